This design comes from an exercise in tuning for small area on the open sky130 flow, not from production work. RTL that was checked went through simulation tests only; none was proved equivalent to the original. Order is by start time. A run may have started before the one above it ended, and the first run may already hold edits. The series may have gaps, and a smaller design here may also do less where the tests do not look. For runs 4 to 6, only the layout was checked, not whether the RTL still works. The clock port is modelled as an ideal driver; clocking choices that lean on that would not hold on a real chip. Power and IR drop assume default switching activity.

### flow/design.v
module topLevel (input start, stop, clr, countDown, timeSet, lap, clk, reset, output [3:0] an, output [0:6] seg, output dp, output [2:0] stateOut);
	wire enable, up, resetCount, slow_clk, flashing, flashState, lapState, manualTrigger, fastish_clk;
	wire [3:0] mins, tens, ones, tenths;
	controller ctrl( enable, up, resetCount, flashState, lapState, manualTrigger, start, stop, clr, countDown, timeSet, lap, clk, reset, flashing, stateOut);
	counter cnt(mins, tens, ones, tenths, flashing, enable, up, resetCount, manualTrigger, slow_clk , fastish_clk, clk, reset);
	display disp(seg, an, dp, mins, tens, ones, tenths, clk, reset, flashState, lapState);
	clk_div clockDivider(clk, reset, slow_clk, fastish_clk);
endmodule
module controller ( enable, up, resetCount, flashState, lapState, manualTrigger, start, stop, clr, countDown, timeSet, lap, clk, reset, flashing, stateOut);
	output enable, up, resetCount, flashState, lapState , manualTrigger;
	input start, stop, clr, countDown, timeSet, lap, clk, reset, flashing;
	output [2:0] stateOut;
	reg [2:0] presentState, nextState;
	parameter Zero = 3'b000, CntUp = 3'b001, CntDwn = 3'b010, HoldDisp = 3'b011, Flash = 3'b100, Lap = 3'b110, TimeJog = 3'b111;
	always @(posedge clk or posedge reset)
		if(reset) presentState <= Zero;
		else presentState <= nextState;
	always @(start, stop, clr, countDown, timeSet, lap, presentState, flashing) begin
		case (presentState)
			Zero: nextState = timeSet ? TimeJog : (start ? (countDown ? CntDwn : CntUp) : Zero);  
			CntUp: nextState = flashing ? Flash: (lap ? Lap: ( stop ? HoldDisp : CntUp));  
			CntDwn: nextState = flashing ? Flash: ( stop ? HoldDisp : CntDwn);  
			HoldDisp: nextState = clr ? Zero : (timeSet ? TimeJog : ((start ? (countDown ? CntDwn : CntUp) : HoldDisp))); 
			Flash: begin	if( start | stop) nextState = start ? (countDown ? CntDwn : CntUp) : Zero; 
					else nextState = Flash; end
			Lap: nextState = start ? (countDown ? CntDwn : CntUp): Lap;
			TimeJog: nextState = timeSet ? TimeJog : HoldDisp;
			default: nextState = Zero;
		endcase
	end
	assign enable = presentState == Zero | presentState == CntDwn | presentState == CntUp | presentState == Lap | (presentState == TimeJog & start);
	assign up = (presentState == CntUp) | (presentState == HoldDisp & ~countDown) | (presentState == Lap & ~countDown) | (presentState == TimeJog & ~countDown);
	assign resetCount = (presentState == Zero) | presentState == Flash;
	assign flashState = (presentState == Flash);
	assign lapState = presentState == Lap;
	assign stateOut = presentState; 
	assign manualTrigger = (presentState == TimeJog) & start;
endmodule
module counter(mins, tens, ones, tenths, flashTrue, enable, up, resetCount, manualTrigger, slow_clk, fastish_clk, clk, rst);
	output [3:0] mins, tens, ones, tenths;
	output flashTrue;
	input  enable, up, resetCount, manualTrigger, fastish_clk, slow_clk, clk, rst;
	wire tenthsUpEn, tenthsDwnEn;
	wire onesUpEn, onesDwnEn, onesEnable;
	wire tensUpEn, tensDwnEn, tensEnable;
	wire minsEnable;
	wire tenthsRollover, minsRollover;
	wire internalClock;
	assign internalClock = manualTrigger ? fastish_clk : slow_clk;
	count tenthsCount (tenths, clk, rst, internalClock, resetCount, enable, up, tenthsUpEn, tenthsDwnEn, tenthsRollover);
	count onesCount (ones, clk, rst, internalClock, resetCount, onesEnable, up, onesUpEn, onesDwnEn,);
	count5 tensCount (tens, clk, rst, internalClock, resetCount, tensEnable, up, tensUpEn, tensDwnEn);
	count minsCount (mins, clk, rst, internalClock, resetCount, minsEnable, up, , ,minsRollover);  
	assign onesEnable = (resetCount && enable) || tenthsUpEn || tenthsDwnEn;
	assign tensEnable = (resetCount && enable) || onesUpEn || onesDwnEn;
	assign minsEnable = (resetCount && enable) || tensUpEn || tensDwnEn;
	assign flashTrue = ((tenthsRollover  & mins == 0  & tens == 0 & ones == 0 & tenths == 0 & ~up) | (minsRollover & mins == 9 & tens == 5 & ones == 9 & tenths==9 & up)) & enable;
endmodule
module count(cnt,clk,rst,tick,clr,en,up,upen,bken, rollover);
	output [3:0] cnt;
	output       upen, bken;
	output reg rollover;
	input        clk, rst, tick, clr, en, up;
	reg    [3:0] cnt, ncnt;
	always @(posedge clk or posedge rst)
	begin
		if(rst)
			cnt <= 0;
		else if(tick && en)  
			if(clr)
				cnt <=  0;  
			else
				cnt <= ncnt;  
		else
			cnt <= cnt; 
	end
	always @(cnt or up)
	begin
		if(up)begin
			rollover = cnt == 9 ? 1'b1 : 1'b0;
			ncnt=(cnt==9) ? 0 : cnt+1;
		end else begin
			rollover = cnt == 0 ? 1'b1 : 1'b0;
			ncnt=(cnt==0) ? 9 : cnt-1;
		end
	end
	assign upen = (cnt==9) && up && en;
	assign bken = (cnt==0) && !up && en;
endmodule
module count5(cnt,clk,rst,tick,clr,en,up,upen,bken);
	output [3:0] cnt;
	output       upen, bken;
	input        clk, rst, tick, clr, en, up;
	reg    [3:0] cnt, ncnt;
	always @(posedge clk or posedge rst)
	begin
		if(rst)
			cnt <= 0;
		else if(tick && en)
			if(clr)
				cnt <= 0;
			else
				cnt <= ncnt;
		else
			cnt <= cnt;
	end
	always @(cnt or up)
	begin
		if(up)
			ncnt=(cnt==5) ? 0 : cnt+1;
		else
			ncnt=(cnt==0) ? 5 : cnt-1;
	end
	assign upen = (cnt==5) && up && en;
	assign bken = (cnt==0) && !up && en;
endmodule
module display (sevenSeg, displaySelect, decimal, mins, tens, ones, tenths, clk, reset, flashState, lapState);
	output [6:0] sevenSeg;
	output [3:0] displaySelect;
	output decimal;
	input [3:0] mins, tens, ones, tenths;
	input clk, reset, flashState, lapState;
	wire [3:0] hexVal;
	wire [3:0] blankDisp; 
	reg [10:0] clk_div_cnt;
	reg [3:0] minsHold, tensHold, onesHold, tenthsHold;
	reg [3:0] minsLast, tensLast, onesLast, tenthsLast;
	always @(posedge clk)
	   if (!lapState) begin
	       minsLast <= mins;
	       tensLast <= tens;
	       onesLast <= ones;
	       tenthsLast <= tenths;
	   end
	always @(*)
	   if (lapState) begin
	       minsHold =  minsLast;
	       tensHold =  tensLast;
	       onesHold =  onesLast;
	       tenthsHold =  tenthsLast;
	   end
	   else begin 
	       minsHold = mins;
	       tensHold = tens;
	       onesHold = ones;
	       tenthsHold = tenths;
        end
	always @(posedge clk or posedge reset)
	   if (reset) clk_div_cnt <= 0;
	   else clk_div_cnt <= clk_div_cnt + 1;
	assign blankDisp = flashState ? ((clk_div_cnt[10] == 1) ? 4'b1111: 4'b0000) : 4'b0000; 
	Mux4Machine #(.NUMSVAR(6)) mux (hexVal, displaySelect, minsHold, tensHold, onesHold, tenthsHold, clk, reset, blankDisp);
	sevenseghexdecoder decode (sevenSeg, hexVal, flashState);
	assign decimal = ~((displaySelect == 4'b0111) | (displaySelect == 4'b1101));
endmodule
module Mux4Machine(muxd,adrive,A,B,C,D,clk,reset,blank);
  output [3:0] muxd;  
  output [3:0] adrive;   
  input  [3:0] A,B,C,D,blank;
  input        clk,reset;
  reg    [3:0] muxd, adrive;
  parameter NUMSVAR=20;
  reg    [NUMSVAR:1] nS, S;  
  always @(posedge clk)
    if (reset) S <= 0;
    else  S <= nS;
  always @(S)
    nS = S + 1;
  always @(S[NUMSVAR:NUMSVAR-1] or A or B or C or D or blank)
  begin
    case(S[NUMSVAR:NUMSVAR-1])
        2'b11: begin muxd=A; adrive=(!blank[3] ? 4'b0111 : 4'b1111); end
        2'b10: begin muxd=B; adrive=(!blank[2] ? 4'b1011 : 4'b1111); end
        2'b01: begin muxd=C; adrive=(!blank[1] ? 4'b1101 : 4'b1111); end
        2'b00: begin muxd=D; adrive=(!blank[0] ? 4'b1110 : 4'b1111); end
        default: begin muxd=A; adrive=4'b1111; end
    endcase
  end
endmodule
module sevenseghexdecoder(Seg, HexVal, flashState);
	output [0:6] Seg;
	input [3:0] HexVal;
	input flashState;
	reg [0:6] Seg;
	always @(*)
	begin
	   if (~flashState)
            case (HexVal)
                4'h0:	Seg = 7'b000_0001;  
                4'h1:	Seg = 7'b100_1111;
                4'h2:	Seg = 7'b001_0010;
                4'h3:	Seg = 7'b000_0110;
                4'h4:	Seg = 7'b100_1100;
                4'h5:	Seg = 7'b010_0100;
                4'h6:	Seg = 7'b010_0000;
                4'h7:	Seg = 7'b000_1111;
                4'h8:	Seg = 7'b000_0000;
                4'h9:	Seg = 7'b000_0100;
                4'hA:	Seg = 7'b000_1000;
                4'hB:	Seg = 7'b110_0000;
                4'hC:	Seg = 7'b011_0001;
                4'hD:	Seg = 7'b100_0010;
                4'hE:	Seg = 7'b011_0000;
                4'hF:	Seg = 7'b011_1000;	
                default: Seg = 7'b111_1111;  
            endcase
          else Seg = 7'b000_0001;
	end
endmodule
module clk_div(input clk, rst, output clk_divide, faster_clk_divide);
	reg [9:0] clk_cnt;
	wire [9:0] next_cnt;
	always @(posedge clk, posedge rst)
		if (rst) clk_cnt <= 10'd0;
		else clk_cnt <= next_cnt;
	assign next_cnt = (clk_cnt == 10'd610) ? 10'd0 : clk_cnt + 10'd1;  
	assign clk_divide = ~clk_cnt[9] & next_cnt[9];  
	assign faster_clk_divide = ~clk_cnt[7] & next_cnt[7];
endmodule
### flow/run.sh
#!/bin/bash
# synth_recipe.tcl (not shown) runs the flow's synth.tcl, then flattens the netlist and writes it again
# the make line also repeats each setting of config.mk as NAME=value (left out here)
make -C /OpenROAD-flow-scripts/flow DESIGN_CONFIG=/design/flow/config.mk WORK_HOME=/design/flow/orfs CLKGATE_MAP_FILE= SYNTH_SCRIPT=/design/flow/synth_recipe.tcl finish
### flow/config.mk
export PLATFORM = sky130hd
export DESIGN_NAME = topLevel
export DESIGN_NICKNAME = topLevel
export VERILOG_FILES = /design/flow/design.v
export SDC_FILE = /design/flow/constraint.sdc
export NUM_CORES = 4
export LEC_CHECK = 0
export CAP_MARGIN = 20
export CORE_MARGIN = 2
export CORE_UTILIZATION = 40
export SLEW_MARGIN = 20
### flow/constraint.sdc
create_clock -name core_clock -period 6.0 [get_ports {clk}]
set_input_delay 1.2000 -clock core_clock [delete_from_list [all_inputs] [get_ports {clk}]]
set_output_delay 1.2000 -clock core_clock [all_outputs]
set_load 0.01 [all_outputs]
==> results of run 1 <==
layout make-up:
type / count / area [µm²]
inverter: 17 / 63.8
timing repair buffer: 25 / 243
clock inverter: 4 / 28.8
clock buffer: 12 / 165
sequential: 62 / 1440
multi-input combinational: 360 / 2480
fill: 996 / 5600
tap: 136 / 170
how the worst min path moves through the flow:
stage,start,endpoint,slack (ns),depth (start not counted)
after floorplan,disp.mux.S[1],disp.mux.S[1],0.41,1
after global placement,disp.tenthsLast[0],disp.tenthsLast[0],0.42,2
after detailed placement,disp.tenthsLast[1],disp.tenthsLast[1],0.43,2
after CTS,disp.tenthsLast[1],disp.tenthsLast[1],0.44,2
after global routing,disp.tenthsLast[3],disp.tenthsLast[3],0.46,2
final,disp.minsLast[0],disp.minsLast[0],0.44,2
flip-flops by register name (all words and copies together), names as in the netlist:
register,count
cnt.onesCount.cnt,4
disp.onesLast,4
disp.clk_div_cnt,11
disp.minsLast,4
clockDivider.clk_cnt,10
cnt.minsCount.cnt,4
ctrl.presentState,3
cnt.tensCount.cnt,4
disp.mux.S,6
cnt.tenthsCount.cnt,4
disp.tenthsLast,4
disp.tensLast,4
layer usage:
layer / track usage / share of wire
met5: 0 / 0
met4: 0.0461 / 0.018
met3: 0.0519 / 0.039
met2: 0.271 / 0.47
met1: 0.239 / 0.48
critical path, cell delays in order (launching register included):
cell and delay [ns]:
dfrtp_1 0.67, and3b_4 0.54, mux4_2 0.57, mux2i_1 0.38
inv_1 0.16, ha_1 0.34, nor2_1 0.11, a21oi_1 0.06
a211oi_2 0.22, clkdlybuf4s50_1 0.56
metrics by stage:
step                hold WS, ns  area, µm²
floorplan                 0.408       4120
global placement          0.421       4390
detailed placement        0.430       4390
CTS                       0.439       4590
global route              0.459       4590
finish                    0.435       4590
kinds of logic (layout without fill, tap and decap cells):
kind of cell	count (synthesis)	in the layout
XOR/XNOR	23	23
adder cells (fa/ha/maj)	17	17
AND/OR/NAND/NOR	182	182
buffers and inverters	45	58
flip-flops	62	62
AO/OA/AOI/OAI	107	107
multiplexers	31	31
cells in the final DEF, fill, tap and decap left out, types with 4 or more instances in the layout:
cell | netlist | final
and3_1 | 5 | 5
nor3_1 | 11 | 11
nand2_1 | 62 | 62
o211ai_1 | 8 | 8
nand3_1 | 20 | 20
a21oi_1 | 19 | 19
nor2b_1 | 7 | 7
o21ai_0 | 27 | 27
ha_1 | 17 | 17
nor2_1 | 33 | 33
inv_1 | 17 | 17
mux2_2 | 9 | 9
xnor2_1 | 16 | 16
mux4_2 | 6 | 6
nand4_1 | 9 | 9
dfxtp_1 | 22 | 22
clkdlybuf4s50_1 | 0 | 22
clkbuf_8 | 0 | 12
xor2_1 | 7 | 7
nand2b_1 | 5 | 5
and2_1 | 4 | 4
a211oi_1 | 8 | 8
a22oi_1 | 4 | 4
dfrtp_1 | 40 | 40
mux2i_1 | 15 | 15
synthesized netlist by cell type, drive strengths merged, types with 9 or more instances:
library cell	count
mux2	9
nand3	20
nand4	9
inv	17
nand2	62
clkbuf	16
dfrtp	40
buf	12
ha	17
a21oi	21
xnor2	16
nor3	11
mux2i	16
dfxtp	22
a211oi	9
nor2	34
o21ai	30
power by group through the flow:
stage               combinational, mW  clock (mW)  sequential [mW]
floorplan                       0.362           0            0.463
global placement                0.443           0            0.475
detailed placement              0.446           0            0.477
CTS                             0.448       0.367            0.468
global route                    0.498       0.386            0.473
finish                          0.452       0.356            0.468
==> summary.txt, run 1 <==
Run status
  • Status: no timing/DRC/antenna violations

CTS
  • Number of buffers created by CTS: 9
  • Post-CTS resize count: 0
  • TritonCTS clock tree: yes
  • H-tree lvl count: 3
  • Clock latency on the worst-skew pair: 0.36 ns
  • Root Buffer: clkbuf_8
  • CTS clk-pin slew, worst paths: 0.07 ns
  • Max Root-Sink Buffers: 2
  • CTS Hold Buffers Added: 0
  • Setup Buffers After CTS: 0
  • Clock Sinks: 62

STA
  • Worst-Margin Slew: 0.858 ns
  • Final Setup Violations: 0
  • Unrepaired setup endpoints after global routing: false
  • Final Cycle Share: 0.863
  • Maximum clock frequency: 193 MHz
  • Setup TNS: 0 ns
  • Clock skew: 0.00678 ns
  • Fin. max-slew vios: 0
  • Max-slew headroom: 0.426
  • Final hold viol count: 0
  • Setup WS post-layout: 0.824 ns
  • Final worst path period need: 5.18 ns

Placed design
  • Gp weighted congestion: 0.890
  • # placed instances: 600
  • IO Port Bufs: 22
  • Pre-CTS WS: 1.21 ns
  • Final HPWL from detailed placement: 6570 µm

Logic synthesis
  • Ys Warns: 7
  • Post-Synthesis Cells: 467
  • Simple-Gate Fraction of Synth Area: 0.225
  • Adder-cell area share of the yosys netlist: 0.0516
  • Syn_nets: 492
  • Synthesized area per cell: 8.83 µm²
  • Area share of the largest cell type after synthesis: 0.243
  • Synth async-reset ratio: 0.645
  • Sequential fraction of the synthesis area: 0.350
  • Cell Area, Synth: 4120 µm²
  • Synth Flop Type: dfrtp_1
  • Post-synthesis mux area share: 0.0992
  • Distinct cells, synth: 69
  • Post-synth EDFFs: 0
  • Synth Area in Compound Gates: 0.175
  • Synthesized flop and latch total: 62
  • Top cells by area, synth: dfrtp_1 (24%), dfxtp_1 (11%), nand2_1 (5.6%), ha_1 (5.2%), mux2i_1 (3.6%)
  • Leading area contributor after synthesis: dfrtp_1
  • Largest family of logic cells by synthesized area: simple AND/OR/NAND/NOR gates
  • Post-synthesis xor/xnor area fraction: 0.0489

Power and ir drop
  • Combinational power share: 0.354
  • Pwr dens: 278 nW/µm²
  • Pleak: 1.86 nW
  • Net Sw Frac: 0.389
  • Psw: 497 µW
  • Worst IR Drop VDD: 0.000148 V
  • Clk pwr share: 0.279
  • Int Pwr: 779 µW
  • Tot Pwr: 1.28 mW
  • Sequential Power Share: 0.367

Worst setup path
  • Critical Path RT: 4.80 ns
  • FF-to-FF End: cnt.tensCount.cnt[1]
  • Critical Path Source: ctrl.presentState[1]
  • Worst setup path class: flop to output pin
  • R2R depth: 7
  • Critical Path Sink: seg[3]
  • R2R Setup Slk: 3.50 ns
  • Crit start category: flop
  • Reg2Reg Launch Point: cnt.onesCount.cnt[1]
  • Crit path max fanout: 30
  • Crit end category: output pin
  • WP data arrival: 3.98 ns

Route
  • Drt via density: 5.62
  • DRC: 0
  • Pre-antenna DRT Iters: 5
  • Final ANT Viol Nets: 0
  • Vias: 3,462
  • DRT iter0 DRCs: 204
  • DR WL/cell: 15.0 µm
  • Drt total wl: 9260 µm

Final layout
  • # diodes: 0
  • Share of cells above drive strength 1: 0.0979
  • Nets: 500
  • Core Util, Final: 0.450
  • Area delta synth->final: 11.3%
  • Non-Filler Instances: 616

Global route
  • Largest net degree at the start of global routing: 41
  • Initial antenna violation count: 0
  • Global Route Usage Sum: 0.175
  • Number of global-route vias before repair: 3,134
  • Grt total ovfl: 0
  • First-pass GRT wire length: 15,600 µm

Floorplanning
  • Die ar.: 11,100 µm²
  • Core region area: 10,200 µm²
  • Rows: 37
  • Initial Utilization: 0.405
  • Die width: 106 µm
  • Die Y-Extent: 106 µm
  • I/O Pins: 23

Run
  • Maxcap violations: 0

Min path
  • Hold crit path type: flop to flop
==> inputs of run 2 (changes only) <==
==> flow/design.v (replaced) <==
module topLevel (input start, stop, clr, countDown, timeSet, lap, clk, reset,
                 output [3:0] an, output [0:6] seg, output dp, output [2:0] stateOut);
	localparam Zero = 3'b000, CntUp = 3'b001, CntDwn = 3'b010, HoldDisp = 3'b011,
	           Flash = 3'b100, Lap = 3'b110, TimeJog = 3'b111;
	reg [2:0] st;
	reg [9:0] div;        
	reg [10:0] scan;      
	reg [3:0] mins, ones, tenths;
	reg [2:0] tens;
	reg [3:0] dMins, dOnes, dTenths;    
	reg [2:0] dTens;
	wire sZero = ~st[2] & ~st[1] & ~st[0];
	wire sFlash = st[2] & ~st[1];
	wire sJog = st[2] & st[1] & st[0];
	wire counting = st[1] ^ st[0];           
	wire jogRun = sJog & start;
	wire [9:0] divInc = div + 10'd1;
	wire slowTick = ~div[9] & (&div[8:0]);
	wire fastTick = ~div[9] & ~div[7] & (&div[6:0]);
	always @(posedge clk)
		if (reset | (div[9] & div[6] & div[5] & div[1])) div <= 10'd0;
		else div <= divInc;
	always @(posedge clk)
		if (reset) scan <= 11'd0;
		else scan <= scan + 11'd1;
	wire up = st[2] ? ~countDown : st[0];
	wire clrD = reset | (sZero & slowTick);
	wire step = (jogRun & fastTick) | (counting & slowTick);
	wire e1 = up ? (tenths[3] & tenths[0]) : (tenths == 4'd0);
	wire e2 = e1 & (up ? (ones[3] & ones[0]) : (ones == 4'd0));
	wire e3 = e2 & (up ? (tens[2] & tens[0]) : (tens == 3'd0));
	wire e4 = e3 & (up ? (mins[3] & mins[0]) : (mins == 4'd0));
	function [3:0] dec10;    
		input [3:0] d;
		input u;
		dec10 = u ? ((d[3] & d[0]) ? 4'd0 : d + 4'd1) : ((d == 4'd0) ? 4'd9 : d - 4'd1);
	endfunction
	function [2:0] dec6;
		input [2:0] d;
		input u;
		dec6 = u ? ((d[2] & d[0]) ? 3'd0 : d + 3'd1) : ((d == 3'd0) ? 3'd5 : d - 3'd1);
	endfunction
	wire [3:0] nTenths = clrD ? 4'd0 : step ? dec10(tenths, up) : tenths;
	wire [3:0] nOnes = clrD ? 4'd0 : (step & e1) ? dec10(ones, up) : ones;
	wire [2:0] nTens = clrD ? 3'd0 : (step & e2) ? dec6(tens, up) : tens;
	wire [3:0] nMins = clrD ? 4'd0 : (step & e3) ? dec10(mins, up) : mins;
	always @(posedge clk) begin
		tenths <= nTenths;
		ones <= nOnes;
		tens <= nTens;
		mins <= nMins;
	end
	wire flashing = e4;      
	wire [2:0] go = countDown ? CntDwn : CntUp;
	reg [2:0] nst;
	always @(*)
		case (st)
			Zero: nst = timeSet ? TimeJog : start ? go : Zero;
			CntUp: nst = flashing ? Flash : lap ? Lap : stop ? HoldDisp : CntUp;
			CntDwn: nst = flashing ? Flash : stop ? HoldDisp : CntDwn;
			HoldDisp: nst = clr ? Zero : timeSet ? TimeJog : start ? go : HoldDisp;
			Flash: nst = start ? go : stop ? Zero : Flash;
			Lap: nst = start ? go : Lap;
			TimeJog: nst = timeSet ? TimeJog : HoldDisp;
			default: nst = Zero;
		endcase
	wire [2:0] nstR = reset ? Zero : nst;
	always @(posedge clk)
		st <= nstR;
	wire nLap = nstR == Lap;
	always @(posedge clk)
		if (!nLap) begin
			dTenths <= nTenths;
			dOnes <= nOnes;
			dTens <= nTens;
			dMins <= nMins;
		end
	wire blank = sFlash & scan[10];
	reg [3:0] hexVal;
	always @(*)
		case (scan[5:4])
			2'b11: hexVal = dMins;
			2'b10: hexVal = {1'b0, dTens};
			2'b01: hexVal = dOnes;
			default: hexVal = dTenths;
		endcase
	assign an = blank ? 4'b1111 : ~(4'b0001 << scan[5:4]);
	assign dp = ~(scan[4] & ~blank);
	wire [3:0] h = sFlash ? 4'd0 : hexVal;
	reg [0:6] dec;
	always @(*)
		case (h)
			4'd0: dec = 7'b000_0001;
			4'd1: dec = 7'b100_1111;
			4'd2: dec = 7'b001_0010;
			4'd3: dec = 7'b000_0110;
			4'd4: dec = 7'b100_1100;
			4'd5: dec = 7'b010_0100;
			4'd6: dec = 7'b010_0000;
			4'd7: dec = 7'b000_1111;
			4'd8: dec = 7'b000_0000;
			default: dec = 7'b000_0100;
		endcase
	assign seg = dec;
	assign stateOut = st;
endmodule
==> summary.txt, run 2 <==
Run status
  • Status: no timing/DRC/antenna violations (unchanged)

Logic synthesis
  • Synth Flop Type: dfxtp_1 (was dfrtp_1)
  • Post-synth EDFFs: 15 (was 0)
  • Leading area contributor after synthesis: dfxtp_1 (was dfrtp_1)
  • Synthesized flop and latch total: 54 (was 62)
  • Top cells by area, synth: dfxtp_1 (24%), edfxtp_1 (14%), ha_1 (8.2%), nor2_1 (6.4%), a21oi_1 (3.6%) (was dfrtp_1 (24%), dfxtp_1 (11%), nand2_1 (5.6%), ha_1 (5.2%), mux2i_1 (3.6%))
  • Syn_nets: 392 (was 492)
  • Post-synth top cells: nor2_1 (55), dfxtp_1 (39), nand2_1 (25), a21oi_1 (23), inv_1 (22) (was nand2_1 (62), dfrtp_1 (40), nor2_1 (33), o21ai_0 (27), dfxtp_1 (22))
  • Sequential fraction of the synthesis area: 0.384 (was 0.350)
  • Count leader, synth: nor2_1 (was nand2_1)
  • Area share of the largest cell type after synthesis: 0.243 (about the same)
  • Post-Synthesis Cells: 363 (was 467)
  • Synth async-reset ratio: 0 (was 0.645)
  • Synthesized area per cell: 8.84 µm² (was 8.83 µm²)
  • Cell Area, Synth: 3210 µm² (was 4120 µm²)
  • Distinct cells, synth: 59 (was 69)
  • Ys Warns: 1 (was 7)

Final layout
  • Footprint of the multi-input gates: 1840 µm² (was 2480 µm²)
  • Area delta synth->final: 12.7% (was 11.3%)
  • Non-Filler Instances: 482 (was 616)
  • Share of cells above drive strength 1: 0.0605 (was 0.0979)
  • Nets: 408 (was 500)
  • Commonest non-fill, non-tap cell in the layout: nor2_1 (was nand2_1)
  • Max FFs per register: 11 (unchanged)
  • Filler cells: 778 (was 996)
  • Biggest register: scan (was disp.clk_div_cnt)
  • Sequential Area: 1230 µm² (was 1440 µm²)
  • Top flop regs: scan (11), div (10) (was disp.clk_div_cnt (11), clockDivider.clk_cnt (10), disp.mux.S (6))
  • # diodes: 0 (unchanged)
  • Commonest non-fill, non-tap cells in the layout: nor2_1 (55), dfxtp_1 (39), nand2_1 (25) (was nand2_1 (62), dfrtp_1 (40), nor2_1 (33))

Global route
  • Number of global-route vias before repair: 2,344 (was 3,134)
  • First-pass GRT wire length: 11,500 µm (was 15,600 µm)
  • Largest net degree at the start of global routing: 18 (was 41)
  • Initial antenna violation count: 0 (unchanged)
  • Global Route Usage Sum: 0.167 (was 0.175)
  • Grt total ovfl: 0 (unchanged)

Worst setup path
  • CP bufs+invs: 2 (unchanged)
  • Crit-path most repeated cell: nor2_1
  • Crit start category: flop (unchanged)
  • Slowest library cell on the worst path: dfxtp_1 (was dfrtp_1)
  • Crit path cell chain: mux4_2 > and2_1 > inv_1 > ha_1 > nor2_1 > a21oi_1 > nor2_1 > clkdlybuf4s50_1 (was and3b_4 > mux4_2 > mux2i_1 > inv_1 > ha_1 > nor2_1 > a21oi_1 > a211oi_2 > clkdlybuf4s50_1)
  • Crit path max fanout: 13 (was 30)
  • CP top delay family: flip-flops (was multiplexers)
  • Crit end category: output pin (unchanged)
  • WP data arrival: 2.88 ns (was 3.98 ns)
  • Worst setup path class: flop to output pin (unchanged)
  • R2R depth: 5 (was 7)
  • Critical Path RT: 4.80 ns (about the same)
  • Critical Path Stages: 8 (was 9)
  • Crit-path max cell delay: 0.67 ns (about the same)

Placed design
  • Gp weighted congestion: 0.868 (was 0.890)
  • Final HPWL from detailed placement: 5000 µm (was 6570 µm)
  • IO Port Bufs: 22 (unchanged)
  • # placed instances: 474 (was 600)
  • Pre-CTS WS: 1.84 ns (was 1.21 ns)

STA
  • Final worst path period need: 4.08 ns (was 5.18 ns)
  • Maximum clock frequency: 245 MHz (was 193 MHz)
  • Setup WS post-layout: 1.92 ns (was 0.824 ns)
  • Final hold viol count: 0 (unchanged)
  • Fin. max-slew vios: 0 (unchanged)
  • Worst-Margin Slew: 0.946 ns (was 0.858 ns)
  • Clock skew: 0.00479 ns (was 0.00678 ns)
  • Unrepaired setup endpoints after global routing: false (unchanged)
  • Max-slew headroom: 0.367 (was 0.426)
  • Final Cycle Share: 0.679 (was 0.863)
  • Final Setup Violations: 0 (unchanged)
  • Setup TNS: 0 ns (unchanged)

Floorplanning
  • Rows: 32 (was 37)
  • Initial Utilization: 0.413 (was 0.405)
  • I/O Pins: 23 (unchanged)
  • Die Y-Extent: 93.6 µm (was 106 µm)
  • Core region area: 7770 µm² (was 10,200 µm²)
  • Die ar.: 8760 µm² (was 11,100 µm²)
  • Die width: 93.6 µm (was 106 µm)

Power and ir drop
  • Tot Pwr: 1.11 mW (was 1.28 mW)
  • Pwr dens: 308 nW/µm² (was 278 nW/µm²)
  • Pleak: 1.32 nW (was 1.86 nW)
  • Worst IR Drop VDD: 0.000147 V (was 0.000148 V)

CTS
  • Max Root-Sink Buffers: 2 (unchanged)
  • H-tree lvl count: 2 (was 3)
  • Number of buffers created by CTS: 5 (was 9)
  • Setup Buffers After CTS: 0 (unchanged)
  • Post-CTS resize count: 0 (unchanged)
  • CTS clk-pin slew, worst paths: 0.10 ns (was 0.07 ns)
  • Clock Sinks: 54 (was 62)
  • TritonCTS clock tree: yes (unchanged)
  • CTS Hold Buffers Added: 0 (unchanged)
  • Clock latency on the worst-skew pair: 0.31 ns (was 0.36 ns)
  • Root Buffer: clkbuf_8 (unchanged)

Route
  • Pre-antenna DRT Iters: 5 (unchanged)
  • DRC: 0 (unchanged)
  • DR WL/cell: 14.2 µm (was 15.0 µm)
  • Drt total wl: 6840 µm (was 9260 µm)
  • DRT iter0 DRCs: 187 (was 204)
  • Final ANT Viol Nets: 0 (unchanged)
  • Drt via density: 5.43 (was 5.62)
  • Vias: 2,615 (was 3,462)

Run
  • Maxcap violations: 0 (unchanged)

Min path
  • Worst hold path depth: 1 (was 2)
  • Hold crit path type: flop to flop (unchanged)
==> run 2: path summary, 6_finish.rpt <==
| check | start | to | slack [ns] |
|---|---|---|---|
| worst min-delay path | div[0] | div[0] | 0.46 |
| worst max register to register | st[2] | dOnes[3] | 2.89 |
| worst max-delay path | scan[5] | seg[3] | 1.92 |
| worst min register to register | div[0] | div[0] | 0.46 |
==> run 2: logic make-up after synthesis <==
kind of cell	Yosys count	synth area share
xor gates and xnor gates	14	0.0382
muxes	6	0.0308
DFF	54	0.384
adders and majority gates	21	0.0819
AOI/OAI and AO/OA	97	0.213
and+or+nand+nor	136	0.209
buffers and inverters	35	0.0433
==> run 2: report_power, final <==
group	switching, mW	internal [mW]
combinational	0.236	0.173
clock	0.126	0.121
sequential	0.0363	0.421
==> run 2: per-stage QoR <==
stage / hold WS [ns] / utilization / instance area [µm²]
after floorplan: 0.418 / - / 3210
after global placement: 0.429 / 0.451 / 3500
after global routing: 0.495 / 0.466 / 3620
final: 0.462 / 0.466 / 3620
after CTS: 0.468 / 0.466 / 3620
after detailed placement: 0.446 / 0.451 / 3500
==> run 2: layer usage <==
layer / wire, µm / vias to the layer above / global-route usage
met2: 3040 / 55 / 0.249
met3: 272 / 7 / 0.0330
met5: 0 / - / 0
met1: 3440 / 1210 / 0.240
met4: 90 / 0 / 0.0592
li1: - / 1343 / -
==> run 2: final cells by class <==
cell class / count / area share
Clock inverter: 1 / 0.00242
Tap cell: 102 / 0.0353
Sequential cell: 54 / 0.340
Inverter: 22 / 0.0228
Clock buffer: 7 / 0.0297
Multi-Input combinational cell: 274 / 0.508
Timing Repair Buffer: 22 / 0.0609
==> run 2: worst register-to-register path: stages (launching register included) <==
cell and delay [ns]:
dfxtp_1 0.66, nand2b_1 0.37, a2111oi_0 0.59, a31oi_1 0.12
o311a_1 0.34, nand3b_1 0.59
==> inputs of run 3 (changes only) <==
==> flow/flow/run.sh (new file) <==
#!/bin/bash
# The standard layout, with an area-oriented abc script, no adder cells, and buf_1 port buffers.
set -euo pipefail
W=$(pwd)
bash standard.sh SYNTH_SCRIPT=$W/flow/synth.tcl AREA_ABC_SCRIPT=$W/flow/area.abc ADDER_MAP_FILE= \
  "BUFFER_PORTS_ARGS=-buffer_cell sky130_fd_sc_hd__buf_1" finish > $W/standard.log 2>&1
==> flow/flow/area.abc (new file) <==
strash
&get -n
&st
&dch -f
&nf -R 1000
&put
==> flow/flow/synth.tcl (new file) <==
# synth_recipe.tcl with one change: abc maps with the area script in flow/area.abc.
proc synth {args} { yosys synth -nofsm -noshare {*}$args }
proc abc {args} {
  set i [lsearch $args -script]
  if { $i >= 0 } { lset args [expr {$i + 1}] $::env(AREA_ABC_SCRIPT) }
  yosys abc {*}$args
}
source $::env(SCRIPTS_DIR)/synth.tcl
# left out here: clear keep_hierarchy, flatten, clean up, hide names made inside functions, write 1_2_yosys.v
==> flow/standard.sh (new file) <==
#!/bin/bash
# synth_recipe.tcl (not shown) runs the flow's synth.tcl, then flattens the netlist and writes it again
# the make line also repeats each setting of config.mk as NAME=value (left out here)
make -C /OpenROAD-flow-scripts/flow DESIGN_CONFIG=/design/flow/config.mk WORK_HOME=/design/flow/orfs CLKGATE_MAP_FILE= SYNTH_SCRIPT=/design/flow/synth_recipe.tcl "${@:-finish}"
removed: flow/run.sh
==> summary.txt, run 3 <==
Run status
  • Status: no timing/DRC/antenna violations (unchanged)

Final layout
  • Commonest non-fill, non-tap cell in the layout: nor2_1 (unchanged)
  • Commonest non-fill, non-tap cells in the layout: nor2_1 (50), dfxtp_1 (39), nand2_1 (32) (was nor2_1 (55), dfxtp_1 (39), nand2_1 (25))
  • Area delta synth->final: 11.0% (was 12.7%)
  • Max FFs per register: 11 (unchanged)
  • Top flop regs: scan (11), div (10) (unchanged)
  • Footprint of the multi-input gates: 1300 µm² (was 1840 µm²)
  • # diodes: 0 (unchanged)
  • Share of cells above drive strength 1: 0.0286 (was 0.0605)
  • Biggest register: scan (unchanged)
  • Nets: 322 (was 408)
  • Sequential Area: 1230 µm² (unchanged)
  • Filler cells: 607 (was 778)

STA
  • Unrepaired setup endpoints after global routing: false (unchanged)
  • Final hold viol count: 0 (unchanged)
  • Worst-Margin Slew: 0.712 ns (was 0.946 ns)
  • Final worst path period need: 3.56 ns (was 4.08 ns)
  • Maximum clock frequency: 281 MHz (was 245 MHz)
  • Fin. max-slew vios: 0 (unchanged)
  • Clock skew: 0.0119 ns (was 0.00479 ns)
  • Final Setup Violations: 0 (unchanged)
  • Setup TNS: 0 ns (unchanged)
  • Max-slew headroom: 0.519 (was 0.367)
  • Hold slack final: 0.477 ns (was 0.462 ns)
  • Final Cycle Share: 0.594 (was 0.679)

Global route
  • Global Route Usage Sum: 0.148 (was 0.167)
  • Initial antenna violation count: 0 (unchanged)
  • Largest net degree at the start of global routing: 20 (was 18)
  • Number of global-route vias before repair: 1,866 (was 2,344)
  • First-pass GRT wire length: 8510 µm (was 11,500 µm)
  • Grt total ovfl: 0 (unchanged)

Placed design
  • Gp weighted congestion: 0.776 (was 0.868)
  • Final HPWL from detailed placement: 3640 µm (was 5000 µm)
  • IO Port Bufs: 22 (unchanged)

Route
  • DRT iter0 DRCs: 104 (was 187)
  • DR WL/cell: 12.9 µm (was 14.2 µm)
  • DRC: 0 (unchanged)
  • Drt total wl: 5010 µm (was 6840 µm)
  • Pre-antenna DRT Iters: 7 (was 5)
  • Drt via density: 5.33 (was 5.43)
  • Final ANT Viol Nets: 0 (unchanged)
  • Vias: 2,077 (was 2,615)

Logic synthesis
  • Synthesized area per cell: 8.92 µm² (was 8.84 µm²)
  • Synthesized flop and latch total: 54 (unchanged)
  • Count leader, synth: nor2_1 (unchanged)
  • Synth async-reset ratio: 0 (unchanged)
  • Distinct cells, synth: 39 (was 59)
  • Post-synth EDFFs: 15 (unchanged)
  • Syn_nets: 292 (was 392)
  • Ys Warns: 1 (unchanged)
  • Leading area contributor after synthesis: dfxtp_1 (unchanged)
  • Sequential fraction of the synthesis area: 0.486 (was 0.384)
  • Post-synth top cells: nor2_1 (50), dfxtp_1 (39), nand2_1 (32), a21oi_1 (19), nor3_1 (18) (was nor2_1 (55), dfxtp_1 (39), nand2_1 (25), a21oi_1 (23), inv_1 (22))
  • Post-Synthesis Cells: 284 (was 363)
  • Synth Flop Type: dfxtp_1 (unchanged)
  • Area share of the largest cell type after synthesis: 0.308 (was 0.243)
  • Top cells by area, synth: dfxtp_1 (31%), edfxtp_1 (18%), nor2_1 (7.4%), nand2_1 (4.7%), xnor2_1 (4.5%) (was dfxtp_1 (24%), edfxtp_1 (14%), ha_1 (8.2%), nor2_1 (6.4%), a21oi_1 (3.6%))
  • Cell Area, Synth: 2530 µm² (was 3210 µm²)

Worst setup path
  • Crit start category: flop (unchanged)
  • Crit path cell chain: nor2b_1 > a22oi_1 > a31oi_1 > clkinv_1 > a21oi_1 > o21ai_0 > a21oi_1 > buf_1 (was mux4_2 > and2_1 > inv_1 > ha_1 > nor2_1 > a21oi_1 > nor2_1 > clkdlybuf4s50_1)
  • Critical Path Source: scan[4] (was scan[5])
  • Reg2Reg Launch Point: st[2] (unchanged)
  • CP bufs+invs: 2 (unchanged)
  • Crit end category: output pin (unchanged)
  • Crit-path most repeated cell: a21oi_1 (was nor2_1)
  • R2R depth: 10 (was 5)
  • Critical Path Sink: seg[3] (unchanged)
  • Critical Path RT: 4.80 ns (about the same)
  • R2R Setup Slk: 2.82 ns (was 2.89 ns)
  • WP data arrival: 2.36 ns (was 2.88 ns)
  • Crit-path max cell delay: 0.44 ns (was 0.67 ns)
  • Crit path max fanout: 7 (was 13)
  • Critical Path Stages: 8 (unchanged)
  • FF-to-FF End: dTens[2] (was dOnes[3])
  • Slowest library cell on the worst path: dfxtp_1 (unchanged)
  • CP top delay family: compound AO/OA/AOI/OAI gates (was flip-flops)
  • Worst setup path class: flop to output pin (unchanged)

Floorplanning
  • Die ar.: 6980 µm² (was 8760 µm²)
  • Die Y-Extent: 83.6 µm (was 93.6 µm)
  • Die width: 83.6 µm (was 93.6 µm)
  • I/O Pins: 23 (unchanged)
  • Core region area: 6030 µm² (was 7770 µm²)
  • Initial Utilization: 0.420 (was 0.413)
  • Rows: 28 (was 32)

CTS
  • Max Root-Sink Buffers: 2 (unchanged)
  • Setup Buffers After CTS: 0 (unchanged)
  • CTS clk-pin slew, worst paths: 0.11 ns (was 0.10 ns)
  • CTS Hold Buffers Added: 0 (unchanged)
  • H-tree lvl count: 2 (unchanged)
  • Clock Sinks: 54 (unchanged)
  • TritonCTS clock tree: yes (unchanged)
  • Post-CTS resize count: 0 (unchanged)
  • Number of buffers created by CTS: 5 (unchanged)
  • Root Buffer: clkbuf_8 (unchanged)
  • Clock latency on the worst-skew pair: 0.31 ns (about the same)

Power and ir drop
  • Net Sw Frac: 0.357 (about the same)
  • Worst IR Drop VDD: 0.000133 V (was 0.000147 V)
  • Pleak: 0.989 nW (was 1.32 nW)
  • Int Pwr: 607 µW (was 715 µW)
  • Clk pwr share: 0.227 (was 0.221)
  • Sequential Power Share: 0.487 (was 0.411)
  • Psw: 337 µW (was 398 µW)
  • Pwr dens: 336 nW/µm² (was 308 nW/µm²)
  • Combinational power share: 0.286 (was 0.368)

Min path
  • Hold crit path type: flop to flop (unchanged)

Run
  • Maxcap violations: 0 (unchanged)
-- run 3: changes by cell type after synthesis, moves of 8 or more --
cell / before / now
inv_1: 22 / 0
o21ai_0: 17 / 7
nor3_1: 7 / 18
clkbuf_1: 12 / 0
nand3_1: 10 / 2
ha_1: 21 / 0
-- run 3: worst min path at each step --
stage | slack [ns] | depth (start not counted) | from | endpoint
after floorplan | 0.43 | 1 | scan[0] | scan[0]
after global placement | 0.45 | 1 | scan[0] | scan[0]
after detailed placement | 0.45 | 1 | scan[0] | scan[0]
after CTS | 0.48 | 1 | scan[0] | scan[0]
after global routing | 0.51 | 1 | div[0] | div[0]
final | 0.48 | 1 | scan[0] | scan[0]
-- run 3: metal layers --
layer / routed length [µm] / share of wire / vias to the layer above / GRT usage
li1: - / - / 1104 / -
met1: 2590 / 0.52 / 927 / 0.207
met5: 0 / 0 / - / 0
met3: 179 / 0.036 / 4 / 0.0425
met2: 2210 / 0.44 / 42 / 0.224
met4: 36 / 0.0072 / 0 / 0.0381
-- run 3: stage by stage --
step           area (µm²)  std cells   util  total power, mW  setup slack (ns)
2_1_floorplan        2530        284      -            0.660              2.75
3_3_place_gp         2720        382  0.451            0.735              2.27
3_5_place_dp         2720        382  0.451            0.739              2.18
4_1_cts              2810        390  0.467            0.954              2.46
5_1_grt              2810        390  0.467             1.01              2.19
6_report             2810        390  0.467            0.944              2.44
-- run 3: final cells by class --
cell class | count | share of cell area
Sequential cell | 54 | 0.438
Clock inverter | 3 | 0.00935
Inverter | 1 | 0.00134
Timing Repair Buffer | 23 | 0.0320
Clock buffer | 5 | 0.0245
Tap cell | 75 | 0.0334
Multi-Input combinational cell | 229 | 0.462
-- run 3: cell families after synthesis --
logic type / share of synthesized area
AO/OA/AOI/OAI: 0.180
XOR/XNOR: 0.0692
buffers and inverters: 0.00148
flip-flops: 0.486
multiplexers: 0.0128
AND/OR/NAND/NOR: 0.250
-- run 3: power by group through the flow --
stage	clock network, mW	logic [mW]	registers [mW]
final	0.214	0.270	0.460
after global routing	0.239	0.303	0.468
after floorplan	0	0.200	0.460
after global placement	0	0.265	0.469
after detailed placement	0	0.270	0.469
after CTS	0.223	0.270	0.461
==> inputs of run 4 (changes only) <==
==> flow/design.v (replaced) <==
module topLevel (input start, stop, clr, countDown, timeSet, lap, clk, reset,
                 output [3:0] an, output [0:6] seg, output dp, output [2:0] stateOut);
	reg [2:0] st;
	reg [9:0] div;        
	reg [10:0] scan;      
	reg [3:0] mins, ones, tenths;
	reg [2:0] tens;
	reg [3:0] dMins, dOnes, dTenths;    
	reg [2:0] dTens;
	wire sZero = ~st[2] & ~st[1] & ~st[0];
	wire sFlash = st[2] & ~st[1];
	wire sJog = st[2] & st[1] & st[0];
	wire counting = st[1] ^ st[0];           
	wire slowTick = ~div[9] & (&div[8:0]);
	wire fastTick = ~div[9] & ~div[7] & (&div[6:0]);
	always @(posedge clk)
		if (reset | (div[9] & div[6] & div[5] & div[1])) div <= 10'd0;
		else div <= div + 10'd1;
	always @(posedge clk)
		if (reset) scan <= 11'd0;
		else scan <= scan + 11'd1;
	wire up = st[2] ? ~countDown : st[0];
	wire c = reset | (sZero & slowTick);
	wire step = (sJog & start & fastTick) | (counting & slowTick);
	wire [3:0] pT = ~(tenths ^ {4{up}});
	wire [3:0] pO = ~(ones ^ {4{up}});
	wire [2:0] pS = ~(tens ^ {3{up}});
	wire [3:0] pM = ~(mins ^ {4{up}});
	wire wT = pT[0] & (up ? tenths[3] : (pT[1] & pT[2] & pT[3]));
	wire wO = pO[0] & (up ? ones[3] : (pO[1] & pO[2] & pO[3]));
	wire wS = pS[0] & (up ? tens[2] : (pS[1] & pS[2]));
	wire wM = pM[0] & (up ? mins[3] : (pM[1] & pM[2] & pM[3]));
	wire sT = step;
	wire sO = sT & wT;
	wire sS = sO & wO;
	wire sM = sS & wS;
	wire [3:0] nTenths = c ? 4'd0 : tenths ^ ({4{sT}} & {(pT[0] & pT[1] & pT[2]) | wT, pT[0] & pT[1] & ~wT, pT[0] & ~wT, 1'b1});
	wire [3:0] nOnes = c ? 4'd0 : ones ^ ({4{sO}} & {(pO[0] & pO[1] & pO[2]) | wO, pO[0] & pO[1] & ~wO, pO[0] & ~wO, 1'b1});
	wire [2:0] nTens = c ? 3'd0 : tens ^ ({3{sS}} & {(pS[0] & pS[1]) | wS, pS[0] & ~wS, 1'b1});
	wire [3:0] nMins = c ? 4'd0 : mins ^ ({4{sM}} & {(pM[0] & pM[1] & pM[2]) | wM, pM[0] & pM[1] & ~wM, pM[0] & ~wM, 1'b1});
	always @(posedge clk) begin
		tenths <= nTenths;
		ones <= nOnes;
		tens <= nTens;
		mins <= nMins;
	end
	wire f = wT & wO & wS & wM;
	wire ts = timeSet, sa = start, sp = stop, cd = countDown, cl = clr, lp = lap;
	wire s2 = st[2], s1 = st[1], s0 = st[0];
	reg [2:0] nst;
	always @(*)
		case (st)
			3'd0: nst = {ts, ts | (sa & cd), ts | (sa & ~cd)};
			3'd1: nst = {f | lp, ~f & (lp | sp), ~f & ~lp};
			3'd2: nst = {f, ~f, ~f & sp};
			3'd3: nst = {~cl & ts, ~cl & (ts | ~sa | cd), ~cl & (ts | ~sa | ~cd)};
			3'd4: nst = {~sa & ~sp, sa & cd, sa & ~cd};
			3'd5: nst = {ts, sa & cd, sa & ~cd};
			3'd6: nst = {~sa, ~sa | cd, sa & ~cd};
			default: nst = {ts, 1'b1, 1'b1};
		endcase
	wire [2:0] nstR = reset ? 3'd0 : nst;
	always @(posedge clk)
		st <= nstR;
	wire nLap = nstR == 3'd6;
	always @(posedge clk)
		if (!nLap) begin
			dTenths <= nTenths;
			dOnes <= nOnes;
			dTens <= nTens;
			dMins <= nMins;
		end
	wire blank = sFlash & scan[10];
	reg [3:0] hexVal;
	always @(*)
		case (scan[5:4])
			2'b11: hexVal = dMins;
			2'b10: hexVal = {1'b0, dTens};
			2'b01: hexVal = dOnes;
			default: hexVal = dTenths;
		endcase
	assign an = blank ? 4'b1111 : ~(4'b0001 << scan[5:4]);
	assign dp = ~(scan[4] & ~blank);
	wire [3:0] h = sFlash ? 4'd0 : hexVal;
	reg [0:6] dec;
	always @(*)
		case (h)
			4'd0: dec = 7'b000_0001;
			4'd1: dec = 7'b100_1111;
			4'd2: dec = 7'b001_0010;
			4'd3: dec = 7'b000_0110;
			4'd4: dec = 7'b100_1100;
			4'd5: dec = 7'b010_0100;
			4'd6: dec = 7'b010_0000;
			4'd7: dec = 7'b000_1111;
			4'd8: dec = 7'b000_0000;
			default: dec = 7'b000_0100;
		endcase
	assign seg = dec;
	assign stateOut = st;
endmodule
--- a/flow/config.mk
+++ b/flow/config.mk
@@ -9,3 +9,6 @@
 export CORE_MARGIN = 2
 export CORE_UTILIZATION = 40
+export CTS_BUF_LIST = sky130_fd_sc_hd__clkbuf_16
+export CTS_CLUSTER_DIAMETER = 500
+export CTS_CLUSTER_SIZE = 100
 export SLEW_MARGIN = 20
==> summary.txt, run 4 <==
CTS
  • CTS clk-pin slew, worst paths: 0.07 ns (was 0.11 ns)
  • Setup Buffers After CTS: 0 (unchanged)
  • Number of buffers created by CTS: 5 (unchanged)
  • TritonCTS clock tree: yes (unchanged)
  • Clock Sinks: 54 (unchanged)
  • Max Root-Sink Buffers: 2 (unchanged)
  • CTS Hold Buffers Added: 0 (unchanged)
  • Post-CTS resize count: 0 (unchanged)
  • H-tree lvl count: 2 (unchanged)
  • Root Buffer: clkbuf_16 (was clkbuf_8)
  • Clock latency on the worst-skew pair: 0.29 ns (was 0.31 ns)

Placed design
  • IO Port Bufs: 22 (unchanged)
  • Gp weighted congestion: 0.866 (was 0.776)
  • Pre-CTS WS: 1.78 ns (was 2.18 ns)
  • Final HPWL from detailed placement: 3510 µm (was 3640 µm)

Worst setup path
  • WP data arrival: 3.99 ns (was 2.36 ns)
  • R2R depth: 10 (unchanged)
  • Crit end category: flop (was output pin)
  • Critical Path RT: 6.10 ns (was 4.80 ns)
  • Critical Path Source: countDown (was scan[4])
  • Worst setup path class: primary input to flop (was flop to output pin)
  • Crit start category: primary input (was flop)
  • Reg2Reg Launch Point: st[2] (unchanged)
  • Crit path max fanout: 19 (was 7)

Logic synthesis
  • Cell Area, Synth: 2470 µm² (was 2530 µm²)
  • Sequential fraction of the synthesis area: 0.498 (was 0.486)
  • Count leader, synth: nor2_1 (unchanged)
  • Post-Synthesis Cells: 272 (was 284)
  • Area share of the largest cell type after synthesis: 0.316 (was 0.308)
  • Synth async-reset ratio: 0 (unchanged)
  • Top cells by area, synth: dfxtp_1 (32%), edfxtp_1 (18%), xnor2_1 (7.4%), nor2_1 (7.3%), nor3_1 (4.1%) (was dfxtp_1 (31%), edfxtp_1 (18%), nor2_1 (7.4%), nand2_1 (4.7%), xnor2_1 (4.5%))
  • Ys Warns: 1 (unchanged)
  • Post-synth top cells: nor2_1 (48), dfxtp_1 (39), nand2_1 (25), xnor2_1 (21), nor3_1 (20) (was nor2_1 (50), dfxtp_1 (39), nand2_1 (32), a21oi_1 (19), nor3_1 (18))
  • Syn_nets: 280 (was 292)
  • Leading area contributor after synthesis: dfxtp_1 (unchanged)
  • Synthesized flop and latch total: 54 (unchanged)
  • Post-synth EDFFs: 15 (unchanged)
  • Synthesized area per cell: 9.08 µm² (was 8.92 µm²)
  • Distinct cells, synth: 34 (was 39)
  • Synth Flop Type: dfxtp_1 (unchanged)

Power and ir drop
  • Pleak: 0.998 nW (was 0.989 nW)
  • Pwr dens: 386 nW/µm² (was 336 nW/µm²)
  • Psw: 380 µW (was 337 µW)
  • Worst IR Drop VDD: 0.000159 V (was 0.000133 V)
  • Net Sw Frac: 0.355 (was 0.357)
  • Sequential Power Share: 0.409 (was 0.487)
  • Combinational power share: 0.327 (was 0.286)
  • Int Pwr: 690 µW (was 607 µW)
  • Clk pwr share: 0.264 (was 0.227)

Final layout
  • Share of cells above drive strength 1: 0.0268 (was 0.0286)
  • Biggest register: scan (unchanged)
  • Area delta synth->final: 12.2% (was 11.0%)
  • Top flop regs: scan (11), div (10) (unchanged)
  • # diodes: 0 (unchanged)
  • Core Util, Final: 0.465 (was 0.467)
  • Nets: 306 (was 322)
  • Commonest non-fill, non-tap cells in the layout: nor2_1 (48), dfxtp_1 (39), nand2_1 (25) (was nor2_1 (50), dfxtp_1 (39), nand2_1 (32))
  • Commonest non-fill, non-tap cell in the layout: nor2_1 (unchanged)
  • Max FFs per register: 11 (unchanged)

Floorplanning
  • Die width: 82.6 µm (was 83.6 µm)
  • Die Y-Extent: 82.6 µm (was 83.6 µm)
  • Initial Utilization: 0.415 (was 0.420)
  • I/O Pins: 23 (unchanged)
  • Core region area: 5960 µm² (was 6030 µm²)
  • Rows: 28 (unchanged)
  • Die ar.: 6820 µm² (was 6980 µm²)

Global route
  • Initial antenna violation count: 0 (unchanged)
  • First-pass GRT wire length: 7570 µm (was 8510 µm)
  • Global Route Usage Sum: 0.148 (about the same)
  • Number of global-route vias before repair: 1,657 (was 1,866)
  • Largest net degree at the start of global routing: 20 (unchanged)
  • Grt total ovfl: 0 (unchanged)

STA
  • Clock skew: 0.00448 ns (was 0.0119 ns)
  • Fin. max-slew vios: 0 (unchanged)
  • Setup WS post-layout: 2.11 ns (was 2.44 ns)
  • Maximum clock frequency: 257 MHz (was 281 MHz)
  • Final hold viol count: 0 (unchanged)
  • Final worst path period need: 3.89 ns (was 3.56 ns)
  • Max-slew headroom: 0.325 (was 0.519)
  • Worst-Margin Slew: 1.01 ns (was 0.712 ns)
  • Unrepaired setup endpoints after global routing: false (unchanged)
  • Setup TNS: 0 ns (unchanged)
  • Final Cycle Share: 0.648 (was 0.594)
  • Final Setup Violations: 0 (unchanged)

Route
  • DRC: 0 (unchanged)
  • Drt via density: 5.15 (was 5.33)
  • Vias: 1,925 (was 2,077)
  • DR WL/cell: 12.9 µm (about the same)
  • Pre-antenna DRT Iters: 4 (was 7)
  • Final ANT Viol Nets: 0 (unchanged)
  • Drt total wl: 4810 µm (was 5010 µm)
  • DRT iter0 DRCs: 94 (was 104)

Min path
  • Worst hold path depth: 1 (unchanged)
  • Worst hold start: div[0] (was scan[0])
  • Hold crit path type: flop to flop (unchanged)

Run
  • Maxcap violations: 0 (unchanged)

Run status
  • Status: no timing/DRC/antenna violations (unchanged)
==> run 4: cell count changes after synthesis, sizes merged, moves of 3 or more <==
cell and change:
a211oi -6, xnor2 +8, o22ai -5, buf +3
nand2 -7, xor2 +3, o31ai -4, a31oi -3
nand2b -3, nor4 +4
==> run 4: kinds of logic (layout without fill, tap and decap cells) <==
group,Yosys count,count (layout),share of synthesized area
XOR/XNOR,31,31,0.110
AO/OA/AOI/OAI,46,46,0.118
flip-flops,54,54,0.498
buffers and inverters,6,33,0.0137
AND/OR/NAND/NOR,135,135,0.260
==> run 4: critical path, stage by stage <==
cell and delay [ns]:
buf_1 0.15, a21oi_2 0.79, xnor2_1 0.24, nor2b_1 0.24, nor2b_1 0.41, and2_0 0.30
nand2_1 0.16, nor2_1 0.18, nor2_1 0.06, a211oi_1 0.26
==> run 4: final timing paths <==
check                  end  slack, ns
setup / recovery  dMins[3]       2.11
hold / removal      div[0]       0.44
setup reg to reg  dMins[3]       2.59
hold reg to reg     div[0]       0.44
==> run 4: cell type report <==
type	count	area [µm²]
well taps	75	93.8
inverters	3	11.3
clock inverters	3	17.5
fillers	604	3180
multi-input cells	212	1210
clock buffers	5	125
repair buffers	22	82.6
flip-flops and latches	54	1230
==> run 4: power by group through the flow <==
stage | registers (mW) | logic, mW | clock network (mW)
floorplan | 0.435 | 0.289 | 0
global placement | 0.446 | 0.341 | 0
detailed placement | 0.446 | 0.348 | 0
CTS | 0.437 | 0.350 | 0.290
global route | 0.442 | 0.399 | 0.305
finish | 0.438 | 0.350 | 0.282
==> run 4: per-stage QoR <==
step	power (mW)	cell area (µm²)	instances	hold slack (ns)
global route	1.15	2770	374	0.452
detailed placement	0.793	2630	366	0.428
floorplan	0.724	2470	272	0.409
finish	1.07	2770	374	0.438
CTS	1.08	2770	374	0.439
global placement	0.787	2630	366	0.424
==> run 4: layer usage <==
metal  up-vias  part of all wire  track usage
met5         -                 0            0
met4         0             0.016       0.0590
met3         6             0.039       0.0424
met2        32              0.44        0.233
met1       874              0.51        0.191
li1       1013                 -            -
==> inputs of run 5 (changes only) <==
--- a/flow/config.mk
+++ b/flow/config.mk
@@ -8,7 +8,6 @@
 export CAP_MARGIN = 20
 export CORE_MARGIN = 2
-export CORE_UTILIZATION = 40
-export CTS_BUF_LIST = sky130_fd_sc_hd__clkbuf_16
-export CTS_CLUSTER_DIAMETER = 500
-export CTS_CLUSTER_SIZE = 100
+export CORE_UTILIZATION = 60
+export CTS_BUF_LIST = sky130_fd_sc_hd__clkbuf_4 sky130_fd_sc_hd__clkbuf_8
+export CTS_CLUSTER_SIZE = 30
 export SLEW_MARGIN = 20
==> summary.txt, run 5 <==
Final layout
  • Top flop regs: scan (11), div (10) (unchanged)
  • Filler cells: 332 (was 604)
  • # diodes: 0 (unchanged)
  • Nets: 306 (unchanged)
  • Biggest register: scan (unchanged)
  • Commonest non-fill, non-tap cell in the layout: nor2_1 (unchanged)
  • Share of cells above drive strength 1: 0.0301 (was 0.0268)
  • Area delta synth->final: 9.72% (was 12.2%)
  • Final instance area: 2710 µm² (was 2770 µm²)
  • Commonest non-fill, non-tap cells in the layout: nor2_1 (48), dfxtp_1 (39), nand2_1 (25) (unchanged)
  • Max FFs per register: 11 (unchanged)
  • Core Util, Final: 0.683 (was 0.465)

Route
  • Vias: 1,969 (was 1,925)
  • Final ANT Viol Nets: 0 (unchanged)
  • Drt via density: 5.64 (was 5.15)
  • DR WL/cell: 13.8 µm (was 12.9 µm)
  • Drt total wl: 4800 µm (was 4810 µm)
  • DRT iter0 DRCs: 83 (was 94)
  • DRC: 0 (unchanged)
  • Pre-antenna DRT Iters: 4 (unchanged)

Worst setup path
  • Reg2Reg Launch Point: st[0] (was st[2])
  • Critical Path Sink: dOnes[3] (was dMins[3])
  • R2R depth: 9 (was 10)
  • Critical Path RT: 5.87 ns (was 6.10 ns)
  • R2R Setup Slk: 2.50 ns (was 2.59 ns)
  • Crit start category: primary input (unchanged)
  • WP data arrival: 3.84 ns (was 3.99 ns)
  • Critical Path Source: countDown (unchanged)
  • Crit path max fanout: 19 (unchanged)
  • Worst setup path class: primary input to flop (unchanged)
  • Crit end category: flop (unchanged)
  • FF-to-FF End: dOnes[3] (was dMins[3])

STA
  • Final worst path period need: 3.96 ns (was 3.89 ns)
  • Worst-Margin Slew: 1.04 ns (was 1.01 ns)
  • Fin. max-slew vios: 0 (unchanged)
  • Final Setup Violations: 0 (unchanged)
  • Unrepaired setup endpoints after global routing: false (unchanged)
  • Setup WS post-layout: 2.04 ns (was 2.11 ns)
  • Clock skew: 0.00727 ns (was 0.00448 ns)
  • Final hold viol count: 0 (unchanged)
  • Max-slew headroom: 0.308 (was 0.325)
  • Maximum clock frequency: 252 MHz (was 257 MHz)
  • Setup TNS: 0 ns (unchanged)
  • Final Cycle Share: 0.661 (was 0.648)

Global route
  • Global Route Usage Sum: 0.227 (was 0.148)
  • Number of global-route vias before repair: 1,757 (was 1,657)
  • First-pass GRT wire length: 7820 µm (was 7570 µm)
  • Grt total ovfl: 0 (unchanged)
  • Largest net degree at the start of global routing: 20 (unchanged)
  • Initial antenna violation count: 0 (unchanged)

CTS
  • TritonCTS clock tree: yes (unchanged)
  • Max Root-Sink Buffers: 2 (unchanged)
  • H-tree lvl count: 2 (unchanged)
  • Number of buffers created by CTS: 5 (unchanged)
  • Root Buffer: clkbuf_8 (was clkbuf_16)
  • CTS clk-pin slew, worst paths: 0.09 ns (was 0.07 ns)
  • Post-CTS resize count: 0 (unchanged)
  • Setup Buffers After CTS: 0 (unchanged)
  • Clock Sinks: 54 (unchanged)
  • CTS Hold Buffers Added: 0 (unchanged)
  • Clock latency on the worst-skew pair: 0.31 ns (was 0.29 ns)

Floorplanning
  • Rows: 23 (was 28)
  • Die ar.: 4650 µm² (was 6820 µm²)
  • I/O Pins: 23 (unchanged)
  • Die width: 68.2 µm (was 82.6 µm)
  • Die Y-Extent: 68.2 µm (was 82.6 µm)
  • Initial Utilization: 0.622 (was 0.415)
  • Core region area: 3970 µm² (was 5960 µm²)

Logic synthesis
  • Count leader, synth: nor2_1 (unchanged)
  • Syn_nets: 280 (unchanged)
  • Post-Synthesis Cells: 272 (unchanged)
  • Sequential fraction of the synthesis area: 0.498 (unchanged)
  • Post-synth top cells: nor2_1 (48), dfxtp_1 (39), nand2_1 (25), xnor2_1 (21), nor3_1 (20) (unchanged)
  • Area share of the largest cell type after synthesis: 0.316 (unchanged)
  • Synth async-reset ratio: 0 (unchanged)
  • Synth Flop Type: dfxtp_1 (unchanged)
  • Post-synth EDFFs: 15 (unchanged)
  • Synthesized flop and latch total: 54 (unchanged)
  • Cell Area, Synth: 2470 µm² (unchanged)
  • Leading area contributor after synthesis: dfxtp_1 (unchanged)
  • Ys Warns: 1 (unchanged)
  • Top cells by area, synth: dfxtp_1 (32%), edfxtp_1 (18%), xnor2_1 (7.4%), nor2_1 (7.3%), nor3_1 (4.1%) (unchanged)
  • Synthesized area per cell: 9.08 µm² (unchanged)
  • Distinct cells, synth: 34 (unchanged)

Placed design
  • Gp weighted congestion: 0.887 (was 0.866)
  • Final HPWL from detailed placement: 3430 µm (was 3510 µm)
  • Pre-CTS WS: 1.75 ns (was 1.78 ns)
  • IO Port Bufs: 22 (unchanged)
  • Placed cell area: 2600 µm² (was 2630 µm²)

Power and ir drop
  • Tot Pwr: 1.04 mW (was 1.07 mW)
  • Pwr dens: 382 nW/µm² (was 386 nW/µm²)
  • Net Sw Frac: 0.358 (was 0.355)
  • Worst IR Drop VDD: 0.000179 V (was 0.000159 V)
  • Int Pwr: 665 µW (was 690 µW)
  • Pleak: 0.978 nW (was 0.998 nW)
  • Clk pwr share: 0.238 (was 0.264)
  • Psw: 371 µW (was 380 µW)
  • Sequential Power Share: 0.423 (was 0.409)
  • Combinational power share: 0.339 (was 0.327)

Min path
  • Hold crit path type: flop to flop (unchanged)

Run
  • Maxcap violations: 0 (unchanged)

Run status
  • Status: no timing/DRC/antenna violations (unchanged)
[run 5: cell counts after synthesis]
Identical to the previous run, type by type.
[run 5: cell families (layout without fill, tap and decap cells)]
kind of cell              after synthesis  in the layout  synth area share
and+or+nand+nor                       135            135             0.260
DFF                                    54             54             0.498
AOI/OAI and AO/OA                      46             46             0.118
xor gates and xnor gates               31             31             0.110
buffers and inverters                   6             33            0.0137
[run 5: through the flow]
stage / cells / hold slack (ns)
2_1_floorplan: 272 / 0.409
3_3_place_gp: 341 / 0.421
3_5_place_dp: 341 / 0.440
4_1_cts: 349 / 0.460
5_1_grt: 349 / 0.488
6_report: 349 / 0.458
[run 5: final cells by class]
type | count | area, µm² | share of cell area
Sequential cell | 54 | 1230 | 0.454
Inverter | 3 | 11.3 | 0.00415
Multi-Input combinational cell | 212 | 1210 | 0.446
Tap cell | 50 | 62.6 | 0.0231
Clock inverter | 2 | 37.5 | 0.0138
Clock buffer | 6 | 76.3 | 0.0281
Timing Repair Buffer | 22 | 82.6 | 0.0305
[run 5: per-layer routing]
| metal | wire length, µm | part of all wire | track usage | up-vias |
|---|---|---|---|---|
| li1 | - | - | - | 1027 |
| met1 | 2390 | 0.50 | 0.309 | 885 |
| met2 | 2110 | 0.44 | 0.359 | 47 |
| met3 | 203 | 0.042 | 0.0362 | 10 |
| met4 | 105 | 0.022 | 0.0975 | 0 |
| met5 | 0 | 0 | 0 | - |
[run 5: worst min path at each step]
| stage | startpoint | slack, ns | endpoint | depth (start not counted) |
|---|---|---|---|---|
| after global routing | div[0] | 0.49 | div[0] | 1 |
| after CTS | div[0] | 0.46 | div[0] | 1 |
| after global placement | div[0] | 0.42 | div[0] | 1 |
| final | div[0] | 0.46 | div[0] | 1 |
| after detailed placement | div[0] | 0.44 | div[0] | 1 |
| after floorplan | div[0] | 0.41 | div[0] | 1 |
[run 5: critical path, cell delays in order]
cell and delay, ns:
buf_1 0.16, a21oi_2 0.81, xnor2_1 0.26, nor2b_1 0.25, nand4_1 0.21, a21oi_1 0.18
o32ai_1 0.10, nor2_1 0.16, nand3b_1 0.51
[run 5: power by group through the flow]
stage                     Clock (mW)  Combinational (mW)  Sequential [mW]
after global placement             0               0.340            0.446
after detailed placement           0               0.346            0.446
after floorplan                    0               0.289            0.435
final                          0.247               0.351            0.438
after CTS                      0.253               0.349            0.437
after global routing           0.261               0.400            0.442
==> inputs of run 6 (changes only) <==
==> flow/flow/run.sh (replaced) <==
#!/bin/bash
# The standard layout with these changes: synthesis maps with the abc script in
# flow/area.abc and without adder cells; ports get buf_1 buffers; the clock port drives
# four clkbuf_8 buffers, each feeding a group of nearby registers (flow/pre_cts.tcl).
set -euo pipefail
W=$(pwd)
bash standard.sh SYNTH_SCRIPT=$W/flow/synth.tcl AREA_ABC_SCRIPT=$W/flow/area.abc ADDER_MAP_FILE= \
  "BUFFER_PORTS_ARGS=-buffer_cell sky130_fd_sc_hd__buf_1" \
  PRE_CTS_TCL=$W/flow/pre_cts.tcl ONE_CLKBUF=sky130_fd_sc_hd__clkbuf_8 ONE_CLKBUF_N=4 \
  finish > $W/standard.log 2>&1
==> flow/flow/area.abc (replaced) <==
strash
&get -n
&st
&deepsyn -I 10 -J 100
&dch -f
&nf -R 1000 -p
&put
==> flow/flow/pre_cts.tcl (new file) <==
# Clock tree: the clock port drives ONE_CLKBUF_N buffers (ONE_CLKBUF), each placed at the
# centroid of a group of registers found by k-means on their locations.
set block [ord::get_db_block]
set clknet [$block findNet clk]
set master [[ord::get_db] findMaster $::env(ONE_CLKBUF)]
set k $::env(ONE_CLKBUF_N)
set sinks {}
set xs {}
set ys {}
foreach it [$clknet getITerms] {
  set b [[$it getInst] getBBox]
  lappend sinks $it
  lappend xs [expr {([$b xMin] + [$b xMax]) / 2.0}]
  lappend ys [expr {([$b yMin] + [$b yMax]) / 2.0}]
}
set n [llength $sinks]
# start the centres on sinks spread through the list sorted by y then x
set order [lsort -integer -indices [lmap x $xs y $ys {expr {int($y) * 100000 + int($x)}}]]
set cx {}
set cy {}
for {set j 0} {$j < $k} {incr j} {
  set i [lindex $order [expr {int(($j + 0.5) * $n / $k)}]]
  lappend cx [lindex $xs $i]
  lappend cy [lindex $ys $i]
}
set cap [expr {int(ceil(double($n) / $k))}]
for {set iter 0} {$iter < 50} {incr iter} {
  # balanced assignment: each sink goes to the nearest centre that still has room,
  # taking sinks in order of how much they prefer their best centre
  set cnt [lrepeat $k 0]
  set asg [lrepeat $n -1]
  set pairs {}
  for {set i 0} {$i < $n} {incr i} {
    for {set j 0} {$j < $k} {incr j} {
      set d [expr {abs([lindex $xs $i] - [lindex $cx $j]) + abs([lindex $ys $i] - [lindex $cy $j])}]
      lappend pairs [list $d $i $j]
    }
  }
  foreach p [lsort -real -index 0 $pairs] {
    lassign $p d i j
    if { [lindex $asg $i] >= 0 || [lindex $cnt $j] >= $cap } { continue }
    lset asg $i $j
    lset cnt $j [expr {[lindex $cnt $j] + 1}]
  }
  set nx [lrepeat $k 0.0]
  set ny [lrepeat $k 0.0]
  for {set i 0} {$i < $n} {incr i} {
    set j [lindex $asg $i]
    lset nx $j [expr {[lindex $nx $j] + [lindex $xs $i]}]
    lset ny $j [expr {[lindex $ny $j] + [lindex $ys $i]}]
  }
  for {set j 0} {$j < $k} {incr j} {
    if { [lindex $cnt $j] > 0 } {
      lset cx $j [expr {[lindex $nx $j] / [lindex $cnt $j]}]
      lset cy $j [expr {[lindex $ny $j] / [lindex $cnt $j]}]
    }
  }
}
for {set j 0} {$j < $k} {incr j} {
  set inst [odb::dbInst_create $block $master clkbuf_leaf_$j]
  set net [odb::dbNet_create $block clknet_leaf_$j]
  $net setSigType CLOCK
  [$inst findITerm A] connect $clknet
  [$inst findITerm X] connect $net
  $inst setLocation [expr {int([lindex $cx $j])}] [expr {int([lindex $cy $j])}]
  $inst setPlacementStatus PLACED
  set nets($j) $net
}
for {set i 0} {$i < $n} {incr i} {
  set it [lindex $sinks $i]
  $it disconnect
  $it connect $nets([lindex $asg $i])
}
puts "clock: $k [$master getName] buffers, sinks per buffer: $cnt"
# The clock port now drives only the buffers above; point CTS at a net with a single
# sink so that it builds nothing.
foreach net [$block getNets] {
  if { [$net getSigType] ne "SIGNAL" || [llength [$net getBTerms]] > 0 } { continue }
  if { [llength [$net getITerms]] == 2 } {
    set ::env(CTS_ARGS) "-clk_nets [$net getName]"
    break
  }
}
puts "CTS_ARGS: $::env(CTS_ARGS)"
--- a/flow/config.mk
+++ b/flow/config.mk
@@ -9,5 +9,3 @@
 export CORE_MARGIN = 2
 export CORE_UTILIZATION = 60
-export CTS_BUF_LIST = sky130_fd_sc_hd__clkbuf_4 sky130_fd_sc_hd__clkbuf_8
-export CTS_CLUSTER_SIZE = 30
 export SLEW_MARGIN = 20
==> summary.txt, run 6 <==
Logic synthesis
  • Synth async-reset ratio: 0 (unchanged)
  • Area share of the largest cell type after synthesis: 0.322 (was 0.316)
  • Count leader, synth: nor2_1 (unchanged)
  • Sequential fraction of the synthesis area: 0.508 (was 0.498)
  • Ys Warns: 1 (unchanged)
  • Post-synth top cells: nor2_1 (44), dfxtp_1 (39), nor3_1 (22), a21oi_1 (21), nand2_1 (19) (was nor2_1 (48), dfxtp_1 (39), nand2_1 (25), xnor2_1 (21), nor3_1 (20))
  • Leading area contributor after synthesis: dfxtp_1 (unchanged)
  • Post-synth EDFFs: 15 (unchanged)
  • Distinct cells, synth: 39 (was 34)
  • Synth Flop Type: dfxtp_1 (unchanged)
  • Syn_nets: 272 (was 280)
  • Synthesized area per cell: 9.18 µm² (was 9.08 µm²)
  • Cell Area, Synth: 2420 µm² (was 2470 µm²)
  • Top cells by area, synth: dfxtp_1 (32%), edfxtp_1 (19%), nor2_1 (6.8%), nor3_1 (4.5%), a21oi_1 (4.3%) (was dfxtp_1 (32%), edfxtp_1 (18%), xnor2_1 (7.4%), nor2_1 (7.3%), nor3_1 (4.1%))
  • Synthesized flop and latch total: 54 (unchanged)
  • Post-Synthesis Cells: 264 (was 272)

Global route
  • Number of global-route vias before repair: 1,578 (was 1,757)
  • Grt total ovfl: 0 (unchanged)
  • First-pass GRT wire length: 7380 µm (was 7820 µm)
  • Global Route Usage Sum: 0.206 (was 0.227)
  • Initial antenna violation count: 0 (unchanged)
  • Largest net degree at the start of global routing: 17 (was 20)

STA
  • Final hold viol count: 0 (unchanged)
  • Max-slew headroom: 0.314 (was 0.308)
  • Worst-Margin Slew: 1.00 ns (was 1.04 ns)
  • Fin. max-slew vios: 0 (unchanged)
  • Unrepaired setup endpoints after global routing: false (unchanged)
  • Setup TNS: 0 ns (unchanged)
  • Hold slack final: 0.471 ns (was 0.458 ns)
  • Maximum clock frequency: 240 MHz (was 252 MHz)
  • Final Setup Violations: 0 (unchanged)
  • Final Cycle Share: 0.694 (was 0.661)
  • Final worst path period need: 4.16 ns (was 3.96 ns)
  • Clock skew: 0.00878 ns (was 0.00727 ns)

Worst setup path
  • Crit end category: flop (unchanged)
  • R2R depth: 9 (unchanged)
  • WP data arrival: 3.87 ns (was 3.84 ns)
  • Crit-path max cell delay: 0.52 ns (was 0.81 ns)
  • Crit path max fanout: 15 (was 19)
  • CP top delay family: simple AND/OR/NAND/NOR gates (unchanged)
  • Slowest library cell on the worst path: nand3b_1 (was a21oi_2)
  • Crit start category: primary input (unchanged)
  • Critical Path RT: 5.71 ns (was 5.87 ns)
  • CP bufs+invs: 1 (unchanged)
  • Crit path cell chain: buf_1 > mux2i_1 > or3_1 > nor3_1 > a31oi_1 > a211o_1 > nor2_1 > nand2_1 > nand3_1 > nor2_1 > nor3_1 > nand3b_1 (was buf_1 > a21oi_2 > xnor2_1 > nor2b_1 > nand4_1 > a21oi_1 > o32ai_1 > nor2_1 > nand3b_1)
  • Critical Path Stages: 12 (was 9)
  • Worst setup path class: primary input to flop (unchanged)

Run
  • Maxcap violations: 0 (unchanged)

Route
  • Drt via density: 5.69 (was 5.64)
  • Pre-antenna DRT Iters: 4 (unchanged)
  • DRC: 0 (unchanged)
  • Drt total wl: 4530 µm (was 4800 µm)
  • Final ANT Viol Nets: 0 (unchanged)
  • DR WL/cell: 13.4 µm (was 13.8 µm)
  • DRT iter0 DRCs: 94 (was 83)
  • Vias: 1,916 (was 1,969)

Final layout
  • Top flop regs: scan (11), div (10) (unchanged)
  • Max FFs per register: 11 (unchanged)
  • Commonest non-fill, non-tap cells in the layout: nor2_1 (44), dfxtp_1 (39), nor3_1 (22), buf_1 (22), a21oi_1 (21) (was nor2_1 (48), dfxtp_1 (39), nand2_1 (25))
  • Area delta synth->final: 7.33% (was 9.72%)
  • Commonest non-fill, non-tap cell in the layout: nor2_1 (unchanged)
  • # diodes: 0 (unchanged)
  • Nets: 297 (was 306)
  • Filler cells: 327 (was 332)
  • Sequential Area: 1230 µm² (unchanged)
  • Footprint of the multi-input gates: 1140 µm² (was 1210 µm²)
  • Biggest register: scan (unchanged)
  • Share of cells above drive strength 1: 0.0209 (was 0.0301)

Min path
  • Worst hold path depth: 1 (unchanged)
  • Hold crit path type: flop to flop (unchanged)

Power and ir drop
  • Pleak: 0.950 nW (was 0.978 nW)
  • Pwr dens: 319 nW/µm² (was 382 nW/µm²)
  • Tot Pwr: 831 µW (was 1.04 mW)
  • Worst IR Drop VDD: 0.000197 V (was 0.000179 V)

Floorplanning
  • Die width: 67.6 µm (was 68.2 µm)
  • Die Y-Extent: 67.6 µm (was 68.2 µm)
  • Die ar.: 4570 µm² (was 4650 µm²)
  • I/O Pins: 23 (unchanged)
  • Initial Utilization: 0.615 (was 0.622)
  • Core region area: 3940 µm² (was 3970 µm²)
  • Rows: 23 (unchanged)

CTS
  • CTS clk-pin slew, worst paths: 0.08 ns (was 0.09 ns)
  • Post-CTS resize count: 0 (unchanged)
  • Setup Buffers After CTS: 0 (unchanged)
  • Clock latency on the worst-skew pair: 0.15 ns (was 0.31 ns)
  • CTS Hold Buffers Added: 0 (unchanged)

Placed design
  • Final HPWL from detailed placement: 3400 µm (was 3430 µm)
  • Gp weighted congestion: 0.825 (was 0.887)
  • IO Port Bufs: 22 (unchanged)

Run status
  • Status: no timing/DRC/antenna violations (unchanged)
==> run 6: stage by stage <==
stage	cell area (µm²)	cells	worst slack, ns	utilization
2_1_floorplan	2420	264	2.27	-
3_3_place_gp	2550	333	1.76	0.646
3_5_place_dp	2550	333	1.68	0.646
4_1_cts	2600	337	1.67	0.660
5_1_grt	2600	337	1.40	0.660
6_report	2600	337	1.84	0.660
==> run 6: where the power goes <==
group          internal, mW  switching (mW)
sequential            0.419          0.0316
clock                0.0613          0.0872
combinational        0.0878           0.145
total                 0.568           0.264
==> run 6: layout make-up <==
class                           instances  share of cell area
Timing Repair Buffer                   22              0.0317
Multi-Input combinational cell        200               0.440
Tap cell                               50              0.0240
Inverter                                7              0.0101
Buffer                                  4              0.0212
Sequential cell                        54               0.473
==> run 6: cells by family after synthesis <==
kind of cell | Yosys count | synth area share
mux | 4 | 0.0268
compound gates | 56 | 0.144
flops | 54 | 0.508
simple gates | 126 | 0.251
xor+xnor | 14 | 0.0506
buf+inv | 10 | 0.0201
==> run 6: path summary, 6_finish.rpt <==
check,from,end,slack [ns]
hold / removal,div[0],div[0],0.47
setup / recovery,countDown,dTens[0],1.84
hold reg to reg,div[0],div[0],0.47
setup reg to reg,st[2],dTens[0],2.39
==> run 6: per-layer routing <==
metal | routed length (µm) | part of all wire | up-vias | track usage
li1 | - | - | 1000 | -
met1 | 2260 | 0.50 | 873 | 0.300
met2 | 2020 | 0.45 | 35 | 0.338
met3 | 176 | 0.039 | 8 | 0.0183
met4 | 76 | 0.017 | 0 | 0.0306
met5 | 0 | 0 | - | 0
==> inputs of run 7 (changes only) <==
--- a/flow/design.v
+++ b/flow/design.v
@@ -25,18 +25,18 @@
 	wire [3:0] pT = ~(tenths ^ {4{up}});
 	wire [3:0] pO = ~(ones ^ {4{up}});
-	wire [2:0] pS = ~(tens ^ {3{up}});
 	wire [3:0] pM = ~(mins ^ {4{up}});
-	wire wT = pT[0] & (up ? tenths[3] : (pT[1] & pT[2] & pT[3]));
-	wire wO = pO[0] & (up ? ones[3] : (pO[1] & pO[2] & pO[3]));
-	wire wS = pS[0] & (up ? tens[2] : (pS[1] & pS[2]));
-	wire wM = pM[0] & (up ? mins[3] : (pM[1] & pM[2] & pM[3]));
+	wire wT = pT[3] & pT[2];
+	wire wO = pO[3] & pO[2];
+	wire wM = pM[3] & pM[2];
+	wire wS = up ? (tens == 3'd0) : (tens == 3'd3);
 	wire sT = step;
 	wire sO = sT & wT;
 	wire sS = sO & wO;
 	wire sM = sS & wS;
-	wire [3:0] nTenths = c ? 4'd0 : tenths ^ ({4{sT}} & {(pT[0] & pT[1] & pT[2]) | wT, pT[0] & pT[1] & ~wT, pT[0] & ~wT, 1'b1});
-	wire [3:0] nOnes = c ? 4'd0 : ones ^ ({4{sO}} & {(pO[0] & pO[1] & pO[2]) | wO, pO[0] & pO[1] & ~wO, pO[0] & ~wO, 1'b1});
-	wire [2:0] nTens = c ? 3'd0 : tens ^ ({3{sS}} & {(pS[0] & pS[1]) | wS, pS[0] & ~wS, 1'b1});
-	wire [3:0] nMins = c ? 4'd0 : mins ^ ({4{sM}} & {(pM[0] & pM[1] & pM[2]) | wM, pM[0] & pM[1] & ~wM, pM[0] & ~wM, 1'b1});
+	wire [3:0] nTenths = c ? 4'd3 : tenths ^ ({4{sT}} & {(pT[0] & pT[1] & pT[2]) | wT, (pT[0] & pT[1]) | wT, pT[0] | wT, 1'b1});
+	wire [3:0] nOnes = c ? 4'd3 : ones ^ ({4{sO}} & {(pO[0] & pO[1] & pO[2]) | wO, (pO[0] & pO[1]) | wO, pO[0] | wO, 1'b1});
+	wire [3:0] nMins = c ? 4'd3 : mins ^ ({4{sM}} & {(pM[0] & pM[1] & pM[2]) | wM, (pM[0] & pM[1]) | wM, pM[0] | wM, 1'b1});
+	wire [2:0] tensStep = up ? (wS ? 3'd3 : tens + 3'd1) : (wS ? 3'd0 : tens - 3'd1);
+	wire [2:0] nTens = c ? 3'd3 : sS ? tensStep : tens;
 	always @(posedge clk) begin
 		tenths <= nTenths;
@@ -72,28 +72,23 @@
 		end
 	wire blank = sFlash & scan[10];
-	reg [3:0] hexVal;
-	always @(*)
-		case (scan[5:4])
-			2'b11: hexVal = dMins;
-			2'b10: hexVal = {1'b0, dTens};
-			2'b01: hexVal = dOnes;
-			default: hexVal = dTenths;
-		endcase
+	wire [3:0] sel = {4{~sFlash}} & (4'b0001 << scan[5:4]);
+	wire [3:0] h = ({4{sel[3]}} & dMins) | ({4{sel[2]}} & {~(|dTens), dTens}) |
+	               ({4{sel[1]}} & dOnes) | ({4{sel[0]}} & dTenths);
 	assign an = blank ? 4'b1111 : ~(4'b0001 << scan[5:4]);
 	assign dp = ~(scan[4] & ~blank);
-	wire [3:0] h = sFlash ? 4'd0 : hexVal;
 	reg [0:6] dec;
 	always @(*)
 		case (h)
-			4'd0: dec = 7'b000_0001;
-			4'd1: dec = 7'b100_1111;
-			4'd2: dec = 7'b001_0010;
-			4'd3: dec = 7'b000_0110;
-			4'd4: dec = 7'b100_1100;
-			4'd5: dec = 7'b010_0100;
-			4'd6: dec = 7'b010_0000;
-			4'd7: dec = 7'b000_1111;
-			4'd8: dec = 7'b000_0000;
-			default: dec = 7'b000_0100;
+			4'd3: dec = 7'b000_0001;
+			4'd4: dec = 7'b100_1111;
+			4'd5: dec = 7'b001_0010;
+			4'd6: dec = 7'b000_0110;
+			4'd7: dec = 7'b100_1100;
+			4'd8: dec = 7'b010_0100;
+			4'd9: dec = 7'b010_0000;
+			4'd10: dec = 7'b000_1111;
+			4'd11: dec = 7'b000_0000;
+			4'd12: dec = 7'b000_0100;
+			default: dec = 7'b000_0001;
 		endcase
 	assign seg = dec;
==> summary.txt, run 7 <==
STA
  • Unrepaired setup endpoints after global routing: false (unchanged)
  • Max-slew headroom: 0.354 (was 0.314)
  • Hold slack final: 0.479 ns (was 0.471 ns)
  • Final Cycle Share: 0.696 (was 0.694)
  • Final worst path period need: 4.17 ns (was 4.16 ns)
  • Setup WS post-layout: 1.83 ns (was 1.84 ns)
  • Clock skew: 0.00790 ns (was 0.00878 ns)
  • Setup TNS: 0 ns (unchanged)
  • Maximum clock frequency: 240 MHz (about the same)
  • Final hold viol count: 0 (unchanged)
  • Worst-Margin Slew: 0.969 ns (was 1.00 ns)
  • Fin. max-slew vios: 0 (unchanged)
  • Final Setup Violations: 0 (unchanged)

Worst setup path
  • Crit start category: primary input (unchanged)
  • WP data arrival: 3.89 ns (was 3.87 ns)
  • Crit-path most repeated cell: a21oi_1
  • Crit path max fanout: 15 (unchanged)
  • Crit end category: flop (unchanged)
  • Worst setup path class: primary input to flop (unchanged)
  • Critical Path RT: 5.72 ns (was 5.71 ns)
  • FF-to-FF End: dTens[2] (was dTens[0])
  • R2R Setup Slk: 2.33 ns (was 2.39 ns)
  • R2R depth: 11 (was 9)
  • Reg2Reg Launch Point: div[1] (was st[2])
  • Slowest library cell on the worst path: a21oi_1 (was nand3b_1)
  • Crit path cell chain: buf_1 > a21oi_1 > nand3_1 > nor3_1 > o21bai_1 > o31ai_1 > a21oi_1 > nand2b_1 > a31oi_1 > nand3b_1 (was buf_1 > mux2i_1 > or3_1 > nor3_1 > a31oi_1 > a211o_1 > nor2_1 > nand2_1 > nand3_1 > nor2_1 > nor3_1 > nand3b_1)
  • Crit-path max cell delay: 0.79 ns (was 0.52 ns)

Final layout
  • Final instance area: 2580 µm² (was 2600 µm²)
  • Non-Filler Instances: 334 (was 337)
  • Sequential Area: 1230 µm² (unchanged)
  • Top flop regs: scan (11), div (10) (unchanged)
  • Max FFs per register: 11 (unchanged)
  • Footprint of the multi-input gates: 1150 µm² (was 1140 µm²)
  • Commonest non-fill, non-tap cells in the layout: dfxtp_1 (39), a21oi_1 (34), nand2_1 (27), nor2_1 (27), buf_1 (22) (was nor2_1 (44), dfxtp_1 (39), nor3_1 (22), buf_1 (22), a21oi_1 (21))
  • # diodes: 0 (unchanged)
  • Commonest non-fill, non-tap cell in the layout: dfxtp_1 (was nor2_1)
  • Biggest register: scan (unchanged)
  • Nets: 294 (was 297)
  • Share of cells above drive strength 1: 0.0176 (was 0.0209)
  • Area delta synth->final: 7.38% (was 7.33%)
  • Filler cells: 337 (was 327)
  • Core Util, Final: 0.656 (was 0.660)

CTS
  • Clock latency on the worst-skew pair: 0.14 ns (was 0.15 ns)
  • Post-CTS resize count: 0 (unchanged)
  • Setup Buffers After CTS: 0 (unchanged)
  • CTS Hold Buffers Added: 0 (unchanged)
  • CTS clk-pin slew, worst paths: 0.08 ns (about the same)

Floorplanning
  • Die ar.: 4530 µm² (was 4570 µm²)
  • Core region area: 3940 µm² (unchanged)
  • Die width: 67.3 µm (was 67.6 µm)
  • Initial Utilization: 0.611 (was 0.615)
  • I/O Pins: 23 (unchanged)
  • Die Y-Extent: 67.3 µm (was 67.6 µm)
  • Rows: 23 (unchanged)

Min path
  • Hold crit path type: flop to flop (unchanged)
  • Worst hold path depth: 1 (unchanged)
  • Hold path endpoint: div[0] (unchanged)
  • Worst hold start: div[0] (unchanged)

Logic synthesis
  • Post-synth EDFFs: 15 (unchanged)
  • Count leader, synth: dfxtp_1 (was nor2_1)
  • Syn_nets: 269 (was 272)
  • Synthesized flop and latch total: 54 (unchanged)
  • Synth async-reset ratio: 0 (unchanged)
  • Synthesized area per cell: 9.22 µm² (was 9.18 µm²)
  • Leading area contributor after synthesis: dfxtp_1 (unchanged)
  • Area share of the largest cell type after synthesis: 0.324 (was 0.322)
  • Post-synth top cells: dfxtp_1 (39), a21oi_1 (34), nand2_1 (27), nor2_1 (27), nor3_1 (18) (was nor2_1 (44), dfxtp_1 (39), nor3_1 (22), a21oi_1 (21), nand2_1 (19))
  • Post-Synthesis Cells: 261 (was 264)
  • Ys Warns: 1 (unchanged)
  • Synth Flop Type: dfxtp_1 (unchanged)
  • Top cells by area, synth: dfxtp_1 (32%), edfxtp_1 (19%), a21oi_1 (7.1%), nand2_1 (4.2%), nor2_1 (4.2%) (was dfxtp_1 (32%), edfxtp_1 (19%), nor2_1 (6.8%), nor3_1 (4.5%), a21oi_1 (4.3%))
  • Distinct cells, synth: 38 (was 39)
  • Cell Area, Synth: 2410 µm² (was 2420 µm²)
  • Sequential fraction of the synthesis area: 0.511 (was 0.508)

Run status
  • Status: no timing/DRC/antenna violations (unchanged)

Route
  • Final ANT Viol Nets: 0 (unchanged)
  • DRT iter0 DRCs: 94 (unchanged)
  • Drt total wl: 4420 µm (was 4530 µm)
  • DR WL/cell: 13.2 µm (was 13.4 µm)
  • Vias: 1,898 (was 1,916)
  • DRC: 0 (unchanged)
  • Pre-antenna DRT Iters: 5 (was 4)
  • Drt via density: 5.68 (was 5.69)

Placed design
  • IO Port Bufs: 22 (unchanged)
  • Final HPWL from detailed placement: 3270 µm (was 3400 µm)
  • Pre-CTS WS: 1.62 ns (was 1.68 ns)
  • Gp weighted congestion: 0.884 (was 0.825)
  • # placed instances: 330 (was 333)
  • Placed cell area: 2530 µm² (was 2550 µm²)

Global route
  • Initial antenna violation count: 0 (unchanged)
  • Met2 Resource Use GR: 0.350 (was 0.338)
  • Largest net degree at the start of global routing: 18 (was 17)
  • Met1 Use GR: 0.305 (was 0.300)
  • First-pass GRT wire length: 7620 µm (was 7380 µm)
  • Grt total ovfl: 0 (unchanged)
  • Number of global-route vias before repair: 1,694 (was 1,578)
  • Global Route Usage Sum: 0.210 (was 0.206)
  • Met3 usage: 0.0200 (was 0.0183)
  • GRT busiest layer: met2 (unchanged)

Power and ir drop
  • Tot Pwr: 822 µW (was 831 µW)
  • Pwr dens: 318 nW/µm² (was 319 nW/µm²)
  • Worst IR Drop VDD: 0.000215 V (was 0.000197 V)
  • Pleak: 0.972 nW (was 0.950 nW)

Run
  • Maxcap violations: 0 (unchanged)
[run 7: area by class of cell]
| type | instances | area share |
|---|---|---|
| repair buffers | 22 | 0.0319 |
| well taps | 50 | 0.0242 |
| multi-input cells | 203 | 0.445 |
| plain buffers | 4 | 0.0213 |
| flip-flops and latches | 54 | 0.476 |
| inverters | 1 | 0.00145 |
[run 7: power breakdown]
part / total (mW) / internal [mW] / switching (mW)
combinational: 0.231 / 0.0877 / 0.144
sequential: 0.446 / 0.411 / 0.0347
clock: 0.145 / 0.0612 / 0.0840
total: 0.822 / 0.560 / 0.262
[run 7: per-layer routing]
layer  routed length [µm]  part of all wire
met5                    0                 0
met4                   43            0.0097
met3                  166             0.038
met2                 1990              0.45
met1                 2220              0.50
[run 7: cells by family (layout without fill, tap and decap cells)]
logic type                after synthesis  after routing  synth area share
DFF                                    54             54             0.511
buffers and inverters                   4             27            0.0109
and+or+nand+nor                       117            117             0.240
muxes                                   4              4            0.0223
xor gates and xnor gates               11             11            0.0400
AOI/OAI and AO/OA                      71             71             0.175
[run 7: worst max path at each step]
| stage | startpoint | endpoint | slack [ns] | cells past startpoint |
|---|---|---|---|---|
| finish | countDown | dOnes[3] | 1.83 | 10 |
| global route | countDown | dMins[2] | 1.45 | 10 |
| CTS | countDown | dOnes[3] | 1.63 | 10 |
| detailed placement | countDown | dOnes[3] | 1.62 | 10 |
| global placement | countDown | dOnes[1] | 1.75 | 10 |
| floorplan | scan[4] | seg[0] | 2.24 | 10 |
[run 7: worst max-delay path: cells and delay by family]
kind                   cells  cell delay (ns)
and+or+nand+nor            4             1.04
buffers and inverters      1             0.12
AOI/OAI and AO/OA          5             1.53
==> inputs of run 8 (changes only) <==
==> flow/flow/run.sh (replaced) <==
#!/bin/bash
# The standard layout with these changes: synthesis maps with the abc script in
# flow/area.abc and without adder cells; ports get buf_1 buffers; the clock port drives
# three clkbuf_8 buffers, each feeding a group of nearby registers (flow/pre_cts.tcl).
set -euo pipefail
W=$(pwd)
bash standard.sh SYNTH_SCRIPT=$W/flow/synth.tcl AREA_ABC_SCRIPT=$W/flow/area.abc ADDER_MAP_FILE= \
  "BUFFER_PORTS_ARGS=-buffer_cell sky130_fd_sc_hd__buf_1" \
  PRE_CTS_TCL=$W/flow/pre_cts.tcl ONE_CLKBUF=sky130_fd_sc_hd__clkbuf_8 ONE_CLKBUF_N=3 \
  finish > $W/standard.log 2>&1
==> summary.txt, run 8 <==
Final layout
  • Biggest register: scan (unchanged)
  • Commonest non-fill, non-tap cells in the layout: dfxtp_1 (39), a21oi_1 (34), nand2_1 (27), nor2_1 (27), buf_1 (22) (unchanged)
  • Footprint of the multi-input gates: 1150 µm² (unchanged)
  • Max FFs per register: 11 (unchanged)
  • Top flop regs: scan (11), div (10) (unchanged)
  • Sequential Area: 1230 µm² (unchanged)
  • Non-Filler Instances: 333 (was 334)
  • Share of cells above drive strength 1: 0.0141 (was 0.0176)
  • Filler cells: 335 (was 337)
  • # diodes: 0 (unchanged)
  • Area delta synth->final: 6.81% (was 7.38%)
  • Commonest non-fill, non-tap cell in the layout: dfxtp_1 (unchanged)
  • Nets: 293 (was 294)

Global route
  • Initial antenna violation count: 0 (unchanged)
  • First-pass GRT wire length: 7700 µm (was 7620 µm)
  • Number of global-route vias before repair: 1,711 (was 1,694)
  • Grt total ovfl: 0 (unchanged)
  • Largest net degree at the start of global routing: 19 (was 18)
  • Global Route Usage Sum: 0.211 (was 0.210)

Min path
  • Hold crit path type: flop to flop (unchanged)

Route
  • Vias: 1,894 (was 1,898)
  • DRC: 0 (unchanged)
  • Final ANT Viol Nets: 0 (unchanged)
  • DRT iter0 DRCs: 84 (was 94)
  • Drt total wl: 4400 µm (was 4420 µm)
  • Drt via density: 5.69 (was 5.68)
  • DR WL/cell: 13.2 µm (about the same)
  • Pre-antenna DRT Iters: 4 (was 5)

Placed design
  • # placed instances: 330 (unchanged)
  • IO Port Bufs: 22 (unchanged)
  • Gp weighted congestion: 0.884 (unchanged)
  • Final HPWL from detailed placement: 3270 µm (unchanged)

STA
  • Setup TNS: 0 ns (unchanged)
  • Unrepaired setup endpoints after global routing: false (unchanged)
  • Fin. max-slew vios: 0 (unchanged)
  • Final worst path period need: 4.15 ns (was 4.17 ns)
  • Max-slew headroom: 0.349 (was 0.354)
  • Final Setup Violations: 0 (unchanged)
  • Final hold viol count: 0 (unchanged)
  • Worst-Margin Slew: 0.977 ns (was 0.969 ns)
  • Maximum clock frequency: 241 MHz (was 240 MHz)
  • Final Cycle Share: 0.692 (was 0.696)
  • Clock skew: 0.00704 ns (was 0.00790 ns)

Worst setup path
  • WP data arrival: 3.88 ns (was 3.89 ns)
  • Slowest library cell on the worst path: a21oi_1 (unchanged)
  • Worst setup path class: primary input to flop (unchanged)
  • Crit-path most repeated cell: a21oi_1 (unchanged)
  • Critical Path RT: 5.73 ns (was 5.72 ns)
  • Crit path max fanout: 15 (unchanged)
  • Crit-path max cell delay: 0.79 ns (about the same)
  • Crit end category: flop (unchanged)
  • CP bufs+invs: 1 (unchanged)
  • Crit start category: primary input (unchanged)
  • CP top delay family: compound AO/OA/AOI/OAI gates (unchanged)
  • Crit path cell chain: buf_1 > a21oi_1 > nand3_1 > nor3_1 > o21bai_1 > o31ai_1 > a21oi_1 > nand2b_1 > a31oi_1 > nand3b_1 (unchanged)

Power and ir drop
  • Worst IR Drop VDD: 0.000221 V (was 0.000215 V)
  • Tot Pwr: 806 µW (was 822 µW)
  • Pleak: 0.965 nW (was 0.972 nW)
  • Pwr dens: 314 nW/µm² (was 318 nW/µm²)

Logic synthesis
  • Post-synth EDFFs: 15 (unchanged)
  • Leading area contributor after synthesis: dfxtp_1 (unchanged)
  • Post-Synthesis Cells: 261 (unchanged)
  • Ys Warns: 1 (unchanged)
  • Syn_nets: 269 (unchanged)
  • Distinct cells, synth: 38 (unchanged)
  • Post-synth top cells: dfxtp_1 (39), a21oi_1 (34), nand2_1 (27), nor2_1 (27), nor3_1 (18) (unchanged)
  • Area share of the largest cell type after synthesis: 0.324 (unchanged)
  • Count leader, synth: dfxtp_1 (unchanged)
  • Synth Flop Type: dfxtp_1 (unchanged)
  • Sequential fraction of the synthesis area: 0.511 (unchanged)
  • Cell Area, Synth: 2410 µm² (unchanged)
  • Synth async-reset ratio: 0 (unchanged)
  • Synthesized area per cell: 9.22 µm² (unchanged)
  • Top cells by area, synth: dfxtp_1 (32%), edfxtp_1 (19%), a21oi_1 (7.1%), nand2_1 (4.2%), nor2_1 (4.2%) (unchanged)
  • Synthesized flop and latch total: 54 (unchanged)

Floorplanning
  • Core region area: 3940 µm² (unchanged)
  • Die Y-Extent: 67.3 µm (unchanged)
  • I/O Pins: 23 (unchanged)
  • Rows: 23 (unchanged)
  • Initial Utilization: 0.611 (unchanged)
  • Die ar.: 4530 µm² (unchanged)
  • Die width: 67.3 µm (unchanged)

CTS
  • CTS Hold Buffers Added: 0 (unchanged)
  • Setup Buffers After CTS: 0 (unchanged)
  • Clock latency on the worst-skew pair: 0.16 ns (was 0.14 ns)
  • Post-CTS resize count: 0 (unchanged)
  • CTS clk-pin slew, worst paths: 0.10 ns (was 0.08 ns)

Run status
  • Status: no timing/DRC/antenna violations (unchanged)

Run
  • Maxcap violations: 0 (unchanged)
==> run 8: cell counts after synthesis <==
No cell type changed its count.
==> run 8: final cells by class <==
cell class                      instances  share of cell area
Multi-Input combinational cell        203               0.447
Inverter                                1             0.00146
Buffer                                  3              0.0161
Sequential cell                        54               0.479
Timing Repair Buffer                   22              0.0321
Tap cell                               50              0.0243
==> run 8: logic make-up (layout without fill, tap and decap cells) <==
logic type | after synthesis | in the layout | synth area share
and+or+nand+nor | 117 | 117 | 0.240
AOI/OAI and AO/OA | 71 | 71 | 0.175
DFF | 54 | 54 | 0.511
xor gates and xnor gates | 11 | 11 | 0.0400
muxes | 4 | 4 | 0.0223
buffers and inverters | 4 | 26 | 0.0109
==> run 8: worst paths after layout <==
path / startpoint / to / slack, ns / cells after the start
worst max-delay path: countDown / dOnes[1] / 1.85 / 10
worst min-delay path: scan[0] / scan[0] / 0.48 / 1
worst max register to register: div[1] / dTens[2] / 2.30 / 11
worst min register to register: scan[0] / scan[0] / 0.48 / 1
==> run 8: power breakdown <==
group | switching, mW | internal [mW] | total, mW
Combinational | 0.144 | 0.0877 | 0.232
Sequential | 0.0344 | 0.411 | 0.445
Clock | 0.0826 | 0.0465 | 0.129
==> run 8: through the flow <==
stage | setup WS (ns) | hold slack (ns) | utilization | area [µm²]
floorplan | 2.24 | 0.434 | - | 2410
detailed placement | 1.62 | 0.461 | 0.642 | 2530
global placement | 1.75 | 0.449 | 0.642 | 2530
finish | 1.85 | 0.484 | 0.652 | 2570
CTS | 1.63 | 0.461 | 0.652 | 2570
global route | 1.48 | 0.521 | 0.652 | 2570
==> run 8: routing by layer <==
layer,up-vias,track usage,wire [µm]
met5,-,0,0
met4,0,0.0281,61
met3,7,0.0133,143
met2,41,0.360,2020
met1,840,0.304,2180
li1,1006,-,-
==> inputs of run 9 (changes only) <==
--- a/flow/design.v
+++ b/flow/design.v
@@ -56,5 +56,5 @@
 			3'd3: nst = {~cl & ts, ~cl & (ts | ~sa | cd), ~cl & (ts | ~sa | ~cd)};
 			3'd4: nst = {~sa & ~sp, sa & cd, sa & ~cd};
-			3'd5: nst = {ts, sa & cd, sa & ~cd};
+			3'd5: nst = {~sa, 1'b1, 1'b1};
 			3'd6: nst = {~sa, ~sa | cd, sa & ~cd};
 			default: nst = {ts, 1'b1, 1'b1};
==> summary.txt, run 9 <==
Logic synthesis
  • Syn_nets: 278 (was 269)
  • Distinct cells, synth: 36 (was 38)
  • Area share of the largest cell type after synthesis: 0.323 (was 0.324)
  • Post-Synthesis Cells: 270 (was 261)
  • Leading area contributor after synthesis: dfxtp_1 (unchanged)
  • Top cells by area, synth: dfxtp_1 (32%), edfxtp_1 (19%), a21oi_1 (6.6%), nor2_1 (5.1%), nand2_1 (4.4%) (was dfxtp_1 (32%), edfxtp_1 (19%), a21oi_1 (7.1%), nand2_1 (4.2%), nor2_1 (4.2%))
  • Post-synth EDFFs: 15 (unchanged)
  • Synthesized area per cell: 8.94 µm² (was 9.22 µm²)
  • Ys Warns: 1 (unchanged)
  • Count leader, synth: dfxtp_1 (unchanged)
  • Synth Flop Type: dfxtp_1 (unchanged)
  • Post-synthesis xor/xnor area fraction: 0.0472 (was 0.0400)
  • Synth Area in Compound Gates: 0.173 (was 0.175)
  • Sequential fraction of the synthesis area: 0.510 (was 0.511)
  • Largest family of logic cells by synthesized area: simple AND/OR/NAND/NOR gates (unchanged)
  • Adder-cell area share of the yosys netlist: 0 (unchanged)
  • Simple-Gate Fraction of Synth Area: 0.241 (was 0.240)
  • Synthesized flop and latch total: 54 (unchanged)
  • Cell Area, Synth: 2410 µm² (about the same)
  • Post-synth top cells: dfxtp_1 (39), nor2_1 (33), a21oi_1 (32), nand2_1 (28), nor3_1 (21) (was dfxtp_1 (39), a21oi_1 (34), nand2_1 (27), nor2_1 (27), nor3_1 (18))
  • Post-synthesis mux area share: 0.0130 (was 0.0223)
  • Synth async-reset ratio: 0 (unchanged)

Floorplanning
  • Die ar.: 4550 µm² (was 4530 µm²)
  • Die Y-Extent: 67.4 µm (was 67.3 µm)
  • Core region area: 3940 µm² (unchanged)
  • Die width: 67.4 µm (was 67.3 µm)
  • I/O Pins: 23 (unchanged)
  • Rows: 23 (unchanged)
  • Initial Utilization: 0.613 (was 0.611)

Placed design
  • Gp weighted congestion: 0.867 (was 0.884)
  • Placed cell area: 2540 µm² (was 2530 µm²)
  • IO Port Bufs: 22 (unchanged)
  • # placed instances: 340 (was 330)
  • Pre-CTS WS: 2.00 ns (was 1.62 ns)
  • Final HPWL from detailed placement: 3270 µm (about the same)

Global route
  • Initial antenna violation count: 0 (unchanged)
  • Grt total ovfl: 0 (unchanged)
  • Largest net degree at the start of global routing: 20 (was 19)
  • Number of global-route vias before repair: 1,614 (was 1,711)
  • Global Route Usage Sum: 0.201 (was 0.211)
  • First-pass GRT wire length: 7210 µm (was 7700 µm)

Power and ir drop
  • Net Sw Frac: 0.342 (was 0.324)
  • Pwr dens: 327 nW/µm² (was 314 nW/µm²)
  • Sequential Power Share: 0.525 (was 0.553)
  • Int Pwr: 556 µW (was 545 µW)
  • Worst IR Drop VDD: 0.000150 V (was 0.000221 V)
  • Combinational power share: 0.315 (was 0.287)
  • Psw: 289 µW (was 261 µW)
  • Clk pwr share: 0.160 (about the same)
  • Pleak: 0.919 nW (was 0.965 nW)
  • Tot Pwr: 845 µW (was 806 µW)

STA
  • Worst-Margin Slew: 0.719 ns (was 0.977 ns)
  • Hold slack final: 0.480 ns (was 0.484 ns)
  • Final hold viol count: 0 (unchanged)
  • Unrepaired setup endpoints after global routing: false (unchanged)
  • Setup TNS: 0 ns (unchanged)
  • Setup WS post-layout: 2.16 ns (was 1.85 ns)
  • Maximum clock frequency: 260 MHz (was 241 MHz)
  • Fin. max-slew vios: 0 (unchanged)
  • Final worst path period need: 3.84 ns (was 4.15 ns)
  • Final Setup Violations: 0 (unchanged)
  • Clock skew: 0.0162 ns (was 0.00704 ns)
  • Final Cycle Share: 0.640 (was 0.692)
  • Max-slew headroom: 0.521 (was 0.349)

Final layout
  • Max FFs per register: 11 (unchanged)
  • Commonest non-fill, non-tap cell in the layout: dfxtp_1 (unchanged)
  • Commonest non-fill, non-tap cells in the layout: dfxtp_1 (39), nor2_1 (33), a21oi_1 (32) (was dfxtp_1 (39), a21oi_1 (34), nand2_1 (27), nor2_1 (27), buf_1 (22))
  • Biggest register: scan (unchanged)
  • Nets: 303 (was 293)
  • # diodes: 0 (unchanged)
  • Final instance area: 2590 µm² (was 2570 µm²)
  • Core Util, Final: 0.656 (was 0.652)
  • Filler cells: 334 (was 335)
  • Share of cells above drive strength 1: 0.0137 (was 0.0141)
  • Top flop regs: scan (11), div (10) (unchanged)
  • Sequential Area: 1230 µm² (unchanged)
  • Area delta synth->final: 7.10% (was 6.81%)
  • Non-Filler Instances: 343 (was 333)
  • Footprint of the multi-input gates: 1150 µm² (about the same)

CTS
  • CTS Hold Buffers Added: 0 (unchanged)
  • Setup Buffers After CTS: 0 (unchanged)
  • Post-CTS resize count: 0 (unchanged)
  • Clock latency on the worst-skew pair: 0.17 ns (was 0.16 ns)
  • CTS clk-pin slew, worst paths: 0.12 ns (was 0.10 ns)

Route
  • Drt via density: 5.56 (was 5.69)
  • Pre-antenna DRT Iters: 4 (unchanged)
  • DR WL/cell: 12.7 µm (was 13.2 µm)
  • DRC: 0 (unchanged)
  • Vias: 1,908 (was 1,894)
  • Drt total wl: 4370 µm (was 4400 µm)
  • Final ANT Viol Nets: 0 (unchanged)
  • DRT iter0 DRCs: 66 (was 84)

Worst setup path
  • Critical Path RT: 4.80 ns (was 5.73 ns)
  • Worst setup path class: flop to output pin (was primary input to flop)
  • R2R Setup Slk: 2.57 ns (was 2.30 ns)
  • WP data arrival: 2.64 ns (was 3.88 ns)
  • Crit start category: flop (was primary input)
  • Crit path max fanout: 12 (was 15)
  • R2R depth: 12 (was 11)
  • Crit end category: output pin (was flop)

Min path
  • Worst hold path depth: 1 (unchanged)
  • Hold crit path type: flop to flop (unchanged)

Run status
  • Status: no timing/DRC/antenna violations (unchanged)

Run
  • Maxcap violations: 0 (unchanged)
-- run 9: per-layer routing --
metal  vias up  track usage  routed length, µm
li1       1025            -                  -
met2        26        0.354               2010
met4         0       0.0255                 67
met1       848        0.282               2170
met3         9       0.0117                116
met5         -            0                  0
-- run 9: worst max-delay path, stage by stage (launching register included) --
cell	delay, ns
dfxtp_1	0.54
nand2b_1	0.25
o22ai_1	0.09
or3_1	0.31
or3_1	0.39
nor2_1	0.13
a211oi_1	0.07
nand2_1	0.12
o21ai_0	0.10
o21bai_1	0.19
nor2_1	0.12
buf_1	0.17
-- run 9: cell type report --
class                   instances  share of cell area
flip-flops and latches         54               0.476
multi-input cells             209               0.443
repair buffers                 23              0.0348
inverters                       4             0.00581
plain buffers                   3              0.0160
well taps                      50              0.0242
-- run 9: cell families after synthesis --
group,after synthesis
xor+xnor,13
flops,54
mux,3
simple gates,122
compound gates,71
buf+inv,7
-- run 9: power groups by stage --
stage / combinational (mW) / clock [mW] / sequential (mW)
floorplan: 0.214 / 0 / 0.441
global route: 0.302 / 0.148 / 0.450
CTS: 0.266 / 0.100 / 0.452
detailed placement: 0.264 / 0 / 0.452
global placement: 0.262 / 0 / 0.451
finish: 0.266 / 0.135 / 0.444
-- run 9: path summary, 6_finish.rpt --
kind / endpoint / start
worst max-delay path: seg[2] / scan[4]
worst min-delay path: scan[0] / scan[0]
worst max register to register: dTens[2] / div[1]
worst min register to register: scan[0] / scan[0]
==> inputs of run 10 (changes only) <==
==> flow/flow/run.sh (replaced) <==
#!/bin/bash
# The standard layout with these changes: synthesis maps the logic with each abc script
# flow/abc_*.abc, keeps the smallest result, and uses no adder cells; ports get buf_1
# buffers; the clock port drives three clkbuf_8 buffers, each feeding a group of nearby
# registers (flow/pre_cts.tcl).
set -euo pipefail
W=$(pwd)
bash standard.sh SYNTH_SCRIPT=$W/flow/synth.tcl "AREA_ABC_SCRIPTS=$(ls $W/flow/abc_*.abc | tr '\n' ' ')" ADDER_MAP_FILE= \
  "BUFFER_PORTS_ARGS=-buffer_cell sky130_fd_sc_hd__buf_1" \
  PRE_CTS_TCL=$W/flow/pre_cts.tcl ONE_CLKBUF=sky130_fd_sc_hd__clkbuf_8 ONE_CLKBUF_N=3 \
  finish > $W/standard.log 2>&1
==> flow/flow/abc_b6.abc (new file) <==
strash
&get -n
&st
&deepsyn -I 10 -J 100
&dch -f
&nf -R 1000 -p
&put
==> flow/flow/abc_e3.abc (new file) <==
strash
&get -n
&st
&deepsyn -I 10 -J 100
&dch -f
&nf -R 1000 -p -E 100
&put
==> flow/flow/abc_s4.abc (new file) <==
strash
&get -n
&st
&deepsyn -I 10 -J 100 -S 3
&dch -f
&nf -R 1000 -p
&put
==> flow/flow/abc_s5.abc (new file) <==
strash
&get -n
&st
&deepsyn -I 10 -J 100 -S 5
&dch -f
&nf -R 1000 -p -E 100
&put
==> flow/flow/synth.tcl (replaced) <==
# synth_recipe.tcl with one change: abc maps the logic with each script in AREA_ABC_SCRIPTS
# (in flow/) and keeps the smallest result.
proc synth {args} { yosys synth -nofsm -noshare {*}$args }
proc abc {args} {
  set i [lsearch $args -script]
  set lib [lindex $args [expr {[lsearch $args -liberty] + 1}]]
  yosys design -save pre_abc
  set best_area 1e18
  set best ""
  foreach script $::env(AREA_ABC_SCRIPTS) {
    yosys design -load pre_abc
    lset args [expr {$i + 1}] $script
    yosys abc {*}$args
    yosys tee -q -o $::env(OBJECTS_DIR)/abc_area.txt stat -liberty $lib
    set f [open $::env(OBJECTS_DIR)/abc_area.txt]
    set txt [read $f]
    close $f
    regexp {Chip area for module[^:]*:\s*([0-9.]+)} $txt -> area
    puts "abc script $script: area $area"
    if { $area < $best_area } {
      set best_area $area
      set best $script
      yosys design -save best_abc
    }
  }
  yosys design -load best_abc
  puts "abc: kept $best (area $best_area)"
}
source $::env(SCRIPTS_DIR)/synth.tcl
# left out here: clear keep_hierarchy, flatten, clean up, hide names made inside functions, write 1_2_yosys.v
removed: flow/flow/area.abc
==> summary.txt, run 10 <==
Route
  • Pre-antenna DRT Iters: 7 (was 4)
  • DR WL/cell: 12.7 µm (about the same)
  • DRT iter0 DRCs: 54 (was 66)
  • Final ANT Viol Nets: 0 (unchanged)
  • Drt via density: 5.63 (was 5.56)
  • DRC: 0 (unchanged)
  • Vias: 1,882 (was 1,908)
  • Drt total wl: 4250 µm (was 4370 µm)

Worst setup path
  • Crit end category: output pin (unchanged)
  • WP data arrival: 2.45 ns (was 2.64 ns)
  • Critical Path RT: 4.80 ns (about the same)
  • Crit start category: flop (unchanged)
  • Worst setup path class: flop to output pin (unchanged)
  • Crit path max fanout: 11 (was 12)

Placed design
  • Final HPWL from detailed placement: 3210 µm (was 3270 µm)
  • Gp weighted congestion: 0.823 (was 0.867)
  • IO Port Bufs: 22 (unchanged)

Final layout
  • Top flop regs: scan (11), div (10) (unchanged)
  • # diodes: 0 (unchanged)
  • Share of cells above drive strength 1: 0.0246 (was 0.0137)
  • Area delta synth->final: 7.13% (was 7.10%)
  • Nets: 294 (was 303)
  • Max FFs per register: 11 (unchanged)
  • Biggest register: scan (unchanged)
  • Commonest non-fill, non-tap cells in the layout: dfxtp_1 (39), nor2_1 (37), a21oi_1 (24) (was dfxtp_1 (39), nor2_1 (33), a21oi_1 (32))
  • Commonest non-fill, non-tap cell in the layout: dfxtp_1 (unchanged)

STA
  • Maximum clock frequency: 274 MHz (was 260 MHz)
  • Clock skew: 0.00878 ns (was 0.0162 ns)
  • Final hold viol count: 0 (unchanged)
  • Max-slew headroom: 0.531 (was 0.521)
  • Final worst path period need: 3.65 ns (was 3.84 ns)
  • Worst-Margin Slew: 0.696 ns (was 0.719 ns)
  • Final Cycle Share: 0.608 (was 0.640)
  • Unrepaired setup endpoints after global routing: false (unchanged)
  • Final Setup Violations: 0 (unchanged)
  • Setup TNS: 0 ns (unchanged)
  • Fin. max-slew vios: 0 (unchanged)

Power and ir drop
  • Int Pwr: 544 µW (was 556 µW)
  • Sequential Power Share: 0.542 (was 0.525)
  • Pwr dens: 315 nW/µm² (was 327 nW/µm²)
  • Worst IR Drop VDD: 0.000132 V (was 0.000150 V)
  • Net Sw Frac: 0.329 (was 0.342)
  • Pleak: 0.912 nW (was 0.919 nW)
  • Psw: 267 µW (was 289 µW)
  • Tot Pwr: 811 µW (was 845 µW)
  • Combinational power share: 0.298 (was 0.315)
  • Clk pwr share: 0.161 (was 0.160)

Floorplanning
  • Core region area: 3910 µm² (was 3940 µm²)
  • Rows: 23 (unchanged)
  • I/O Pins: 23 (unchanged)
  • Initial Utilization: 0.614 (was 0.613)
  • Die width: 67.3 µm (was 67.4 µm)
  • Die ar.: 4530 µm² (was 4550 µm²)
  • Die Y-Extent: 67.3 µm (was 67.4 µm)

Global route
  • Largest net degree at the start of global routing: 20 (unchanged)
  • Initial antenna violation count: 0 (unchanged)
  • Number of global-route vias before repair: 1,597 (was 1,614)
  • First-pass GRT wire length: 7020 µm (was 7210 µm)
  • Global Route Usage Sum: 0.197 (was 0.201)
  • Grt total ovfl: 0 (unchanged)

Logic synthesis
  • Area share of the largest cell type after synthesis: 0.325 (was 0.323)
  • Ys Warns: 1 (unchanged)
  • Synth async-reset ratio: 0 (unchanged)
  • Top cells by area, synth: dfxtp_1 (32%), edfxtp_1 (19%), nor2_1 (5.8%), a21oi_1 (5.0%), o21ai_0 (4.8%) (was dfxtp_1 (32%), edfxtp_1 (19%), a21oi_1 (6.6%), nor2_1 (5.1%), nand2_1 (4.4%))
  • Distinct cells, synth: 35 (was 36)
  • Cell Area, Synth: 2400 µm² (was 2410 µm²)
  • Synthesized flop and latch total: 54 (unchanged)
  • Syn_nets: 269 (was 278)
  • Synth Flop Type: dfxtp_1 (unchanged)
  • Post-synth EDFFs: 15 (unchanged)
  • Post-Synthesis Cells: 261 (was 270)
  • Synthesized area per cell: 9.21 µm² (was 8.94 µm²)
  • Sequential fraction of the synthesis area: 0.512 (was 0.510)
  • Count leader, synth: dfxtp_1 (unchanged)
  • Post-synth top cells: dfxtp_1 (39), nor2_1 (37), a21oi_1 (24), o21ai_0 (23), nand2_1 (20) (was dfxtp_1 (39), nor2_1 (33), a21oi_1 (32), nand2_1 (28), nor3_1 (21))
  • Leading area contributor after synthesis: dfxtp_1 (unchanged)

CTS
  • CTS clk-pin slew, worst paths: 0.10 ns (was 0.12 ns)
  • Setup Buffers After CTS: 0 (unchanged)
  • Clock latency on the worst-skew pair: 0.16 ns (was 0.17 ns)
  • CTS Hold Buffers Added: 0 (unchanged)
  • Post-CTS resize count: 0 (unchanged)

Min path
  • Hold crit path type: flop to flop (unchanged)

Run status
  • Status: no timing/DRC/antenna violations (unchanged)

Run
  • Maxcap violations: 0 (unchanged)
-- run 10: cell count changes in the layout (fill, tap and decap cells not counted), sizes merged, moves of 5 or more --
cell and change:
and2 +5, o21ai +11, a21oi -8, nand2b -5, nor3 -5, nand2 -8
o21a -6
-- run 10: logic make-up after synthesis --
group / after synthesis / synth area share
XOR/XNOR: 11 / 0.0401
multiplexers: 8 / 0.0494
AND/OR/NAND/NOR: 116 / 0.233
buffers and inverters: 11 / 0.0219
flip-flops: 54 / 0.512
AO/OA/AOI/OAI: 61 / 0.144
-- run 10: power groups by stage --
stage | sequential [mW] | combinational, mW | clock [mW]
finish | 0.439 | 0.241 | 0.130
global placement | 0.446 | 0.237 | 0
floorplan | 0.437 | 0.195 | 0
global route | 0.443 | 0.273 | 0.148
CTS | 0.448 | 0.241 | 0.100
detailed placement | 0.448 | 0.240 | 0
-- run 10: worst paths after layout --
check	from	endpoint	slack [ns]	cells after the start
setup reg to reg	div[1]	dOnes[3]	2.49	14
hold / removal	scan[10]	scan[10]	0.45	1
setup / recovery	scan[4]	seg[2]	2.35	9
hold reg to reg	scan[10]	scan[10]	0.45	1
-- run 10: through the flow --
step / std cells / cell area [µm²] / util / setup slack [ns] / hold WS (ns)
2_1_floorplan: 261 / 2400 / - / 2.17 / 0.422
3_3_place_gp: 331 / 2530 / 0.648 / 2.36 / 0.434
3_5_place_dp: 331 / 2530 / 0.648 / 2.30 / 0.442
4_1_cts: 334 / 2580 / 0.658 / 2.28 / 0.442
5_1_grt: 334 / 2580 / 0.658 / 2.07 / 0.502
6_report: 334 / 2580 / 0.658 / 2.35 / 0.455
-- run 10: routing by layer --
metal,GRT usage,share of wire,up-vias
met2,0.345,0.46,20
li1,-,-,984
met5,0,0,-
met3,0.0100,0.021,4
met1,0.283,0.51,874
met4,0.0128,0.0082,0
-- run 10: worst max-delay path, cell delays in order, from the launching register on --
cell and delay (ns):
dfxtp_1 0.58, mux4_2 0.61, nor2_1 0.18, mux2i_1 0.23
a21oi_1 0.09, nand2_1 0.09, o21ai_0 0.10, o21bai_1 0.19
nor2_1 0.09, buf_1 0.15
-- run 10: area by class of cell --
type | instances | area, µm²
Buffer | 3 | 41.3
Fill cell | 323 | 1340
Inverter | 8 | 30.0
Multi-Input combinational cell | 196 | 1120
Sequential cell | 54 | 1230
Tap cell | 50 | 62.6
Timing Repair Buffer | 23 | 90.1
==> inputs of run 11 (changes only) <==
--- a/flow/design.v
+++ b/flow/design.v
@@ -10,5 +10,5 @@
 	wire sZero = ~st[2] & ~st[1] & ~st[0];
 	wire sFlash = st[2] & ~st[1];
-	wire sJog = st[2] & st[1] & st[0];
+	wire sJog = st[2] & st[0];
 	wire counting = st[1] ^ st[0];           
 	wire slowTick = ~div[9] & (&div[8:0]);
==> flow/flow/run.sh (replaced) <==
#!/bin/bash
# The standard layout with these changes:
# - synthesis maps the logic with abc (no adder cells): each script flow/abc_*.abc is tried
#   in a synthesis of its own (try_*/, logs in try_*.log), and the layout uses the script
#   whose netlist has the smallest cell area;
# - ports get buf_1 buffers;
# - the clock port drives three clkbuf_8 buffers, each feeding a group of nearby
#   registers (flow/pre_cts.tcl).
set -euo pipefail
W=$(pwd)
COMMON=(ADDER_MAP_FILE= "BUFFER_PORTS_ARGS=-buffer_cell sky130_fd_sc_hd__buf_1"
  PRE_CTS_TCL=$W/flow/pre_cts.tcl ONE_CLKBUF=sky130_fd_sc_hd__clkbuf_8 ONE_CLKBUF_N=3)
for s in $W/flow/abc_*.abc; do
  n=$(basename $s .abc)
  bash standard.sh SYNTH_SCRIPT=$W/flow/synth.tcl "AREA_ABC_SCRIPTS=$s" "${COMMON[@]}" \
    WORK_HOME=$W/try_$n synth > $W/try_$n.log 2>&1 &
  while [ $(jobs -rp | wc -l) -ge ${NUM_CORES:-4} ]; do sleep 1; done
done
wait
best=""
best_area=""
for s in $W/flow/abc_*.abc; do
  n=$(basename $s .abc)
  f=$W/try_$n/reports/sky130hd/topLevel/base/synth_stat.txt
  [ -f $f ] || continue
  a=$(grep -m1 "Chip area" $f | awk '{print $NF}')
  echo "$n: $a" >> $W/synth_choice.log
  if [ -z "$best" ] || awk -v a=$a -v b=$best_area 'BEGIN{exit !(a < b)}'; then
    best=$s
    best_area=$a
  fi
done
echo "kept $best ($best_area)" >> $W/synth_choice.log
bash standard.sh SYNTH_SCRIPT=$W/flow/synth.tcl "AREA_ABC_SCRIPTS=$best" "${COMMON[@]}" \
  finish > $W/standard.log 2>&1
==> flow/flow/abc_s0e.abc (new file) <==
strash
&get -n
&st
&deepsyn -I 10 -J 100 -S 0
&dch -f
&nf -R 1000 -p -E 100
&put
==> flow/flow/abc_s0p.abc (new file) <==
strash
&get -n
&st
&deepsyn -I 10 -J 100 -S 0
&dch -f
&nf -R 1000 -p
&put
==> flow/flow/abc_s3e.abc (new file) <==
strash
&get -n
&st
&deepsyn -I 10 -J 100 -S 3
&dch -f
&nf -R 1000 -p -E 100
&put
==> flow/flow/abc_s3p.abc (new file) <==
strash
&get -n
&st
&deepsyn -I 10 -J 100 -S 3
&dch -f
&nf -R 1000 -p
&put
==> flow/flow/abc_s5e.abc (new file) <==
strash
&get -n
&st
&deepsyn -I 10 -J 100 -S 5
&dch -f
&nf -R 1000 -p -E 100
&put
==> flow/flow/abc_s5p.abc (new file) <==
strash
&get -n
&st
&deepsyn -I 10 -J 100 -S 5
&dch -f
&nf -R 1000 -p
&put
==> flow/flow/abc_s7e.abc (new file) <==
strash
&get -n
&st
&deepsyn -I 10 -J 100 -S 7
&dch -f
&nf -R 1000 -p -E 100
&put
==> flow/flow/abc_s7p.abc (new file) <==
strash
&get -n
&st
&deepsyn -I 10 -J 100 -S 7
&dch -f
&nf -R 1000 -p
&put
removed: flow/flow/abc_b6.abc
removed: flow/flow/abc_e3.abc
removed: flow/flow/abc_s4.abc
removed: flow/flow/abc_s5.abc
==> summary.txt, run 11 <==
CTS
  • Post-CTS resize count: 0 (unchanged)
  • CTS clk-pin slew, worst paths: 0.11 ns (was 0.10 ns)
  • Clock latency on the worst-skew pair: 0.17 ns (was 0.16 ns)
  • CTS Hold Buffers Added: 0 (unchanged)
  • Setup Buffers After CTS: 0 (unchanged)

Floorplanning
  • Core region area: 3740 µm² (was 3910 µm²)
  • Die width: 66.9 µm (was 67.3 µm)
  • Initial Utilization: 0.635 (was 0.614)
  • Die ar.: 4480 µm² (was 4530 µm²)
  • I/O Pins: 23 (unchanged)
  • Rows: 22 (was 23)
  • Die Y-Extent: 66.9 µm (was 67.3 µm)

Power and ir drop
  • Pleak: 0.904 nW (was 0.912 nW)
  • Tot Pwr: 787 µW (was 811 µW)
  • Pwr dens: 309 nW/µm² (was 315 nW/µm²)
  • Worst IR Drop VDD: 0.000145 V (was 0.000132 V)

Final layout
  • Top flop regs: scan (11), div (10) (unchanged)
  • # diodes: 0 (unchanged)
  • Biggest register: scan (unchanged)
  • Final instance area: 2550 µm² (was 2580 µm²)
  • Max FFs per register: 11 (unchanged)
  • Area delta synth->final: 7.11% (was 7.13%)
  • Commonest non-fill, non-tap cells in the layout: dfxtp_1 (39), nor2_1 (31), nand2_1 (29), a21oi_1 (29), buf_1 (22) (was dfxtp_1 (39), nor2_1 (37), a21oi_1 (24))
  • Nets: 289 (was 294)
  • Core Util, Final: 0.680 (was 0.658)
  • Commonest non-fill, non-tap cell in the layout: dfxtp_1 (unchanged)
  • Share of cells above drive strength 1: 0.0179 (was 0.0246)

STA
  • Maximum clock frequency: 278 MHz (was 274 MHz)
  • Hold slack final: 0.485 ns (was 0.455 ns)
  • Setup TNS: 0 ns (unchanged)
  • Unrepaired setup endpoints after global routing: false (unchanged)
  • Max-slew headroom: 0.521 (was 0.531)
  • Final worst path period need: 3.60 ns (was 3.65 ns)
  • Final Cycle Share: 0.600 (was 0.608)
  • Fin. max-slew vios: 0 (unchanged)
  • Final hold viol count: 0 (unchanged)
  • Worst-Margin Slew: 0.718 ns (was 0.696 ns)
  • Final Setup Violations: 0 (unchanged)
  • Clock skew: 0.0100 ns (was 0.00878 ns)

Logic synthesis
  • Synth Flop Type: dfxtp_1 (unchanged)
  • Syn_nets: 264 (was 269)
  • Sequential fraction of the synthesis area: 0.518 (was 0.512)
  • Top cells by area, synth: dfxtp_1 (33%), edfxtp_1 (19%), a21oi_1 (6.1%), nor2_1 (4.9%), nand2_1 (4.6%) (was dfxtp_1 (32%), edfxtp_1 (19%), nor2_1 (5.8%), a21oi_1 (5.0%), o21ai_0 (4.8%))
  • Area share of the largest cell type after synthesis: 0.328 (was 0.325)
  • Post-Synthesis Cells: 256 (was 261)
  • Leading area contributor after synthesis: dfxtp_1 (unchanged)
  • Ys Warns: 1 (unchanged)
  • Post-synth top cells: dfxtp_1 (39), nor2_1 (31), a21oi_1 (29), nand2_1 (29), nor3_1 (17) (was dfxtp_1 (39), nor2_1 (37), a21oi_1 (24), o21ai_0 (23), nand2_1 (20))
  • Distinct cells, synth: 39 (was 35)
  • Synthesized flop and latch total: 54 (unchanged)
  • Count leader, synth: dfxtp_1 (unchanged)
  • Synth async-reset ratio: 0 (unchanged)
  • Cell Area, Synth: 2380 µm² (was 2400 µm²)
  • Post-synth EDFFs: 15 (unchanged)
  • Synthesized area per cell: 9.29 µm² (was 9.21 µm²)

Placed design
  • Final HPWL from detailed placement: 3160 µm (was 3210 µm)
  • Gp weighted congestion: 0.973 (was 0.823)
  • IO Port Bufs: 22 (unchanged)
  • Placed cell area: 2500 µm² (was 2530 µm²)

Global route
  • Grt total ovfl: 0 (unchanged)
  • Global Route Usage Sum: 0.200 (was 0.197)
  • Largest net degree at the start of global routing: 19 (was 20)
  • Number of global-route vias before repair: 1,601 (was 1,597)
  • First-pass GRT wire length: 7090 µm (was 7020 µm)
  • Initial antenna violation count: 0 (unchanged)

Min path
  • Hold crit path type: flop to flop (unchanged)

Route
  • Pre-antenna DRT Iters: 4 (was 7)
  • Drt total wl: 4190 µm (was 4250 µm)
  • DRT iter0 DRCs: 65 (was 54)
  • DRC: 0 (unchanged)
  • Final ANT Viol Nets: 0 (unchanged)
  • DR WL/cell: 12.8 µm (was 12.7 µm)
  • Vias: 1,843 (was 1,882)
  • Drt via density: 5.64 (was 5.63)

Worst setup path
  • R2R depth: 12 (was 14)
  • Critical Path RT: 4.80 ns (about the same)
  • Crit-path max cell delay: 0.52 ns (was 0.61 ns)
  • Crit start category: flop (unchanged)
  • FF-to-FF End: dOnes[3] (unchanged)
  • Slowest library cell on the worst path: dfxtp_1 (was mux4_2)
  • Critical Path Stages: 10 (was 9)
  • WP data arrival: 2.40 ns (was 2.45 ns)
  • Crit path max fanout: 10 (was 11)
  • Critical Path Source: scan[5] (was scan[4])
  • Worst setup path class: flop to output pin (unchanged)
  • Crit path cell chain: nor2b_1 > or3b_1 > o21ai_0 > nand2_1 > nor2_1 > nand2_1 > o22ai_1 > o21bai_1 > nor2_1 > buf_1 (was mux4_2 > nor2_1 > mux2i_1 > a21oi_1 > nand2_1 > o21ai_0 > o21bai_1 > nor2_1 > buf_1)
  • Critical Path Sink: seg[2] (unchanged)
  • CP top delay family: simple AND/OR/NAND/NOR gates (was multiplexers)
  • CP bufs+invs: 1 (unchanged)
  • Crit end category: output pin (unchanged)
  • R2R Setup Slk: 2.89 ns (was 2.49 ns)
  • Reg2Reg Launch Point: div[0] (was div[1])

Run
  • Maxcap violations: 0 (unchanged)

Run status
  • Status: no timing/DRC/antenna violations (unchanged)
## run 11: power breakdown
group          switching (mW)  internal (mW)  total, mW
Combinational           0.132         0.0821      0.214
Sequential             0.0250          0.411      0.436
Clock                  0.0895         0.0467      0.136
## run 11: layer usage
metal  global-route usage  wire [µm]  vias to the layer above
li1                     -          -                      968
met1                0.290       2170                      839
met2                0.346       1870                       33
met3              0.00845        114                        3
met4               0.0153         31                        0
met5                    0          0                        -
## run 11: area by class of cell
type,count,area [µm²]
buffer,3,41.3
fill,321,1200
inverter,2,7.51
multi-input combinational,197,1120
sequential,54,1230
tap,48,60.1
timing repair buffer,23,90.1
## run 11: how the worst min path moves through the flow
stage	from	end	cells past startpoint
after global placement	scan[0]	scan[0]	1
after CTS	scan[0]	scan[0]	1
after detailed placement	scan[0]	scan[0]	1
final	scan[0]	scan[0]	1
after global routing	scan[0]	scan[0]	1
after floorplan	scan[0]	scan[0]	1
## run 11: cells by family after synthesis
logic type             after synthesis  synth area share
XOR/XNOR                            16            0.0589
multiplexers                         3            0.0184
AND/OR/NAND/NOR                    113             0.226
buffers and inverters                5            0.0126
AO/OA/AOI/OAI                       65             0.166
flip-flops                          54             0.518
## run 11: per-stage QoR
stage | cells | setup slack [ns]
after CTS | 327 | 2.33
after floorplan | 256 | 2.48
after global placement | 324 | 2.44
after detailed placement | 324 | 2.35
final | 327 | 2.40
after global routing | 327 | 2.13
## run 11: worst reg2reg max path, cell delays in order, from the launching register on
cell and delay [ns]:
dfxtp_1 0.40, and3_1 0.23, and3_1 0.26, and3_1 0.28, and3_1 0.28, a32oi_1 0.16, nor3_1 0.37, nor3b_1 0.30
mux2_1 0.17, nor2_1 0.05, nor2_1 0.16, xnor2_1 0.13, nor2_1 0.07
==> inputs of run 12 (changes only) <==
==> flow/flow/abc_e3.abc (new file) <==
strash
&get -n
&st
&deepsyn -I 10 -J 100
&dch -f
&nf -R 1000 -p -E 100
&put
--- a/flow/config.mk
+++ b/flow/config.mk
@@ -6,6 +6,6 @@
 export NUM_CORES = 4
 export LEC_CHECK = 0
-export CAP_MARGIN = 20
+export CAP_MARGIN = 0
 export CORE_MARGIN = 2
 export CORE_UTILIZATION = 60
-export SLEW_MARGIN = 20
+export SLEW_MARGIN = 0
removed: flow/flow/abc_s0e.abc
removed: flow/flow/abc_s0p.abc
removed: flow/flow/abc_s3e.abc
removed: flow/flow/abc_s3p.abc
removed: flow/flow/abc_s5e.abc
removed: flow/flow/abc_s5p.abc
removed: flow/flow/abc_s7e.abc
removed: flow/flow/abc_s7p.abc
==> summary.txt, run 12 <==
Run status
  • Status: no timing/DRC/antenna violations (unchanged)

Power and ir drop
  • Pwr dens: 309 nW/µm² (unchanged)
  • Pleak: 0.904 nW (unchanged)
  • Sequential Power Share: 0.555 (about the same)
  • Combinational power share: 0.272 (about the same)
  • Worst IR Drop VDD: 0.000145 V (unchanged)
  • Tot Pwr: 787 µW (unchanged)
  • Net Sw Frac: 0.313 (unchanged)
  • Clk pwr share: 0.173 (about the same)
  • Int Pwr: 540 µW (unchanged)
  • Psw: 247 µW (unchanged)

Logic synthesis
  • Post-synth EDFFs: 15 (unchanged)
  • Distinct cells, synth: 39 (unchanged)
  • Synth async-reset ratio: 0 (unchanged)
  • Top cells by area, synth: dfxtp_1 (33%), edfxtp_1 (19%), a21oi_1 (6.1%), nor2_1 (4.9%), nand2_1 (4.6%) (unchanged)
  • Synthesized area per cell: 9.29 µm² (unchanged)
  • Post-synth top cells: dfxtp_1 (39), nor2_1 (31), a21oi_1 (29), nand2_1 (29), nor3_1 (17) (unchanged)
  • Synthesized flop and latch total: 54 (unchanged)
  • Leading area contributor after synthesis: dfxtp_1 (unchanged)
  • Count leader, synth: dfxtp_1 (unchanged)
  • Area share of the largest cell type after synthesis: 0.328 (unchanged)
  • Ys Warns: 1 (unchanged)
  • Synth Flop Type: dfxtp_1 (unchanged)
  • Cell Area, Synth: 2380 µm² (unchanged)
  • Post-Synthesis Cells: 256 (unchanged)
  • Sequential fraction of the synthesis area: 0.518 (unchanged)
  • Syn_nets: 264 (unchanged)

Final layout
  • Nets: 289 (unchanged)
  • Max FFs per register: 11 (unchanged)
  • Final instance area: 2550 µm² (unchanged)
  • Non-Filler Instances: 327 (unchanged)
  • Biggest register: scan (unchanged)
  • Core Util, Final: 0.680 (unchanged)
  • Commonest non-fill, non-tap cells in the layout: dfxtp_1 (39), nor2_1 (31), nand2_1 (29), a21oi_1 (29), buf_1 (22) (unchanged)
  • Top flop regs: scan (11), div (10) (unchanged)
  • Share of cells above drive strength 1: 0.0179 (unchanged)
  • # diodes: 0 (unchanged)
  • Area delta synth->final: 7.11% (unchanged)
  • Commonest non-fill, non-tap cell in the layout: dfxtp_1 (unchanged)

Worst setup path
  • R2R depth: 12 (unchanged)
  • WP data arrival: 2.40 ns (about the same)
  • Crit end category: output pin (unchanged)
  • Crit start category: flop (unchanged)
  • Reg2Reg Launch Point: div[0] (unchanged)
  • Crit path max fanout: 10 (unchanged)
  • FF-to-FF End: dOnes[3] (unchanged)
  • Worst setup path class: flop to output pin (unchanged)
  • Critical Path RT: 4.80 ns (about the same)
  • R2R Setup Slk: 2.89 ns (about the same)

Floorplanning
  • I/O Pins: 23 (unchanged)
  • Die ar.: 4480 µm² (unchanged)
  • Initial Utilization: 0.635 (unchanged)
  • Die Y-Extent: 66.9 µm (unchanged)
  • Die width: 66.9 µm (unchanged)
  • Core region area: 3740 µm² (unchanged)
  • Rows: 22 (unchanged)

Placed design
  • # placed instances: 324 (unchanged)
  • IO Port Bufs: 22 (unchanged)
  • Final HPWL from detailed placement: 3160 µm (unchanged)
  • Pre-CTS WS: 2.35 ns (unchanged)
  • Placed cell area: 2500 µm² (unchanged)
  • Gp weighted congestion: 0.973 (unchanged)

Route
  • Vias: 1,843 (unchanged)
  • DRC: 0 (unchanged)
  • Drt via density: 5.64 (unchanged)
  • DRT iter0 DRCs: 65 (unchanged)
  • Drt total wl: 4190 µm (unchanged)
  • Final ANT Viol Nets: 0 (unchanged)
  • DR WL/cell: 12.8 µm (unchanged)
  • Pre-antenna DRT Iters: 4 (unchanged)

CTS
  • CTS Hold Buffers Added: 0 (unchanged)
  • Clock latency on the worst-skew pair: 0.17 ns (about the same)
  • Post-CTS resize count: 0 (unchanged)
  • CTS clk-pin slew, worst paths: 0.11 ns (about the same)
  • Setup Buffers After CTS: 0 (unchanged)

STA
  • Final hold viol count: 0 (unchanged)
  • Unrepaired setup endpoints after global routing: false (unchanged)
  • Clock skew: 0.0100 ns (unchanged)
  • Setup WS post-layout: 2.40 ns (unchanged)
  • Final worst path period need: 3.60 ns (unchanged)
  • Fin. max-slew vios: 0 (unchanged)
  • Maximum clock frequency: 278 MHz (unchanged)
  • Final Setup Violations: 0 (unchanged)
  • Final Cycle Share: 0.600 (unchanged)
  • Max-slew headroom: 0.521 (unchanged)
  • Setup TNS: 0 ns (unchanged)
  • Worst-Margin Slew: 0.718 ns (unchanged)
  • Hold slack final: 0.485 ns (unchanged)

Global route
  • Number of global-route vias before repair: 1,601 (unchanged)
  • First-pass GRT wire length: 7090 µm (unchanged)
  • Global Route Usage Sum: 0.200 (unchanged)
  • Initial antenna violation count: 0 (unchanged)
  • Largest net degree at the start of global routing: 19 (unchanged)
  • Grt total ovfl: 0 (unchanged)

Run
  • Maxcap violations: 0 (unchanged)

Min path
  • Hold path endpoint: scan[0] (unchanged)
  • Hold crit path type: flop to flop (unchanged)
  • Worst hold start: scan[0] (unchanged)
  • Worst hold path depth: 1 (unchanged)
==> run 12: worst max path at each step <==
stage                         start  cells past startpoint    endpoint  slack, ns
final                       scan[5]                     10      seg[2]       2.40
after global routing        scan[5]                      9      seg[2]       2.13
after CTS                 countDown                     12  dTenths[0]       2.33
after detailed placement  countDown                     12  dTenths[0]       2.35
after global placement    countDown                     12    dTens[0]       2.44
after floorplan           countDown                     10    dMins[0]       2.48
==> run 12: cells by family (layout without fill, tap and decap cells) <==
kind of cell / Yosys count / count (layout) / synth area share
and+or+nand+nor: 113 / 113 / 0.226
AOI/OAI and AO/OA: 65 / 65 / 0.166
DFF: 54 / 54 / 0.518
xor gates and xnor gates: 16 / 16 / 0.0589
buffers and inverters: 5 / 28 / 0.0126
muxes: 3 / 3 / 0.0184
==> run 12: critical path, cell delays in order (launching register included) <==
cell	delay, ns
dfxtp_1	0.52
nor2b_1	0.31
or3b_1	0.36
o21ai_0	0.21
nand2_1	0.12
nor2_1	0.15
nand2_1	0.09
o22ai_1	0.16
o21bai_1	0.15
nor2_1	0.05
buf_1	0.12
==> run 12: power groups by stage <==
stage	Combinational, mW	Sequential [mW]	Clock (mW)
floorplan	0.174	0.437	0
global placement	0.212	0.445	0
detailed placement	0.214	0.445	0
CTS	0.214	0.445	0.100
global route	0.246	0.442	0.148
finish	0.214	0.436	0.136
==> run 12: area by class of cell <==
| cell class | instances | area (µm²) |
|---|---|---|
| plain buffers | 3 | 41.3 |
| fillers | 321 | 1200 |
| inverters | 2 | 7.51 |
| multi-input cells | 197 | 1120 |
| flip-flops and latches | 54 | 1230 |
| well taps | 48 | 60.1 |
| repair buffers | 23 | 90.1 |
==> run 12: metal layers <==
layer / global-route usage / vias up / routed length [µm]
met5: 0 / - / 0
met3: 0.00845 / 3 / 114
met4: 0.0153 / 0 / 31
met1: 0.290 / 839 / 2170
met2: 0.346 / 33 / 1870
li1: - / 968 / -
==> inputs of run 13 (changes only) <==
--- a/flow/flow/run.sh
+++ b/flow/flow/run.sh
@@ -10,5 +10,5 @@
 W=$(pwd)
 COMMON=(ADDER_MAP_FILE= "BUFFER_PORTS_ARGS=-buffer_cell sky130_fd_sc_hd__buf_1"
-  PRE_CTS_TCL=$W/flow/pre_cts.tcl ONE_CLKBUF=sky130_fd_sc_hd__clkbuf_8 ONE_CLKBUF_N=3)
+  PRE_GLOBAL_PLACE_TCL=$W/flow/pre_place.tcl PRE_CTS_TCL=$W/flow/pre_cts.tcl ONE_CLKBUF=sky130_fd_sc_hd__clkbuf_8 ONE_CLKBUF_N=3)
 for s in $W/flow/abc_*.abc; do
   n=$(basename $s .abc)
==> flow/flow/pre_place.tcl (new file) <==
# Placement is not timing-driven here, so remove the synthesis buffers as timing-driven
# placement would.
remove_buffers
--- a/flow/config.mk
+++ b/flow/config.mk
@@ -6,6 +6,7 @@
 export NUM_CORES = 4
 export LEC_CHECK = 0
-export CAP_MARGIN = 0
+export CAP_MARGIN = 20
 export CORE_MARGIN = 2
 export CORE_UTILIZATION = 60
-export SLEW_MARGIN = 0
+export GPL_TIMING_DRIVEN = 0
+export SLEW_MARGIN = 20
==> summary.txt, run 13 <==
Power and ir drop
  • Pwr dens: 308 nW/µm² (was 309 nW/µm²)
  • Worst IR Drop VDD: 0.000176 V (was 0.000145 V)
  • Pleak: 0.899 nW (was 0.904 nW)

CTS
  • Setup Buffers After CTS: 0 (unchanged)
  • Post-CTS resize count: 0 (unchanged)
  • CTS clk-pin slew, worst paths: 0.10 ns (was 0.11 ns)
  • Clock latency on the worst-skew pair: 0.16 ns (was 0.17 ns)
  • CTS Hold Buffers Added: 0 (unchanged)

Logic synthesis
  • Cell Area, Synth: 2380 µm² (unchanged)
  • Leading area contributor after synthesis: dfxtp_1 (unchanged)
  • Sequential fraction of the synthesis area: 0.518 (unchanged)
  • Synthesized flop and latch total: 54 (unchanged)
  • Synth Area in Compound Gates: 0.166 (unchanged)
  • Synth Flop Type: dfxtp_1 (unchanged)
  • Syn_nets: 264 (unchanged)
  • Top cells by area, synth: dfxtp_1 (33%), edfxtp_1 (19%), a21oi_1 (6.1%), nor2_1 (4.9%), nand2_1 (4.6%) (unchanged)
  • Synth async-reset ratio: 0 (unchanged)
  • Post-synth EDFFs: 15 (unchanged)
  • Simple-Gate Fraction of Synth Area: 0.226 (unchanged)
  • Area share of the largest cell type after synthesis: 0.328 (unchanged)
  • Ys Warns: 1 (unchanged)
  • Largest family of logic cells by synthesized area: simple AND/OR/NAND/NOR gates (unchanged)
  • Synthesized area per cell: 9.29 µm² (unchanged)
  • Adder-cell area share of the yosys netlist: 0 (unchanged)
  • Distinct cells, synth: 39 (unchanged)
  • Post-synthesis xor/xnor area fraction: 0.0589 (unchanged)
  • Count leader, synth: dfxtp_1 (unchanged)
  • Post-Synthesis Cells: 256 (unchanged)
  • Post-synth top cells: dfxtp_1 (39), nor2_1 (31), a21oi_1 (29), nand2_1 (29), nor3_1 (17) (unchanged)
  • Post-synthesis mux area share: 0.0184 (unchanged)

Final layout
  • Share of cells above drive strength 1: 0.0144 (was 0.0179)
  • Commonest non-fill, non-tap cells in the layout: dfxtp_1 (39), nor2_1 (31), nand2_1 (29), a21oi_1 (29), buf_1 (22) (unchanged)
  • Commonest non-fill, non-tap cell in the layout: dfxtp_1 (unchanged)
  • Top flop regs: scan (11), div (10) (unchanged)
  • Core Util, Final: 0.678 (was 0.680)
  • Area delta synth->final: 6.79% (was 7.11%)
  • Max FFs per register: 11 (unchanged)
  • Nets: 288 (was 289)
  • # diodes: 0 (unchanged)
  • Biggest register: scan (unchanged)

STA
  • Final Setup Violations: 0 (unchanged)
  • Fin. max-slew vios: 0 (unchanged)
  • Final hold viol count: 0 (unchanged)
  • Maximum clock frequency: 244 MHz (was 278 MHz)
  • Clock skew: 0.00364 ns (was 0.0100 ns)
  • Final Cycle Share: 0.682 (was 0.600)
  • Final worst path period need: 4.09 ns (was 3.60 ns)
  • Unrepaired setup endpoints after global routing: false (unchanged)
  • Worst-Margin Slew: 0.956 ns (was 0.718 ns)
  • Max-slew headroom: 0.362 (was 0.521)
  • Setup TNS: 0 ns (unchanged)

Global route
  • Largest net degree at the start of global routing: 19 (unchanged)
  • Initial antenna violation count: 0 (unchanged)
  • First-pass GRT wire length: 7420 µm (was 7090 µm)
  • Number of global-route vias before repair: 1,649 (was 1,601)
  • Global Route Usage Sum: 0.210 (was 0.200)
  • Grt total ovfl: 0 (unchanged)

Worst setup path
  • Crit start category: primary input (was flop)
  • R2R depth: 11 (was 12)
  • Critical Path Stages: 11 (was 10)
  • Critical Path Source: countDown (was scan[5])
  • Crit-path most repeated cell: nand2_1
  • Crit path cell chain: buf_1 > a21oi_1 > nand2_1 > nand2_1 > o21ai_0 > nor4_1 > nand2_1 > o21ai_0 > nand2_1 > a31oi_1 > nand2b_1 (was nor2b_1 > or3b_1 > o21ai_0 > nand2_1 > nor2_1 > nand2_1 > o22ai_1 > o21bai_1 > nor2_1 > buf_1)
  • FF-to-FF End: dOnes[0] (was dOnes[3])
  • Crit path max fanout: 15 (was 10)
  • Critical Path Sink: dOnes[0] (was seg[2])
  • WP data arrival: 3.88 ns (was 2.40 ns)
  • Slowest library cell on the worst path: a21oi_1 (was dfxtp_1)
  • Critical Path RT: 5.79 ns (was 4.80 ns)
  • Reg2Reg Launch Point: st[2] (was div[0])
  • Worst setup path class: primary input to flop (was flop to output pin)
  • Crit-path max cell delay: 0.75 ns (was 0.52 ns)
  • CP top delay family: simple AND/OR/NAND/NOR gates (unchanged)
  • Crit end category: flop (was output pin)
  • CP bufs+invs: 1 (unchanged)
  • R2R Setup Slk: 2.34 ns (was 2.89 ns)

Placed design
  • Final HPWL from detailed placement: 3230 µm (was 3160 µm)
  • Gp weighted congestion: 0.935 (was 0.973)
  • IO Port Bufs: 22 (unchanged)

Route
  • DRT iter0 DRCs: 67 (was 65)
  • Vias: 1,792 (was 1,843)
  • DRC: 0 (unchanged)
  • Final ANT Viol Nets: 0 (unchanged)
  • DR WL/cell: 13.0 µm (was 12.8 µm)
  • Drt total wl: 4250 µm (was 4190 µm)
  • Pre-antenna DRT Iters: 4 (unchanged)
  • Drt via density: 5.50 (was 5.64)

Floorplanning
  • Die ar.: 4480 µm² (unchanged)
  • Rows: 22 (unchanged)
  • Core region area: 3740 µm² (unchanged)
  • Die Y-Extent: 66.9 µm (unchanged)
  • Die width: 66.9 µm (unchanged)
  • I/O Pins: 23 (unchanged)
  • Initial Utilization: 0.635 (unchanged)

Min path
  • Hold crit path type: flop to flop (unchanged)
  • Worst hold path depth: 1 (unchanged)

Run status
  • Status: no timing/DRC/antenna violations (unchanged)

Run
  • Maxcap violations: 0 (unchanged)
## run 13: cell count changes in the layout (fill, tap and decap cells not counted)
cell   previous run  this run
buf_4             1         0
## run 13: kinds of logic after synthesis
family / Yosys count
AND/OR/NAND/NOR: 113
AO/OA/AOI/OAI: 65
flip-flops: 54
XOR/XNOR: 16
buffers and inverters: 5
multiplexers: 3
## run 13: where the power goes
part           internal [mW]  switching (mW)  leakage, nW
combinational         0.0773           0.136        0.415
clock                 0.0466          0.0854       0.0216
sequential             0.411          0.0254        0.462
## run 13: worst min-delay path by stage
stage | from | endpoint | slack [ns]
4_1_cts | scan[0] | scan[0] | 0.46
5_1_grt | div[0] | div[0] | 0.51
2_1_floorplan | scan[0] | scan[0] | 0.43
3_5_place_dp | scan[0] | scan[0] | 0.46
3_3_place_gp | scan[0] | scan[0] | 0.45
6_report | scan[0] | scan[0] | 0.48
## run 13: layout make-up
cell class	count	area, µm²
Buffer	3	41.3
Inverter	2	7.51
Tap cell	48	60.1
Fill cell	320	1200
Multi-Input combinational cell	197	1120
Sequential cell	54	1230
Timing Repair Buffer	22	82.6
## run 13: routing by layer
metal | vias to the layer above | GRT usage | part of all wire
li1 | 970 | - | -
met1 | 802 | 0.297 | 0.51
met2 | 18 | 0.374 | 0.46
met3 | 2 | 0.0118 | 0.024
met4 | 0 | 0.0128 | 0.0049
met5 | - | 0 | 0
## run 13: through the flow
step	power, mW	hold WS, ns	std cells	setup WS (ns)	area, µm²
2_1_floorplan	0.611	0.434	256	2.48	2380
6_report	0.782	0.483	326	1.91	2540
4_1_cts	0.760	0.455	326	1.67	2540
3_5_place_dp	0.660	0.455	323	1.67	2500
3_3_place_gp	0.654	0.445	323	1.72	2500
5_1_grt	0.834	0.506	326	1.51	2540
==> inputs of run 14 (changes only) <==
==> flow/flow/run.sh (replaced) <==
#!/bin/bash
# The standard layout with these changes:
# - synthesis maps the logic with the area-oriented abc script flow/area.abc and uses no
#   adder cells (flow/synth.tcl is synth_recipe.tcl with abc pointed at that script);
# - ports get buf_1 buffers;
# - placement is not timing-driven; the synthesis buffers are removed before it
#   (flow/pre_place.tcl), as timing-driven placement would;
# - the clock port drives three clkbuf_8 buffers, each feeding a group of nearby
#   registers (flow/pre_cts.tcl).
set -euo pipefail
W=$(pwd)
bash standard.sh SYNTH_SCRIPT=$W/flow/synth.tcl AREA_ABC_SCRIPTS=$W/flow/area.abc ADDER_MAP_FILE= \
  "BUFFER_PORTS_ARGS=-buffer_cell sky130_fd_sc_hd__buf_1" \
  PRE_GLOBAL_PLACE_TCL=$W/flow/pre_place.tcl \
  PRE_CTS_TCL=$W/flow/pre_cts.tcl ONE_CLKBUF=sky130_fd_sc_hd__clkbuf_8 ONE_CLKBUF_N=3 \
  finish > $W/standard.log 2>&1
==> flow/flow/area.abc (new file) <==
strash
&get -n
&st
&deepsyn -I 10 -J 100
&dch -f
&nf -R 1000 -p -E 100
&put
removed: flow/flow/abc_e3.abc
==> summary.txt, run 14 <==
Run status
  • Status: no timing/DRC/antenna violations (unchanged)

Placed design
  • Placed cell area: 2500 µm² (unchanged)
  • Final HPWL from detailed placement: 3230 µm (unchanged)
  • IO Port Bufs: 22 (unchanged)
  • Gp weighted congestion: 0.935 (unchanged)
  • # placed instances: 323 (unchanged)

Logic synthesis
  • Post-Synthesis Cells: 256 (unchanged)
  • Syn_nets: 264 (unchanged)
  • Post-synth EDFFs: 15 (unchanged)
  • Sequential fraction of the synthesis area: 0.518 (unchanged)
  • Synth async-reset ratio: 0 (unchanged)
  • Distinct cells, synth: 39 (unchanged)
  • Ys Warns: 1 (unchanged)
  • Synth Flop Type: dfxtp_1 (unchanged)
  • Area share of the largest cell type after synthesis: 0.328 (unchanged)
  • Cell Area, Synth: 2380 µm² (unchanged)
  • Synthesized area per cell: 9.29 µm² (unchanged)
  • Synthesized flop and latch total: 54 (unchanged)
  • Leading area contributor after synthesis: dfxtp_1 (unchanged)
  • Count leader, synth: dfxtp_1 (unchanged)
  • Top cells by area, synth: dfxtp_1 (33%), edfxtp_1 (19%), a21oi_1 (6.1%), nor2_1 (4.9%), nand2_1 (4.6%) (unchanged)
  • Post-synth top cells: dfxtp_1 (39), nor2_1 (31), a21oi_1 (29), nand2_1 (29), nor3_1 (17) (unchanged)

Route
  • Final ANT Viol Nets: 0 (unchanged)
  • DRC: 0 (unchanged)
  • Pre-antenna DRT Iters: 4 (unchanged)
  • Drt via density: 5.50 (unchanged)
  • Vias: 1,792 (unchanged)
  • DR WL/cell: 13.0 µm (unchanged)
  • DRT iter0 DRCs: 67 (unchanged)
  • Drt total wl: 4250 µm (unchanged)

Worst setup path
  • Critical Path RT: 5.79 ns (about the same)
  • Crit path max fanout: 15 (unchanged)
  • Worst setup path class: primary input to flop (unchanged)
  • Crit-path max cell delay: 0.75 ns (about the same)
  • WP data arrival: 3.88 ns (about the same)
  • Crit path cell chain: buf_1 > a21oi_1 > nand2_1 > nand2_1 > o21ai_0 > nor4_1 > nand2_1 > o21ai_0 > nand2_1 > a31oi_1 > nand2b_1 (unchanged)
  • Crit end category: flop (unchanged)
  • Crit-path most repeated cell: nand2_1 (unchanged)
  • Crit start category: primary input (unchanged)
  • Slowest library cell on the worst path: a21oi_1 (unchanged)

Power and ir drop
  • Worst IR Drop VDD: 0.000176 V (unchanged)
  • Clk pwr share: 0.169 (about the same)
  • Pwr dens: 308 nW/µm² (unchanged)
  • Pleak: 0.899 nW (unchanged)
  • Psw: 247 µW (unchanged)
  • Net Sw Frac: 0.316 (unchanged)
  • Sequential Power Share: 0.558 (about the same)
  • Int Pwr: 535 µW (unchanged)
  • Combinational power share: 0.273 (about the same)

Run
  • Maxcap violations: 0 (unchanged)

STA
  • Final Setup Violations: 0 (unchanged)
  • Clock skew: 0.00364 ns (unchanged)
  • Final hold viol count: 0 (unchanged)
  • Unrepaired setup endpoints after global routing: false (unchanged)
  • Fin. max-slew vios: 0 (unchanged)
  • Setup TNS: 0 ns (unchanged)
  • Final worst path period need: 4.09 ns (unchanged)
  • Worst-Margin Slew: 0.956 ns (unchanged)
  • Maximum clock frequency: 244 MHz (unchanged)
  • Final Cycle Share: 0.682 (unchanged)
  • Max-slew headroom: 0.362 (unchanged)

Global route
  • Initial antenna violation count: 0 (unchanged)
  • Number of global-route vias before repair: 1,649 (unchanged)
  • Largest net degree at the start of global routing: 19 (unchanged)
  • Grt total ovfl: 0 (unchanged)
  • Global Route Usage Sum: 0.210 (unchanged)
  • First-pass GRT wire length: 7420 µm (unchanged)

Final layout
  • Commonest non-fill, non-tap cells in the layout: dfxtp_1 (39), nor2_1 (31), nand2_1 (29), a21oi_1 (29), buf_1 (22) (unchanged)
  • Commonest non-fill, non-tap cell in the layout: dfxtp_1 (unchanged)
  • Max FFs per register: 11 (unchanged)
  • Nets: 288 (unchanged)
  • Area delta synth->final: 6.79% (unchanged)
  • Top flop regs: scan (11), div (10) (unchanged)
  • Non-Filler Instances: 326 (unchanged)
  • # diodes: 0 (unchanged)
  • Biggest register: scan (unchanged)
  • Final instance area: 2540 µm² (unchanged)
  • Share of cells above drive strength 1: 0.0144 (unchanged)

CTS
  • CTS clk-pin slew, worst paths: 0.10 ns (about the same)
  • Post-CTS resize count: 0 (unchanged)
  • Clock latency on the worst-skew pair: 0.16 ns (about the same)
  • CTS Hold Buffers Added: 0 (unchanged)
  • Setup Buffers After CTS: 0 (unchanged)

Floorplanning
  • Die ar.: 4480 µm² (unchanged)
  • Rows: 22 (unchanged)
  • Initial Utilization: 0.635 (unchanged)
  • Die width: 66.9 µm (unchanged)
  • I/O Pins: 23 (unchanged)
  • Die Y-Extent: 66.9 µm (unchanged)
  • Core region area: 3740 µm² (unchanged)

Min path
  • Hold crit path type: flop to flop (unchanged)
run 14: cell counts after synthesis:
Identical to the previous run, type by type.
run 14: metal layers:
metal,share of wire,GRT usage
met1,0.51,0.297
met5,0,0
met4,0.0049,0.0128
met2,0.46,0.374
met3,0.024,0.0118
run 14: worst paths after layout:
check                  from        to  slack [ns]  cells past startpoint
setup / recovery  countDown  dOnes[0]        1.91                     11
hold reg to reg     scan[0]   scan[0]        0.48                      1
setup reg to reg      st[2]  dOnes[0]        2.34                     11
hold / removal      scan[0]   scan[0]        0.48                      1
run 14: metrics by stage:
stage | power [mW] | setup slack, ns | hold WS (ns) | util
3_3_place_gp | 0.654 | 1.72 | 0.445 | 0.667
5_1_grt | 0.834 | 1.51 | 0.506 | 0.678
3_5_place_dp | 0.660 | 1.67 | 0.455 | 0.667
4_1_cts | 0.760 | 1.67 | 0.455 | 0.678
6_report | 0.782 | 1.91 | 0.483 | 0.678
2_1_floorplan | 0.611 | 2.48 | 0.434 | -
run 14: cell families (layout without fill, tap and decap cells):
kind of cell / after synthesis / after routing / synth area share
compound gates: 65 / 65 / 0.166
xor+xnor: 16 / 16 / 0.0589
buf+inv: 5 / 27 / 0.0126
flops: 54 / 54 / 0.518
mux: 3 / 3 / 0.0184
simple gates: 113 / 113 / 0.226
run 14: layout make-up:
class	instances	area (µm²)
Tap cell	48	60.1
Buffer	3	41.3
Sequential cell	54	1230
Inverter	2	7.51
Multi-Input combinational cell	197	1120
Timing Repair Buffer	22	82.6
Fill cell	320	1200
run 14: power groups by stage:
stage	clock (mW)	combinational, mW	sequential, mW
2_1_floorplan	0	0.174	0.437
3_3_place_gp	0	0.210	0.444
3_5_place_dp	0	0.215	0.445
4_1_cts	0.100	0.215	0.445
5_1_grt	0.147	0.245	0.442
6_report	0.132	0.214	0.437
run 14: worst max-delay path, delay by kind of cell:
kind | cells | cell delay [ns]
buffers and inverters | 1 | 0.08
AO/OA/AOI/OAI | 4 | 1.29
AND/OR/NAND/NOR | 6 | 1.29
==> inputs of run 15 (changes only) <==
--- a/flow/flow/run.sh
+++ b/flow/flow/run.sh
@@ -6,5 +6,5 @@
 # - placement is not timing-driven; the synthesis buffers are removed before it
 #   (flow/pre_place.tcl), as timing-driven placement would;
-# - the clock port drives three clkbuf_8 buffers, each feeding a group of nearby
+# - the clock port drives three buf_6 buffers, each feeding a group of nearby
 #   registers (flow/pre_cts.tcl).
 set -euo pipefail
@@ -13,4 +13,4 @@
   "BUFFER_PORTS_ARGS=-buffer_cell sky130_fd_sc_hd__buf_1" \
   PRE_GLOBAL_PLACE_TCL=$W/flow/pre_place.tcl \
-  PRE_CTS_TCL=$W/flow/pre_cts.tcl ONE_CLKBUF=sky130_fd_sc_hd__clkbuf_8 ONE_CLKBUF_N=3 \
+  PRE_CTS_TCL=$W/flow/pre_cts.tcl ONE_CLKBUF=sky130_fd_sc_hd__buf_6 ONE_CLKBUF_N=3 \
   finish > $W/standard.log 2>&1
==> summary.txt, run 15 <==
Run status
  • Status: no timing/DRC/antenna violations (unchanged)

Final layout
  • Filler cells: 321 (was 320)
  • Area delta synth->final: 6.47% (was 6.79%)
  • Top flop regs: scan (11), div (10) (unchanged)
  • Max FFs per register: 11 (unchanged)
  • Nets: 288 (unchanged)
  • Share of cells above drive strength 1: 0.0144 (unchanged)
  • Commonest non-fill, non-tap cell in the layout: dfxtp_1 (unchanged)
  • Non-Filler Instances: 326 (unchanged)
  • Core Util, Final: 0.676 (was 0.678)
  • # diodes: 0 (unchanged)
  • Biggest register: scan (unchanged)
  • Commonest non-fill, non-tap cells in the layout: dfxtp_1 (39), nor2_1 (31), nand2_1 (29), a21oi_1 (29), buf_1 (22) (unchanged)

Logic synthesis
  • Synthesized area per cell: 9.29 µm² (unchanged)
  • Sequential fraction of the synthesis area: 0.518 (unchanged)
  • Post-Synthesis Cells: 256 (unchanged)
  • Ys Warns: 1 (unchanged)
  • Synth Flop Type: dfxtp_1 (unchanged)
  • Post-synth EDFFs: 15 (unchanged)
  • Syn_nets: 264 (unchanged)
  • Area share of the largest cell type after synthesis: 0.328 (unchanged)
  • Synth async-reset ratio: 0 (unchanged)
  • Post-synth top cells: dfxtp_1 (39), nor2_1 (31), a21oi_1 (29), nand2_1 (29), nor3_1 (17) (unchanged)
  • Leading area contributor after synthesis: dfxtp_1 (unchanged)
  • Count leader, synth: dfxtp_1 (unchanged)
  • Top cells by area, synth: dfxtp_1 (33%), edfxtp_1 (19%), a21oi_1 (6.1%), nor2_1 (4.9%), nand2_1 (4.6%) (unchanged)
  • Cell Area, Synth: 2380 µm² (unchanged)
  • Synthesized flop and latch total: 54 (unchanged)
  • Distinct cells, synth: 39 (unchanged)

Placed design
  • Gp weighted congestion: 0.935 (unchanged)
  • IO Port Bufs: 22 (unchanged)
  • Final HPWL from detailed placement: 3230 µm (unchanged)
  • Pre-CTS WS: 1.67 ns (unchanged)
  • # placed instances: 323 (unchanged)

Global route
  • Initial antenna violation count: 0 (unchanged)
  • Global Route Usage Sum: 0.210 (unchanged)
  • Grt total ovfl: 0 (unchanged)
  • GRT busiest layer: met2 (unchanged)
  • Met3 usage: 0.0118 (unchanged)
  • First-pass GRT wire length: 7420 µm (unchanged)
  • Largest net degree at the start of global routing: 19 (unchanged)
  • Met1 Use GR: 0.297 (unchanged)
  • Number of global-route vias before repair: 1,649 (unchanged)
  • Met2 Resource Use GR: 0.374 (unchanged)

Worst setup path
  • CP bufs+invs: 1 (unchanged)
  • Crit path cell chain: buf_1 > a21oi_1 > nand2_1 > nand2_1 > o21ai_0 > nor4_1 > nand2_1 > o21ai_0 > nand2_1 > a31oi_1 > nand2b_1 (unchanged)
  • CP top delay family: simple AND/OR/NAND/NOR gates (unchanged)
  • R2R depth: 11 (unchanged)
  • Crit-path most repeated cell: nand2_1 (unchanged)
  • Critical Path Stages: 11 (unchanged)
  • Crit-path max cell delay: 0.75 ns (about the same)
  • Worst setup path class: primary input to flop (unchanged)
  • Critical Path RT: 5.77 ns (was 5.79 ns)
  • Crit path max fanout: 15 (unchanged)
  • Crit end category: flop (unchanged)
  • Reg2Reg Launch Point: st[2] (unchanged)
  • Critical Path Source: countDown (unchanged)
  • WP data arrival: 3.88 ns (about the same)
  • R2R Setup Slk: 2.34 ns (about the same)
  • Slowest library cell on the worst path: a21oi_1 (unchanged)
  • Crit start category: primary input (unchanged)

STA
  • Fin. max-slew vios: 0 (unchanged)
  • Final Cycle Share: 0.686 (was 0.682)
  • Final worst path period need: 4.11 ns (was 4.09 ns)
  • Worst-Margin Slew: 0.956 ns (about the same)
  • Clock skew: 0.00416 ns (was 0.00364 ns)
  • Maximum clock frequency: 243 MHz (was 244 MHz)
  • Unrepaired setup endpoints after global routing: false (unchanged)
  • Final hold viol count: 0 (unchanged)
  • Max-slew headroom: 0.362 (about the same)
  • Setup TNS: 0 ns (unchanged)
  • Setup WS post-layout: 1.89 ns (was 1.91 ns)
  • Final Setup Violations: 0 (unchanged)
  • Hold slack final: 0.485 ns (was 0.483 ns)

Power and ir drop
  • Worst IR Drop VDD: 0.000180 V (was 0.000176 V)
  • Pwr dens: 307 nW/µm² (was 308 nW/µm²)
  • Clk pwr share: 0.162 (was 0.169)
  • Net Sw Frac: 0.318 (was 0.316)
  • Int Pwr: 529 µW (was 535 µW)
  • Psw: 247 µW (about the same)
  • Sequential Power Share: 0.562 (was 0.558)
  • Pleak: 0.895 nW (was 0.899 nW)
  • Combinational power share: 0.275 (was 0.273)

Route
  • DRC: 0 (unchanged)
  • Vias: 1,791 (was 1,792)
  • DRT iter0 DRCs: 65 (was 67)
  • Final ANT Viol Nets: 0 (unchanged)
  • Pre-antenna DRT Iters: 4 (unchanged)
  • Drt via density: 5.49 (was 5.50)
  • DR WL/cell: 13.0 µm (about the same)
  • Drt total wl: 4250 µm (about the same)

CTS
  • Setup Buffers After CTS: 0 (unchanged)
  • CTS clk-pin slew, worst paths: 0.11 ns (was 0.10 ns)
  • Post-CTS resize count: 0 (unchanged)
  • Clock latency on the worst-skew pair: 0.14 ns (was 0.16 ns)
  • CTS Hold Buffers Added: 0 (unchanged)

Min path
  • Worst hold start: scan[0] (unchanged)
  • Worst hold path depth: 1 (unchanged)
  • Hold crit path type: flop to flop (unchanged)

Floorplanning
  • Rows: 22 (unchanged)
  • Die Y-Extent: 66.9 µm (unchanged)
  • Die width: 66.9 µm (unchanged)
  • I/O Pins: 23 (unchanged)
  • Core region area: 3740 µm² (unchanged)
  • Die ar.: 4480 µm² (unchanged)
  • Initial Utilization: 0.635 (unchanged)

Run
  • Maxcap violations: 0 (unchanged)
==> run 15: kinds of logic (layout without fill, tap and decap cells) <==
logic type	after synthesis	in the layout	share of synthesized area
buffers and inverters	5	27	0.0126
AO/OA/AOI/OAI	65	65	0.166
multiplexers	3	3	0.0184
flip-flops	54	54	0.518
XOR/XNOR	16	16	0.0589
AND/OR/NAND/NOR	113	113	0.226
==> run 15: stage by stage <==
step           total power [mW]  cell area [µm²]
6_report                  0.776             2530
3_5_place_dp              0.660             2500
2_1_floorplan             0.611             2380
4_1_cts                   0.755             2530
5_1_grt                   0.827             2530
3_3_place_gp              0.654             2500
==> run 15: area by class of cell <==
cell class / instances / area (µm²) / area share
well taps: 48 / 60.1 / 0.0237
plain buffers: 3 / 33.8 / 0.0133
repair buffers: 22 / 82.6 / 0.0326
flip-flops and latches: 54 / 1230 / 0.486
inverters: 2 / 7.51 / 0.00297
multi-input cells: 197 / 1120 / 0.441
==> run 15: final timing paths <==
path,to
max,dOnes[0]
min,scan[0]
max reg2reg,dOnes[0]
min reg2reg,scan[0]
==> run 15: layer usage <==
| layer | up-vias | part of all wire |
|---|---|---|
| met2 | 18 | 0.46 |
| met3 | 2 | 0.024 |
| met4 | 0 | 0.0049 |
| met5 | - | 0 |
| li1 | 971 | - |
| met1 | 800 | 0.51 |
==> run 15: power by group through the flow <==
stage	logic, mW	clock network (mW)	registers (mW)
2_1_floorplan	0.174	0	0.437
3_3_place_gp	0.210	0	0.444
3_5_place_dp	0.215	0	0.445
4_1_cts	0.215	0.0943	0.445
5_1_grt	0.245	0.141	0.442
6_report	0.214	0.126	0.437

port drivers added, routing unchanged:
Ports are ideal in the flow. The routed layouts listed here were re-timed in OpenROAD. Step 1 assumes that a clkbuf_16 drives the clock port and a buf_2 every other input. Step 2 times the ports against the registers' clock, not the clock port: input delays grow and output delays shrink by t, the midpoint of the rising clock arrivals with the driver on. Slacks: ideal ports / drivers / drivers and shift; pairs: ideal ports / drivers.
run	t, ns	setup slack, ns	latest minus earliest clock arrival (ns)	slew at the worst register clock pin (ns)	pins driven straight from the clock port
run 1	0.385	0.824 / 0.793 / 1.178	0.008 / 0.008	0.07 / 0.07	1
run 2	0.344	1.924 / 1.891 / 1.869	0.005 / 0.005	0.10 / 0.10	1
run 3	0.336	2.438 / 2.409 / 2.195	0.012 / 0.012	0.11 / 0.11	1
run 4	0.324	2.110 / 2.121 / 1.797	0.005 / 0.005	0.07 / 0.07	1
run 5	0.334	2.037 / 2.044 / 1.710	0.008 / 0.008	0.10 / 0.10	1
run 6	0.197	1.836 / 1.863 / 1.666	0.009 / 0.009	0.09 / 0.09	4
run 7	0.195	1.826 / 1.861 / 1.666	0.008 / 0.008	0.08 / 0.08	4
run 8	0.204	1.848 / 1.875 / 1.671	0.008 / 0.007	0.10 / 0.10	3
run 9	0.205	2.157 / 2.114 / 2.012	0.016 / 0.017	0.12 / 0.12	3
run 10	0.200	2.349 / 2.305 / 2.281	0.009 / 0.009	0.10 / 0.10	3
run 11	0.203	2.401 / 2.359 / 2.308	0.010 / 0.010	0.11 / 0.11	3
run 12	0.203	2.401 / 2.359 / 2.308	0.010 / 0.010	0.11 / 0.11	3
run 13	0.200	1.907 / 1.926 / 1.726	0.004 / 0.004	0.10 / 0.10	3
run 14	0.200	1.907 / 1.926 / 1.726	0.004 / 0.004	0.10 / 0.10	3
run 15	0.180	1.887 / 1.909 / 1.729	0.005 / 0.004	0.11 / 0.11	3
After both steps every run listed still meets setup and hold. For run 5, which loses most, drivers alone change the setup slack by +0.007 ns; drivers and shift together by -0.327 ns.
